This is an optimization exercise on Yosys and OpenROAD, whose aim is small area, not a production implementation. At most, simulation tests tie the RTL to the original design; equivalence was not proved. Runs are listed by start time; runs that overlapped did not see each other's results, and the first one shown may already differ from the original design. The series may have gaps, and a smaller design here may also do less where the tests do not look. For runs 3 and 7, only the layout was checked, not whether the RTL still works. The clock cells of runs 4 to 14 come from the design's own scripts or RTL, not from TritonCTS. The flow treats the clock pin as an ideal source. Dropping or thinning the clock tree relies on that and would not hold on a real chip. Power and IR drop assume default switching activity.

==> design/flow/design.v <==
module clk_div4 (
	input i_clk,
	input i_rst,
	output o_clk,
	output o_ce
);
reg [1:0] cnt;
	always @ (posedge i_clk)
	begin
		if (i_rst) cnt <= 0;
		else cnt <= cnt + 1;
	end
	assign o_clk = cnt[1];
	assign o_ce = (cnt == 2'd1);
endmodule
module data_enable (
    input i_clk,
    input i_rst,
    input i_ce,
    output o_data_enable,
	 output [8:0] o_col,
	 output [8:0] o_row
);
localparam TOTAL_HORIZONTAL = 525;
localparam TOTAL_VERTICAL = 290;
localparam HORIZONTAL_BLANKING = 45;
localparam VERTICAL_BLANKING = 18;
wire w_hsync;
wire w_vsync;
reg [9:0] r_hcounter;
reg [8:0] r_vcounter;
    always @ (posedge i_clk)
    begin
        if (i_rst)
        begin
            r_hcounter <= 0;
            r_vcounter <= 0;
        end
        else if (i_ce)
        begin
        if (r_hcounter == TOTAL_HORIZONTAL-1)
        begin
            r_hcounter <= 0;
            if(r_vcounter == TOTAL_VERTICAL-1) r_vcounter <= 0;
            else r_vcounter <= r_vcounter + 1;
        end
        else r_hcounter <= r_hcounter + 1;
        end
    end
    assign w_hsync = r_hcounter < HORIZONTAL_BLANKING ? 1'b0 : 1'b1;
    assign w_vsync = r_vcounter < VERTICAL_BLANKING ? 1'b0 : 1'b1;
    assign o_data_enable = w_hsync & w_vsync;
	 assign o_col = r_hcounter < HORIZONTAL_BLANKING ? 1'b0 : r_hcounter-HORIZONTAL_BLANKING;
	 assign o_row = r_vcounter < VERTICAL_BLANKING ? 1'b0 : r_vcounter-VERTICAL_BLANKING;
endmodule
module debouncer (
	input i_clk,
	input i_rst,
	input i_ce,
	input i_switch,
	output reg o_switch
);
reg [13:0] cnt;
localparam debounceLimit = 10000;
always @ (posedge i_clk)
begin
	 if (i_rst)
		begin
			cnt <= 0;
			o_switch <= 1'b0;
		end
	 else if (i_ce)
		begin
	 if(i_switch != o_switch && cnt < debounceLimit)
		cnt <= cnt + 1;
	 else if(cnt == debounceLimit)
		begin
			cnt <= 0;
			o_switch <= i_switch;
		end
	 else
		cnt <= 0;
		end
end
endmodule
module player #(
	parameter start_x = 0,
	parameter start_y = 0) (
	input i_clk,
	input i_rst,
	input i_ce,
	input i_up,
	input i_down,
	input [8:0] i_col,
	input [8:0] i_row,
	output o_color,
	output [8:0] o_y,
	output [6:0] o_h
);
localparam width = 5;
localparam height = 50;
reg r_last_up;
reg r_last_down;
wire [8:0] x = start_x;
reg [8:0] y;
	always @ (posedge i_clk)
	begin
		if (i_rst)
		begin
			y <= start_y;
			r_last_up <= 1'b0;
			r_last_down <= 1'b0;
		end
		else if (i_ce)
		begin
		if(~r_last_up & i_up)
		begin
			if(y>9) y <= y - 10;
			else y <= y;
		end
		if(~r_last_down & i_down)
			if((y+height)<270) y <= y + 10;
			else y <= y;
		begin
		end
		r_last_up <= i_up;
		r_last_down <= i_down;
		end
	end
	assign o_color = ((i_col >= x && i_col < x+width) && (i_row >= y && i_row < y+height)) ? 1'b1 : 1'b0;
	assign o_y = y;
	assign o_h = height;
endmodule
module ball #(
	parameter start_x = 235,
	parameter start_y = 135) (
	input i_clk,
	input i_rst,
	input i_ce,
	input [8:0] i_col,
	input [8:0] i_row,
	input [8:0] i_y1,
	input [6:0] i_h1,
	input [8:0] i_y2,
	input [6:0] i_h2,
	output o_color
);
localparam player_width = 5;
localparam player_heigth = 30;
localparam size = 5;
reg [8:0] x;
reg [8:0] y;
reg dir_x;
reg dir_y;
reg [11:0] cnt;
	always @ (posedge i_clk)
	begin
		if (i_rst)
		begin
			x <= start_x;
			y <= start_y;
			dir_x <= 0;
			dir_y <= 0;
			cnt <= 0;
		end
		else if (i_ce)
		begin
		cnt <= cnt + 1;
		if(cnt == 0)
		begin
			if(dir_x) x <= x + 1;
			else x <= x - 1;
			if(dir_y) y <= y + 1;
			else y <= y - 1;
		end
		if(cnt == 2)
		begin
		   if((x == 5 && (y >= i_y1 && (y+size) <= (i_y1+50))) || (x+size == 473 && (y >= i_y2 && (y+size) <= (i_y2+50))))
			begin
				dir_x <= ~dir_x;
			end
			else 
			begin
				dir_x <= dir_x;
			end
			if(y == 0 || y+size == 269)
			begin
				dir_y <= ~dir_y;
			end
			else dir_y <= dir_y; 
			if(x < 5 || x+size > 473 )
			begin
				x <= 235;
				y <= 135;
			end
			else 
			begin
				x <= x;
				y <= y;
			end
		end
		end
	end
	assign o_color = ((i_col >= x && i_col < x+size) && (i_row >= y && i_row < y+size)) ? 1'b1 : 1'b0;
endmodule
module LCD_AT043TN25_DE2_115 (
	input i_clk,
	input i_rst,
	input [3:0] i_sw,
	output o_clk,
	output o_data_enable,
	output [7:0] o_red,
	output [7:0] o_green,
	output [7:0] o_blue
);
wire w_clk;
wire w_ce;
wire w_player1;
wire w_player2;
wire w_ball;
wire [3:0] w_sw;
wire [8:0] w_col;
wire [8:0] w_row;
wire [8:0] w_y1;
wire [8:0] w_y2;
wire [6:0] w_h1;
wire [6:0] w_h2;
	clk_div4 divider (.i_clk(i_clk), .i_rst(i_rst), .o_clk(w_clk), .o_ce(w_ce));
	data_enable DE (.i_clk(i_clk), .i_rst(i_rst), .i_ce(w_ce), .o_data_enable(o_data_enable), .o_col(w_col), .o_row(w_row));
	debouncer db1 (.i_clk(i_clk), .i_rst(i_rst), .i_ce(w_ce), .i_switch(i_sw[0]), .o_switch(w_sw[0]));
	debouncer db2 (.i_clk(i_clk), .i_rst(i_rst), .i_ce(w_ce), .i_switch(i_sw[1]), .o_switch(w_sw[1]));
	debouncer db3 (.i_clk(i_clk), .i_rst(i_rst), .i_ce(w_ce), .i_switch(i_sw[2]), .o_switch(w_sw[2]));
	debouncer db4 (.i_clk(i_clk), .i_rst(i_rst), .i_ce(w_ce), .i_switch(i_sw[3]), .o_switch(w_sw[3]));
	player #(.start_x(0), .start_y(10)) player1 (.i_clk(i_clk), .i_rst(i_rst), .i_ce(w_ce), .i_up(w_sw[0]), .i_down(w_sw[1]), .i_col(w_col), .i_row(w_row), .o_color(w_player1), .o_y(w_y1), .o_h(w_h1));
	player #(.start_x(474), .start_y(40)) player2 (.i_clk(i_clk), .i_rst(i_rst), .i_ce(w_ce), .i_up(w_sw[2]), .i_down(w_sw[3]), .i_col(w_col), .i_row(w_row), .o_color(w_player2), .o_y(w_y2), .o_h(w_h2));
	ball b1 (.i_clk(i_clk), .i_rst(i_rst), .i_ce(w_ce), .i_col(w_col), .i_row(w_row), .o_color(w_ball), .i_y1(w_y1), .i_h1(w_h1), .i_y2(w_y2), .i_h2(w_h2));
	assign o_clk = w_clk;
	assign o_red = {8{w_player1}} | {8{w_player2}};
	assign o_green = {8{w_player1}} | {8{w_player2}} | {8{w_ball}};
	assign o_blue = {8{w_player2}} | {8{w_ball}};
endmodule
==> design/flow/run.sh <==
#!/bin/bash
# synth_recipe.tcl (not shown) runs the flow's synth.tcl, then flattens the netlist and writes it again
# the make line also repeats each setting of config.mk as NAME=value (left out here)
make -C /OpenROAD-flow-scripts/flow DESIGN_CONFIG=/design/flow/config.mk WORK_HOME=/design/flow/orfs CLKGATE_MAP_FILE= SYNTH_SCRIPT=/design/flow/synth_recipe.tcl finish
==> design/flow/config.mk <==
export PLATFORM = sky130hd
export DESIGN_NAME = LCD_AT043TN25_DE2_115
export DESIGN_NICKNAME = LCD_AT043TN25_DE2_115
export VERILOG_FILES = /design/flow/design.v
export SDC_FILE = /design/flow/constraint.sdc
export NUM_CORES = 4
export LEC_CHECK = 0
export CAP_MARGIN = 20
export CORE_MARGIN = 2
export CORE_UTILIZATION = 40
export SLEW_MARGIN = 20
==> design/flow/constraint.sdc <==
create_clock -name core_clock -period 10.0 [get_ports {i_clk}]
set_input_delay 2.0000 -clock core_clock [delete_from_list [all_inputs] [get_ports {i_clk}]]
set_output_delay 2.0000 -clock core_clock [all_outputs]
set_load 0.01 [all_outputs]
==> results.yml, run 1 <==
floorplan:
  core_area_um2: 26700
  num_io_pins: 32
  core.rowCount: 60
  die_h_um: 168
  die_x_um: 168
  initial_utilization: 0.404
  dieArea_um2: 28200
global_routing:
  gr-usage-all-layers: 0.181
  grt_max_degree: 70
  gr-total-overflow: 0
  grt_pass1_vias: 8520
  grt_pass1_wl_mm: 42.4
  antenna_found_initial: 0
clocking:
  cts_sinks: 133
  cts_setup_buffers: 0
  cts-resized-gates: 0
  postCtsHoldBufs: 0
  root_buffer: "clkbuf_16"
  clk_pin_slew_worst_paths_ps: 60
  cts_buffer_depth: 2
  htreeDepth: 4
  numCtsBuffers: 17
  cts_tree: "yes"
  clk_latency_ps: 420
synth:
  synth-edff-count: 0
  synthCells: 1328
  synth_top_area_cell: "dfxtp_1"
  synthAdderAreaFrac: 0.177
  synth_area_leaders: "dfxtp_1, ha_1, xor2_1"
  yosys.area.top_type_share: 0.247
  synth_seq_cells: 133
  synth_cell_type_count: 70
  ys_top_cells_by_count: "nor2_1, ha_1, dfxtp_1"
  synth_xor_area_frac: 0.114
  synth_top_flop_cell: "dfxtp_1"
  synthArstFlopShare: 0
  syn_area_um2: 10800
  synth-compound-area-share: 0.155
  syn_area_per_cell_um2: 8.10
  synth_top_family_by_area: "simple AND/OR/NAND/NOR gates"
  yosys_warnings: 6
  synth_mux_area_frac: 0.0300
  ys_seq_area_frac: 0.247
  yosysMostFrequentCell: "nor2_1"
  syn-num-nets: 1482
  synth-simple-area-share: 0.212
hold_path:
  min_path_cells: 1
  hold_class: "reg2reg"
finish:
  num-nets-final: 1463
  finalNonFillerCells: 1662
  antenna_cells: 0
  syn_to_final_growth_pct: 9.09
  layout-drive-gt1-share: 0.0409
sta:
  setup_viol: 0
  tns_ps: 0
  finalCriticalPeriod_ps: 6740
  finalHoldViolCount: 0
  finalClockSkew_ps: 15.2
  relSlewSlack: 0.318
  finalCritPeriodShare: 0.674
  slew_viol_final: 0
  fmax_mhz: 148
  rsz0062_at_grt: "no"
  worstMarginPinSlew_ps: 1020
routing:
  wl_mm: 24.9
  drc: 0
  drt_iter0_markers: 484
  first_pass_iters: 6
  wire_per_inst_um: 15.0
  vias: 8947
  vias_per_cell: 5.38
  antenna_left: 0
place:
  dp.cells: 1631
  place.gp.congestion: 0.931
  dp_hpwl_mm: 18.7
  portBuffers: 31
critical_path:
  cp_slowest_cell: "clkdlybuf4s50_1"
  start_kind: "flop"
  reg2reg_depth: 11
  path_depth: 16
  crit_buf_inv: 2
  crit_type: "reg2out"
  crit_arrival_ps: 4740
  critPathMaxFanout: 10
  crit_path_cell_trace: "inv_1 -> ha_1 -> nor2_1 -> o21ai_1 -> and3_1 -> nor2_1 -> ha_1 -> nor2b_1 -> o21a_1 -> o21a_1 -> o21ai_0 -> a21oi_1 -> o211a_1 -> nor4_1 -> or3_1 -> clkdlybuf4s50_1"
  crit_family: "simple AND/OR/NAND/NOR gates"
  critical_path.max_stage_delay_ps: 590
  cp.required_ps: 8000
  end_kind: "output pin"
power_and_ir_drop:
  p_leak_nw: 4.93
  peakVddDrop_mv: 0.0987
  p_total_mw: 1.33
  pwr_density_cell_nw_per_um2: 113
flow_run:
  cap_violations: 0
status:
  status: "timing/DRC/antenna clean"
==> state kept, by name, indices dropped and copies added, names as in the netlist, 9 cells and up <==
name	flops
DE.r_hcounter	10
DE.r_vcounter	9
b1.cnt	12
b1.x	9
b1.y	9
db1.cnt	14
db2.cnt	14
db3.cnt	14
db4.cnt	14
==> worst paths after layout <==
check / from / slack [ps] / to
setup / recovery: DE.r_hcounter[0]$_SDFFE_PP0N_ / 3260 / o_green[5]
hold / removal: divider.cnt[0]$_SDFF_PP0_ / 430 / divider.cnt[0]$_SDFF_PP0_
setup reg to reg: b1.y[0]$_SDFFE_PP1P_ / 6490 / b1.dir_x$_SDFFE_PP0P_
hold reg to reg: divider.cnt[0]$_SDFF_PP0_ / 430 / divider.cnt[0]$_SDFF_PP0_
==> metal layers <==
| metal | vias to the layer above | part of all wire | global-route usage | wire (um) |
|---|---|---|---|---|
| met1 | 4141 | 0.49 | 0.242 | 12200 |
| met2 | 152 | 0.45 | 0.299 | 11300 |
| li1 | 4627 | - | - | - |
| met4 | 0 | 0.015 | 0.0518 | 383 |
| met5 | - | 0 | 0 | 0 |
| met3 | 27 | 0.043 | 0.0327 | 1070 |
==> where the power goes <==
group / switching, mW / internal (mW)
Combinational: 0.0851 / 0.0591
Sequential: 0.0178 / 0.539
Clock: 0.243 / 0.381
==> cells in the final DEF, fill, tap and decap left out, types with 38 or more instances in the layout <==
cell type and instances:
nor2_1 167, ha_1 143, dfxtp_1 133, inv_1 87, nand2_1 84, xor2_1 73
a21oi_1 71, xnor2_1 65, nand3_1 40, nand4_1 38
==> final cells by class <==
type                    instances  area, um^2
clock inverters                10         123
well taps                     341         427
multi-input cells            1034        7400
inverters                      87         327
fillers                      2636       14900
flip-flops and latches        133        2660
repair buffers                 36         343
clock buffers                  21         460
==> kinds of logic (layout without fill, tap and decap cells) <==
group / count (synthesis) / after routing
flip-flops: 133 / 133
multiplexers: 32 / 32
buffers and inverters: 161 / 154
AND/OR/NAND/NOR: 470 / 470
AO/OA/AOI/OAI: 243 / 243
adder cells (fa/ha/maj): 150 / 150
XOR/XNOR: 139 / 139
==> metrics by stage <==
step	instance area, um^2	worst slack (ps)	utilization	hold slack (ps)
floorplan	10800	4450	-	397
global placement	11200	3770	0.419	409
detailed placement	11200	3680	0.419	420
CTS	11700	3220	0.441	434
global route	11700	2850	0.441	447
finish	11700	3260	0.441	434
==> inputs of run 2 (changes only) <==
==> design/flow/design.v (replaced) <==
module data_enable (
	input i_clk,
	input i_rst,
	output o_ce,
	output o_pclk,
	output o_data_enable,
	output [8:0] o_col,
	output [8:0] o_row
);
reg [11:0] t;
reg [8:0] vc;
wire wrap_h = ~t[11] & (&t[10:8]) & (&t[6:0]);
wire wrap_v = vc[8] & ~vc[7] & (&vc[3:0]);
reg [11:0] t_inc;
reg [8:0] v_inc;
reg c;
integer i;
always @*
begin
	c = 1'b1;
	for (i = 0; i < 12; i = i + 1)
	begin
		t_inc[i] = t[i] ^ c;
		c = c & t[i];
	end
	c = wrap_h;
	for (i = 0; i < 9; i = i + 1)
	begin
		v_inc[i] = vc[i] ^ c;
		c = c & vc[i];
	end
end
always @ (posedge i_clk)
begin
	if (i_rst)
	begin
		t <= 12'd3918;
		vc <= 9'd494;
	end
	else
	begin
		if (wrap_h) t <= 12'd3916;
		else t <= t_inc;
		if (wrap_h & wrap_v) vc <= 9'd494;
		else vc <= v_inc;
	end
end
assign o_ce = t[1] & t[0];
assign o_pclk = ~t[1];
assign o_data_enable = ~t[11] & ~(vc[8] & vc[7]);
assign o_col = t[10:2];
assign o_row = vc;
endmodule
module debouncer (
	input i_clk,
	input i_rst,
	input i_ce,
	input i_switch,
	output reg o_switch,
	output o_rise
);
localparam [15:0] P = 16'haaaa;
localparam [15:0] F = 16'hf2fe ^ P;
localparam [15:0] R = 16'h0003 ^ P;
reg [15:0] q;
reg r_last;
wire full = (q == F);
wire clr = i_ce & ~((i_switch ^ o_switch) & ~full);
wire fb = ~(q[15] ^ q[13] ^ q[12] ^ q[10]);
always @ (posedge i_clk)
begin
	if (i_rst)
	begin
		q <= R;
		o_switch <= 1'b0;
		r_last <= 1'b0;
	end
	else
	begin
		if (clr) q <= P;
		else q <= {~q[14:0], fb};
		if (i_ce)
		begin
			r_last <= o_switch;
			if (full) o_switch <= i_switch;
		end
	end
end
assign o_rise = o_switch & ~r_last;
endmodule
module player #(
	parameter start_k = 1) (
	input i_clk,
	input i_rst,
	input i_ce,
	input i_up,
	input i_down,
	output reg [4:0] k
);
reg [4:0] k_next;
reg c;
integer i;
always @*
begin
	c = 1'b1;
	for (i = 0; i < 5; i = i + 1)
	begin
		k_next[i] = k[i] ^ c;
		c = c & (k[i] ^ ~i_down);
	end
end
wire move = i_ce & (i_down ? (k != 5'd22) : (i_up & (k != 5'd0)));
	always @ (posedge i_clk)
	begin
		if (i_rst) k <= start_k;
		else if (move) k <= k_next;
	end
endmodule
module ball (
	input i_clk,
	input i_rst,
	input i_ce,
	input [8:0] i_col,
	input [8:0] i_row,
	input [4:0] i_k1,
	input [4:0] i_k2,
	output o_color
);
reg [8:0] x;
reg [8:0] y;
reg dir_x;
reg dir_y;
reg [11:0] cnt;
function [8:0] sub9(input [8:0] a, input [8:0] b);
	integer i;
	reg c;
	begin
		c = 1'b1;
		for (i = 0; i < 9; i = i + 1)
		begin
			sub9[i] = a[i] ^ ~b[i] ^ c;
			c = (a[i] & ~b[i]) | (c & (a[i] | ~b[i]));
		end
	end
endfunction
function [8:0] step9(input [8:0] a, input up, input en);
	integer i;
	reg c;
	begin
		c = en;
		for (i = 0; i < 9; i = i + 1)
		begin
			step9[i] = a[i] ^ c;
			c = c & (a[i] ^ ~up);
		end
	end
endfunction
function [8:0] ten(input [4:0] k);
	integer i;
	reg c;
	reg [5:0] hi;
	reg a, b;
	begin
		c = 1'b0;
		for (i = 0; i < 6; i = i + 1)
		begin
			a = (i < 5) ? k[i] : 1'b0;
			b = (i + 2 < 5) ? k[i+2] : 1'b0;
			hi[i] = a ^ b ^ c;
			c = (a & b) | (c & (a ^ b));
		end
		ten = {hi, k[1:0], 1'b0};
	end
endfunction
reg [11:0] cnt_inc;
reg cc;
integer j;
always @*
begin
	cc = i_ce;
	for (j = 0; j < 12; j = j + 1)
	begin
		cnt_inc[j] = cnt[j] ^ cc;
		cc = cc & cnt[j];
	end
end
wire c0 = ~|cnt;
wire c2 = ~|cnt[11:2] & cnt[1] & ~cnt[0];
wire x_lo = ~|x[8:3] & ~x[1];           
wire x_hi = (&x[8:6]) & x[4] & x[2];    
wire [8:0] d = sub9(y, ten(x[8] ? i_k2 : i_k1));
wire in_p = (d <= 9'd45);
wire flip_x = ((x_lo & x[0]) | (x_hi & ~x[0])) & in_p;
wire flip_y = ~|y | (y[8] & y[3]);
wire out = (x_lo & ~x[0]) | (x_hi & x[0]);
wire chk = i_ce & c2;
wire ld = i_rst | (chk & out);
	always @ (posedge i_clk)
	begin
		if (ld)
		begin
			x <= 9'd235;
			y <= 9'd135;
		end
		else
		begin
			x <= step9(x, dir_x, i_ce & c0);
			y <= step9(y, dir_y, i_ce & c0);
		end
		if (i_rst)
		begin
			dir_x <= 1'b0;
			dir_y <= 1'b0;
		end
		else if (chk)
		begin
			if (flip_x) dir_x <= ~dir_x;
			if (flip_y) dir_y <= ~dir_y;
		end
	end
	always @ (posedge i_clk)
		if (i_rst) cnt <= 12'd0;
		else cnt <= cnt_inc;
wire [8:0] dc = sub9(i_col, x);
wire [8:0] dr = sub9(i_row, y);
assign o_color = (~|dc[8:3] & ~(dc[2] & (dc[1] | dc[0]))) & (~|dr[8:3] & ~(dr[2] & (dr[1] | dr[0])));
endmodule
module LCD_AT043TN25_DE2_115 (
	input i_clk,
	input i_rst,
	input [3:0] i_sw,
	output o_clk,
	output o_data_enable,
	output [7:0] o_red,
	output [7:0] o_green,
	output [7:0] o_blue
);
wire w_ce;
wire [3:0] w_rise;
wire [3:0] w_sw;
wire [8:0] w_col;
wire [8:0] w_row;
wire [4:0] w_k1;
wire [4:0] w_k2;
wire w_ball;
function [8:0] sub9(input [8:0] a, input [8:0] b);
	integer i;
	reg c;
	begin
		c = 1'b1;
		for (i = 0; i < 9; i = i + 1)
		begin
			sub9[i] = a[i] ^ ~b[i] ^ c;
			c = (a[i] & ~b[i]) | (c & (a[i] | ~b[i]));
		end
	end
endfunction
function [8:0] ten(input [4:0] k);
	integer i;
	reg c;
	reg [5:0] hi;
	reg a, b;
	begin
		c = 1'b0;
		for (i = 0; i < 6; i = i + 1)
		begin
			a = (i < 5) ? k[i] : 1'b0;
			b = (i + 2 < 5) ? k[i+2] : 1'b0;
			hi[i] = a ^ b ^ c;
			c = (a & b) | (c & (a ^ b));
		end
		ten = {hi, k[1:0], 1'b0};
	end
endfunction
	data_enable DE (.i_clk(i_clk), .i_rst(i_rst), .o_ce(w_ce), .o_pclk(o_clk), .o_data_enable(o_data_enable), .o_col(w_col), .o_row(w_row));
	debouncer db1 (.i_clk(i_clk), .i_rst(i_rst), .i_ce(w_ce), .i_switch(i_sw[0]), .o_switch(w_sw[0]), .o_rise(w_rise[0]));
	debouncer db2 (.i_clk(i_clk), .i_rst(i_rst), .i_ce(w_ce), .i_switch(i_sw[1]), .o_switch(w_sw[1]), .o_rise(w_rise[1]));
	debouncer db3 (.i_clk(i_clk), .i_rst(i_rst), .i_ce(w_ce), .i_switch(i_sw[2]), .o_switch(w_sw[2]), .o_rise(w_rise[2]));
	debouncer db4 (.i_clk(i_clk), .i_rst(i_rst), .i_ce(w_ce), .i_switch(i_sw[3]), .o_switch(w_sw[3]), .o_rise(w_rise[3]));
	player #(.start_k(1)) player1 (.i_clk(i_clk), .i_rst(i_rst), .i_ce(w_ce), .i_up(w_rise[0]), .i_down(w_rise[1]), .k(w_k1));
	player #(.start_k(4)) player2 (.i_clk(i_clk), .i_rst(i_rst), .i_ce(w_ce), .i_up(w_rise[2]), .i_down(w_rise[3]), .k(w_k2));
	ball b1 (.i_clk(i_clk), .i_rst(i_rst), .i_ce(w_ce), .i_col(w_col), .i_row(w_row), .i_k1(w_k1), .i_k2(w_k2), .o_color(w_ball));
	wire [8:0] r = sub9(w_row, ten(w_col[8] ? w_k2 : w_k1));
	wire in_rows = ~|r[8:6] & (r[5:0] < 6'd50);
	wire c1 = ~|w_col[8:3] & ~(w_col[2] & (w_col[1] | w_col[0]));
	wire c2 = (w_col[8:3] == 6'b111011) & (w_col[2:0] != 3'd0) & (w_col[2:0] != 3'd1) & (w_col[2:0] != 3'd7);
	wire p1 = c1 & in_rows;
	wire p2 = c2 & in_rows;
	assign o_red = {8{p1 | p2}};
	assign o_green = {8{p1 | p2 | w_ball}};
	assign o_blue = {8{p2 | w_ball}};
endmodule
==> run 2 against run 1 <==
Register-to-register slack worse by 1100 ps. Clock-buffer cell count fell by 1. Clock skew decreased by 9.7 ps. Critical path depth is 1 lower. Sequential share of layout area rose by 13 points. Maximum frequency is 12% lower. Final area fell by 35%. Synthesized cell count down 47%. Clock power is 7.4% lower. Sequential power about the same. Die area decreased by 37%. Total power fell by 9.4%.
==> results.yml, run 2 <==
hold_path:
  hold_class: "reg2reg"
  hp-start: "db2.q[6]$_SDFF_PP0_"
finish:
  layout-drive-gt1-share: 0.0710
  antenna_cells: 0
  fin_util: 0.461
  fillCellCount: 1562
  regArea_um2: 2700
  final_cell_mix: "dfxtp_1, nor2_1, nand2_1, inv_1, ha_1"
  num-nets-final: 781
  syn_to_final_growth_pct: 13.1
  final_common_cell: "dfxtp_1"
  multi_input_area_um2: 3570
sta:
  finalCritPeriodShare: 0.767
  setup_viol: 0
  tns_ps: 0
  worstMarginPinSlew_ps: 814
  hold_slack_ps: 373
  finalHoldViolCount: 0
  finalClockSkew_ps: 5.45
  finalCriticalPeriod_ps: 7670
  slew_viol_final: 0
  fmax_mhz: 130
  rsz0062_at_grt: "no"
  relSlewSlack: 0.453
routing:
  vias_per_cell: 4.93
  vias: 4629
  drt_iter0_markers: 179
  first_pass_iters: 7
  wl_mm: 12.6
  drc: 0
  wire_per_inst_um: 13.4
  antenna_left: 0
critical_path:
  crit_path_cell_trace: "mux2_2 -> ha_1 -> fa_1 -> fa_1 -> fa_1 -> fa_1 -> inv_1 -> fa_1 -> inv_1 -> fa_1 -> nor4b_1 -> nand2_1 -> a21oi_1 -> nand2b_1 -> clkdlybuf4s50_1"
  critical_path.max_stage_delay_ps: 590
  rrSetupSlack_ps: 5420
  crit_arrival_ps: 5670
  cp_common_cell: "fa_1"
  crit_family: "adder cells"
  cp_slowest_cell: "clkdlybuf4s50_1"
  critPathMaxFanout: 9
  crit_type: "reg2out"
  worstReg2RegStart: "b1.x[8]$_SDFF_PP0_"
  worstSetupStartpoint: "DE.t[10]$_SDFF_PP1_"
  start_kind: "flop"
  crit_buf_inv: 3
  cp.required_ps: 8000
  end_kind: "output pin"
power_and_ir_drop:
  peakVddDrop_mv: 0.138
  pwr_density_cell_nw_per_um2: 157
  p_leak_nw: 3.13
place:
  portBuffers: 31
  place.gp.congestion: 0.782
  dp_hpwl_mm: 9.14
clocking:
  htreeDepth: 4
  cts_buffer_depth: 2
  cts_setup_buffers: 0
  cts-resized-gates: 0
  root_buffer: "clkbuf_16"
  cts_sinks: 135
  cts_tree: "yes"
  clk_latency_ps: 420
  clk_pin_slew_worst_paths_ps: 60
  postCtsHoldBufs: 0
  numCtsBuffers: 17
synth:
  yosys.area.top_type_share: 0.401
  synth_area_leaders: "dfxtp_1, fa_1, ha_1"
  syn_area_per_cell_um2: 9.60
  synth_top_area_cell: "dfxtp_1"
  synthArstFlopShare: 0
  syn-num-nets: 777
  synth_top_flop_cell: "dfxtp_1"
  synth_cell_type_count: 47
  syn_area_um2: 6740
  ys_seq_area_frac: 0.401
  synth_seq_cells: 135
  synthCells: 702
  yosys_warnings: 6
  ys_top_cells_by_count: "dfxtp_1, nor2_1, nand2_1"
  synth-edff-count: 0
  yosysMostFrequentCell: "dfxtp_1"
global_routing:
  gr-usage-all-layers: 0.154
  gr-total-overflow: 0
  grt_max_degree: 61
  grt_pass1_wl_mm: 22.1
  antenna_found_initial: 0
  grt_pass1_vias: 4741
floorplan:
  core_area_um2: 16500
  dieArea_um2: 17900
  num_io_pins: 32
  die_x_um: 134
  die_h_um: 134
  core.rowCount: 47
  initial_utilization: 0.408
status:
  status: "timing/DRC/antenna clean"
flow_run:
  cap_violations: 0
## run 2: cell types whose count changed after synthesis, sizes merged, moves of 27 or more
cell,delta
a21oi,-57
ha,-105
inv,-35
nand4,-30
nor2,-103
o21ai,-27
xnor2,-31
xor2,-47
## run 2: worst paths after layout
| path | endpoint | cells after the start |
|---|---|---|
| max | o_green[0] | 15 |
| min | db2.q[7]$_SDFF_PP1_ | 1 |
| max reg2reg | b1.dir_x$_SDFFE_PP0P_ | 13 |
| min reg2reg | db2.q[7]$_SDFF_PP1_ | 1 |
## run 2: final cells by class
class                           instances  area share
Timing Repair Buffer                   35      0.0440
Sequential cell                       135       0.354
Multi-Input combinational cell        465       0.468
Inverter                               52      0.0256
Clock buffer                           20      0.0586
Clock inverter                         11      0.0133
Tap cell                              220      0.0361
## run 2: stage by stage
| stage | setup slack, ps | instance area [um^2] | power, mW | std cells |
|---|---|---|---|---|
| floorplan | 3440 | 6740 | 0.616 | 702 |
| global placement | 2980 | 7080 | 0.631 | 907 |
| detailed placement | 2810 | 7080 | 0.635 | 907 |
| CTS | 2340 | 7630 | 1.22 | 938 |
| global route | 1920 | 7630 | 1.25 | 938 |
| finish | 2330 | 7630 | 1.20 | 938 |
## run 2: cells by family (layout without fill, tap and decap cells)
logic type,after synthesis,after routing,synth area share
AO/OA/AOI/OAI,44,44,0.0418
XOR/XNOR,61,61,0.0792
adder cells (fa/ha/maj),69,69,0.161
buffers and inverters,102,118,0.0696
flip-flops,135,135,0.401
multiplexers,22,22,0.0336
AND/OR/NAND/NOR,269,269,0.213
## run 2: per-layer routing
layer | GRT usage | vias up | share of wire
li1 | - | 2324 | -
met1 | 0.189 | 2228 | 0.47
met2 | 0.262 | 61 | 0.48
met3 | 0.0370 | 16 | 0.033
met4 | 0.0579 | 0 | 0.017
met5 | 0 | - | 0
## run 2: report_power, final
| part | total (mW) | internal (mW) | leakage [nW] | switching (mW) |
|---|---|---|---|---|
| sequential | 0.559 | 0.549 | 1.10 | 0.0102 |
| combinational | 0.0636 | 0.0262 | 1.76 | 0.0373 |
| clock | 0.578 | 0.347 | 0.270 | 0.231 |
==> inputs of run 3 (changes only) <==
==> design/flow/design.v (replaced) <==
module data_enable (
	input i_clk,
	input i_rst,
	output o_ce,
	output o_pclk,
	output o_data_enable,
	output o_wrap_h,
	output [8:0] o_col,
	output reg [4:0] rq,
	output reg [3:0] rr
);
reg [11:0] t;
wire wrap_h = ~t[11] & (&t[10:8]) & (&t[6:0]);
wire last_row = rq[4] & rq[3] & ~rq[2] & rq[1] & rq[0] & ~rr[3] & ~rr[2] & ~rr[1] & rr[0];
wire rr9 = rr[3] & rr[0];
reg [11:0] t_inc;
reg [4:0] rq_inc;
reg [3:0] rr_inc;
reg c;
integer i;
always @*
begin
	c = 1'b1;
	for (i = 0; i < 12; i = i + 1)
	begin
		t_inc[i] = t[i] ^ c;
		c = c & t[i];
	end
	c = 1'b1;
	for (i = 0; i < 4; i = i + 1)
	begin
		rr_inc[i] = rr[i] ^ c;
		c = c & rr[i];
	end
	c = rr9;
	for (i = 0; i < 5; i = i + 1)
	begin
		rq_inc[i] = rq[i] ^ c;
		c = c & rq[i];
	end
end
always @ (posedge i_clk)
begin
	if (i_rst)
	begin
		t <= 12'd3918;
		rq <= 5'd30;
		rr <= 4'd2;
	end
	else
	begin
		if (wrap_h) t <= 12'd3916;
		else t <= t_inc;
		if (wrap_h)
		begin
			if (last_row)
			begin
				rq <= 5'd30;
				rr <= 4'd2;
			end
			else
			begin
				rq <= rq_inc;
				rr <= rr9 ? 4'd0 : rr_inc;
			end
		end
	end
end
assign o_ce = t[1] & t[0];
assign o_pclk = ~t[1];
assign o_data_enable = ~t[11] & ~(&rq[4:1]);
assign o_wrap_h = wrap_h;
assign o_col = t[10:2];
endmodule
module debouncer (
	input i_clk,
	input i_rst,
	input i_ce,
	input i_switch,
	output reg o_switch,
	output o_rise
);
localparam [13:0] P = 14'h2aaa;
localparam [13:0] F = 14'h022a ^ P;
localparam [13:0] R = 14'h0003 ^ P;
reg [13:0] q;
reg r_last;
wire full = (q == F);
wire clr = i_ce & ~((i_switch ^ o_switch) & ~full);
wire fb = q[13] ^ q[12] ^ q[11] ^ q[1];
always @ (posedge i_clk)
begin
	if (i_rst)
	begin
		q <= R;
		o_switch <= 1'b0;
		r_last <= 1'b0;
	end
	else
	begin
		if (clr) q <= P;
		else q <= {~q[12:0], fb};
		if (i_ce)
		begin
			r_last <= o_switch;
			if (full) o_switch <= i_switch;
		end
	end
end
assign o_rise = o_switch & ~r_last;
endmodule
module player #(
	parameter start_k = 1) (
	input i_clk,
	input i_rst,
	input i_ce,
	input i_up,
	input i_down,
	output reg [4:0] k
);
reg [4:0] k_next;
reg c;
integer i;
always @*
begin
	c = 1'b1;
	for (i = 0; i < 5; i = i + 1)
	begin
		k_next[i] = k[i] ^ c;
		c = c & (k[i] ^ ~i_down);
	end
end
wire move = i_ce & (i_down ? (k != 5'd22) : (i_up & (k != 5'd0)));
	always @ (posedge i_clk)
	begin
		if (i_rst) k <= start_k;
		else if (move) k <= k_next;
	end
endmodule
module ball (
	input i_clk,
	input i_rst,
	input i_ce,
	input [8:0] i_col,
	input [4:0] i_rq,
	input [3:0] i_rr,
	input [4:0] i_k1,
	input [4:0] i_k2,
	output o_color
);
reg [8:0] x;
reg [4:0] yq;
reg [3:0] yr;
reg dir_x;
reg dir_y;
reg [11:0] cnt;
function [8:0] sub9(input [8:0] a, input [8:0] b);
	integer i;
	reg c;
	begin
		c = 1'b1;
		for (i = 0; i < 9; i = i + 1)
		begin
			sub9[i] = a[i] ^ ~b[i] ^ c;
			c = (a[i] & ~b[i]) | (c & (a[i] | ~b[i]));
		end
	end
endfunction
function [4:0] sub5(input [4:0] a, input [4:0] b);
	integer i;
	reg c;
	begin
		c = 1'b1;
		for (i = 0; i < 5; i = i + 1)
		begin
			sub5[i] = a[i] ^ ~b[i] ^ c;
			c = (a[i] & ~b[i]) | (c & (a[i] | ~b[i]));
		end
	end
endfunction
function [8:0] step9(input [8:0] a, input up, input en);
	integer i;
	reg c;
	begin
		c = en;
		for (i = 0; i < 9; i = i + 1)
		begin
			step9[i] = a[i] ^ c;
			c = c & (a[i] ^ ~up);
		end
	end
endfunction
function [4:0] step5(input [4:0] a, input up, input en);
	integer i;
	reg c;
	begin
		c = en;
		for (i = 0; i < 5; i = i + 1)
		begin
			step5[i] = a[i] ^ c;
			c = c & (a[i] ^ ~up);
		end
	end
endfunction
function [3:0] step4(input [3:0] a, input up);
	integer i;
	reg c;
	begin
		c = 1'b1;
		for (i = 0; i < 4; i = i + 1)
		begin
			step4[i] = a[i] ^ c;
			c = c & (a[i] ^ ~up);
		end
	end
endfunction
reg [11:0] cnt_inc;
reg cc;
integer j;
always @*
begin
	cc = i_ce;
	for (j = 0; j < 12; j = j + 1)
	begin
		cnt_inc[j] = cnt[j] ^ cc;
		cc = cc & cnt[j];
	end
end
wire c0 = ~|cnt;
wire c2 = ~|cnt[11:2] & cnt[1] & ~cnt[0];
wire st = i_ce & c0;
wire x_lo = ~|x[8:3] & ~x[1];           
wire x_hi = (&x[8:6]) & x[4] & x[2];    
wire yr0 = ~|yr;
wire yr9 = yr[3] & yr[0];
wire [4:0] e = sub5(yq, x[8] ? i_k2 : i_k1);
wire in_p = ~|e[4:2] | ((e == 5'd4) & ~(yr[3] | (yr[2] & yr[1])));
wire flip_x = ((x_lo & x[0]) | (x_hi & ~x[0])) & in_p;
wire flip_y = (~|yq & yr0) | ((yq == 5'd26) & (yr == 4'd4));
wire out = (x_lo & ~x[0]) | (x_hi & x[0]);
wire chk = i_ce & c2;
wire ld = i_rst | (chk & out);
	always @ (posedge i_clk)
	begin
		if (ld)
		begin
			x <= 9'd235;
			yq <= 5'd13;
			yr <= 4'd5;
		end
		else
		begin
			x <= step9(x, dir_x, st);
			yq <= step5(yq, dir_y, st & (dir_y ? yr9 : yr0));
			if (st) yr <= dir_y ? (yr9 ? 4'd0 : step4(yr, 1'b1)) : (yr0 ? 4'd9 : step4(yr, 1'b0));
		end
		if (i_rst)
		begin
			dir_x <= 1'b0;
			dir_y <= 1'b0;
		end
		else if (chk)
		begin
			if (flip_x) dir_x <= ~dir_x;
			if (flip_y) dir_y <= ~dir_y;
		end
	end
	always @ (posedge i_clk)
		if (i_rst) cnt <= 12'd0;
		else cnt <= cnt_inc;
wire [8:0] dc = sub9(i_col, x);
wire hcol = ~|dc[8:3] & ~(dc[2] & (dc[1] | dc[0]));
wire [4:0] eq = sub5(i_rq, yq);
wire [4:0] f = sub5({1'b0, i_rr}, {1'b0, yr});
wire f04 = ~f[4] & ~f[3] & ~(f[2] & (f[1] | f[0]));    
wire fm = f[4] & ~f[3] & ((f[2] & f[1] & f[0]) | ~f[2]) | (f[4] & f[3] & ~f[2] & ~(f[1] & f[0]));  
wire hrow = ((eq == 5'd0) & f04) | ((eq == 5'd1) & fm);
assign o_color = hcol & hrow;
endmodule
module LCD_AT043TN25_DE2_115 (
	input i_clk,
	input i_rst,
	input [3:0] i_sw,
	output o_clk,
	output o_data_enable,
	output [7:0] o_red,
	output [7:0] o_green,
	output [7:0] o_blue
);
wire w_ce;
wire w_wrap_h;
wire [3:0] w_rise;
wire [3:0] w_sw;
wire [8:0] w_col;
wire [4:0] w_rq;
wire [3:0] w_rr;
wire [4:0] w_k1;
wire [4:0] w_k2;
wire w_ball;
function [4:0] sub5(input [4:0] a, input [4:0] b);
	integer i;
	reg c;
	begin
		c = 1'b1;
		for (i = 0; i < 5; i = i + 1)
		begin
			sub5[i] = a[i] ^ ~b[i] ^ c;
			c = (a[i] & ~b[i]) | (c & (a[i] | ~b[i]));
		end
	end
endfunction
	data_enable DE (.i_clk(i_clk), .i_rst(i_rst), .o_ce(w_ce), .o_pclk(o_clk), .o_data_enable(o_data_enable), .o_wrap_h(w_wrap_h), .o_col(w_col), .rq(w_rq), .rr(w_rr));
	debouncer db1 (.i_clk(i_clk), .i_rst(i_rst), .i_ce(w_ce), .i_switch(i_sw[0]), .o_switch(w_sw[0]), .o_rise(w_rise[0]));
	debouncer db2 (.i_clk(i_clk), .i_rst(i_rst), .i_ce(w_ce), .i_switch(i_sw[1]), .o_switch(w_sw[1]), .o_rise(w_rise[1]));
	debouncer db3 (.i_clk(i_clk), .i_rst(i_rst), .i_ce(w_ce), .i_switch(i_sw[2]), .o_switch(w_sw[2]), .o_rise(w_rise[2]));
	debouncer db4 (.i_clk(i_clk), .i_rst(i_rst), .i_ce(w_ce), .i_switch(i_sw[3]), .o_switch(w_sw[3]), .o_rise(w_rise[3]));
	player #(.start_k(1)) player1 (.i_clk(i_clk), .i_rst(i_rst), .i_ce(w_ce), .i_up(w_rise[0]), .i_down(w_rise[1]), .k(w_k1));
	player #(.start_k(4)) player2 (.i_clk(i_clk), .i_rst(i_rst), .i_ce(w_ce), .i_up(w_rise[2]), .i_down(w_rise[3]), .k(w_k2));
	ball b1 (.i_clk(i_clk), .i_rst(i_rst), .i_ce(w_ce), .i_col(w_col), .i_rq(w_rq), .i_rr(w_rr), .i_k1(w_k1), .i_k2(w_k2), .o_color(w_ball));
	wire [4:0] r = sub5(w_rq, w_col[8] ? w_k2 : w_k1);
	wire in_rows = ~r[4] & ~r[3] & ~(r[2] & (r[1] | r[0]));
	wire c1 = ~|w_col[8:3] & ~(w_col[2] & (w_col[1] | w_col[0]));
	wire c2 = (w_col[8:3] == 6'b111011) & (w_col[2:0] != 3'd0) & (w_col[2:0] != 3'd1) & (w_col[2:0] != 3'd7);
	wire p1 = c1 & in_rows;
	wire p2 = c2 & in_rows;
	assign o_red = {8{p1 | p2}};
	assign o_green = {8{p1 | p2 | w_ball}};
	assign o_blue = {8{p2 | w_ball}};
endmodule
==> design/flow/flow/run.sh (new file) <==
#!/bin/bash
# Own layout flow: the standard flow (standard.sh) with
#  - synthesis: the standard script, but ABC maps with an area-oriented
#    script (flow/abc.script) and Yosys's extract_fa is skipped, so ABC sees
#    all the logic; registers are made exactly as in the standard synthesis
#  - port buffers: the smallest buffer (buf_1) instead of the default pick
#  - clock tree: small clock buffers, no dummy loads
set -euo pipefail
H=$(pwd)
export MY_ABC_SCRIPT=$H/flow/abc.script
export MY_NO_FA=1
bash standard.sh \
  SYNTH_SCRIPT=$H/flow/synth.tcl \
  "CTS_ARGS=-sink_clustering_enable -repair_clock_nets -dont_use_dummy_load -buf_list {sky130_fd_sc_hd__clkbuf_2 sky130_fd_sc_hd__clkbuf_4 sky130_fd_sc_hd__clkbuf_8}" \
  "BUFFER_PORTS_ARGS=-buffer_cell sky130_fd_sc_hd__buf_1" \
  CORE_UTILIZATION=60 \
  finish > standard.log 2>&1
==> design/flow/flow/abc.script (new file) <==
&get -n
&st
&dch -f
&nf -R 1000 -p
&put
&get -n
&st
&syn2
&dch -f
&nf -R 1000 -p
&put
topo
==> design/flow/flow/synth.tcl (new file) <==
proc synth {args} { yosys synth -nofsm -noshare {*}$args }
proc abc {args} {
  set i [lsearch $args -script]
  if { $i >= 0 && [info exists ::env(MY_ABC_SCRIPT)] } { lset args [expr {$i+1}] $::env(MY_ABC_SCRIPT) }
  yosys abc {*}$args
}
proc extract_fa {args} { if {[info exists ::env(MY_NO_FA)]} { return } ; yosys extract_fa {*}$args }
source $::env(SCRIPTS_DIR)/synth.tcl
# left out here: clear keep_hierarchy, flatten, clean up, hide names made inside functions, write 1_2_yosys.v
==> design/flow/standard.sh (new file) <==
#!/bin/bash
# synth_recipe.tcl (not shown) runs the flow's synth.tcl, then flattens the netlist and writes it again
# the make line also repeats each setting of config.mk as NAME=value (left out here)
make -C /OpenROAD-flow-scripts/flow DESIGN_CONFIG=/design/flow/config.mk WORK_HOME=/design/flow/orfs CLKGATE_MAP_FILE= SYNTH_SCRIPT=/design/flow/synth_recipe.tcl "${@:-finish}"
removed: design/flow/run.sh
==> run 3 against run 2 <==
Sequential power is 5.0% lower. Final cell count is 9.9% lower. Synthesized cell count is 2.1% lower.
==> results.yml, run 3 <==
status:
  status: "timing/DRC/antenna clean"
place:
  dp_hpwl_mm: 8.20
  place.gp.congestion: 0.861
  dp_slack_ps: 4760
  portBuffers: 31
synth:
  synth_cell_type_count: 48
  synthArstFlopShare: 0
  synth_seq_cells: 127
  ys_seq_area_frac: 0.437
  yosys.area.top_type_share: 0.437
  synth_top_area_cell: "dfxtp_1"
  synth_area_leaders: "dfxtp_1, xnor2_1, nand2_1"
  syn_area_um2: 5810
  yosysMostFrequentCell: "dfxtp_1"
  syn_area_per_cell_um2: 8.46
  synth-edff-count: 0
  synthCells: 687
  yosys_warnings: 6
  synth_top_flop_cell: "dfxtp_1"
  syn-num-nets: 693
  ys_top_cells_by_count: "dfxtp_1, nand2_1, nor2_1"
sta:
  slew_viol_final: 0
  finalHoldViolCount: 0
  worstMarginPinSlew_ps: 1140
  relSlewSlack: 0.240
  fmax_mhz: 176
  finalCriticalPeriod_ps: 5700
  finalCritPeriodShare: 0.570
  hold_slack_ps: 376
  setup_viol: 0
  tns_ps: 0
  finalClockSkew_ps: 36.1
  rsz0062_at_grt: "no"
  setup_ws_ps: 4300
routing:
  antenna_left: 0
  first_pass_iters: 4
  drc: 0
  vias_per_cell: 5.55
  vias: 4689
  drt_iter0_markers: 116
  wire_per_inst_um: 13.8
  wl_mm: 11.7
global_routing:
  gr-total-overflow: 0
  antenna_found_initial: 0
  grt_max_degree: 59
  grt_use_met3: 0.0568
  gr-usage-all-layers: 0.239
  grt_pass1_vias: 4319
  gr-max-usage-layer: "met2"
  grt_pass1_wl_mm: 19.5
  use_met1: 0.291
  grt_use_met2: 0.410
clocking:
  postCtsHoldBufs: 0
  htreeDepth: 4
  numCtsBuffers: 17
  cts_sinks: 127
  clk_latency_ps: 440
  cts_tree: "yes"
  cts_buffer_depth: 2
  clk_pin_slew_worst_paths_ps: 70
  cts_setup_buffers: 0
  cts-resized-gates: 0
  root_buffer: "clkbuf_8"
critical_path:
  crit_type: "reg2out"
  worstSetupStartpoint: "b1.x[0]$_SDFF_PP1_"
  worstReg2RegStart: "DE.t[0]$_SDFF_PP0_"
  rrSetupSlack_ps: 6650
  critPathMaxFanout: 13
  cp.required_ps: 8000
  reg2reg_depth: 10
  start_kind: "flop"
  r2r-end: "b1.x[8]$_SDFF_PP0_"
  end_kind: "output pin"
  crit_path_end: "o_blue[4]"
  crit_arrival_ps: 3700
floorplan:
  initial_utilization: 0.623
  die_h_um: 102
  die_x_um: 102
  num_io_pins: 32
  core_area_um2: 9330
  dieArea_um2: 10500
  core.rowCount: 35
finish:
  num-nets-final: 724
  antenna_cells: 0
  layout-drive-gt1-share: 0.0279
  final_common_cell: "dfxtp_1"
  final_cell_mix: "dfxtp_1, nand2_1, nor2_1, xnor2_1, a21oi_1"
  syn_to_final_growth_pct: 6.37
  fin_util: 0.663
power_and_ir_drop:
  p_leak_nw: 2.26
  p_total_mw: 0.903
  peakVddDrop_mv: 0.113
  pwr_density_cell_nw_per_um2: 146
hold_path:
  hold_class: "reg2reg"
  hp-start: "db2.q[6]$_SDFF_PP0_"
flow_run:
  cap_violations: 0
run 3: cell types whose count changed in the layout (fill, tap and decap cells not counted), moves of 13 or more:
cell             delta
inv_1              -52
ha_1               -39
a21oi_1            +32
buf_1              +30
clkdlybuf4s50_1    -30
fa_1               -30
o21ai_0            +28
nand2_1            +24
nor2_1             +19
clkinv_1           +18
clkbuf_16          -17
clkbuf_8           +16
nor3_1             +13
run 3: how the worst min path moves through the flow:
stage	end	slack, ps	depth (start not counted)
final	db2.q[7]$_SDFF_PP1_	380	1
after global routing	db2.q[7]$_SDFF_PP1_	390	1
after CTS	db2.q[7]$_SDFF_PP1_	380	1
after detailed placement	db3.q[9]$_SDFF_PP1_	370	1
after global placement	db1.q[7]$_SDFF_PP1_	360	1
after floorplan	db1.q[5]$_SDFF_PP1_	360	1
run 3: worst max-delay path, cell delays in order, from the launching register on:
cell and delay [ps]:
dfxtp_1 560, nand2b_1 110, maj3_1 380, o21ai_0 230, nand2_1 100, nand2_1 70, o21ai_0 90, a21oi_1 270
a21oi_1 80, maj3_1 380, o21ai_0 220, a22o_1 160, nand3_1 100, o21ai_0 290, buf_1 220
run 3: cells by family after synthesis:
| logic type | count (synthesis) | synth area share |
|---|---|---|
| xor+xnor | 74 | 0.111 |
| simple gates | 307 | 0.256 |
| compound gates | 117 | 0.116 |
| mux | 18 | 0.0312 |
| buf+inv | 39 | 0.0387 |
| flops | 127 | 0.437 |
| fa+ha+maj | 5 | 0.00861 |
run 3: layer usage:
layer  vias to the layer above  wire length (um)
met5                         -                 0
met4                         0               141
met3                        12               401
met2                        69              5710
met1                      2182              5440
li1                       2426                 -
run 3: final cells by class:
| type | count | area [um^2] |
|---|---|---|
| Clock buffer | 17 | 234 |
| Tap cell | 129 | 161 |
| Multi-Input combinational cell | 521 | 3050 |
| Sequential cell | 127 | 2540 |
| Inverter | 18 | 67.6 |
| Timing Repair Buffer | 33 | 133 |
| Fill cell | 788 | 3140 |
run 3: per-stage QoR:
step / cell area [um^2] / std cells
after detailed placement: 5950 / 828
final: 6180 / 845
after global routing: 6180 / 845
after global placement: 5950 / 828
after floorplan: 5810 / 687
after CTS: 6180 / 845
run 3: where the power goes:
| group | leakage, nW | internal (mW) | switching [mW] |
|---|---|---|---|
| Combinational | 1.11 | 0.0232 | 0.0343 |
| Sequential | 1.03 | 0.518 | 0.0137 |
| Clock | 0.122 | 0.149 | 0.165 |
| Total | 2.26 | 0.690 | 0.213 |
==> inputs of run 4 (changes only) <==
--- a/design/flow/design.v
+++ b/design/flow/design.v
@@ -81,32 +81,29 @@
 	output o_rise
 );
 localparam [13:0] P = 14'h2aaa;
-localparam [13:0] F = 14'h022a ^ P;
+localparam [13:0] F = 14'h0763 ^ P;
 localparam [13:0] R = 14'h0003 ^ P;
 reg [13:0] q;
 reg r_last;
 wire full = (q == F);
 wire clr = i_ce & ~((i_switch ^ o_switch) & ~full);
-wire fb = q[13] ^ q[12] ^ q[11] ^ q[1];
+wire fb = q[13] ^ q[12];
 always @ (posedge i_clk)
 begin
 	if (i_rst)
 	begin
 		q <= R;
 		o_switch <= 1'b0;
-		r_last <= 1'b0;
 	end
 	else
 	begin
 		if (clr) q <= P;
 		else q <= {~q[12:0], fb};
-		if (i_ce)
-		begin
-			r_last <= o_switch;
-			if (full) o_switch <= i_switch;
-		end
+		if (i_ce & full) o_switch <= i_switch;
 	end
 end
+always @ (posedge i_clk)
+	if (i_ce) r_last <= o_switch;
 assign o_rise = o_switch & ~r_last;
 endmodule
 module player #(
@@ -148,33 +145,33 @@
 	input [4:0] i_k2,
 	output o_color
 );
-reg [8:0] x;
-reg [4:0] yq;
-reg [3:0] yr;
+reg [8:0] xn;
+reg [4:0] yqn;
+reg [3:0] yrn;
 reg dir_x;
 reg dir_y;
 reg [11:0] cnt;
-function [8:0] sub9(input [8:0] a, input [8:0] b);
+function [8:0] add9(input [8:0] a, input [8:0] b, input cin);
 	integer i;
 	reg c;
 	begin
-		c = 1'b1;
+		c = cin;
 		for (i = 0; i < 9; i = i + 1)
 		begin
-			sub9[i] = a[i] ^ ~b[i] ^ c;
-			c = (a[i] & ~b[i]) | (c & (a[i] | ~b[i]));
+			add9[i] = a[i] ^ b[i] ^ c;
+			c = (a[i] & b[i]) | (c & (a[i] | b[i]));
 		end
 	end
 endfunction
-function [4:0] sub5(input [4:0] a, input [4:0] b);
+function [4:0] add5(input [4:0] a, input [4:0] b, input cin);
 	integer i;
 	reg c;
 	begin
-		c = 1'b1;
+		c = cin;
 		for (i = 0; i < 5; i = i + 1)
 		begin
-			sub5[i] = a[i] ^ ~b[i] ^ c;
-			c = (a[i] & ~b[i]) | (c & (a[i] | ~b[i]));
+			add5[i] = a[i] ^ b[i] ^ c;
+			c = (a[i] & b[i]) | (c & (a[i] | b[i]));
 		end
 	end
 endfunction
@@ -229,30 +226,30 @@
 wire c0 = ~|cnt;
 wire c2 = ~|cnt[11:2] & cnt[1] & ~cnt[0];
 wire st = i_ce & c0;
-wire x_lo = ~|x[8:3] & ~x[1];           
-wire x_hi = (&x[8:6]) & x[4] & x[2];    
-wire yr0 = ~|yr;
-wire yr9 = yr[3] & yr[0];
-wire [4:0] e = sub5(yq, x[8] ? i_k2 : i_k1);
-wire in_p = ~|e[4:2] | ((e == 5'd4) & ~(yr[3] | (yr[2] & yr[1])));
-wire flip_x = ((x_lo & x[0]) | (x_hi & ~x[0])) & in_p;
-wire flip_y = (~|yq & yr0) | ((yq == 5'd26) & (yr == 4'd4));
-wire out = (x_lo & ~x[0]) | (x_hi & x[0]);
+wire x_lo = (&xn[8:3]) & xn[1];              
+wire x_hi = ~|xn[8:6] & ~xn[4] & ~xn[2];     
+wire yr0 = &yrn;                             
+wire yr9 = ~yrn[3] & ~yrn[0];                
+wire [4:0] s = add5(yqn, xn[8] ? i_k1 : i_k2, 1'b0);
+wire in_p = (&s[4:2]) | ((s == 5'b11011) & yrn[3] & (yrn[2] | yrn[1]));
+wire flip_x = ((x_lo & ~xn[0]) | (x_hi & xn[0])) & in_p;
+wire flip_y = ((&yqn) & yr0) | (~yqn[4] & ~yqn[3] & ~yqn[1] & ~yrn[2] & yrn[1] & yrn[0]);
+wire out = (x_lo & xn[0]) | (x_hi & ~xn[0]);
 wire chk = i_ce & c2;
 wire ld = i_rst | (chk & out);
 	always @ (posedge i_clk)
 	begin
 		if (ld)
 		begin
-			x <= 9'd235;
-			yq <= 5'd13;
-			yr <= 4'd5;
+			xn <= ~9'd235;
+			yqn <= ~5'd13;
+			yrn <= ~4'd5;
 		end
 		else
 		begin
-			x <= step9(x, dir_x, st);
-			yq <= step5(yq, dir_y, st & (dir_y ? yr9 : yr0));
-			if (st) yr <= dir_y ? (yr9 ? 4'd0 : step4(yr, 1'b1)) : (yr0 ? 4'd9 : step4(yr, 1'b0));
+			xn <= step9(xn, ~dir_x, st);
+			yqn <= step5(yqn, ~dir_y, st & (dir_y ? yr9 : yr0));
+			if (st) yrn <= dir_y ? (yr9 ? 4'b1111 : step4(yrn, 1'b0)) : (yr0 ? ~4'd9 : step4(yrn, 1'b1));
 		end
 		if (i_rst)
 		begin
@@ -268,10 +265,10 @@
 	always @ (posedge i_clk)
 		if (i_rst) cnt <= 12'd0;
 		else cnt <= cnt_inc;
-wire [8:0] dc = sub9(i_col, x);
+wire [8:0] dc = add9(i_col, xn, 1'b1);
 wire hcol = ~|dc[8:3] & ~(dc[2] & (dc[1] | dc[0]));
-wire [4:0] eq = sub5(i_rq, yq);
-wire [4:0] f = sub5({1'b0, i_rr}, {1'b0, yr});
+wire [4:0] eq = add5(i_rq, yqn, 1'b1);
+wire [4:0] f = add5({1'b0, i_rr}, {1'b1, yrn}, 1'b1);
 wire f04 = ~f[4] & ~f[3] & ~(f[2] & (f[1] | f[0]));    
 wire fm = f[4] & ~f[3] & ((f[2] & f[1] & f[0]) | ~f[2]) | (f[4] & f[3] & ~f[2] & ~(f[1] & f[0]));  
 wire hrow = ((eq == 5'd0) & f04) | ((eq == 5'd1) & fm);
==> design/flow/flow/run.sh (replaced) <==
#!/bin/bash
# Own layout flow: the standard flow (standard.sh) with
#  - synthesis: the standard script, but ABC maps with an area-oriented
#    script (flow/abc.script) and Yosys's extract_fa is skipped, so ABC sees
#    all the logic; registers are made exactly as in the standard synthesis
#  - port buffers: the smallest buffer (buf_1) instead of the default pick
#  - clock tree: flow/manual_cts.tcl replaces TritonCTS with a two-level
#    tree (clock port -> one root buffer -> MCTS_NB leaf buffers, each
#    driving one balanced k-means cluster of flip-flops)
set -euo pipefail
H=$(pwd)
export MY_ABC_SCRIPT=$H/flow/abc.script
export MY_NO_FA=1
export MCTS_NB=10
export MCTS_CELL=sky130_fd_sc_hd__clkbuf_8
export MCTS_ROOT=sky130_fd_sc_hd__clkbuf_8
bash standard.sh \
  SYNTH_SCRIPT=$H/flow/synth.tcl \
  PRE_CTS_TCL=$H/flow/manual_cts.tcl \
  "BUFFER_PORTS_ARGS=-buffer_cell sky130_fd_sc_hd__buf_1" \
  CORE_UTILIZATION=60 \
  finish > standard.log 2>&1
==> design/flow/flow/abc.script (replaced) <==
strash
&get -n
&st
&syn3
&dch -f
&nf -R 1000 -p -F 8 -A 4
&put
mfs2
&get -n
&st
&dch -f
&nf -R 1000 -p -F 8 -A 4
&put
topo
==> design/flow/flow/manual_cts.tcl (new file) <==
# Manual clock tree: the clock port drives NB clock buffers, each driving
# one cluster of flip-flops (k-means on the flip-flop positions).
rename clock_tree_synthesis orfs_clock_tree_synthesis
proc clock_tree_synthesis {args} {
  set nb [expr {[info exists ::env(MCTS_NB)] ? $::env(MCTS_NB) : 4}]
  set cell [expr {[info exists ::env(MCTS_CELL)] ? $::env(MCTS_CELL) : "sky130_fd_sc_hd__clkbuf_8"}]
  set block [ord::get_db_block]
  set clk [$block findNet i_clk]
  set master [[ord::get_db] findMaster $cell]
  set sinks {}
  foreach it [$clk getITerms] {
    if {[$it isInputSignal]} {
      set inst [$it getInst]
      set bb [$inst getBBox]
      lappend sinks [list $it [expr {([$bb xMin] + [$bb xMax]) / 2}] [expr {([$bb yMin] + [$bb yMax]) / 2}]]
    }
  }
  set n [llength $sinks]
  # initial centres: spread along the sorted x order
  set sorted [lsort -real -index 1 $sinks]
  set cx {}; set cy {}
  for {set k 0} {$k < $nb} {incr k} {
    set s [lindex $sorted [expr {int(($k + 0.5) * $n / $nb)}]]
    lappend cx [lindex $s 1]; lappend cy [lindex $s 2]
  }
  # balanced k-means: each cluster holds at most ceil(n/nb) sinks
  set cap [expr {int(ceil(double($n) / $nb))}]
  for {set iter 0} {$iter < 30} {incr iter} {
    set pairs {}
    set idx 0
    foreach s $sinks {
      for {set k 0} {$k < $nb} {incr k} {
        set d [expr {abs([lindex $s 1] - [lindex $cx $k]) + abs([lindex $s 2] - [lindex $cy $k])}]
        lappend pairs [list $d $idx $k]
      }
      incr idx
    }
    set pairs [lsort -real -index 0 $pairs]
    set assign [lrepeat $n -1]
    set cnt [lrepeat $nb 0]
    foreach p $pairs {
      lassign $p d i k
      if {[lindex $assign $i] >= 0} continue
      if {[lindex $cnt $k] >= $cap} continue
      lset assign $i $k
      lset cnt $k [expr {[lindex $cnt $k] + 1}]
    }
    set sx [lrepeat $nb 0.0]; set sy [lrepeat $nb 0.0]
    for {set i 0} {$i < $n} {incr i} {
      set k [lindex $assign $i]
      set s [lindex $sinks $i]
      lset sx $k [expr {[lindex $sx $k] + [lindex $s 1]}]
      lset sy $k [expr {[lindex $sy $k] + [lindex $s 2]}]
    }
    for {set k 0} {$k < $nb} {incr k} {
      if {[lindex $cnt $k] > 0} {
        lset cx $k [expr {[lindex $sx $k] / [lindex $cnt $k]}]
        lset cy $k [expr {[lindex $sy $k] / [lindex $cnt $k]}]
      }
    }
  }
  # root buffer at the centre of the leaf buffers, driven by the clock port
  set rcell [expr {[info exists ::env(MCTS_ROOT)] ? $::env(MCTS_ROOT) : "sky130_fd_sc_hd__clkbuf_8"}]
  set root [odb::dbInst_create $block [[ord::get_db] findMaster $rcell] "clkbuf_m_root"]
  set rx 0.0; set ry 0.0
  for {set k 0} {$k < $nb} {incr k} { set rx [expr {$rx + [lindex $cx $k] / $nb}]; set ry [expr {$ry + [lindex $cy $k] / $nb}] }
  $root setLocation [expr {int($rx)}] [expr {int($ry)}]
  $root setPlacementStatus PLACED
  set rnet [odb::dbNet_create $block "clknet_m_root"]
  $rnet setSigType CLOCK
  [$root findITerm A] connect $clk
  [$root findITerm X] connect $rnet
  for {set k 0} {$k < $nb} {incr k} {
    set inst [odb::dbInst_create $block $master "clkbuf_m_$k"]
    $inst setLocation [expr {int([lindex $cx $k])}] [expr {int([lindex $cy $k])}]
    $inst setPlacementStatus PLACED
    set net [odb::dbNet_create $block "clknet_m_$k"]
    $net setSigType CLOCK
    [$inst findITerm A] connect $rnet
    [$inst findITerm X] connect $net
    set members($k) {}
  }
  for {set i 0} {$i < $n} {incr i} {
    set k [lindex $assign $i]
    set it [lindex [lindex $sinks $i] 0]
    $it disconnect
    $it connect [$block findNet "clknet_m_$k"]
  }
  set_propagated_clock [all_clocks]
  puts "manual clock tree: $n sinks, $nb buffers ($cell), cluster sizes $cnt"
}
==> run 4 against run 3 <==
Largest cell class unchanged. Final cell count fell by 4.7%. Largest power group unchanged. Synthesized cell count fell by 2.3%. Sequential power rose by 2%. Synthesized area fell by 3.1%.
==> results.yml, run 4 <==
sta:
  rsz0062_at_grt: "no"
  finalCritPeriodShare: 0.516
  tns_ps: 0
  slew_viol_final: 0
  setup_viol: 0
  fmax_mhz: 194
  finalClockSkew_ps: 22.1
  relSlewSlack: 0.517
  finalCriticalPeriod_ps: 5160
  finalHoldViolCount: 0
  worstMarginPinSlew_ps: 722
  setup_ws_ps: 4840
place:
  dp_slack_ps: 5250
  place.gp.congestion: 0.833
  portBuffers: 31
  dp_hpwl_mm: 7.96
critical_path:
  r2r-end: "DE.rq[4]$_SDFFE_PP1P_"
  critPathMaxFanout: 9
  end_kind: "output pin"
  crit_path_cell_trace: "mux2i_1 -> nand2_1 -> nand3_1 -> a21oi_1 -> nor3_1 -> a21boi_0 -> or2_0 -> buf_1"
  rrSetupSlack_ps: 6960
  start_kind: "flop"
  crit_arrival_ps: 3160
  cp.required_ps: 8000
  crit_type: "reg2out"
  critical_path.max_stage_delay_ps: 620
  cp_slowest_cell: "a21boi_0"
  crit_buf_inv: 1
  reg2reg_depth: 11
  crit_family: "simple AND/OR/NAND/NOR gates"
  worstReg2RegStart: "DE.t[3]$_SDFF_PP1_"
power_and_ir_drop:
  peakVddDrop_mv: 0.138
  pwr_density_cell_nw_per_um2: 146
  p_leak_nw: 2.14
  p_total_mw: 0.862
synth:
  synth_top_area_cell: "dfxtp_1"
  synth-simple-area-share: 0.259
  ys_top_cells_by_count: "dfxtp_1, nor2_1, nand2_1"
  synthCells: 671
  yosys_warnings: 6
  syn-num-nets: 677
  synth_cell_type_count: 45
  synth_xor_area_frac: 0.0824
  synth_top_flop_cell: "dfxtp_1"
  synth_top_family_by_area: "simple AND/OR/NAND/NOR gates"
  synth_seq_cells: 127
  synth_area_leaders: "dfxtp_1, nor2_1, nand2_1"
  yosysMostFrequentCell: "dfxtp_1"
  syn_area_um2: 5640
  yosys.area.top_type_share: 0.437
  ys_seq_area_frac: 0.458
  synthAdderAreaFrac: 0.00178
  synth_mux_area_frac: 0.0198
  syn_area_per_cell_um2: 8.40
  synthArstFlopShare: 0
  synth-edff-count: 4
  synth-compound-area-share: 0.144
global_routing:
  grt_max_degree: 61
  antenna_found_initial: 0
  gr-total-overflow: 0
  gr-usage-all-layers: 0.220
  grt_pass1_wl_mm: 19.2
  grt_pass1_vias: 4359
routing:
  drc: 0
  drt_iter0_markers: 145
  wire_per_inst_um: 13.8
  vias_per_cell: 5.80
  first_pass_iters: 5
  antenna_left: 0
  wl_mm: 11.1
  vias: 4668
finish:
  antenna_cells: 0
  syn_to_final_growth_pct: 4.71
  num-nets-final: 702
  final_common_cell: "dfxtp_1"
  layout-drive-gt1-share: 0.0202
  final_cell_mix: "dfxtp_1, nor2_1, nand2_1, a21oi_1, nor3_1"
clocking:
  clk_pin_slew_worst_paths_ps: 100
  postCtsHoldBufs: 0
  cts_setup_buffers: 0
  clk_latency_ps: 420
  cts-resized-gates: 0
flow_run:
  cap_violations: 0
hold_path:
  hold_class: "reg2reg"
  hp-start: "db1.q[2]$_SDFF_PP0_"
  worstHoldEndpoint: "db1.q[3]$_SDFF_PP1_"
  min_path_cells: 1
floorplan:
  dieArea_um2: 10200
  die_x_um: 101
  initial_utilization: 0.613
  die_h_um: 101
  core.rowCount: 35
  num_io_pins: 32
  core_area_um2: 9200
status:
  status: "timing/DRC/antenna clean"
[run 4: how the worst max path moves through the flow]
| stage | slack, ps | cells past startpoint | startpoint | endpoint |
|---|---|---|---|---|
| after detailed placement | 5250 | 8 | DE.t[10]$_SDFF_PP1_ | o_green[3] |
| after floorplan | 5370 | 8 | DE.t[10]$_SDFF_PP1_ | o_green[1] |
| after global routing | 4470 | 8 | DE.t[10]$_SDFF_PP1_ | o_green[0] |
| after CTS | 4780 | 8 | DE.t[10]$_SDFF_PP1_ | o_green[3] |
| after global placement | 5440 | 8 | DE.t[10]$_SDFF_PP1_ | o_green[6] |
| final | 4840 | 8 | DE.t[10]$_SDFF_PP1_ | o_green[3] |
[run 4: power by group]
| group | internal [mW] | total, mW | switching (mW) | leakage, nW |
|---|---|---|---|---|
| clock network | 0.0984 | 0.252 | 0.154 | 0.0791 |
| registers | 0.522 | 0.539 | 0.0174 | 1.04 |
| logic | 0.0283 | 0.0708 | 0.0425 | 1.02 |
[run 4: layer usage]
metal / vias up / wire length [um] / track usage
li1: 2386 / - / -
met1: 2192 / 4950 / 0.286
met2: 73 / 5530 / 0.403
met3: 17 / 428 / 0.0180
met4: 0 / 221 / 0.0426
met5: - / 0 / 0
[run 4: cells by family (layout without fill, tap and decap cells)]
kind of cell    after synthesis  after routing
flops                       127            127
buf+inv                      32             55
fa+ha+maj                     1              1
mux                          11             11
compound gates              134            134
simple gates                313            313
xor+xnor                     53             53
[run 4: layout make-up]
| type | instances | area [um^2] |
|---|---|---|
| multi-input cells | 512 | 2850 |
| flip-flops and latches | 127 | 2580 |
| fillers | 843 | 3300 |
| repair buffers | 33 | 133 |
| plain buffers | 11 | 151 |
| well taps | 111 | 139 |
| inverters | 11 | 41.3 |
[run 4: per-stage QoR]
stage	util	cell area, um^2	instances	hold slack [ps]
CTS	0.642	5900	805	368
detailed placement	0.625	5750	794	361
floorplan	-	5640	671	353
finish	0.642	5900	805	363
global placement	0.625	5750	794	361
global route	0.642	5900	805	380
==> inputs of run 5 (changes only) <==
==> design/flow/flow/run.sh (replaced) <==
#!/bin/bash
# Own layout flow: the standard flow (standard.sh) with
#  - synthesis: the standard script, but ABC maps with an area-oriented
#    script (flow/abc.script) and Yosys's extract_fa is skipped, so ABC sees
#    all the logic; registers are made exactly as in the standard synthesis
#  - port buffers: the smallest buffer (buf_1) instead of the default pick
#  - clock tree: flow/manual_cts.tcl replaces TritonCTS with a two-level
#    tree (clock port -> one root buffer -> leaf buffers, each driving one
#    balanced k-means cluster of flip-flops)
set -euo pipefail
H=$(pwd)
export MY_ABC_SCRIPT=$H/flow/abc.script
export MY_NO_FA=1
export MCTS_MAX_SLEW=0.110
export MCTS_CONFIGS="{9 sky130_fd_sc_hd__clkbuf_8 sky130_fd_sc_hd__clkbuf_2} {10 sky130_fd_sc_hd__clkbuf_8 sky130_fd_sc_hd__clkbuf_2} {10 sky130_fd_sc_hd__clkbuf_8 sky130_fd_sc_hd__clkbuf_4} {12 sky130_fd_sc_hd__clkbuf_8 sky130_fd_sc_hd__clkbuf_8} {16 sky130_fd_sc_hd__clkbuf_8 sky130_fd_sc_hd__clkbuf_8}"
bash standard.sh \
  SYNTH_SCRIPT=$H/flow/synth.tcl \
  PRE_CTS_TCL=$H/flow/manual_cts.tcl \
  "BUFFER_PORTS_ARGS=-buffer_cell sky130_fd_sc_hd__buf_1" \
  CORE_UTILIZATION=70 \
  finish > standard.log 2>&1
==> design/flow/flow/manual_cts.tcl (replaced) <==
# Manual clock tree, in place of TritonCTS: the clock port drives one root
# buffer, which drives NB leaf buffers, each driving one balanced k-means
# cluster of flip-flops. Configurations are tried from the smallest area up,
# and the first whose estimated worst flip-flop clock slew is within
# MCTS_MAX_SLEW (ns) is kept.
rename clock_tree_synthesis orfs_clock_tree_synthesis

proc mcts_cluster {sinks nb} {
  set n [llength $sinks]
  set sorted [lsort -real -index 1 $sinks]
  set cx {}; set cy {}
  for {set k 0} {$k < $nb} {incr k} {
    set s [lindex $sorted [expr {int(($k + 0.5) * $n / $nb)}]]
    lappend cx [lindex $s 1]; lappend cy [lindex $s 2]
  }
  set cap [expr {int(ceil(double($n) / $nb))}]
  for {set iter 0} {$iter < 30} {incr iter} {
    set pairs {}
    set idx 0
    foreach s $sinks {
      for {set k 0} {$k < $nb} {incr k} {
        lappend pairs [list [expr {abs([lindex $s 1] - [lindex $cx $k]) + abs([lindex $s 2] - [lindex $cy $k])}] $idx $k]
      }
      incr idx
    }
    set pairs [lsort -real -index 0 $pairs]
    set assign [lrepeat $n -1]
    set cnt [lrepeat $nb 0]
    foreach p $pairs {
      lassign $p d i k
      if {[lindex $assign $i] >= 0} continue
      if {[lindex $cnt $k] >= $cap} continue
      lset assign $i $k
      lset cnt $k [expr {[lindex $cnt $k] + 1}]
    }
    set sx [lrepeat $nb 0.0]; set sy [lrepeat $nb 0.0]
    for {set i 0} {$i < $n} {incr i} {
      set k [lindex $assign $i]
      set s [lindex $sinks $i]
      lset sx $k [expr {[lindex $sx $k] + [lindex $s 1]}]
      lset sy $k [expr {[lindex $sy $k] + [lindex $s 2]}]
    }
    for {set k 0} {$k < $nb} {incr k} {
      if {[lindex $cnt $k] > 0} {
        lset cx $k [expr {[lindex $sx $k] / [lindex $cnt $k]}]
        lset cy $k [expr {[lindex $sy $k] / [lindex $cnt $k]}]
      }
    }
  }
  return [list $assign $cx $cy $cnt]
}

proc mcts_build {clk sinks nb cell rcell} {
  set block [ord::get_db_block]
  set db [ord::get_db]
  lassign [mcts_cluster $sinks $nb] assign cx cy cnt
  set root [odb::dbInst_create $block [$db findMaster $rcell] "clkbuf_m_root"]
  set rx 0.0; set ry 0.0
  for {set k 0} {$k < $nb} {incr k} {
    set rx [expr {$rx + [lindex $cx $k] / $nb}]
    set ry [expr {$ry + [lindex $cy $k] / $nb}]
  }
  $root setLocation [expr {int($rx)}] [expr {int($ry)}]
  $root setPlacementStatus PLACED
  set rnet [odb::dbNet_create $block "clknet_m_root"]
  $rnet setSigType CLOCK
  [$root findITerm A] connect $clk
  [$root findITerm X] connect $rnet
  for {set k 0} {$k < $nb} {incr k} {
    set inst [odb::dbInst_create $block [$db findMaster $cell] "clkbuf_m_$k"]
    $inst setLocation [expr {int([lindex $cx $k])}] [expr {int([lindex $cy $k])}]
    $inst setPlacementStatus PLACED
    set net [odb::dbNet_create $block "clknet_m_$k"]
    $net setSigType CLOCK
    [$inst findITerm A] connect $rnet
    [$inst findITerm X] connect $net
  }
  for {set i 0} {$i < [llength $sinks]} {incr i} {
    set it [lindex [lindex $sinks $i] 0]
    $it disconnect
    $it connect [$block findNet "clknet_m_[lindex $assign $i]"]
  }
  return $cnt
}

proc mcts_undo {clk sinks nb} {
  set block [ord::get_db_block]
  foreach s $sinks {
    set it [lindex $s 0]
    $it disconnect
    $it connect $clk
  }
  for {set k 0} {$k < $nb} {incr k} {
    odb::dbInst_destroy [$block findInst "clkbuf_m_$k"]
    odb::dbNet_destroy [$block findNet "clknet_m_$k"]
  }
  odb::dbInst_destroy [$block findInst "clkbuf_m_root"]
  odb::dbNet_destroy [$block findNet "clknet_m_root"]
}

proc mcts_worst_slew {sinks} {
  estimate_parasitics -placement
  set worst 0
  foreach s $sinks {
    set it [lindex $s 0]
    set pin [get_pins "[[$it getInst] getName]/[[$it getMTerm] getName]"]
    set sl [get_property $pin slew_max]
    if {$sl > $worst} { set worst $sl }
  }
  return $worst
}

proc clock_tree_synthesis {args} {
  set maxslew [expr {[info exists ::env(MCTS_MAX_SLEW)] ? $::env(MCTS_MAX_SLEW) : 0.112}]
  set configs [expr {[info exists ::env(MCTS_CONFIGS)] ? $::env(MCTS_CONFIGS) : {
    {12 sky130_fd_sc_hd__clkbuf_4} {14 sky130_fd_sc_hd__clkbuf_4} {9 sky130_fd_sc_hd__clkbuf_8}
    {10 sky130_fd_sc_hd__clkbuf_8} {12 sky130_fd_sc_hd__clkbuf_8} {16 sky130_fd_sc_hd__clkbuf_8}}}]
  set rcell sky130_fd_sc_hd__clkbuf_8
  set block [ord::get_db_block]
  set clk [$block findNet i_clk]
  set sinks {}
  foreach it [$clk getITerms] {
    if {[$it isInputSignal]} {
      set bb [[$it getInst] getBBox]
      lappend sinks [list $it [expr {([$bb xMin] + [$bb xMax]) / 2}] [expr {([$bb yMin] + [$bb yMax]) / 2}]]
    }
  }
  set_propagated_clock [all_clocks]
  set last [expr {[llength $configs] - 1}]
  set i 0
  foreach cfg $configs {
    lassign $cfg nb cell rc
    if {$rc eq ""} { set rc $rcell }
    set cnt [mcts_build $clk $sinks $nb $cell $rc]
    set w [mcts_worst_slew $sinks]
    puts "manual clock tree: [llength $sinks] sinks, root $rc, $nb x $cell, clusters $cnt, worst clock slew $w"
    if {$w <= $maxslew || $i == $last} break
    mcts_undo $clk $sinks $nb
    incr i
  }
}
==> run 5 against run 4 <==
Still clean on timing, DRC and antenna. Synthesized area is the same. Clock power shrank 8.7%. Global-route usage is 3.6 points higher. Setup slack lost 200 ps. Synthesized cell count is the same. Total power down 2.5%. Final cell count shrank 1.2%. First-iteration DRC count grew 100%. Combinational power about the same. Die area decreased by 14%. Sequential share of layout area increased by 0.25 points. Worst hold slack better by 19 ps. Largest power group unchanged.
==> results.yml, run 5 <==
status:
  status: "timing/DRC/antenna clean"
finish:
  num-nets-final: 701
  syn_to_final_growth_pct: 4.11
  final_common_cell: "dfxtp_1"
  final_cell_mix: "dfxtp_1, nor2_1, nand2_1, a21oi_1, nor3_1"
  layout-drive-gt1-share: 0.0188
  antenna_cells: 0
  fin_util: 0.755
synth:
  yosys_warnings: 6
  yosysMostFrequentCell: "dfxtp_1"
  ys_seq_area_frac: 0.458
  synth-edff-count: 4
  synth_top_area_cell: "dfxtp_1"
  synthCells: 671
  synthArstFlopShare: 0
  syn-num-nets: 677
  synth_area_leaders: "dfxtp_1, nor2_1, nand2_1"
  syn_area_um2: 5640
  synth_seq_cells: 127
  synth_cell_type_count: 45
  synth_top_flop_cell: "dfxtp_1"
  syn_area_per_cell_um2: 8.40
  ys_top_cells_by_count: "dfxtp_1, nor2_1, nand2_1"
  yosys.area.top_type_share: 0.437
critical_path:
  crit_type: "reg2out"
  end_kind: "output pin"
  critical_path.max_stage_delay_ps: 550
  critPathMaxFanout: 11
  cp_slowest_cell: "dfxtp_1"
  crit_arrival_ps: 3360
  cp.required_ps: 8000
  reg2reg_depth: 10
  start_kind: "flop"
  crit_path_cell_trace: "nor2_1 -> o21a_1 -> a21oi_1 -> o211ai_1 -> o21ai_0 -> a32oi_1 -> a21oi_1 -> nand2_1 -> o21ai_0 -> o2111ai_1 -> nor2_1 -> or2_0 -> buf_1"
place:
  portBuffers: 31
  place.gp.congestion: 0.812
  dp_hpwl_mm: 8.04
global_routing:
  grt_pass1_wl_mm: 19.1
  gr-total-overflow: 0
  gr-usage-all-layers: 0.257
  antenna_found_initial: 0
  grt_pass1_vias: 4292
  grt_max_degree: 61
sta:
  slew_viol_final: 0
  finalHoldViolCount: 0
  hold_slack_ps: 381
  finalCritPeriodShare: 0.536
  relSlewSlack: 0.478
  setup_viol: 0
  fmax_mhz: 186
  finalCriticalPeriod_ps: 5360
  rsz0062_at_grt: "no"
  finalClockSkew_ps: 29.1
  tns_ps: 0
  worstMarginPinSlew_ps: 780
routing:
  wl_mm: 11.5
  wire_per_inst_um: 14.4
  drc: 0
  first_pass_iters: 5
  vias_per_cell: 5.93
  drt_iter0_markers: 295
  vias: 4717
  antenna_left: 0
floorplan:
  die_h_um: 93.7
  core_area_um2: 7770
  dieArea_um2: 8780
  core.rowCount: 32
  initial_utilization: 0.726
  die_x_um: 93.7
  num_io_pins: 32
hold_path:
  hold_class: "reg2reg"
  min_path_cells: 1
power_and_ir_drop:
  peakVddDrop_mv: 0.125
  pwr_density_cell_nw_per_um2: 143
  p_total_mw: 0.841
  p_leak_nw: 2.13
  power.share.switching: 0.249
  power.internal_mw: 0.632
  p_sw_mw: 0.209
  seqPwrFrac: 0.641
  comb_power_share: 0.084
  pwr-share-clk: 0.274
clocking:
  cts-resized-gates: 0
  postCtsHoldBufs: 0
  clk_latency_ps: 650
  clk_pin_slew_worst_paths_ps: 110
  cts_setup_buffers: 0
flow_run:
  cap_violations: 0
-- run 5: cell count changes in the layout (fill, tap and decap cells not counted) --
cell / delta
clkbuf_8: -2
clkbuf_2: +1
-- run 5: power by group through the flow --
| stage | clock network [mW] | logic (mW) | registers [mW] |
|---|---|---|---|
| after CTS | 0.234 | 0.0708 | 0.539 |
| after floorplan | 0 | 0.0525 | 0.546 |
| after global routing | 0.253 | 0.0796 | 0.542 |
| after detailed placement | 0 | 0.0705 | 0.550 |
| final | 0.230 | 0.0710 | 0.539 |
| after global placement | 0 | 0.0676 | 0.550 |
-- run 5: path summary, 6_finish.rpt --
path / slack, ps / to / from
worst max-delay path: 4640 / o_green[4] / b1.yrn[0]$_SDFFE_PP0P_
worst min register to register: 380 / db3.q[3]$_SDFF_PP1_ / db3.q[2]$_SDFF_PP0_
worst min-delay path: 380 / db3.q[3]$_SDFF_PP1_ / db3.q[2]$_SDFF_PP0_
worst max register to register: 6960 / b1.cnt[11]$_SDFF_PP0_ / DE.t[0]$_SDFF_PP0_
-- run 5: metrics by stage --
stage / setup WS (ps) / instance area (um^2) / cells
floorplan: 5370 / 5640 / 671
global placement: 5440 / 5740 / 785
detailed placement: 5290 / 5740 / 785
CTS: 4610 / 5870 / 795
global route: 4320 / 5870 / 795
finish: 4640 / 5870 / 795
-- run 5: per-layer routing --
layer  up-vias  share of wire  GRT usage
met5         -              0          0
met3        26          0.039     0.0177
met4         0          0.023     0.0580
met2       104           0.50      0.468
met1      2205           0.44      0.333
li1       2382              -          -
-- run 5: cell type report --
type	count	area, um^2
buffer	10	129
sequential	127	2580
inverter	11	41.3
fill	584	1900
tap	102	128
multi-input combinational	512	2850
timing repair buffer	33	133
-- run 5: critical path: cells and delay by family (launching register included) --
kind | cells | cell delay (ps)
compound gates | 8 | 1280
buf+inv | 1 | 200
flops | 1 | 550
simple gates | 4 | 670
-- run 5: kinds of logic (layout without fill, tap and decap cells) --
group | after synthesis | in the layout | synth area share
AOI/OAI and AO/OA | 134 | 134 | 0.144
xor gates and xnor gates | 53 | 53 | 0.0824
adders and majority gates | 1 | 1 | 0.00178
buffers and inverters | 32 | 54 | 0.0353
DFF | 127 | 127 | 0.458
muxes | 11 | 11 | 0.0198
and+or+nand+nor | 313 | 313 | 0.259
==> inputs of run 6 (changes only) <==
--- a/design/flow/flow/run.sh
+++ b/design/flow/flow/run.sh
@@ -12,10 +12,10 @@
 export MY_ABC_SCRIPT=$H/flow/abc.script
 export MY_NO_FA=1
 export MCTS_MAX_SLEW=0.110
-export MCTS_CONFIGS="{9 sky130_fd_sc_hd__clkbuf_8 sky130_fd_sc_hd__clkbuf_2} {10 sky130_fd_sc_hd__clkbuf_8 sky130_fd_sc_hd__clkbuf_2} {10 sky130_fd_sc_hd__clkbuf_8 sky130_fd_sc_hd__clkbuf_4} {12 sky130_fd_sc_hd__clkbuf_8 sky130_fd_sc_hd__clkbuf_8} {16 sky130_fd_sc_hd__clkbuf_8 sky130_fd_sc_hd__clkbuf_8}"
+export MCTS_CONFIGS="{7 sky130_fd_sc_hd__clkbuf_8 sky130_fd_sc_hd__clkbuf_2} {8 sky130_fd_sc_hd__clkbuf_8 sky130_fd_sc_hd__clkbuf_2} {9 sky130_fd_sc_hd__clkbuf_8 sky130_fd_sc_hd__clkbuf_2} {10 sky130_fd_sc_hd__clkbuf_8 sky130_fd_sc_hd__clkbuf_2} {10 sky130_fd_sc_hd__clkbuf_8 sky130_fd_sc_hd__clkbuf_4} {12 sky130_fd_sc_hd__clkbuf_8 sky130_fd_sc_hd__clkbuf_8} {16 sky130_fd_sc_hd__clkbuf_8 sky130_fd_sc_hd__clkbuf_8}"
 bash standard.sh \
   SYNTH_SCRIPT=$H/flow/synth.tcl \
   PRE_CTS_TCL=$H/flow/manual_cts.tcl \
   "BUFFER_PORTS_ARGS=-buffer_cell sky130_fd_sc_hd__buf_1" \
-  CORE_UTILIZATION=70 \
+  CORE_UTILIZATION=80 \
   finish > standard.log 2>&1
==> run 6 against run 5 <==
Still clean on timing, DRC and antenna. Synthesized cell count unchanged. Clock power about the same. First-iteration DRC count fell by 2.7%. Final cell count is 0.75% lower. Setup slack worse by 45 ps. Worst hold slack better by 15 ps. Utilization increased by 11 points.
==> results.yml, run 6 <==
sta:
  setup_ws_ps: 4590
  slew_viol_final: 0
  worstMarginPinSlew_ps: 726
  setup_viol: 0
  finalHoldViolCount: 0
  relSlewSlack: 0.512
  rsz0062_at_grt: "no"
  finalCriticalPeriod_ps: 5410
  finalCritPeriodShare: 0.541
  tns_ps: 0
  finalClockSkew_ps: 19.8
  fmax_mhz: 185
power_and_ir_drop:
  p_sw_mw: 0.209
  peakVddDrop_mv: 0.152
  seqPwrFrac: 0.643
  pwr_density_cell_nw_per_um2: 143
  pwr-share-clk: 0.271
  power.share.switching: 0.248
  p_leak_nw: 2.13
  power.internal_mw: 0.632
  comb_power_share: 0.086
floorplan:
  dieArea_um2: 7730
  initial_utilization: 0.829
  num_io_pins: 32
  die_h_um: 87.9
  core_area_um2: 6790
  core.rowCount: 30
  die_x_um: 87.9
routing:
  wire_per_inst_um: 16.1
  antenna_left: 0
  vias: 4969
  vias_per_cell: 6.30
  drc: 0
  drt_iter0_markers: 287
  first_pass_iters: 5
  wl_mm: 12.7
synth:
  ys_seq_area_frac: 0.458
  synthArstFlopShare: 0
  yosysMostFrequentCell: "dfxtp_1"
  syn_area_um2: 5640
  syn-num-nets: 677
  synth_area_leaders: "dfxtp_1, nor2_1, nand2_1"
  synth_top_area_cell: "dfxtp_1"
  syn_area_per_cell_um2: 8.40
  synth-edff-count: 4
  ys_top_cells_by_count: "dfxtp_1, nor2_1, nand2_1"
  synth_cell_type_count: 45
  yosys_warnings: 6
  synth_top_flop_cell: "dfxtp_1"
  yosys.area.top_type_share: 0.437
  synth_seq_cells: 127
  synthCells: 671
critical_path:
  crit_path_cell_trace: "mux2i_1 -> nand2_1 -> nand3_1 -> a21oi_1 -> nor3_1 -> a21boi_0 -> or2_0 -> buf_1"
  critical_path.max_stage_delay_ps: 650
  critPathMaxFanout: 9
  cp_slowest_cell: "a21boi_0"
  cp.required_ps: 8000
  crit_arrival_ps: 3410
  end_kind: "output pin"
  start_kind: "flop"
  crit_type: "reg2out"
clocking:
  cts-resized-gates: 0
  clk_pin_slew_worst_paths_ps: 90
  clk_latency_ps: 620
  postCtsHoldBufs: 0
  cts_setup_buffers: 0
place:
  dp_slack_ps: 5260
  dp_hpwl_mm: 9.13
  place.gp.congestion: 0.845
  portBuffers: 31
finish:
  antenna_cells: 0
  layout-drive-gt1-share: 0.0188
  syn_to_final_growth_pct: 3.97
  num-nets-final: 701
  fillCellCount: 379
  final_cell_mix: "dfxtp_1, nor2_1, nand2_1, a21oi_1, nor3_1"
  final_common_cell: "dfxtp_1"
global_routing:
  grt_pass1_vias: 4615
  gr-usage-all-layers: 0.325
  grt_max_degree: 61
  grt_pass1_wl_mm: 20.4
  antenna_found_initial: 0
  gr-total-overflow: 0
hold_path:
  hold_class: "reg2reg"
status:
  status: "timing/DRC/antenna clean"
flow_run:
  cap_violations: 0
[run 6: final cells by class]
class                      count  area (um^2)  area share
timing repair buffer          33          133      0.0226
inverter                      11         41.3     0.00705
multi-input combinational    512         2850       0.487
sequential                   127         2580       0.441
buffer                        10          129      0.0220
tap                           96          120      0.0205
[run 6: cell families (layout without fill, tap and decap cells)]
family | Yosys count | after routing | share of synthesized area
AOI/OAI and AO/OA | 134 | 134 | 0.144
xor gates and xnor gates | 53 | 53 | 0.0824
DFF | 127 | 127 | 0.458
muxes | 11 | 11 | 0.0198
buffers and inverters | 32 | 54 | 0.0353
adders and majority gates | 1 | 1 | 0.00178
and+or+nand+nor | 313 | 313 | 0.259
[run 6: routing by layer]
| layer | GRT usage | vias to the layer above | wire length, um | share of wire |
|---|---|---|---|---|
| li1 | - | 2401 | - | - |
| met1 | 0.382 | 2310 | 4970 | 0.39 |
| met2 | 0.605 | 197 | 6660 | 0.52 |
| met3 | 0.0283 | 61 | 566 | 0.044 |
| met4 | 0.136 | 0 | 539 | 0.042 |
| met5 | 0 | - | 0 | 0 |
[run 6: path summary, 6_finish.rpt]
path,from,endpoint,slack (ps),cells past startpoint
hold / removal,db1.q[6]$_SDFF_PP0_,db1.q[7]$_SDFF_PP1_,400,1
setup / recovery,DE.t[10]$_SDFF_PP1_,o_green[1],4590,8
hold reg to reg,db1.q[6]$_SDFF_PP0_,db1.q[7]$_SDFF_PP1_,400,1
setup reg to reg,DE.t[1]$_SDFF_PP1_,DE.rq[4]$_SDFFE_PP1P_,6830,11
[run 6: worst max-delay path, delay by kind of cell, from the launching register on]
kind            cells  cell delay (ps)
simple gates        4              970
compound gates      2              720
flops               1              590
mux                 1              330
buf+inv             1              200
[run 6: power by group through the flow]
stage / clock (mW) / sequential (mW) / combinational, mW
3_5_place_dp: 0 / 0.551 / 0.0704
5_1_grt: 0.247 / 0.542 / 0.0798
3_3_place_gp: 0 / 0.549 / 0.0669
4_1_cts: 0.230 / 0.540 / 0.0711
2_1_floorplan: 0 / 0.546 / 0.0525
6_report: 0.228 / 0.540 / 0.0720
[run 6: metrics by stage]
step                      area (um^2)   util  power (mW)  hold slack [ps]  cells
after CTS                        5860  0.862       0.841              391    789
final                            5860  0.862       0.840              396    789
after global placement           5730  0.843       0.616              360    779
after detailed placement         5730  0.843       0.622              362    779
after floorplan                  5640      -       0.599              353    671
after global routing             5860  0.862       0.869              407    789
==> inputs of run 7 (changes only) <==
--- a/design/flow/design.v
+++ b/design/flow/design.v
@@ -150,7 +150,6 @@
 reg [3:0] yrn;
 reg dir_x;
 reg dir_y;
-reg [11:0] cnt;
 function [8:0] add9(input [8:0] a, input [8:0] b, input cin);
 	integer i;
 	reg c;
@@ -211,21 +210,12 @@
 		end
 	end
 endfunction
-reg [11:0] cnt_inc;
-reg cc;
-integer j;
-always @*
-begin
-	cc = i_ce;
-	for (j = 0; j < 12; j = j + 1)
-	begin
-		cnt_inc[j] = cnt[j] ^ cc;
-		cc = cc & cnt[j];
-	end
-end
-wire c0 = ~|cnt;
-wire c2 = ~|cnt[11:2] & cnt[1] & ~cnt[0];
-wire st = i_ce & c0;
+reg [13:0] cnt;
+wire cz = (cnt[12:0] == 13'h0aaa);
+wire cfb = ~(cnt[13] ^ cnt[12] ^ cnt[11] ^ cnt[1]) ^ cz;
+wire c0 = (cnt == (14'h0001 ^ 14'h2aaa));
+wire c2 = (cnt == (14'h0155 ^ 14'h2aaa));
+wire st = c0;
 wire x_lo = (&xn[8:3]) & xn[1];              
 wire x_hi = ~|xn[8:6] & ~xn[4] & ~xn[2];     
 wire yr0 = &yrn;                             
@@ -235,7 +225,7 @@
 wire flip_x = ((x_lo & ~xn[0]) | (x_hi & xn[0])) & in_p;
 wire flip_y = ((&yqn) & yr0) | (~yqn[4] & ~yqn[3] & ~yqn[1] & ~yrn[2] & yrn[1] & yrn[0]);
 wire out = (x_lo & xn[0]) | (x_hi & ~xn[0]);
-wire chk = i_ce & c2;
+wire chk = c2;
 wire ld = i_rst | (chk & out);
 	always @ (posedge i_clk)
 	begin
@@ -263,8 +253,8 @@
 		end
 	end
 	always @ (posedge i_clk)
-		if (i_rst) cnt <= 12'd0;
-		else cnt <= cnt_inc;
+		if (i_rst) cnt <= 14'h2aaa;
+		else cnt <= {~cnt[12:0], cfb};
 wire [8:0] dc = add9(i_col, xn, 1'b1);
 wire hcol = ~|dc[8:3] & ~(dc[2] & (dc[1] | dc[0]));
 wire [4:0] eq = add5(i_rq, yqn, 1'b1);
==> design/flow/flow/run.sh (replaced) <==
#!/bin/bash
# Own layout flow: the standard flow (standard.sh) with
#  - synthesis: the standard script (flow/synth.tcl wraps it), but Yosys's
#    extract_fa is skipped, so ABC sees all the logic, and ABC maps with
#    each area-oriented script flow/abc*.script, keeping the smallest
#    result; registers are made exactly as in the standard synthesis
#  - port buffers: the smallest buffer (buf_1) instead of the default pick
#  - clock tree: flow/manual_cts.tcl replaces TritonCTS with a two-level
#    tree (clock port -> one root buffer -> leaf buffers, each driving one
#    balanced k-means cluster of flip-flops)
set -euo pipefail
H=$(pwd)
export MY_ABC_SCRIPTS="$H/flow/abc6.script $H/flow/abc5.script $H/flow/abc1.script $H/flow/abc10.script $H/flow/abc11.script $H/flow/abc12.script"
export MY_NO_FA=1
export MCTS_MAX_SLEW=0.110
export MCTS_CONFIGS="{8 sky130_fd_sc_hd__clkbuf_8 sky130_fd_sc_hd__clkbuf_2} {9 sky130_fd_sc_hd__clkbuf_8 sky130_fd_sc_hd__clkbuf_2} {10 sky130_fd_sc_hd__clkbuf_8 sky130_fd_sc_hd__clkbuf_2} {10 sky130_fd_sc_hd__clkbuf_8 sky130_fd_sc_hd__clkbuf_4} {12 sky130_fd_sc_hd__clkbuf_8 sky130_fd_sc_hd__clkbuf_8} {16 sky130_fd_sc_hd__clkbuf_8 sky130_fd_sc_hd__clkbuf_8}"
bash standard.sh \
  SYNTH_SCRIPT=$H/flow/synth.tcl \
  PRE_CTS_TCL=$H/flow/manual_cts.tcl \
  "BUFFER_PORTS_ARGS=-buffer_cell sky130_fd_sc_hd__buf_1" \
  CORE_UTILIZATION=70 \
  finish > standard.log 2>&1
==> design/flow/flow/abc1.script (new file) <==
&get -n
&st
&dch -f
&nf -R 1000 -p
&put
&get -n
&st
&syn2
&dch -f
&nf -R 1000 -p
&put
topo
==> design/flow/flow/abc10.script (new file) <==
strash
&get -n
&st
&syn3
&dch -f
&nf -R 1000 -p -F 10 -A 6 -C 32
&put
mfs2
&get -n
&st
&dch -f
&nf -R 1000 -p -F 10 -A 6 -C 32
&put
topo
==> design/flow/flow/abc11.script (new file) <==
strash
&get -n
&st
&syn3
&syn2
&dch -f
&nf -R 1000 -p -F 8 -A 4
&put
mfs2
&get -n
&st
&dch -f
&nf -R 1000 -p -F 8 -A 4
&put
mfs2
&get -n
&st
&dch -f
&nf -R 1000 -p -F 8 -A 4
&put
topo
==> design/flow/flow/abc12.script (new file) <==
strash
&get -n
&st
&syn3
&dch -f
&nf -R 1000 -p -F 8 -A 4 -E 10
&put
mfs2
&get -n
&st
&dch -f
&nf -R 1000 -p -F 8 -A 4 -E 10
&put
topo
==> design/flow/flow/abc5.script (new file) <==
&get -n
&st
&dch -f
&nf -R 1000 -p
&put
&get -n
&st
&syn2
&dch -f
&nf -R 1000 -p
&put
&get -n
&st
&synch2
&dch -f
&nf -R 1000 -p
&put
&get -n
&st
&dc2
&dch -f
&nf -R 1000 -p
&put
topo
==> design/flow/flow/abc6.script (new file) <==
strash
&get -n
&st
&syn3
&dch -f
&nf -R 1000 -p -F 8 -A 4
&put
mfs2
&get -n
&st
&dch -f
&nf -R 1000 -p -F 8 -A 4
&put
topo
==> design/flow/flow/synth.tcl (replaced) <==
proc synth {args} { yosys synth -nofsm -noshare {*}$args }
# ABC: map with each script in MY_ABC_SCRIPTS and keep the smallest result
proc abc {args} {
  set i [lsearch $args -script]
  if { $i < 0 || ![info exists ::env(MY_ABC_SCRIPTS)] } { yosys abc {*}$args; return }
  set libargs {}
  foreach lib $::env(LIB_FILES) { lappend libargs -liberty $lib }
  yosys design -save pre_abc
  set best 1e18
  set n 0
  foreach script $::env(MY_ABC_SCRIPTS) {
    yosys design -load pre_abc
    lset args [expr {$i+1}] $script
    yosys abc {*}$args
    set f $::env(OBJECTS_DIR)/abc_try_$n.txt
    yosys tee -q -o $f stat {*}$libargs
    set fh [open $f r]; set txt [read $fh]; close $fh
    regexp {Chip area for module '[^']*': ([0-9.]+)} $txt -> area
    puts "ABC try $n ($script): area $area"
    if { $area < $best } { set best $area; yosys design -save best_abc }
    incr n
  }
  yosys design -load best_abc
  puts "ABC best area $best"
}
proc extract_fa {args} { if {[info exists ::env(MY_NO_FA)]} { return } ; yosys extract_fa {*}$args }
source $::env(SCRIPTS_DIR)/synth.tcl
# left out here: clear keep_hierarchy, flatten, clean up, hide names made inside functions, write 1_2_yosys.v
removed: design/flow/flow/abc.script
==> run 7 against run 6 <==
Largest cell class unchanged. Via count down 8.6%. Highest routed layer unchanged. Register-to-register slack better by 230 ps. Clock skew down 12 ps. Combinational power up 72%. Still clean on timing, DRC and antenna. Synthesized area down 0.87%. Final cell count down 2.2%.
==> results.yml, run 7 <==
status:
  status: "timing/DRC/antenna clean"
routing:
  wl_mm: 11.0
  drc: 0
  wire_per_inst_um: 14.3
  drt_iter0_markers: 217
  vias: 4544
  antenna_left: 0
  vias_per_cell: 5.89
  first_pass_iters: 4
sta:
  tns_ps: 0
  slew_viol_final: 0
  finalCriticalPeriod_ps: 5730
  worstMarginPinSlew_ps: 708
  finalClockSkew_ps: 7.89
  setup_viol: 0
  fmax_mhz: 174
  hold_slack_ps: 385
  rsz0062_at_grt: "no"
  finalCritPeriodShare: 0.573
  finalHoldViolCount: 0
  relSlewSlack: 0.526
global_routing:
  grt_pass1_vias: 4319
  grt_pass1_wl_mm: 18.5
  antenna_found_initial: 0
  grt_max_degree: 62
  gr-usage-all-layers: 0.252
  gr-total-overflow: 0
synth:
  synth_top_flop_cell: "dfxtp_1"
  synthArstFlopShare: 0
  ys_top_cells_by_count: "dfxtp_1, nor2_1, nand2_1"
  yosys.area.top_type_share: 0.448
  synth_seq_cells: 129
  yosys_warnings: 6
  syn-num-nets: 656
  synth_area_leaders: "dfxtp_1, nor2_1, nand2_1"
  syn_area_per_cell_um2: 8.59
  yosysMostFrequentCell: "dfxtp_1"
  syn_area_um2: 5590
  synth-edff-count: 4
  synth_cell_type_count: 48
  ys_seq_area_frac: 0.469
  synth_top_area_cell: "dfxtp_1"
  synthCells: 650
clocking:
  clk_latency_ps: 610
  cts-resized-gates: 0
  cts_setup_buffers: 0
  clk_pin_slew_worst_paths_ps: 100
  postCtsHoldBufs: 0
finish:
  syn_to_final_growth_pct: 3.76
  final_cell_mix: "dfxtp_1, nor2_1, nand2_1, a21oi_1, o21ai_0"
  layout-drive-gt1-share: 0.0164
  fillCellCount: 594
  num-nets-final: 678
  final_common_cell: "dfxtp_1"
  antenna_cells: 0
power_and_ir_drop:
  peakVddDrop_mv: 0.140
  p_leak_nw: 2.13
  pwr_density_cell_nw_per_um2: 158
floorplan:
  dieArea_um2: 8710
  num_io_pins: 32
  die_h_um: 93.3
  initial_utilization: 0.723
  die_x_um: 93.3
  core.rowCount: 32
  core_area_um2: 7730
critical_path:
  critPathMaxFanout: 8
  crit_type: "reg2out"
  crit_arrival_ps: 3730
  end_kind: "output pin"
  start_kind: "flop"
  cp.required_ps: 8000
place:
  dp_hpwl_mm: 7.98
  portBuffers: 31
  place.gp.congestion: 0.849
flow_run:
  cap_violations: 0
hold_path:
  hold_class: "reg2reg"
-- run 7: final cells by class --
| class | instances | area (um^2) | share of cell area |
|---|---|---|---|
| tap | 102 | 128 | 0.0220 |
| timing repair buffer | 32 | 125 | 0.0216 |
| buffer | 9 | 115 | 0.0199 |
| inverter | 9 | 33.8 | 0.00583 |
| multi-input combinational | 491 | 2770 | 0.478 |
| sequential | 129 | 2620 | 0.452 |
-- run 7: worst paths after layout --
check                      start  cells after the start                     to  slack, ps
max          b1.xn[2]$_SDFF_PP1_                     13              o_blue[0]       4270
min          db4.q[2]$_SDFF_PP0_                      1    db4.q[3]$_SDFF_PP1_        380
max reg2reg  b1.xn[8]$_SDFF_PP1_                      9  b1.dir_x$_SDFFE_PP0P_       7060
min reg2reg  db4.q[2]$_SDFF_PP0_                      1    db4.q[3]$_SDFF_PP1_        380
-- run 7: metrics by stage --
step | cells | util | total power, mW | instance area [um^2] | setup WS, ps
3_5_place_dp | 763 | 0.735 | 0.706 | 5680 | 4970
4_1_cts | 772 | 0.750 | 0.921 | 5800 | 4260
5_1_grt | 772 | 0.750 | 0.959 | 5800 | 3980
2_1_floorplan | 650 | - | 0.671 | 5590 | 5340
3_3_place_gp | 763 | 0.735 | 0.696 | 5680 | 5200
6_report | 772 | 0.750 | 0.916 | 5800 | 4270
-- run 7: routing by layer --
metal	global-route usage	routed length [um]
met2	0.448	5320
met1	0.331	5100
met5	0	0
met4	0.0600	186
met3	0.0226	423
-- run 7: power breakdown --
| group | internal, mW | total (mW) | switching (mW) | leakage, nW |
|---|---|---|---|---|
| logic | 0.0516 | 0.124 | 0.0723 | 1.01 |
| registers | 0.539 | 0.570 | 0.0313 | 1.05 |
| clock network | 0.0732 | 0.222 | 0.149 | 0.0617 |
| total | 0.664 | 0.916 | 0.252 | 2.13 |
-- run 7: worst max-delay path: stages (launching register included) --
cell and delay, ps:
dfxtp_1 450, and2_0 210, a21oi_1 60, a21oi_1 350
a21oi_1 150, o21ai_0 230, nand2_1 90, clkinv_1 70
nor2_1 50, o311ai_0 500, a22oi_1 180, a311o_1 380
nand2b_1 220, buf_1 190
-- run 7: cell families (layout without fill, tap and decap cells) --
| family | count (synthesis) | count (layout) | share of synthesized area |
|---|---|---|---|
| and+or+nand+nor | 287 | 287 | 0.236 |
| AOI/OAI and AO/OA | 132 | 132 | 0.143 |
| DFF | 129 | 129 | 0.469 |
| xor gates and xnor gates | 56 | 56 | 0.0878 |
| buffers and inverters | 30 | 50 | 0.0343 |
| muxes | 14 | 14 | 0.0260 |
| adders and majority gates | 2 | 2 | 0.00358 |
==> inputs of run 8 (changes only) <==
--- a/design/flow/design.v
+++ b/design/flow/design.v
@@ -150,6 +150,7 @@
 reg [3:0] yrn;
 reg dir_x;
 reg dir_y;
+reg [11:0] cnt;
 function [8:0] add9(input [8:0] a, input [8:0] b, input cin);
 	integer i;
 	reg c;
@@ -210,12 +211,21 @@
 		end
 	end
 endfunction
-reg [13:0] cnt;
-wire cz = (cnt[12:0] == 13'h0aaa);
-wire cfb = ~(cnt[13] ^ cnt[12] ^ cnt[11] ^ cnt[1]) ^ cz;
-wire c0 = (cnt == (14'h0001 ^ 14'h2aaa));
-wire c2 = (cnt == (14'h0155 ^ 14'h2aaa));
-wire st = c0;
+reg [11:0] cnt_inc;
+reg cc;
+integer j;
+always @*
+begin
+	cc = i_ce;
+	for (j = 0; j < 12; j = j + 1)
+	begin
+		cnt_inc[j] = cnt[j] ^ cc;
+		cc = cc & cnt[j];
+	end
+end
+wire c0 = ~|cnt;
+wire c2 = ~|cnt[11:2] & cnt[1] & ~cnt[0];
+wire st = i_ce & c0;
 wire x_lo = (&xn[8:3]) & xn[1];              
 wire x_hi = ~|xn[8:6] & ~xn[4] & ~xn[2];     
 wire yr0 = &yrn;                             
@@ -225,7 +235,7 @@
 wire flip_x = ((x_lo & ~xn[0]) | (x_hi & xn[0])) & in_p;
 wire flip_y = ((&yqn) & yr0) | (~yqn[4] & ~yqn[3] & ~yqn[1] & ~yrn[2] & yrn[1] & yrn[0]);
 wire out = (x_lo & xn[0]) | (x_hi & ~xn[0]);
-wire chk = c2;
+wire chk = i_ce & c2;
 wire ld = i_rst | (chk & out);
 	always @ (posedge i_clk)
 	begin
@@ -253,8 +263,8 @@
 		end
 	end
 	always @ (posedge i_clk)
-		if (i_rst) cnt <= 14'h2aaa;
-		else cnt <= {~cnt[12:0], cfb};
+		if (i_rst) cnt <= 12'd0;
+		else cnt <= cnt_inc;
 wire [8:0] dc = add9(i_col, xn, 1'b1);
 wire hcol = ~|dc[8:3] & ~(dc[2] & (dc[1] | dc[0]));
 wire [4:0] eq = add5(i_rq, yqn, 1'b1);
--- a/design/flow/flow/run.sh
+++ b/design/flow/flow/run.sh
@@ -10,7 +10,7 @@
 #    balanced k-means cluster of flip-flops)
 set -euo pipefail
 H=$(pwd)
-export MY_ABC_SCRIPTS="$H/flow/abc6.script $H/flow/abc5.script $H/flow/abc1.script $H/flow/abc10.script $H/flow/abc11.script $H/flow/abc12.script"
+export MY_ABC_SCRIPTS="$H/flow/abc6.script $H/flow/abc21.script $H/flow/abc23.script $H/flow/abc26.script $H/flow/abc11.script $H/flow/abc10.script $H/flow/abc12.script $H/flow/abc27.script $H/flow/abc5.script $H/flow/abc20.script"
 export MY_NO_FA=1
 export MCTS_MAX_SLEW=0.110
 export MCTS_CONFIGS="{8 sky130_fd_sc_hd__clkbuf_8 sky130_fd_sc_hd__clkbuf_2} {9 sky130_fd_sc_hd__clkbuf_8 sky130_fd_sc_hd__clkbuf_2} {10 sky130_fd_sc_hd__clkbuf_8 sky130_fd_sc_hd__clkbuf_2} {10 sky130_fd_sc_hd__clkbuf_8 sky130_fd_sc_hd__clkbuf_4} {12 sky130_fd_sc_hd__clkbuf_8 sky130_fd_sc_hd__clkbuf_8} {16 sky130_fd_sc_hd__clkbuf_8 sky130_fd_sc_hd__clkbuf_8}"
==> design/flow/flow/abc20.script (new file) <==
strash
&get -n
&st
&syn3
&dch -f
&nf -R 1000 -p -F 8 -A 4
&put
mfs2
&get -n
&st
&syn3
&dch -f
&nf -R 1000 -p -F 8 -A 4
&put
topo
==> design/flow/flow/abc21.script (new file) <==
strash
&get -n
&st
&dc2
&dch -f
&nf -R 1000 -p -F 8 -A 4
&put
mfs2
&get -n
&st
&dch -f
&nf -R 1000 -p -F 8 -A 4
&put
topo
==> design/flow/flow/abc23.script (new file) <==
strash
&get -n
&st
&syn4
&dch -f
&nf -R 1000 -p -F 8 -A 4
&put
mfs2
&get -n
&st
&dch -f
&nf -R 1000 -p -F 8 -A 4
&put
topo
==> design/flow/flow/abc26.script (new file) <==
strash
&get -n
&st
&synch2
&dch -f
&nf -R 1000 -p -F 8 -A 4
&put
mfs2
&get -n
&st
&dch -f
&nf -R 1000 -p -F 8 -A 4
&put
topo
==> design/flow/flow/abc27.script (new file) <==
strash
dch -f
map -a
mfs2
strash
&get -n
&st
&dch -f
&nf -R 1000 -p -F 8 -A 4
&put
topo
--- a/design/flow/flow/synth.tcl
+++ b/design/flow/flow/synth.tcl
@@ -11,12 +11,15 @@
   foreach script $::env(MY_ABC_SCRIPTS) {
     yosys design -load pre_abc
     lset args [expr {$i+1}] $script
-    yosys abc {*}$args
+    if { [catch { yosys abc {*}$args } err] } { puts "ABC try $n ($script) failed: $err"; incr n; continue }
     set f $::env(OBJECTS_DIR)/abc_try_$n.txt
     yosys tee -q -o $f stat {*}$libargs
     set fh [open $f r]; set txt [read $fh]; close $fh
     regexp {Chip area for module '[^']*': ([0-9.]+)} $txt -> area
     puts "ABC try $n ($script): area $area"
+    # a result far below the first script's means the script broke the logic
+    if { $n == 0 } { set ref $area }
+    if { $area < 0.9 * $ref } { puts "ABC try $n rejected"; incr n; continue }
     if { $area < $best } { set best $area; yosys design -save best_abc }
     incr n
   }
removed: design/flow/flow/abc1.script
==> run 8 against run 7 <==
Clock power up 3%. Largest power group unchanged. Global-route usage up 0.22 points. Total power down 11%. Maximum frequency up 8.0%. Wire length down 1.3%. Highest routed layer unchanged. Critical path depth unchanged. Flip-flop and latch count down 2. Sequential share of layout area down 0.72 points. Sequential power down 6.8%.
==> results.yml, run 8 <==
status:
  status: "timing/DRC/antenna clean"
synth:
  synth_top_area_cell: "dfxtp_1"
  ys_seq_area_frac: 0.463
  synth-edff-count: 4
  ys_top_cells_by_count: "dfxtp_1, nor2_1, nand2_1"
  syn_area_um2: 5580
  synthArstFlopShare: 0
  synth_cell_type_count: 49
  synth_area_leaders: "dfxtp_1, nor2_1, xnor2_1"
  yosys.area.top_type_share: 0.442
  synth_top_flop_cell: "dfxtp_1"
  syn-num-nets: 647
  syn_area_per_cell_um2: 8.70
  yosysMostFrequentCell: "dfxtp_1"
  synth_seq_cells: 127
  synthCells: 641
  yosys_warnings: 6
clocking:
  postCtsHoldBufs: 0
  clk_latency_ps: 640
  clk_pin_slew_worst_paths_ps: 90
  cts-resized-gates: 0
  cts_setup_buffers: 0
hold_path:
  hold_class: "reg2reg"
  hp-start: "db1.q[10]$_SDFF_PP0_"
sta:
  slew_viol_final: 0
  setup_ws_ps: 4690
  relSlewSlack: 0.538
  finalCritPeriodShare: 0.531
  hold_slack_ps: 384
  finalClockSkew_ps: 12.6
  fmax_mhz: 188
  tns_ps: 0
  finalCriticalPeriod_ps: 5310
  setup_viol: 0
  worstMarginPinSlew_ps: 687
  rsz0062_at_grt: "no"
  finalHoldViolCount: 0
critical_path:
  crit_arrival_ps: 3310
  cp.required_ps: 8000
  worstSetupStartpoint: "b1.xn[1]$_SDFF_PP0_"
  end_kind: "output pin"
  critPathMaxFanout: 8
  crit_type: "reg2out"
  start_kind: "flop"
  worstReg2RegStart: "DE.t[0]$_SDFF_PP0_"
global_routing:
  gr-usage-all-layers: 0.254
  grt_pass1_wl_mm: 18.7
  grt_pass1_vias: 4314
  grt_max_degree: 54
  gr-total-overflow: 0
  antenna_found_initial: 0
power_and_ir_drop:
  seqPwrFrac: 0.653
  power.share.switching: 0.235
  pwr-share-clk: 0.281
  p_total_mw: 0.814
  peakVddDrop_mv: 0.122
  comb_power_share: 0.066
  power.internal_mw: 0.622
  pwr_density_cell_nw_per_um2: 140
  p_leak_nw: 2.18
  p_sw_mw: 0.191
flow_run:
  cap_violations: 0
routing:
  antenna_left: 0
  first_pass_iters: 5
  vias_per_cell: 5.89
  drt_iter0_markers: 253
  wire_per_inst_um: 14.3
  drc: 0
  vias: 4500
  wl_mm: 10.9
floorplan:
  core.rowCount: 32
  num_io_pins: 32
  core_area_um2: 7730
  dieArea_um2: 8700
  die_x_um: 93.3
  initial_utilization: 0.722
  die_h_um: 93.3
place:
  dp_hpwl_mm: 7.87
  place.gp.congestion: 0.860
  portBuffers: 31
  dp_slack_ps: 5380
finish:
  final_cell_mix: "dfxtp_1, nor2_1, nand2_1, a21oi_1, xnor2_1"
  layout-drive-gt1-share: 0.0181
  final_common_cell: "dfxtp_1"
  antenna_cells: 0
  syn_to_final_growth_pct: 4.02
  num-nets-final: 670
  fillCellCount: 598
[run 8: cell count changes in the layout (fill, tap and decap cells not counted), sizes merged, moves of 7 or more]
cell    delta
and3       +7
nand2     -21
nand2b     -7
nor2b      +9
[run 8: area by class of cell]
type | count | area [um^2] | area share
sequential | 127 | 2580 | 0.445
multi-input combinational | 487 | 2810 | 0.485
inverter | 6 | 22.5 | 0.00388
tap | 102 | 128 | 0.0220
timing repair buffer | 32 | 125 | 0.0216
buffer | 10 | 129 | 0.0222
[run 8: critical path, stage by stage (launching register included)]
cell and delay, ps:
dfxtp_1 400, o22ai_1 210, nand2_1 100, maj3_1 360, o21ai_0 120, a21oi_1 120
nor2_1 140, nor2_1 70, maj3_1 360, o22ai_1 150, o21ai_0 120, o211ai_1 130
nand3_1 220, buf_1 180
[run 8: stage by stage]
step	area [um^2]	cells	utilization
4_1_cts	5800	764	0.751
3_3_place_gp	5670	754	0.734
3_5_place_dp	5670	754	0.734
2_1_floorplan	5580	641	-
5_1_grt	5800	764	0.751
6_report	5800	764	0.751
[run 8: path summary, 6_finish.rpt]
check / to / slack [ps] / cells past startpoint
worst max-delay path: o_green[4] / 4690 / 13
worst max register to register: b1.cnt[11]$_SDFF_PP0_ / 6660 / 11
worst min-delay path: db1.q[11]$_SDFF_PP1_ / 380 / 1
worst min register to register: db1.q[11]$_SDFF_PP1_ / 380 / 1
[run 8: routing by layer]
layer  up-vias  share of wire  track usage
met4         0          0.018       0.0588
met1      2100           0.46        0.319
met5         -              0            0
li1       2280              -            -
met3        18          0.042       0.0282
met2       102           0.48        0.468
[run 8: power by group through the flow]
stage / Sequential, mW / Clock [mW] / Combinational, mW
2_1_floorplan: 0.540 / 0 / 0.0397
3_3_place_gp: 0.542 / 0 / 0.0514
3_5_place_dp: 0.543 / 0 / 0.0532
4_1_cts: 0.531 / 0.236 / 0.0536
5_1_grt: 0.533 / 0.253 / 0.0605
6_report: 0.531 / 0.229 / 0.0537
[run 8: cell families after synthesis]
kind of cell | count (synthesis) | synth area share
flops | 127 | 0.463
buf+inv | 27 | 0.0323
mux | 16 | 0.0296
xor+xnor | 61 | 0.0958
simple gates | 283 | 0.241
fa+ha+maj | 3 | 0.00539
compound gates | 124 | 0.133
==> inputs of run 9 (changes only) <==
--- a/design/flow/flow/run.sh
+++ b/design/flow/flow/run.sh
@@ -10,7 +10,7 @@
 #    balanced k-means cluster of flip-flops)
 set -euo pipefail
 H=$(pwd)
-export MY_ABC_SCRIPTS="$H/flow/abc6.script $H/flow/abc21.script $H/flow/abc23.script $H/flow/abc26.script $H/flow/abc11.script $H/flow/abc10.script $H/flow/abc12.script $H/flow/abc27.script $H/flow/abc5.script $H/flow/abc20.script"
+export MY_ABC_SCRIPTS="$H/flow/abc6.script $H/flow/abc21.script $H/flow/abc23.script $H/flow/abc26.script $H/flow/abc11.script $H/flow/abc10.script $H/flow/abc12.script $H/flow/abc27.script $H/flow/abc5.script $H/flow/abc20.script $H/flow/abc_g2.script $H/flow/abc_g4.script $H/flow/abc_g6.script $H/flow/abc_g13.script $H/flow/abc_g16.script $H/flow/abc_g19.script $H/flow/abc_g23.script"
 export MY_NO_FA=1
 export MCTS_MAX_SLEW=0.110
 export MCTS_CONFIGS="{8 sky130_fd_sc_hd__clkbuf_8 sky130_fd_sc_hd__clkbuf_2} {9 sky130_fd_sc_hd__clkbuf_8 sky130_fd_sc_hd__clkbuf_2} {10 sky130_fd_sc_hd__clkbuf_8 sky130_fd_sc_hd__clkbuf_2} {10 sky130_fd_sc_hd__clkbuf_8 sky130_fd_sc_hd__clkbuf_4} {12 sky130_fd_sc_hd__clkbuf_8 sky130_fd_sc_hd__clkbuf_8} {16 sky130_fd_sc_hd__clkbuf_8 sky130_fd_sc_hd__clkbuf_8}"
==> design/flow/flow/abc_g13.script (new file) <==
strash
&get -n
&st
&dc2
&syn4
&dch -f
&nf -R 1000 -p -F 8 -A 4
&put
mfs2
&get -n
&st
&dch -f
&nf -R 1000 -p -F 8 -A 4
&put
topo
==> design/flow/flow/abc_g16.script (new file) <==
strash
&get -n
&st
&dc2
&syn4
&dch -f
&nf -R 1000 -p -F 12 -A 8 -C 24
&put
mfs2
&get -n
&st
&dc2
&dch -f
&nf -R 1000 -p -F 12 -A 8 -C 24
&put
topo
==> design/flow/flow/abc_g19.script (new file) <==
strash
&get -n
&st
&synch2
&dc2
&dch -f
&nf -R 1000 -p -F 12 -A 8 -C 24
&put
mfs2
&get -n
&st
&dch -f
&nf -R 1000 -p -F 12 -A 8 -C 24
&put
topo
==> design/flow/flow/abc_g2.script (new file) <==
strash
&get -n
&st
&dc2
&dch -f
&nf -R 1000 -p -F 8 -A 4
&put
mfs2
&get -n
&st
&dc2
&dch -f
&nf -R 1000 -p -F 8 -A 4
&put
topo
==> design/flow/flow/abc_g23.script (new file) <==
strash
&get -n
&st
&b
&dc2
&dch -f
&nf -R 1000 -p -F 12 -A 8 -C 24
&put
mfs2
&get -n
&st
&dch -f
&nf -R 1000 -p -F 12 -A 8 -C 24
&put
topo
==> design/flow/flow/abc_g4.script (new file) <==
strash
&get -n
&st
&dc2
&dch -f
&nf -R 1000 -p -F 12 -A 8 -C 24
&put
mfs2
&get -n
&st
&dc2
&dch -f
&nf -R 1000 -p -F 12 -A 8 -C 24
&put
topo
==> design/flow/flow/abc_g6.script (new file) <==
strash
&get -n
&st
&syn4
&dch -f
&nf -R 1000 -p -F 8 -A 4
&put
mfs2
&get -n
&st
&dc2
&dch -f
&nf -R 1000 -p -F 8 -A 4
&put
topo
==> run 9 against run 8 <==
Wire length grew 2.9%. Via count grew 3.7%. Final cell count grew 0.92%. Synthesized area is essentially flat. Clock skew grew 3.7 ps. Largest cell class unchanged. Combinational power shrank 5.4%. Register-to-register slack gained 70 ps. Synthesized cell count grew 0.94%. Setup slack lost 5.7 ps. Clock power is essentially flat. Die area is essentially flat. Flip-flop and latch count is the same.
==> results.yml, run 9 <==
status:
  status: "timing/DRC/antenna clean"
place:
  place.gp.congestion: 0.934
  dp.cells: 761
  dp_hpwl_mm: 8.14
  dpl-instance-area_um2: 5680
  dp_slack_ps: 5400
  portBuffers: 31
critical_path:
  r2r-end: "DE.rq[4]$_SDFFE_PP1P_"
  rrSetupSlack_ps: 6730
  worstReg2RegStart: "DE.t[1]$_SDFF_PP1_"
  crit_path_cell_trace: "mux2i_1 -> o21ai_0 -> a21oi_1 -> o22ai_1 -> nor2_1 -> a21oi_1 -> nand3_1 -> a21oi_1 -> nand2b_1 -> buf_1"
  reg2reg_depth: 12
  start_kind: "flop"
  crit_family: "compound AO/OA/AOI/OAI gates"
  end_kind: "output pin"
  path_depth: 10
  critPathMaxFanout: 9
  crit_buf_inv: 1
  cp.required_ps: 8000
  crit_type: "reg2out"
  critical_path.max_stage_delay_ps: 590
  crit_arrival_ps: 3310
  cp_common_cell: "a21oi_1"
  cp_slowest_cell: "dfxtp_1"
routing:
  first_pass_iters: 5
  vias: 4667
  vias_per_cell: 6.05
  drt_iter0_markers: 195
  drc: 0
  antenna_left: 0
  wl_mm: 11.2
  wire_per_inst_um: 14.5
floorplan:
  die_x_um: 93.2
  core.rowCount: 32
  initial_utilization: 0.721
  num_io_pins: 32
  core_area_um2: 7730
  die_h_um: 93.2
  dieArea_um2: 8690
global_routing:
  antenna_found_initial: 0
  gr-usage-all-layers: 0.262
  gr-total-overflow: 0
  grt_pass1_wl_mm: 19.2
  grt_max_degree: 55
  grt_pass1_vias: 4414
synth:
  synth_area_leaders: "dfxtp_1, nor2_1, a21oi_1"
  syn_area_um2: 5570
  syn-num-nets: 653
  synth_seq_cells: 127
  synth_cell_type_count: 48
  synth_top_area_cell: "dfxtp_1"
  yosys_warnings: 6
  syn_area_per_cell_um2: 8.61
  ys_top_cells_by_count: "dfxtp_1, nor2_1, nand2_1"
  yosys.area.top_type_share: 0.442
  synthArstFlopShare: 0
  ys_seq_area_frac: 0.463
  synthCells: 647
  yosysMostFrequentCell: "dfxtp_1"
  synth_top_flop_cell: "dfxtp_1"
  synth-edff-count: 4
finish:
  multi_input_area_um2: 2800
  final_cell_mix: "dfxtp_1, nor2_1, nand2_1, a21oi_1, o21ai_0"
  num-nets-final: 677
  layout-drive-gt1-share: 0.0194
  syn_to_final_growth_pct: 4.15
  antenna_cells: 0
  fin_util: 0.751
  finalNonFillerCells: 771
  regArea_um2: 2580
  fillCellCount: 578
  final_area_um2: 5800
  final_common_cell: "dfxtp_1"
clocking:
  cts_setup_buffers: 0
  postCtsHoldBufs: 0
  clk_pin_slew_worst_paths_ps: 100
  clk_latency_ps: 640
  cts-resized-gates: 0
sta:
  slew_viol_final: 0
  finalCriticalPeriod_ps: 5310
  worstMarginPinSlew_ps: 695
  relSlewSlack: 0.532
  finalHoldViolCount: 0
  hold_slack_ps: 386
  fmax_mhz: 188
  finalClockSkew_ps: 16.3
  rsz0062_at_grt: "no"
  tns_ps: 0
  setup_viol: 0
  finalCritPeriodShare: 0.531
  setup_ws_ps: 4690
power_and_ir_drop:
  p_total_mw: 0.809
  pwr_density_cell_nw_per_um2: 139
  p_leak_nw: 2.11
  peakVddDrop_mv: 0.136
hold_path:
  hold_class: "reg2reg"
  hp-start: "db2.q[2]$_SDFF_PP0_"
  min_path_cells: 1
  worstHoldEndpoint: "db2.q[3]$_SDFF_PP1_"
flow_run:
  cap_violations: 0
## run 9: cell types whose count changed after synthesis, moves of 4 or more
cell      previous run  this run
a21oi_1             45        54
clkinv_1             6        10
nand2_1             67        71
nand2b_1             8         2
nand4b_1             1         6
nor2b_1             16        10
o21a_1               2         7
xnor2_1             33        26
xor2_1              28        22
## run 9: final cells by class
cell class	count	area share
multi-input combinational	489	0.482
timing repair buffer	33	0.0228
tap	102	0.0220
buffer	10	0.0222
sequential	127	0.445
inverter	10	0.00647
## run 9: kinds of logic after synthesis
family,Yosys count,synth area share
compound gates,152,0.167
xor+xnor,48,0.0754
simple gates,273,0.229
flops,127,0.463
mux,15,0.0278
fa+ha+maj,1,0.00180
buf+inv,31,0.0350
## run 9: worst max-delay path by stage
stage,from,endpoint,slack [ps]
3_5_place_dp,DE.t[10]$_SDFF_PP1_,o_green[1],5400
5_1_grt,DE.t[10]$_SDFF_PP1_,o_green[7],4320
3_3_place_gp,DE.t[10]$_SDFF_PP1_,o_green[1],5580
2_1_floorplan,DE.t[10]$_SDFF_PP1_,o_green[1],5540
6_report,DE.t[10]$_SDFF_PP1_,o_green[1],4690
4_1_cts,DE.t[10]$_SDFF_PP1_,o_green[1],4670
## run 9: metal layers
layer | track usage | routed length, um | vias to the layer above
met2 | 0.476 | 5550 | 122
met4 | 0.107 | 446 | 0
met5 | 0 | 0 | -
met3 | 0.0177 | 429 | 37
li1 | - | - | 2341
met1 | 0.322 | 4780 | 2167
## run 9: where the power goes
group / switching (mW) / internal, mW / leakage [nW] / total, mW
Sequential: 0.0128 / 0.519 / 1.04 / 0.532
Combinational: 0.0310 / 0.0197 / 1.00 / 0.0508
Clock: 0.145 / 0.0817 / 0.0689 / 0.227
## run 9: worst register-to-register path: cells and delay by family (launching register included)
family,cells,cell delay (ps)
simple gates,10,2430
flops,1,360
buf+inv,1,260
xor+xnor,1,120
==> inputs of run 10 (changes only) <==
--- a/design/flow/flow/run.sh
+++ b/design/flow/flow/run.sh
@@ -12,11 +12,12 @@
 H=$(pwd)
 export MY_ABC_SCRIPTS="$H/flow/abc6.script $H/flow/abc21.script $H/flow/abc23.script $H/flow/abc26.script $H/flow/abc11.script $H/flow/abc10.script $H/flow/abc12.script $H/flow/abc27.script $H/flow/abc5.script $H/flow/abc20.script $H/flow/abc_g2.script $H/flow/abc_g4.script $H/flow/abc_g6.script $H/flow/abc_g13.script $H/flow/abc_g16.script $H/flow/abc_g19.script $H/flow/abc_g23.script"
 export MY_NO_FA=1
-export MCTS_MAX_SLEW=0.110
+export MCTS_MAX_SLEW=0.118
 export MCTS_CONFIGS="{8 sky130_fd_sc_hd__clkbuf_8 sky130_fd_sc_hd__clkbuf_2} {9 sky130_fd_sc_hd__clkbuf_8 sky130_fd_sc_hd__clkbuf_2} {10 sky130_fd_sc_hd__clkbuf_8 sky130_fd_sc_hd__clkbuf_2} {10 sky130_fd_sc_hd__clkbuf_8 sky130_fd_sc_hd__clkbuf_4} {12 sky130_fd_sc_hd__clkbuf_8 sky130_fd_sc_hd__clkbuf_8} {16 sky130_fd_sc_hd__clkbuf_8 sky130_fd_sc_hd__clkbuf_8}"
 bash standard.sh \
   SYNTH_SCRIPT=$H/flow/synth.tcl \
   PRE_CTS_TCL=$H/flow/manual_cts.tcl \
   "BUFFER_PORTS_ARGS=-buffer_cell sky130_fd_sc_hd__buf_1" \
   CORE_UTILIZATION=70 \
+  PLACE_DENSITY=0.85 \
   finish > standard.log 2>&1
==> run 10 against run 9 <==
Critical path depth is 2 higher. Register-to-register slack improved by 130 ps. Critical endpoint is now o_green[6]. Sequential share of layout area up 0.11 points. Die area stayed put. Combinational power fell by 3%. Wire length down 1.1%. Worst hold slack got worse by 9.2 ps. Flip-flop and latch count is the same. Clock skew down 2.9 ps. Maximum frequency is 0.90% lower. Synthesized cell count did not move. Sequential power barely moved.
==> results.yml, run 10 <==
status:
  status: "timing/DRC/antenna clean"
critical_path:
  start_kind: "flop"
  worstReg2RegStart: "DE.t[1]$_SDFF_PP1_"
  worstSetupStartpoint: "DE.t[10]$_SDFF_PP1_"
  end_kind: "output pin"
  critPathMaxFanout: 9
  crit_type: "reg2out"
  crit_arrival_ps: 3360
  cp.required_ps: 8000
synth:
  yosysMostFrequentCell: "dfxtp_1"
  ys_top_cells_by_count: "dfxtp_1, nor2_1, nand2_1"
  ys_seq_area_frac: 0.463
  synthCells: 647
  synth_cell_type_count: 48
  syn_area_per_cell_um2: 8.61
  yosys.area.top_type_share: 0.442
  synthArstFlopShare: 0
  synth_top_area_cell: "dfxtp_1"
  synth_top_flop_cell: "dfxtp_1"
  synth_area_leaders: "dfxtp_1, nor2_1, a21oi_1"
  synth-edff-count: 4
  yosys_warnings: 6
  syn_area_um2: 5570
  syn-num-nets: 653
  synth_seq_cells: 127
finish:
  num-nets-final: 676
  final_common_cell: "dfxtp_1"
  antenna_cells: 0
  final_cell_mix: "dfxtp_1, nor2_1, nand2_1, a21oi_1, o21ai_0"
  layout-drive-gt1-share: 0.0180
  syn_to_final_growth_pct: 3.91
  finalNonFillerCells: 770
routing:
  wl_mm: 11.1
  first_pass_iters: 7
  vias: 4682
  vias_per_cell: 6.08
  drc: 0
  wire_per_inst_um: 14.4
  drt_iter0_markers: 240
  antenna_left: 0
clocking:
  clk_latency_ps: 620
  postCtsHoldBufs: 0
  clk_pin_slew_worst_paths_ps: 110
  cts-resized-gates: 0
  cts_setup_buffers: 0
sta:
  tns_ps: 0
  finalCritPeriodShare: 0.536
  relSlewSlack: 0.543
  worstMarginPinSlew_ps: 679
  rsz0062_at_grt: "no"
  finalClockSkew_ps: 13.4
  finalHoldViolCount: 0
  setup_viol: 0
  slew_viol_final: 0
  fmax_mhz: 186
  finalCriticalPeriod_ps: 5360
power_and_ir_drop:
  pwr_density_cell_nw_per_um2: 139
  peakVddDrop_mv: 0.125
  p_total_mw: 0.803
  p_leak_nw: 2.10
floorplan:
  core.rowCount: 32
  die_h_um: 93.2
  num_io_pins: 32
  die_x_um: 93.2
  initial_utilization: 0.721
  core_area_um2: 7730
  dieArea_um2: 8690
flow_run:
  cap_violations: 0
place:
  dp.cells: 761
  portBuffers: 31
  place.gp.congestion: 0.878
  dp_hpwl_mm: 7.91
global_routing:
  grt_pass1_wl_mm: 18.6
  gr-usage-all-layers: 0.251
  gr-total-overflow: 0
  antenna_found_initial: 0
  grt_max_degree: 55
  grt_pass1_vias: 4225
hold_path:
  hold_class: "reg2reg"
  hp-start: "db4.q[10]$_SDFF_PP0_"
-- run 10: changes by cell type in the layout (fill, tap and decap cells not counted) --
cell,previous run,this run
clkbuf_8,9,8
-- run 10: stage by stage --
stage	hold WS [ps]	cell area (um^2)	worst slack [ps]	utilization
6_report	376	5790	4640	0.749
2_1_floorplan	358	5570	5540	-
3_5_place_dp	369	5680	5410	0.734
5_1_grt	404	5790	4390	0.749
3_3_place_gp	360	5680	5590	0.734
4_1_cts	377	5790	4710	0.749
-- run 10: final timing paths --
kind	slack [ps]	depth (start not counted)	endpoint
worst max register to register	6860	12	DE.rq[4]$_SDFFE_PP1P_
worst min-delay path	380	1	db4.q[11]$_SDFF_PP1_
worst max-delay path	4640	12	o_green[6]
worst min register to register	380	1	db4.q[11]$_SDFF_PP1_
-- run 10: layer usage --
layer / GRT usage / vias to the layer above / wire length, um / part of all wire
met5: 0 / - / 0 / 0
met2: 0.445 / 123 / 5350 / 0.48
li1: - / 2329 / - / -
met1: 0.333 / 2206 / 4980 / 0.45
met4: 0.0539 / 0 / 212 / 0.019
met3: 0.0266 / 24 / 544 / 0.049
-- run 10: area by class of cell --
class	instances	area, um^2
buffer	9	115
fill	583	1940
inverter	10	37.5
multi-input combinational	489	2800
sequential	127	2580
tap	102	128
timing repair buffer	33	133
-- run 10: cells by family (layout without fill, tap and decap cells) --
family          Yosys count  after routing  synth area share
buf+inv                  31             52            0.0350
simple gates            273            273             0.229
xor+xnor                 48             48            0.0754
flops                   127            127             0.463
mux                      15             15            0.0278
fa+ha+maj                 1              1           0.00180
compound gates          152            152             0.167
-- run 10: where the power goes --
group,internal [mW],switching (mW),leakage (nW)
clock network,0.0732,0.148,0.0617
logic,0.0197,0.0298,1.00
registers,0.519,0.0129,1.04
-- run 10: worst max-delay path: stages, from the launching register on --
cell and delay (ps):
dfxtp_1 600, mux2i_1 190, nor2_1 120, nand2_1 70, o21ai_0 180, a21oi_1 160, o22ai_1 200, nor2_1 80
a21oi_1 110, nand3_1 140, a21oi_1 410, nand2b_1 290, buf_1 180
==> inputs of run 11 (changes only) <==
--- a/design/flow/flow/run.sh
+++ b/design/flow/flow/run.sh
@@ -10,7 +10,7 @@
 #    balanced k-means cluster of flip-flops)
 set -euo pipefail
 H=$(pwd)
-export MY_ABC_SCRIPTS="$H/flow/abc6.script $H/flow/abc21.script $H/flow/abc23.script $H/flow/abc26.script $H/flow/abc11.script $H/flow/abc10.script $H/flow/abc12.script $H/flow/abc27.script $H/flow/abc5.script $H/flow/abc20.script $H/flow/abc_g2.script $H/flow/abc_g4.script $H/flow/abc_g6.script $H/flow/abc_g13.script $H/flow/abc_g16.script $H/flow/abc_g19.script $H/flow/abc_g23.script"
+export MY_ABC_SCRIPTS="$H/flow/abc_h11.script $H/flow/abc_h1.script $H/flow/abc_h7.script $H/flow/abc_h10.script $H/flow/abc6.script $H/flow/abc21.script $H/flow/abc23.script $H/flow/abc26.script $H/flow/abc11.script $H/flow/abc10.script $H/flow/abc12.script $H/flow/abc27.script $H/flow/abc5.script $H/flow/abc20.script $H/flow/abc_g2.script $H/flow/abc_g4.script $H/flow/abc_g6.script $H/flow/abc_g13.script $H/flow/abc_g16.script $H/flow/abc_g19.script $H/flow/abc_g23.script"
 export MY_NO_FA=1
 export MCTS_MAX_SLEW=0.118
 export MCTS_CONFIGS="{8 sky130_fd_sc_hd__clkbuf_8 sky130_fd_sc_hd__clkbuf_2} {9 sky130_fd_sc_hd__clkbuf_8 sky130_fd_sc_hd__clkbuf_2} {10 sky130_fd_sc_hd__clkbuf_8 sky130_fd_sc_hd__clkbuf_2} {10 sky130_fd_sc_hd__clkbuf_8 sky130_fd_sc_hd__clkbuf_4} {12 sky130_fd_sc_hd__clkbuf_8 sky130_fd_sc_hd__clkbuf_8} {16 sky130_fd_sc_hd__clkbuf_8 sky130_fd_sc_hd__clkbuf_8}"
==> design/flow/flow/abc_h1.script (new file) <==
strash
&get -n
&st
&dc2
&dch -f
&nf -R 1000 -p -F 8 -A 4
&put
mfs2
&get -n
&st
&dc2
&dch -f
&nf -R 1000 -p -F 8 -A 4 -a
&put
topo
==> design/flow/flow/abc_h10.script (new file) <==
strash
&get -n
&st
&dc2
&dch -f
&nf -R 1000 -p -F 8 -A 4 -E 50
&put
mfs2
&get -n
&st
&dc2
&dch -f
&nf -R 1000 -p -F 8 -A 4 -E 50
&put
topo
==> design/flow/flow/abc_h11.script (new file) <==
strash
&get -n
&st
&dc2
&dch -f
&nf -R 1000 -F 8 -A 4
&put
mfs2
&get -n
&st
&dc2
&dch -f
&nf -R 1000 -F 8 -A 4
&put
topo
==> design/flow/flow/abc_h7.script (new file) <==
strash
&get -n
&st
&dc2
&dch -f
&nf -R 1000 -p -F 16 -A 8 -C 32
&put
mfs2
&get -n
&st
&dc2
&dch -f
&nf -R 1000 -p -F 16 -A 8 -C 32
&put
topo
==> run 11 against run 10 <==
Largest power group unchanged. Synthesized cell count increased by 0.31%. Clock skew grew 6.3 ps. Clock power grew 4%. Global-route usage rose by 0.34 points. Register-to-register slack got worse by 220 ps. Flip-flop and latch count unchanged. Critical path depth shrank 2. Utilization stayed put. Via count shrank 1.1%. Worst hold slack improved by 11 ps. Synthesized area decreased by 0.25%. Sequential power is essentially flat.
==> results.yml, run 11 <==
critical_path:
  rrSetupSlack_ps: 6640
  start_kind: "flop"
  crit_path_end: "o_green[3]"
  worstReg2RegStart: "DE.t[1]$_SDFF_PP1_"
  reg2reg_depth: 12
  cp_slowest_cell: "dfxtp_1"
  crit_arrival_ps: 3400
  cp_common_cell: "a21oi_1"
  cp.required_ps: 8000
  crit_type: "reg2out"
  crit_path_cell_trace: "mux2_1 -> nor2_1 -> o31ai_1 -> a21oi_1 -> o22ai_1 -> o21ai_0 -> o211ai_1 -> a21oi_1 -> nand2b_1 -> buf_1"
  critical_path.max_stage_delay_ps: 580
  worstSetupStartpoint: "DE.t[10]$_SDFF_PP1_"
  end_kind: "output pin"
  r2r-end: "DE.rq[4]$_SDFFE_PP1P_"
  critPathMaxFanout: 9
finish:
  final_cell_mix: "dfxtp_1, nor2_1, nand2_1, a21oi_1, nor3_1"
  final_common_cell: "dfxtp_1"
  num-nets-final: 679
  fillCellCount: 584
  fin_util: 0.749
  syn_to_final_growth_pct: 4.16
  layout-drive-gt1-share: 0.0194
  antenna_cells: 0
synth:
  syn-num-nets: 655
  synth_area_leaders: "dfxtp_1, nor2_1, a21oi_1"
  synth-edff-count: 4
  synthArstFlopShare: 0
  yosysMostFrequentCell: "dfxtp_1"
  synth_seq_cells: 127
  synthCells: 649
  syn_area_per_cell_um2: 8.57
  syn_area_um2: 5560
  yosys.area.top_type_share: 0.443
  synth_top_flop_cell: "dfxtp_1"
  ys_seq_area_frac: 0.465
  synth_cell_type_count: 50
  ys_top_cells_by_count: "dfxtp_1, nor2_1, nand2_1"
  synth_top_area_cell: "dfxtp_1"
  yosys_warnings: 6
place:
  dp_hpwl_mm: 7.74
  portBuffers: 31
  place.gp.congestion: 0.896
  dp_slack_ps: 5310
routing:
  drt_iter0_markers: 249
  vias: 4631
  vias_per_cell: 5.99
  wire_per_inst_um: 14.2
  first_pass_iters: 4
  wl_mm: 11.0
  antenna_left: 0
  drc: 0
global_routing:
  grt_max_degree: 55
  gr-usage-all-layers: 0.255
  gr-total-overflow: 0
  grt_pass1_wl_mm: 18.9
  antenna_found_initial: 0
  grt_pass1_vias: 4315
clocking:
  cts_setup_buffers: 0
  clk_pin_slew_worst_paths_ps: 80
  clk_latency_ps: 650
  cts-resized-gates: 0
  postCtsHoldBufs: 0
sta:
  finalCritPeriodShare: 0.540
  rsz0062_at_grt: "no"
  relSlewSlack: 0.506
  slew_viol_final: 0
  setup_ws_ps: 4600
  finalCriticalPeriod_ps: 5400
  finalClockSkew_ps: 19.7
  worstMarginPinSlew_ps: 734
  setup_viol: 0
  fmax_mhz: 185
  tns_ps: 0
  finalHoldViolCount: 0
hold_path:
  min_path_cells: 1
  hold_class: "reg2reg"
floorplan:
  core_area_um2: 7730
  core.rowCount: 32
  initial_utilization: 0.719
  num_io_pins: 32
  die_x_um: 93.1
  dieArea_um2: 8670
  die_h_um: 93.1
power_and_ir_drop:
  p_leak_nw: 2.02
  peakVddDrop_mv: 0.130
  pwr_density_cell_nw_per_um2: 140
status:
  status: "timing/DRC/antenna clean"
flow_run:
  cap_violations: 0
run 11: cell count changes in the layout (fill, tap and decap cells not counted), moves of 3 or more:
cell / before / now
a21oi_1: 54 / 62
nor2b_1: 10 / 2
nor3_1: 27 / 34
nand2_1: 71 / 66
a21o_1: 9 / 6
a221oi_1: 0 / 3
and2_0: 8 / 11
and3_1: 12 / 15
clkinv_1: 10 / 13
o21bai_1: 5 / 2
run 11: where the power goes:
group          switching (mW)  leakage (nW)  internal, mW  total (mW)
clock network           0.148        0.0689        0.0817       0.230
registers              0.0118          1.04         0.519       0.531
logic                  0.0311         0.910        0.0192      0.0503
run 11: through the flow:
| step | cells | power, mW | hold slack (ps) | area, um^2 |
|---|---|---|---|---|
| after global placement | 763 | 0.589 | 361 | 5660 |
| after CTS | 773 | 0.815 | 392 | 5790 |
| after global routing | 773 | 0.839 | 400 | 5790 |
| after floorplan | 649 | 0.576 | 358 | 5560 |
| after detailed placement | 763 | 0.592 | 369 | 5660 |
| final | 773 | 0.811 | 387 | 5790 |
run 11: worst min-delay path by stage:
stage	start	end	slack (ps)
2_1_floorplan	db4.q[2]$_SDFF_PP0_	db4.q[3]$_SDFF_PP1_	360
3_3_place_gp	db2.q[2]$_SDFF_PP0_	db2.q[3]$_SDFF_PP1_	360
4_1_cts	db3.q[10]$_SDFF_PP0_	db3.q[11]$_SDFF_PP1_	390
6_report	db3.q[10]$_SDFF_PP0_	db3.q[11]$_SDFF_PP1_	390
5_1_grt	db3.q[10]$_SDFF_PP0_	db3.q[11]$_SDFF_PP1_	400
3_5_place_dp	db4.q[6]$_SDFF_PP0_	db4.q[7]$_SDFF_PP1_	370
run 11: area by class of cell:
| type | instances | area [um^2] | share of cell area |
|---|---|---|---|
| repair buffers | 33 | 133 | 0.0229 |
| multi-input cells | 488 | 2770 | 0.478 |
| flip-flops and latches | 127 | 2580 | 0.446 |
| plain buffers | 10 | 129 | 0.0223 |
| well taps | 102 | 128 | 0.0220 |
| inverters | 13 | 48.8 | 0.00843 |
run 11: cells by family (layout without fill, tap and decap cells):
| kind of cell | count (synthesis) | count (layout) | synth area share |
|---|---|---|---|
| AO/OA/AOI/OAI | 152 | 152 | 0.164 |
| multiplexers | 16 | 16 | 0.0302 |
| AND/OR/NAND/NOR | 272 | 272 | 0.229 |
| XOR/XNOR | 48 | 48 | 0.0756 |
| flip-flops | 127 | 127 | 0.465 |
| buffers and inverters | 34 | 56 | 0.0371 |
run 11: critical path, delay by kind of cell, from the launching register on:
family	cells	cell delay [ps]
DFF	1	580
and+or+nand+nor	2	460
AOI/OAI and AO/OA	6	1160
buffers and inverters	1	180
muxes	1	390
run 11: metal layers:
metal,vias up,global-route usage,part of all wire
met5,-,0,0
met4,0,0.0441,0.019
met3,18,0.0226,0.040
met2,110,0.474,0.49
met1,2177,0.326,0.45
li1,2326,-,-
==> inputs of run 12 (changes only) <==
--- a/design/flow/flow/run.sh
+++ b/design/flow/flow/run.sh
@@ -12,8 +12,8 @@
 H=$(pwd)
 export MY_ABC_SCRIPTS="$H/flow/abc_h11.script $H/flow/abc_h1.script $H/flow/abc_h7.script $H/flow/abc_h10.script $H/flow/abc6.script $H/flow/abc21.script $H/flow/abc23.script $H/flow/abc26.script $H/flow/abc11.script $H/flow/abc10.script $H/flow/abc12.script $H/flow/abc27.script $H/flow/abc5.script $H/flow/abc20.script $H/flow/abc_g2.script $H/flow/abc_g4.script $H/flow/abc_g6.script $H/flow/abc_g13.script $H/flow/abc_g16.script $H/flow/abc_g19.script $H/flow/abc_g23.script"
 export MY_NO_FA=1
-export MCTS_MAX_SLEW=0.118
-export MCTS_CONFIGS="{8 sky130_fd_sc_hd__clkbuf_8 sky130_fd_sc_hd__clkbuf_2} {9 sky130_fd_sc_hd__clkbuf_8 sky130_fd_sc_hd__clkbuf_2} {10 sky130_fd_sc_hd__clkbuf_8 sky130_fd_sc_hd__clkbuf_2} {10 sky130_fd_sc_hd__clkbuf_8 sky130_fd_sc_hd__clkbuf_4} {12 sky130_fd_sc_hd__clkbuf_8 sky130_fd_sc_hd__clkbuf_8} {16 sky130_fd_sc_hd__clkbuf_8 sky130_fd_sc_hd__clkbuf_8}"
+export MCTS_MAX_SLEW=0.115
+export MCTS_CONFIGS="{7 sky130_fd_sc_hd__clkbuf_8 sky130_fd_sc_hd__clkbuf_2} {8 sky130_fd_sc_hd__clkbuf_8 sky130_fd_sc_hd__clkbuf_2} {9 sky130_fd_sc_hd__clkbuf_8 sky130_fd_sc_hd__clkbuf_2} {10 sky130_fd_sc_hd__clkbuf_8 sky130_fd_sc_hd__clkbuf_2} {10 sky130_fd_sc_hd__clkbuf_8 sky130_fd_sc_hd__clkbuf_4} {12 sky130_fd_sc_hd__clkbuf_8 sky130_fd_sc_hd__clkbuf_8} {16 sky130_fd_sc_hd__clkbuf_8 sky130_fd_sc_hd__clkbuf_8}"
 bash standard.sh \
   SYNTH_SCRIPT=$H/flow/synth.tcl \
   PRE_CTS_TCL=$H/flow/manual_cts.tcl \
--- a/design/flow/flow/manual_cts.tcl
+++ b/design/flow/flow/manual_cts.tcl
@@ -5,15 +5,15 @@
 # MCTS_MAX_SLEW (ns) is kept.
 rename clock_tree_synthesis orfs_clock_tree_synthesis
 
-proc mcts_cluster {sinks nb} {
+proc mcts_cluster {sinks nb axis slack} {
   set n [llength $sinks]
-  set sorted [lsort -real -index 1 $sinks]
+  set sorted [lsort -real -index $axis $sinks]
   set cx {}; set cy {}
   for {set k 0} {$k < $nb} {incr k} {
     set s [lindex $sorted [expr {int(($k + 0.5) * $n / $nb)}]]
     lappend cx [lindex $s 1]; lappend cy [lindex $s 2]
   }
-  set cap [expr {int(ceil(double($n) / $nb))}]
+  set cap [expr {int(ceil(double($n) / $nb)) + $slack}]
   for {set iter 0} {$iter < 30} {incr iter} {
     set pairs {}
     set idx 0
@@ -50,10 +50,10 @@
   return [list $assign $cx $cy $cnt]
 }
 
-proc mcts_build {clk sinks nb cell rcell} {
+proc mcts_build {clk sinks nb cell rcell axis slack} {
   set block [ord::get_db_block]
   set db [ord::get_db]
-  lassign [mcts_cluster $sinks $nb] assign cx cy cnt
+  lassign [mcts_cluster $sinks $nb $axis $slack] assign cx cy cnt
   set root [odb::dbInst_create $block [$db findMaster $rcell] "clkbuf_m_root"]
   set rx 0.0; set ry 0.0
   for {set k 0} {$k < $nb} {incr k} {
@@ -126,16 +126,26 @@
     }
   }
   set_propagated_clock [all_clocks]
-  set last [expr {[llength $configs] - 1}]
-  set i 0
+  set variants {{1 0} {2 0} {1 2} {2 2} {1 4} {2 4}}
+  set done 0
   foreach cfg $configs {
     lassign $cfg nb cell rc
     if {$rc eq ""} { set rc $rcell }
-    set cnt [mcts_build $clk $sinks $nb $cell $rc]
-    set w [mcts_worst_slew $sinks]
-    puts "manual clock tree: [llength $sinks] sinks, root $rc, $nb x $cell, clusters $cnt, worst clock slew $w"
-    if {$w <= $maxslew || $i == $last} break
-    mcts_undo $clk $sinks $nb
-    incr i
+    set bestw 1e9; set bestv {}
+    foreach v $variants {
+      lassign $v axis slack
+      set cnt [mcts_build $clk $sinks $nb $cell $rc $axis $slack]
+      set w [mcts_worst_slew $sinks]
+      puts "manual clock tree try: root $rc, $nb x $cell, axis $axis slack $slack, clusters $cnt, worst clock slew $w"
+      mcts_undo $clk $sinks $nb
+      if {$w < $bestw} { set bestw $w; set bestv $v }
+    }
+    if {$bestw <= $maxslew || $cfg eq [lindex $configs end]} {
+      lassign $bestv axis slack
+      set cnt [mcts_build $clk $sinks $nb $cell $rc $axis $slack]
+      set w [mcts_worst_slew $sinks]
+      puts "manual clock tree: [llength $sinks] sinks, root $rc, $nb x $cell, axis $axis slack $slack, clusters $cnt, worst clock slew $w"
+      break
+    }
   }
 }
==> run 12 against run 11 <==
Synthesized area did not move. Largest power group unchanged. Final cell count fell by 0.13%. Global-route usage fell by 0.26 points. Critical path type unchanged. Total power fell by 1.2%.
==> results.yml, run 12 <==
status:
  status: "timing/DRC/antenna clean"
global_routing:
  grt_pass1_wl_mm: 18.7
  antenna_found_initial: 0
  gr-usage-all-layers: 0.252
  grt_pass1_vias: 4271
  gr-total-overflow: 0
  grt_max_degree: 55
synth:
  synth_top_flop_cell: "dfxtp_1"
  synthAdderAreaFrac: 0
  synth_seq_cells: 127
  synth-compound-area-share: 0.164
  syn_area_per_cell_um2: 8.57
  synth-simple-area-share: 0.229
  yosys_warnings: 6
  synth_mux_area_frac: 0.0302
  synth_top_family_by_area: "simple AND/OR/NAND/NOR gates"
  ys_seq_area_frac: 0.465
  synth_area_leaders: "dfxtp_1, nor2_1, a21oi_1"
  synth_cell_type_count: 50
  syn-num-nets: 655
  synthArstFlopShare: 0
  ys_top_cells_by_count: "dfxtp_1, nor2_1, nand2_1"
  syn_area_um2: 5560
  synth_top_area_cell: "dfxtp_1"
  yosysMostFrequentCell: "dfxtp_1"
  synth-edff-count: 4
  synthCells: 649
  yosys.area.top_type_share: 0.443
  synth_xor_area_frac: 0.0756
sta:
  finalHoldViolCount: 0
  tns_ps: 0
  relSlewSlack: 0.506
  hold_slack_ps: 384
  worstMarginPinSlew_ps: 734
  rsz0062_at_grt: "no"
  fmax_mhz: 186
  setup_viol: 0
  finalCriticalPeriod_ps: 5370
  finalClockSkew_ps: 14.8
  slew_viol_final: 0
  finalCritPeriodShare: 0.537
clocking:
  postCtsHoldBufs: 0
  clk_latency_ps: 600
  clk_pin_slew_worst_paths_ps: 100
  cts_setup_buffers: 0
  cts-resized-gates: 0
routing:
  wl_mm: 11.0
  antenna_left: 0
  wire_per_inst_um: 14.2
  drc: 0
  vias: 4602
  vias_per_cell: 5.96
  drt_iter0_markers: 238
  first_pass_iters: 5
critical_path:
  end_kind: "output pin"
  crit_arrival_ps: 3370
  crit_type: "reg2out"
  critPathMaxFanout: 9
  cp.required_ps: 8000
  start_kind: "flop"
floorplan:
  die_h_um: 93.1
  die_x_um: 93.1
  dieArea_um2: 8670
  core.rowCount: 32
  core_area_um2: 7730
  num_io_pins: 32
  initial_utilization: 0.719
power_and_ir_drop:
  comb_power_share: 0.063
  peakVddDrop_mv: 0.143
  pwr_density_cell_nw_per_um2: 139
  p_leak_nw: 2.01
  p_sw_mw: 0.190
  power.share.switching: 0.237
  power.internal_mw: 0.612
  pwr-share-clk: 0.275
  seqPwrFrac: 0.662
finish:
  antenna_cells: 0
  layout-drive-gt1-share: 0.0179
  num-nets-final: 678
  syn_to_final_growth_pct: 3.92
  final_area_um2: 5780
  final_cell_mix: "dfxtp_1, nor2_1, nand2_1, a21oi_1, nor3_1"
  fillCellCount: 587
  final_common_cell: "dfxtp_1"
hold_path:
  hold_class: "reg2reg"
place:
  place.gp.congestion: 0.896
  portBuffers: 31
  dp_hpwl_mm: 7.74
  dpl-instance-area_um2: 5660
flow_run:
  cap_violations: 0
==> run 12: cell counts after synthesis <==
Identical to the previous run, type by type.
==> run 12: path summary, 6_finish.rpt <==
kind / from / endpoint / slack (ps) / cells past startpoint
max reg2reg: DE.t[1]$_SDFF_PP1_ / DE.rq[4]$_SDFFE_PP1P_ / 6670 / 12
min: db1.q[10]$_SDFF_PP0_ / db1.q[11]$_SDFF_PP1_ / 380 / 1
max: DE.t[10]$_SDFF_PP1_ / o_green[3] / 4630 / 10
min reg2reg: db1.q[10]$_SDFF_PP0_ / db1.q[11]$_SDFF_PP1_ / 380 / 1
==> run 12: routing by layer <==
layer  wire length [um]  global-route usage  vias to the layer above
li1                   -                   -                     2326
met1               5090               0.330                     2166
met2               5320               0.466                      103
met3                462              0.0242                        7
met4                 92              0.0282                        0
met5                  0                   0                        -
==> run 12: area by class of cell <==
type,instances,area (um^2),share of cell area
Timing Repair Buffer,33,133,0.0230
Sequential cell,127,2580,0.447
Tap cell,102,128,0.0221
Buffer,9,115,0.0199
Inverter,13,48.8,0.00845
Multi-Input combinational cell,488,2770,0.480
==> run 12: critical path: stages (launching register included) <==
cell      delay [ps]
dfxtp_1          590
mux2_1           400
nor2_1           160
o31ai_1          150
a21oi_1          240
o22ai_1          110
o21ai_0           90
o211ai_1         140
a21oi_1          430
nand2b_1         300
buf_1            180
==> run 12: cells by family (layout without fill, tap and decap cells) <==
group,count (synthesis),in the layout
flops,127,127
buf+inv,34,55
compound gates,152,152
mux,16,16
xor+xnor,48,48
simple gates,272,272
==> run 12: through the flow <==
stage	total power, mW	std cells	setup WS [ps]	utilization
floorplan	0.576	649	5420	-
global placement	0.589	763	5480	0.733
detailed placement	0.592	763	5310	0.733
CTS	0.805	772	4650	0.748
global route	0.831	772	4360	0.748
finish	0.802	772	4630	0.748
==> run 12: power groups by stage <==
stage / clock network [mW] / logic, mW / registers (mW)
after floorplan: 0 / 0.0363 / 0.539
after global routing: 0.241 / 0.0570 / 0.533
after detailed placement: 0 / 0.0495 / 0.542
after global placement: 0 / 0.0477 / 0.542
final: 0.220 / 0.0504 / 0.531
after CTS: 0.224 / 0.0499 / 0.531
==> inputs of run 13 (changes only) <==
--- a/design/flow/design.v
+++ b/design/flow/design.v
@@ -4,7 +4,6 @@
 	output o_ce,
 	output o_pclk,
 	output o_data_enable,
-	output o_wrap_h,
 	output [8:0] o_col,
 	output reg [4:0] rq,
 	output reg [3:0] rr
@@ -69,7 +68,6 @@
 assign o_ce = t[1] & t[0];
 assign o_pclk = ~t[1];
 assign o_data_enable = ~t[11] & ~(&rq[4:1]);
-assign o_wrap_h = wrap_h;
 assign o_col = t[10:2];
 endmodule
 module debouncer (
@@ -81,11 +79,13 @@
 	output o_rise
 );
 localparam [13:0] P = 14'h2aaa;
-localparam [13:0] F = 14'h0763 ^ P;
-localparam [13:0] R = 14'h0003 ^ P;
+localparam [13:0] C = 14'h03ef ^ P;
+localparam [13:0] M = 14'h3f37;
+localparam [13:0] F = (14'h1523 ^ P) & M;
+localparam [13:0] R = 14'h0fbf ^ P;
 reg [13:0] q;
 reg r_last;
-wire full = (q == F);
+wire full = ((q & M) == F);
 wire clr = i_ce & ~((i_switch ^ o_switch) & ~full);
 wire fb = q[13] ^ q[12];
 always @ (posedge i_clk)
@@ -97,7 +97,7 @@
 	end
 	else
 	begin
-		if (clr) q <= P;
+		if (clr) q <= C;
 		else q <= {~q[12:0], fb};
 		if (i_ce & full) o_switch <= i_switch;
 	end
@@ -270,7 +270,7 @@
 wire [4:0] eq = add5(i_rq, yqn, 1'b1);
 wire [4:0] f = add5({1'b0, i_rr}, {1'b1, yrn}, 1'b1);
 wire f04 = ~f[4] & ~f[3] & ~(f[2] & (f[1] | f[0]));    
-wire fm = f[4] & ~f[3] & ((f[2] & f[1] & f[0]) | ~f[2]) | (f[4] & f[3] & ~f[2] & ~(f[1] & f[0]));  
+wire fm = f[4] & (~f[3] | ~(f[2] | (f[1] & f[0])));    
 wire hrow = ((eq == 5'd0) & f04) | ((eq == 5'd1) & fm);
 assign o_color = hcol & hrow;
 endmodule
@@ -285,7 +285,6 @@
 	output [7:0] o_blue
 );
 wire w_ce;
-wire w_wrap_h;
 wire [3:0] w_rise;
 wire [3:0] w_sw;
 wire [8:0] w_col;
@@ -306,7 +305,7 @@
 		end
 	end
 endfunction
-	data_enable DE (.i_clk(i_clk), .i_rst(i_rst), .o_ce(w_ce), .o_pclk(o_clk), .o_data_enable(o_data_enable), .o_wrap_h(w_wrap_h), .o_col(w_col), .rq(w_rq), .rr(w_rr));
+	data_enable DE (.i_clk(i_clk), .i_rst(i_rst), .o_ce(w_ce), .o_pclk(o_clk), .o_data_enable(o_data_enable), .o_col(w_col), .rq(w_rq), .rr(w_rr));
 	debouncer db1 (.i_clk(i_clk), .i_rst(i_rst), .i_ce(w_ce), .i_switch(i_sw[0]), .o_switch(w_sw[0]), .o_rise(w_rise[0]));
 	debouncer db2 (.i_clk(i_clk), .i_rst(i_rst), .i_ce(w_ce), .i_switch(i_sw[1]), .o_switch(w_sw[1]), .o_rise(w_rise[1]));
 	debouncer db3 (.i_clk(i_clk), .i_rst(i_rst), .i_ce(w_ce), .i_switch(i_sw[2]), .o_switch(w_sw[2]), .o_rise(w_rise[2]));
==> run 13 against run 12 <==
Register-to-register slack better by 110 ps. Combinational power about the same. Global-route usage up 1.9 points. Synthesized area down 1.1%. Critical endpoint is now o_green[1]. Clock power about the same. Clock skew up 5.8 ps. Critical path depth unchanged. Still clean on timing, DRC and antenna. Setup slack worse by 300 ps. Sequential power up 2%. Synthesized cell count down 0.46%. Final cell count down 0.39%.
==> results.yml, run 13 <==
global_routing:
  gr-usage-all-layers: 0.271
  grt_max_degree: 35
  gr-total-overflow: 0
  grt_pass1_wl_mm: 19.5
  grt_pass1_vias: 4294
  antenna_found_initial: 0
floorplan:
  initial_utilization: 0.719
  core_area_um2: 7650
  die_x_um: 92.6
  dieArea_um2: 8570
  num_io_pins: 32
  core.rowCount: 32
  die_h_um: 92.6
finish:
  antenna_cells: 0
  final_common_cell: "dfxtp_1"
  layout-drive-gt1-share: 0.0165
  num-nets-final: 675
  fillCellCount: 576
  final_cell_mix: "dfxtp_1, nor2_1, nand2_1, a21oi_1, o21ai_0"
  syn_to_final_growth_pct: 3.94
synth:
  yosysMostFrequentCell: "dfxtp_1"
  synthCells: 646
  syn_area_um2: 5500
  syn-num-nets: 652
  yosys.area.top_type_share: 0.448
  synth-simple-area-share: 0.227
  synth_seq_cells: 127
  synth-compound-area-share: 0.174
  synth_mux_area_frac: 0.0244
  synth_top_family_by_area: "simple AND/OR/NAND/NOR gates"
  synth-edff-count: 4
  ys_seq_area_frac: 0.470
  synthAdderAreaFrac: 0
  synth_top_area_cell: "dfxtp_1"
  synth_area_leaders: "dfxtp_1, nor2_1, nand2_1"
  yosys_warnings: 6
  syn_area_per_cell_um2: 8.51
  ys_top_cells_by_count: "dfxtp_1, nor2_1, nand2_1"
  synthArstFlopShare: 0
  synth_xor_area_frac: 0.0685
  synth_cell_type_count: 47
  synth_top_flop_cell: "dfxtp_1"
critical_path:
  crit_type: "reg2out"
  critical_path.max_stage_delay_ps: 620
  cp.required_ps: 8000
  crit_path_cell_trace: "mux2i_1 -> o22ai_1 -> nand2_1 -> o21ai_0 -> a31oi_1 -> o221ai_1 -> a21oi_1 -> a21boi_0 -> or2_0 -> buf_1"
  crit_path_end: "o_green[1]"
  start_kind: "flop"
  reg2reg_depth: 10
  crit_family: "compound AO/OA/AOI/OAI gates"
  worstSetupStartpoint: "DE.t[10]$_SDFF_PP1_"
  end_kind: "output pin"
  cp_slowest_cell: "a21boi_0"
  worstReg2RegStart: "DE.t[1]$_SDFF_PP1_"
  path_depth: 10
  crit_buf_inv: 1
  rrSetupSlack_ps: 6780
  critPathMaxFanout: 9
  r2r-end: "b1.cnt[11]$_SDFF_PP0_"
  crit_arrival_ps: 3660
power_and_ir_drop:
  seqPwrFrac: 0.667
  power.internal_mw: 0.617
  power.share.switching: 0.239
  peakVddDrop_mv: 0.136
  p_sw_mw: 0.194
  pwr-share-clk: 0.271
  pwr_density_cell_nw_per_um2: 142
  p_leak_nw: 2.08
  p_total_mw: 0.811
  comb_power_share: 0.062
place:
  place.gp.congestion: 0.876
  dp_slack_ps: 5030
  dp_hpwl_mm: 8.20
  portBuffers: 31
clocking:
  clk_pin_slew_worst_paths_ps: 100
  cts-resized-gates: 0
  postCtsHoldBufs: 0
  clk_latency_ps: 630
  cts_setup_buffers: 0
sta:
  fmax_mhz: 177
  finalClockSkew_ps: 20.6
  finalCritPeriodShare: 0.566
  tns_ps: 0
  relSlewSlack: 0.474
  slew_viol_final: 0
  setup_ws_ps: 4340
  setup_viol: 0
  worstMarginPinSlew_ps: 784
  finalCriticalPeriod_ps: 5660
  rsz0062_at_grt: "no"
  finalHoldViolCount: 0
routing:
  wire_per_inst_um: 15.2
  wl_mm: 11.7
  vias: 4679
  first_pass_iters: 4
  drc: 0
  vias_per_cell: 6.08
  antenna_left: 0
  drt_iter0_markers: 251
status:
  status: "timing/DRC/antenna clean"
flow_run:
  cap_violations: 0
hold_path:
  hold_class: "reg2reg"
[run 13: cell types whose count changed in the layout (fill, tap and decap cells not counted), moves of 6 or more]
cell / change
and2_0: -6
o21ai_0: +20
nand2b_1: +8
a31oi_1: +6
nor2b_1: +8
o21a_1: -7
or3_1: -7
xor2_1: -6
nand2_1: +12
nor2_1: -10
[run 13: cell families after synthesis]
kind of cell | count (synthesis)
simple gates | 267
compound gates | 165
flops | 127
xor+xnor | 43
buf+inv | 31
mux | 13
[run 13: power by group through the flow]
stage	registers, mW	clock network [mW]	logic, mW
after floorplan	0.548	0	0.0358
after global placement	0.551	0	0.0476
after detailed placement	0.552	0	0.0497
after CTS	0.540	0.222	0.0503
after global routing	0.543	0.238	0.0574
final	0.541	0.220	0.0504
[run 13: per-stage QoR]
step	instances	hold WS (ps)	area (um^2)	util
after floorplan	646	343	5500	-
after global placement	760	345	5600	0.732
after detailed placement	760	351	5600	0.732
after CTS	769	375	5710	0.747
after global routing	769	383	5710	0.747
final	769	374	5710	0.747
[run 13: worst min-delay path by stage]
| stage | start | cells after the start | endpoint | slack, ps |
|---|---|---|---|---|
| after CTS | db4.q[7]$_SDFF_PP0_ | 1 | db4.q[8]$_SDFF_PP1_ | 370 |
| after global placement | db1.q[7]$_SDFF_PP0_ | 1 | db1.q[8]$_SDFF_PP1_ | 350 |
| after detailed placement | db4.q[7]$_SDFF_PP0_ | 1 | db4.q[8]$_SDFF_PP1_ | 350 |
| final | db4.q[7]$_SDFF_PP0_ | 1 | db4.q[8]$_SDFF_PP1_ | 370 |
| after global routing | db4.q[7]$_SDFF_PP0_ | 1 | db4.q[8]$_SDFF_PP1_ | 380 |
| after floorplan | db1.q[7]$_SDFF_PP0_ | 1 | db1.q[8]$_SDFF_PP1_ | 340 |
[run 13: worst reg2reg max path, delay by kind of cell, from the launching register on]
kind          cells  cell delay (ps)
flops             1              340
buf+inv           1              620
simple gates      9             2210
[run 13: per-layer routing]
metal | wire [um] | part of all wire | track usage
met1 | 4960 | 0.43 | 0.346
met2 | 5830 | 0.50 | 0.489
met3 | 585 | 0.050 | 0.0236
met4 | 285 | 0.024 | 0.0808
met5 | 0 | 0 | 0
[run 13: cell type report]
cell class / instances / area, um^2 / area share
multi-input combinational: 488 / 2720 / 0.476
sequential: 127 / 2580 / 0.452
timing repair buffer: 33 / 131 / 0.0230
tap: 102 / 128 / 0.0223
buffer: 9 / 115 / 0.0202
inverter: 10 / 37.5 / 0.00657
==> inputs of run 14 (changes only) <==
--- a/design/flow/design.v
+++ b/design/flow/design.v
@@ -127,7 +127,7 @@
 		c = c & (k[i] ^ ~i_down);
 	end
 end
-wire move = i_ce & (i_down ? (k != 5'd22) : (i_up & (k != 5'd0)));
+wire move = i_ce & (i_down ? ~(k[4] & k[2] & k[1]) : (i_up & (k != 5'd0)));
 	always @ (posedge i_clk)
 	begin
 		if (i_rst) k <= start_k;
@@ -316,7 +316,7 @@
 	wire [4:0] r = sub5(w_rq, w_col[8] ? w_k2 : w_k1);
 	wire in_rows = ~r[4] & ~r[3] & ~(r[2] & (r[1] | r[0]));
 	wire c1 = ~|w_col[8:3] & ~(w_col[2] & (w_col[1] | w_col[0]));
-	wire c2 = (w_col[8:3] == 6'b111011) & (w_col[2:0] != 3'd0) & (w_col[2:0] != 3'd1) & (w_col[2:0] != 3'd7);
+	wire c2 = (&w_col[8:6]) & w_col[4] & w_col[3] & (w_col[2:0] != 3'd0) & (w_col[2:0] != 3'd1) & (w_col[2:0] != 3'd7);    
 	wire p1 = c1 & in_rows;
 	wire p2 = c2 & in_rows;
 	assign o_red = {8{p1 | p2}};
==> run 14 against run 13 <==
Final area grew 0.11%. Worst hold slack lost 1.3 ps. Via count shrank 3.5%. Utilization shrank 0.31 points. Synthesized area grew 0.23%. Sequential power grew 2%. Die area grew 0.23%. Final cell count shrank 3.1%. Synthesized cell count shrank 3.6%. Global-route usage shrank 1.5 points. Total power grew 2.2%. Critical path type unchanged.
==> results.yml, run 14 <==
synth:
  synth_mux_area_frac: 0.0320
  synth_area_leaders: "dfxtp_1, xnor2_1, nor2_1"
  synth-edff-count: 4
  synthAdderAreaFrac: 0.0127
  synth-simple-area-share: 0.213
  syn-num-nets: 629
  synth_seq_cells: 127
  synth_xor_area_frac: 0.0938
  synth_top_family_by_area: "simple AND/OR/NAND/NOR gates"
  yosys.area.top_type_share: 0.447
  syn_area_per_cell_um2: 8.84
  synthArstFlopShare: 0
  yosys_warnings: 6
  synthCells: 623
  synth-compound-area-share: 0.148
  synth_cell_type_count: 46
  synth_top_flop_cell: "dfxtp_1"
  ys_top_cells_by_count: "dfxtp_1, nor2_1, nand2_1"
  synth_top_area_cell: "dfxtp_1"
  yosysMostFrequentCell: "dfxtp_1"
  syn_area_um2: 5510
  ys_seq_area_frac: 0.469
clocking:
  clk_latency_ps: 600
  cts-resized-gates: 0
  cts_setup_buffers: 0
  postCtsHoldBufs: 0
  clk_pin_slew_worst_paths_ps: 100
global_routing:
  gr-total-overflow: 0
  grt_max_degree: 42
  antenna_found_initial: 0
  grt_pass1_vias: 4205
  gr-usage-all-layers: 0.256
  grt_pass1_wl_mm: 18.6
place:
  portBuffers: 31
  dp_hpwl_mm: 7.99
  place.gp.congestion: 0.832
  dp.cells: 736
  dp_slack_ps: 4840
hold_path:
  hp-start: "db4.q[7]$_SDFF_PP0_"
  worstHoldEndpoint: "db4.q[8]$_SDFF_PP1_"
  hold_class: "reg2reg"
  min_path_cells: 1
flow_run:
  cap_violations: 0
floorplan:
  die_h_um: 92.7
  die_x_um: 92.7
  core_area_um2: 7690
  core.rowCount: 32
  dieArea_um2: 8590
  initial_utilization: 0.716
  num_io_pins: 32
routing:
  vias_per_cell: 6.06
  drt_iter0_markers: 193
  first_pass_iters: 5
  wire_per_inst_um: 15.2
  drc: 0
  vias: 4517
  wl_mm: 11.4
  antenna_left: 0
critical_path:
  cp_slowest_cell: "dfxtp_1"
  r2r-end: "b1.yqn[4]$_SDFF_PP1_"
  critPathMaxFanout: 8
  reg2reg_depth: 10
  cp_common_cell: "maj3_1"
  cp.required_ps: 8000
  crit_type: "reg2out"
  worstReg2RegStart: "DE.t[1]$_SDFF_PP1_"
  crit_arrival_ps: 3790
  crit_path_cell_trace: "xor2_1 -> and3_1 -> nor2_1 -> maj3_1 -> maj3_1 -> a21oi_1 -> nor2_1 -> maj3_1 -> o22ai_1 -> o31ai_1 -> o211ai_1 -> o21ai_0 -> buf_1"
  rrSetupSlack_ps: 6740
  start_kind: "flop"
  critical_path.max_stage_delay_ps: 450
  end_kind: "output pin"
sta:
  finalCriticalPeriod_ps: 5790
  setup_ws_ps: 4210
  setup_viol: 0
  finalClockSkew_ps: 23.0
  slew_viol_final: 0
  worstMarginPinSlew_ps: 912
  finalCritPeriodShare: 0.579
  fmax_mhz: 173
  tns_ps: 0
  relSlewSlack: 0.387
  rsz0062_at_grt: "no"
  finalHoldViolCount: 0
power_and_ir_drop:
  power.internal_mw: 0.626
  peakVddDrop_mv: 0.151
  p_leak_nw: 2.10
  comb_power_share: 0.073
  p_sw_mw: 0.203
  seqPwrFrac: 0.664
  pwr_density_cell_nw_per_um2: 145
  pwr-share-clk: 0.263
  power.share.switching: 0.245
finish:
  final_cell_mix: "dfxtp_1, nor2_1, nand2_1, a21oi_1, o21ai_0"
  syn_to_final_growth_pct: 3.82
  layout-drive-gt1-share: 0.0171
  antenna_cells: 0
  num-nets-final: 651
  multi_input_area_um2: 2750
  fillCellCount: 559
  finalNonFillerCells: 745
  final_common_cell: "dfxtp_1"
  regArea_um2: 2580
status:
  status: "timing/DRC/antenna clean"
==> run 14: cell type report <==
type,instances,share of cell area
repair buffers,32,0.0219
inverters,4,0.00263
well taps,102,0.0223
plain buffers,9,0.0201
multi-input cells,471,0.481
flip-flops and latches,127,0.452
==> run 14: layer usage <==
layer	GRT usage	vias to the layer above	share of wire
met3	0.0285	19	0.042
met2	0.477	76	0.51
met1	0.323	2164	0.43
met4	0.0466	0	0.016
li1	-	2258	-
met5	0	-	0
==> run 14: worst max path at each step <==
| stage | from | to | cells after the start |
|---|---|---|---|
| floorplan | b1.xn[2]$_SDFF_PP1_ | o_blue[1] | 13 |
| global placement | b1.xn[2]$_SDFF_PP1_ | o_blue[1] | 13 |
| detailed placement | b1.xn[2]$_SDFF_PP1_ | o_blue[5] | 13 |
| CTS | b1.xn[2]$_SDFF_PP1_ | o_blue[5] | 13 |
| global route | b1.xn[2]$_SDFF_PP1_ | o_blue[2] | 13 |
| finish | b1.xn[2]$_SDFF_PP1_ | o_blue[6] | 13 |
==> run 14: power groups by stage <==
stage          Sequential (mW)  Clock [mW]  Combinational [mW]
5_1_grt                  0.554       0.237              0.0681
3_3_place_gp             0.560           0              0.0572
3_5_place_dp             0.561           0              0.0600
6_report                 0.550       0.218              0.0605
2_1_floorplan            0.556           0              0.0442
4_1_cts                  0.550       0.223              0.0603
==> run 14: logic make-up after synthesis <==
logic type                 after synthesis
AOI/OAI and AO/OA                      143
xor gates and xnor gates                59
adders and majority gates                7
buffers and inverters                   25
DFF                                    127
muxes                                   17
and+or+nand+nor                        245
==> run 14: through the flow <==
step / hold slack (ps) / power, mW / instance area (um^2) / utilization
4_1_cts: 374 / 0.833 / 5720 / 0.744
5_1_grt: 395 / 0.859 / 5720 / 0.744
2_1_floorplan: 343 / 0.600 / 5510 / -
3_3_place_gp: 347 / 0.617 / 5600 / 0.729
3_5_place_dp: 348 / 0.621 / 5600 / 0.729
6_report: 373 / 0.828 / 5720 / 0.744
==> run 14: critical path: cells and delay by family (launching register included) <==
kind	cells	cell delay [ps]
simple gates	3	340
compound gates	5	850
fa+ha+maj	3	1110
flops	1	450
buf+inv	1	220
xor+xnor	1	210

[separate check: timing with driven ports]
Ports are ideal in the flow. The routed layouts listed here were re-timed in OpenROAD. Step 1 (the two cells are an assumption about what drives the block):
set clk [get_ports {i_clk}]
set_driving_cell -lib_cell sky130_fd_sc_hd__clkbuf_16 $clk
set_driving_cell -lib_cell sky130_fd_sc_hd__buf_2 [delete_from_list [all_inputs] $clk]
Step 2 moves the port delays by t, midway between the first and last clock arrival at a register: inputs arrive t later, outputs are due t later. That takes back most of the time a late clock gives input paths. Slacks: no drivers / after step 1 / after step 2; pairs: no drivers / after step 1.
run | shift t [ns] | slack for setup (ns) | hold slack, ns | latest minus earliest clock arrival (ns) | worst data-port slew with drivers (ns)
run 1 | 0.465 | 3.257 / 3.208 / 3.673 | 0.434 / 0.434 / 0.434 | 0.015 / 0.015 | 0.05
run 2 | 0.456 | 2.331 / 2.288 / 2.744 | 0.373 / 0.373 / 0.373 | 0.006 / 0.006 | 0.03
run 3 | 0.459 | 4.302 / 4.267 / 4.725 | 0.376 / 0.376 / 0.376 | 0.036 / 0.037 | 0.03
run 4 | 0.434 | 4.840 / 4.810 / 5.245 | 0.363 / 0.363 / 0.363 | 0.022 / 0.023 | 0.03
run 5 | 0.661 | 4.637 / 4.610 / 5.271 | 0.381 / 0.381 / 0.381 | 0.029 / 0.029 | 0.03
run 6 | 0.632 | 4.592 / 4.565 / 5.197 | 0.396 / 0.396 / 0.396 | 0.021 / 0.020 | 0.03
run 7 | 0.638 | 4.266 / 4.238 / 4.876 | 0.385 / 0.385 / 0.385 | 0.010 / 0.010 | 0.04
run 8 | 0.663 | 4.691 / 4.663 / 5.326 | 0.384 / 0.384 / 0.384 | 0.013 / 0.013 | 0.04
run 9 | 0.657 | 4.685 / 4.659 / 5.317 | 0.386 / 0.386 / 0.386 | 0.017 / 0.017 | 0.03
run 10 | 0.641 | 4.637 / 4.611 / 5.251 | 0.376 / 0.376 / 0.376 | 0.017 / 0.017 | 0.04
run 11 | 0.665 | 4.601 / 4.574 / 5.239 | 0.387 / 0.387 / 0.387 | 0.020 / 0.020 | 0.04
run 12 | 0.617 | 4.632 / 4.604 / 5.222 | 0.384 / 0.384 / 0.384 | 0.017 / 0.017 | 0.04
run 13 | 0.645 | 4.335 / 4.309 / 4.954 | 0.374 / 0.374 / 0.374 | 0.022 / 0.022 | 0.03
run 14 | 0.615 | 4.211 / 4.185 / 4.800 | 0.373 / 0.373 / 0.373 | 0.023 / 0.023 | 0.03
After both steps every run listed still meets setup and hold.
